What follows belongs to an exercise in optimizing a design on an open flow for a short achievable clock period and few clock cycles; a production flow would make more cautious choices. Where RTL was checked, it was by simulation tests only, not by an equivalence proof against the original. Runs are listed by start time; runs that overlapped did not see each other's results, and the first one shown may already differ from the original design. Not every run is shown, and edits may drop behaviour that the tests do not exercise. No functional check of the RTL was part of runs 8 and 10.

`flow/config.mk`:
```
export PLATFORM = sky130hd
export DESIGN_NAME = rv_top
export DESIGN_NICKNAME = rv_top
export VERILOG_FILES = /design/flow/design.v
export SDC_FILE = /design/flow/constraint.sdc
export NUM_CORES = 4
export LEC_CHECK = 0
export CAP_MARGIN = 20
export CORE_MARGIN = 2
export CORE_UTILIZATION = 40
export PLACE_DENSITY = 0.6
export SLEW_MARGIN = 20
```
`flow/constraint.sdc`:
```
create_clock -name core_clock -period 11.0 [get_ports {clk}]
set_input_delay 2.2000 -clock core_clock [delete_from_list [all_inputs] [get_ports {clk}]]
set_output_delay 2.2000 -clock core_clock [all_outputs]
set_load 0.01 [all_outputs]
```
`flow/design.v`:
```
 localparam
    LW      = 10'b0000011_010,
    SW      = 10'b0100011_010,
    ALU     = 10'b0110011_xxx,
    BEQ     = 10'b1100011_000,
    JAL     = 10'b1101111_xxx,
    ADDI    = 10'b0010011_000;
 localparam
    PC_ALU = 1'b1,
    PC_INC = 1'b0;
 localparam
    IMM_B   = 2'b00,
    IMM_J   = 2'b01,
    IMM_S   = 2'b10,
    IMM_L   = 2'b11;
 localparam
    ALUA_PCC = 2'b00,
    ALUA_REG = 2'b01,
    ALUA_ALUOUT = 2'b10;
 localparam
    ALUB_IMM = 2'b00,
    ALUB_REG = 2'b01,
    ALUB_ONE = 2'b10;
 localparam
    ALU_ADD = 4'b000_0,
    ALU_SUB = 4'b000_1,
    ALU_SLL = 4'b001_0,
    ALU_SLT = 4'b010_0,
    ALU_SLTU= 4'b011_0,
    ALU_XOR = 4'b100_0,
    ALU_SRL = 4'b101_0,
    ALU_SRA = 4'b101_1,
    ALU_OR  = 4'b110_0,
    ALU_AND = 4'b111_0;
 localparam
    WB_MDR      = 2'b00,
    WB_ALUOUT   = 2'b01,
    WB_PC       = 2'b10;
 module rv_dp
    #(parameter
        DPWIDTH = 32,
        RFSIZE  = 32
    )
 (
     output logic [DPWIDTH-1:0] imem_addr,
     output logic [DPWIDTH-1:0] dmem_addr,
     output logic [DPWIDTH-1:0] dmem_dataout,
     input logic [DPWIDTH-1:0] dmem_datain,
     input logic [DPWIDTH-1:0] imem_datain,
     output logic [DPWIDTH-1:0] instr,
     output logic zero,
     input logic pcsourse,
     input logic pcwrite,
     input logic pccen,
     input logic irwrite,
     input logic [1:0] wbsel,
     input logic regwen,
     input logic [1:0] immsel,
     input logic [1:0] asel,
     input logic [1:0] bsel,
     input logic [3:0] alusel,
     input logic mdrwrite,
     input logic memrw,
     input logic clk,
     input logic rst
 );
 localparam
    LW      = 10'b0000011_010,
    SW      = 10'b0100011_010,
    ALU     = 10'b0110011_xxx,
    BEQ     = 10'b1100011_000,
    JAL     = 10'b1101111_xxx,
    ADDI    = 10'b0010011_000;
 localparam
    PC_ALU = 1'b1,
    PC_INC = 1'b0;
 localparam
    IMM_B   = 2'b00,
    IMM_J   = 2'b01,
    IMM_S   = 2'b10,
    IMM_L   = 2'b11;
 localparam
    ALUA_PCC = 2'b00,
    ALUA_REG = 2'b01,
    ALUA_ALUOUT = 2'b10;
 localparam
    ALUB_IMM = 2'b00,
    ALUB_REG = 2'b01,
    ALUB_ONE = 2'b10;
 localparam
    ALU_ADD = 4'b000_0,
    ALU_SUB = 4'b000_1,
    ALU_SLL = 4'b001_0,
    ALU_SLT = 4'b010_0,
    ALU_SLTU= 4'b011_0,
    ALU_XOR = 4'b100_0,
    ALU_SRL = 4'b101_0,
    ALU_SRA = 4'b101_1,
    ALU_OR  = 4'b110_0,
    ALU_AND = 4'b111_0;
 localparam
    WB_MDR      = 2'b00,
    WB_ALUOUT   = 2'b01,
    WB_PC       = 2'b10;
 logic [DPWIDTH-1:0] pc, pcc, ir, a, b, aluout, mdr;
 logic [DPWIDTH-1:0] pc_next;
 always_comb
     if (rst)
         pc_next = 0;
     else if (pcwrite)
         pc_next = (pcsourse == PC_ALU) ? aluout : pc + 4;
     else
         pc_next = pc;
 always_ff @(posedge clk or posedge rst)
     if (rst)
         pc     <= 0;
     else
         pc     <= pc_next;
 assign imem_addr = pc_next;
 always_ff @(posedge clk or posedge rst)
     if (rst)
         pcc    <= 0;
     else if (pccen)
         pcc    <= pc;
 always_ff @(posedge clk or posedge rst)
     if (rst)
         ir     <= 0;
     else if (irwrite)
         ir     <= imem_datain;
 assign instr = ir;
 logic [DPWIDTH-1:0] datad;
 always_comb
    case (wbsel)
        WB_MDR:     datad = mdr;
        WB_ALUOUT:  datad = aluout;
        WB_PC:      datad = pc;
        default:    datad = pc;
    endcase
 logic [4:0] addra, addrb, addrd;
 assign addra = ir[19:15];
 assign addrb = ir[24:20];
 assign addrd = ir[11:7];
 logic [DPWIDTH-1:0] rf [RFSIZE-1:1];
 always_ff @(posedge clk)
     if (regwen && (addrd != 0))  
         rf[addrd]    <= datad;
 always_ff @(posedge clk or posedge rst)
     if (rst)
     begin
         a      <= 0;
         b      <= 0;
     end
     else
     begin
         a      <= (addra == 0) ? 0 : rf[addra];
         b      <= (addrb == 0) ? 0 : rf[addrb];
     end
 logic [DPWIDTH-1:0] imm;
 always_comb
 begin
     case(immsel)
         IMM_J: imm = {{12{ir[31]}},ir[19:12],ir[20],ir[30:21],1'b0};
         IMM_B: imm = {{20{ir[31]}},ir[7],ir[30:25],ir[11:8],1'b0};
         IMM_S: imm = {{21{ir[31]}},ir[30:25],ir[11:7]};
         IMM_L: imm = {{21{ir[31]}},ir[30:20]};
     endcase
 end
 logic [DPWIDTH-1:0] alu_a;
 always @* begin
 if (asel == ALUA_ALUOUT) 
    alu_a = aluout;
 else 
    alu_a = (asel == ALUA_REG) ? a : pcc;
 end
 logic [DPWIDTH-1:0] alu_b;
 always @* begin
 if (bsel == ALUB_ONE) 
    alu_b = 32'hFFFFFFFF;
 else
    alu_b = (bsel == ALUB_REG) ? b : imm;
 end
 integer alu_as;
 always_comb alu_as = alu_a;
 integer alu_bs;
 always_comb alu_bs = alu_b;
 logic [DPWIDTH-1:0] alu_result;
 always_comb
     case (alusel)
         ALU_ADD: alu_result = alu_a + alu_b;
         ALU_SUB: alu_result = alu_a - alu_b;
         ALU_SLL: alu_result = alu_a << alu_b;
         ALU_SLT: alu_result = (alu_as < alu_bs) ? 1 : 0;
         ALU_SLTU:alu_result = (alu_a < alu_b) ? 1 : 0;
         ALU_XOR: alu_result = alu_a ^ alu_b;
         ALU_SRL: alu_result = alu_a >> alu_b;
         ALU_SRA: alu_result = alu_a >>> alu_b;
         ALU_OR : alu_result = alu_a | alu_b;
         ALU_AND: alu_result = alu_a & alu_b;
         default: alu_result = alu_a + alu_b;
     endcase
 assign zero = (alu_result == 0);
 always_ff @(posedge clk or posedge rst)
     if (rst)
         aluout     <= 0;
     else
         aluout     <= alu_result;
 assign dmem_addr = memrw ? aluout : alu_result;
 assign dmem_dataout = b;
 always_ff @(posedge clk or posedge rst)
     if (rst)
         mdr    <= 0;
     else if (mdrwrite)
         mdr    <= dmem_datain;
endmodule
 module rv_ctl
 (
     output logic memrw,
     input logic [31:0] instr,
     input logic zero,
     output logic pcsourse,
     output logic pcwrite,
     output logic pccen,
     output logic irwrite,
     output logic [1:0] wbsel,
     output logic regwen,
     output logic [1:0] immsel,
     output logic [1:0] asel,
     output logic [1:0] bsel,
     output logic [3:0] alusel,
     output logic mdrwrite,
     input logic clk,
     input logic rst
 );
 localparam
    LW      = 10'b0000011_010,
    SW      = 10'b0100011_010,
    ALU     = 10'b0110011_xxx,
    BEQ     = 10'b1100011_000,
    JAL     = 10'b1101111_xxx,
    ADDI    = 10'b0010011_000;
 localparam
    PC_ALU = 1'b1,
    PC_INC = 1'b0;
 localparam
    IMM_B   = 2'b00,
    IMM_J   = 2'b01,
    IMM_S   = 2'b10,
    IMM_L   = 2'b11;
 localparam
    ALUA_PCC = 2'b00,
    ALUA_REG = 2'b01,
    ALUA_ALUOUT = 2'b10;
 localparam
    ALUB_IMM = 2'b00,
    ALUB_REG = 2'b01,
    ALUB_ONE = 2'b10;
 localparam
    ALU_ADD = 4'b000_0,
    ALU_SUB = 4'b000_1,
    ALU_SLL = 4'b001_0,
    ALU_SLT = 4'b010_0,
    ALU_SLTU= 4'b011_0,
    ALU_XOR = 4'b100_0,
    ALU_SRL = 4'b101_0,
    ALU_SRA = 4'b101_1,
    ALU_OR  = 4'b110_0,
    ALU_AND = 4'b111_0;
 localparam
    WB_MDR      = 2'b00,
    WB_ALUOUT   = 2'b01,
    WB_PC       = 2'b10;
 typedef enum{
    FETCH       = 0,
    DECODE      = 1,
    LSW_ADDR    = 2,
    LW_MEM      = 3,
    LW_WB       = 4,
    SW_MEM      = 5,
    RTYPE_ALU   = 6,
    RTYPE_WB    = 7,
    BEQ_EXEC    = 8,
    JAL_EXEC    = 9,
    ADDI_EXEC   = 10
	} sm_type;
sm_type current,next;
 logic [9:0] opcode_funct3;
 always_ff @(posedge clk or posedge rst)
     if (rst)            current <= FETCH;
     else                current <= next;
 assign opcode_funct3 = {instr[6:0], instr[14:12]};
 always_comb
 begin
    case (current)
        FETCH:
            next = DECODE;
        DECODE: begin
            casex (opcode_funct3)
                LW:     next = LSW_ADDR;
                SW:     next = LSW_ADDR;
                ALU:    next = RTYPE_ALU;
                BEQ:    next = BEQ_EXEC;
                JAL:    next = JAL_EXEC;
                ADDI :  next = LSW_ADDR;
                default:next = FETCH; 
            endcase
        end
        LSW_ADDR: begin
            casex (opcode_funct3)
                LW:     next = LW_MEM;
                SW:     next = SW_MEM;
                ADDI:   next = ADDI_EXEC;
                default:next = SW_MEM;
            endcase
        end
        ADDI_EXEC:
            next = RTYPE_WB;
        LW_MEM:
            next = LW_WB;
        LW_WB:
            next = FETCH;
        SW_MEM:
            next = FETCH;
        RTYPE_ALU:
            next = RTYPE_WB;
        RTYPE_WB:
            next = FETCH;
        BEQ_EXEC:
            next = FETCH;
        JAL_EXEC:
            next = FETCH;
        default:  
            next = FETCH;
    endcase
 end
 always_comb
 begin
    pcsourse = PC_INC;
    pcwrite = 1'b0;
    pccen = 1'b0;
    irwrite = 1'b0;
    wbsel = WB_PC;
    regwen = 1'b0;
    immsel = IMM_B;
    asel = ALUA_REG;
    bsel = ALUB_REG;
    alusel = ALU_ADD;
    mdrwrite = 1'b0;
    memrw = 1'b0;
    case (current)
        FETCH:
        begin
            pccen       = 1'b1;
            pcwrite     = 1'b1;
            irwrite     = 1'b1;
            pcsourse    = PC_INC;
        end
        DECODE: begin
            immsel      = IMM_B;
            asel        = ALUA_PCC;
            bsel        = ALUB_IMM;
            alusel      = ALU_ADD;
        end
        LSW_ADDR: begin
            if (opcode_funct3 == ADDI) begin
                immsel = IMM_L;
            end
            else begin
                immsel      = (opcode_funct3 == LW) ? IMM_L : IMM_S;
            end
            asel        = ALUA_REG;
            bsel        = ALUB_IMM;
            alusel      = ALU_ADD;
        end
        ADDI_EXEC: begin
            asel = ALUA_ALUOUT;
            bsel = ALUB_ONE;
            alusel = ALU_XOR;
        end
        LW_MEM:
            mdrwrite    = 1'b1;
        LW_WB: begin
            wbsel       = WB_MDR;
            regwen      = 1'b1;
        end
        SW_MEM:
            memrw       = 1'b1;
        RTYPE_ALU: begin
            asel        = ALUA_REG;
            bsel        = ALUB_REG;
            alusel      = {instr[14:12],instr[30]};  
        end
        RTYPE_WB: begin
            wbsel       = WB_ALUOUT;
            regwen      = 1'b1;
        end
        BEQ_EXEC: begin
            asel        = ALUA_REG;
            bsel        = ALUB_REG;
            alusel      = ALU_SUB;
            pcsourse    = PC_ALU;
            if (zero)
                pcwrite = 1'b1;
        end
        JAL_EXEC: begin
            asel        = ALUA_PCC;
            bsel        = ALUB_IMM;
            alusel      = ALU_ADD;
            pcsourse    = PC_ALU;
            pcwrite     = 1'b1;
            regwen      = 1'b1;
            wbsel       = WB_PC;
        end
    endcase
 end
endmodule
 module rv_top
    #(parameter
        DPWIDTH = 32,
        RFSIZE  = 32
    )
 (
     output logic [DPWIDTH-1:0] imem_addr,
     output logic [DPWIDTH-1:0] dmem_addr,
     output logic [DPWIDTH-1:0] dmem_dataout,
     output logic memrw,
     input logic [DPWIDTH-1:0] dmem_datain,
     input logic [DPWIDTH-1:0] imem_datain,
     input logic clk,
     input logic rst
 );
 logic [DPWIDTH-1:0] instr;
 logic zero;
 logic pcsourse;
 logic pcwrite;
 logic pccen;
 logic irwrite;
 logic [1:0] wbsel;
 logic regwen;
 logic [1:0] immsel;
 logic [1:0] asel;
 logic [1:0] bsel;
 logic [3:0] alusel;
 logic mdrwrite;
 rv_dp
    #(
        .DPWIDTH(DPWIDTH),
        .RFSIZE(RFSIZE)
    ) dp
 (
     .imem_addr(imem_addr),
     .dmem_addr(dmem_addr),
     .dmem_dataout(dmem_dataout),
     .dmem_datain(dmem_datain),
     .imem_datain(imem_datain),
     .instr(instr),
     .zero(zero),
     .pcsourse(pcsourse),
     .pcwrite(pcwrite),
     .pccen(pccen),
     .irwrite(irwrite),
     .wbsel(wbsel),
     .regwen(regwen),
     .immsel(immsel),
     .asel(asel),
     .bsel(bsel),
     .alusel(alusel),
     .mdrwrite(mdrwrite),
     .memrw(memrw),
     .clk(clk),
     .rst(rst)
 );
 rv_ctl ctl
 (
     .memrw(memrw),
     .instr(instr),
     .zero(zero),
     .pcsourse(pcsourse),
     .pcwrite(pcwrite),
     .pccen(pccen),
     .irwrite(irwrite),
     .wbsel(wbsel),
     .regwen(regwen),
     .immsel(immsel),
     .asel(asel),
     .bsel(bsel),
     .alusel(alusel),
     .mdrwrite(mdrwrite),
     .clk(clk),
     .rst(rst)
 );
 endmodule
```
`flow/run.sh`:
```
#!/bin/bash
# synth_recipe.tcl (not shown) runs the flow's synth.tcl, then flattens the netlist and writes it again
# the make line also repeats each setting of config.mk as NAME=value (left out here)
make -C /OpenROAD-flow-scripts/flow DESIGN_CONFIG=/design/flow/config.mk WORK_HOME=/design/flow/orfs CLKGATE_MAP_FILE= SYNTH_SCRIPT=/design/flow/synth_recipe.tcl finish
```
==> summary.txt, run 1 <==
Maximum fanout along the worst path: 14. The number of hold violations in the final report is 0, and the iteration count of the initial detailed-routing pass is 7. For the synthesized instance count, the log shows 4731.

The first global-routing pass estimated 361 mm of wire. Traced cell by cell, the critical path runs through buf_4, nor2b_1, a2111oi_1, nor2_1, buf_4, ha_1, or2_2, a221oi_1, nor3_1, or3b_2, a211oi_2, buf_4, o21ai_0, xnor2_1, nor2_1, or4_1, nor3_1, nand4_1, nor4_4, buf_4, o21ai_0, mux2i_1, nor2_1, clkdlybuf4s50_1. By instance count, the cell type seen most on the critical path is sky130_fd_sc_hd__buf_4.

The count of buffers added on input and output ports is 162. For the total congestion overflow after global routing, the log shows 0. For the post-placement cell area, the log shows 0.0706 mm2.

The tools report the detailed-placement wirelength estimate as 170 mm. Counting instances in the post-synthesis netlist gives the leading cell types as 992 x sky130_fd_sc_hd__edfxtp_1, 560 x sky130_fd_sc_hd__mux4_2, 446 x sky130_fd_sc_hd__nor2_1. Setup violations remaining at the end of the flow were counted as 0. The flip-flop and latch count after synthesis works out to 1220. Master cell of the clock root buffer: sky130_fd_sc_hd__clkbuf_16. For this run, the slowest stage of the critical path takes 0.89 ns. Pin placement for this block handled 163 I/O pins. The number of fillers in the final layout is 14229, and the minimum clock period is 10.74 ns. For the final database, setup skew stands at 0.0413 ns.

In the synthesized netlist the dominant register cell turns out to be sky130_fd_sc_hd__edfxtp_1. The count of routing violations after the opening detailed-route iteration is 7030, and the initial antenna violation count is 13. The net count of the finished layout is 5043.

Entering global routing, the biggest net connects 164 pins. Together, buffers and inverters on the worst path number 5. The via density per instance was 6.64.

After routing the design area is 0.0756 mm2. CTS buffer count: 136. The logs give 0.509 ns for the final hold slack and 148 for the number of rows in the core area. The starting density of the core is 40.3%. Static timing analysis puts the maximum clock frequency at 93.1 MHz. The flow ran to the end and the layout has no timing, DRC or antenna violations.

The horizontal die dimension is 410 um, and the count of final max-slew check failures is 0. The post-synthesis async set-or-reset flop share came out at 18.7%. The number of DRC violations after detailed routing was 0.

The worst setup path is of the flip-flop to output port kind. The tree built by TritonCTS fans out to 1220 sinks. For the number of nets in the synthesized netlist, the log shows 4896. The maximum number of buffers from clock root to sink was 3. The detailed-route via count was 47595; the fraction of layout cells with a size suffix above 1 was 24.5%. The layout overhead on the synthesized area is 14.9%. The standard cell with the maximum stage delay on the critical path was sky130_fd_sc_hd__a2111oi_1. By area the synthesized netlist is led by sky130_fd_sc_hd__edfxtp_1 45%, sky130_fd_sc_hd__mux4_2 19%, sky130_fd_sc_hd__dfrtp_1 8.7%. The floorplan step defined a die boundary enclosing 0.168 mm2.

The run gives 1.09 as the final RePlAce weighted congestion. After synthesis, the mean cell area works out to 13.9 um2. The mapped netlist covers 0.0658 mm2.

The largest delay contributor family on the critical path is simple AND/OR/NAND/NOR gates. Setup repair after global routing left no endpoint under its margin. In the finished design, the share of the clock period the worst path needs comes to 97.7%. The mean routed wirelength per cell is 36.3 um, and the count of yosys warnings during synthesis is 2.

After clock tree synthesis, the clock-pin slew on the worst setup and hold paths is 0.06 ns. For the number of global-route vias before repair, the log shows 45784. The worst slew slack as a fraction of its limit was 9.75%; the total of max-cap violations was 0. After detailed routing, the total wire length is 260 mm.

Once detail routing completed, the nets flagged for antenna violations numbered 0. The worst hold path belongs to the class flip-flop to flip-flop. Data on the critical path arrives at its endpoint at 8.54 ns. For the worst setup path, the data required time is 8.80 ns.

The cell type with the largest total area after synthesis is sky130_fd_sc_hd__edfxtp_1. Of the synthesized area, sequential elements account for 53.9%. In this run the vertical extent of the chip is 410 um.

Number of flops mapped to enable cells by yosys: 992. H-tree level count: 4. The total global routing track utilization is 30.6%. Clock latency on the worst-skew pair, taken at its later pin, is 0.81 ns. The most instantiated library cell after synthesis is sky130_fd_sc_hd__edfxtp_1.

TritonCTS built the clock tree. For the number of distinct library cell variants in the gate-level netlist after synthesis, the log shows 101. Hold repair after CTS inserted 0 buffers.

At the pin with the least slew margin, the transition time is 1.35 ns. The type of element capturing the critical path is an output port. The total area inside the core boundary comes to 0.163 mm2.

In the final timing run, aggregate negative setup slack is 0 ns. STA classifies the critical path startpoint as a flip-flop. The synthesized design devotes to its leading area cell type 45.3% of total area.
cell usage in the layout, fill, tap and decap left out, types with 28 or more instances in the layout:
cell type	count
sky130_fd_sc_hd__nand3_1	146
sky130_fd_sc_hd__buf_4	192
sky130_fd_sc_hd__mux2i_1	193
sky130_fd_sc_hd__clkbuf_1	28
sky130_fd_sc_hd__a31oi_1	37
sky130_fd_sc_hd__a22oi_1	42
sky130_fd_sc_hd__nor2_1	412
sky130_fd_sc_hd__o21ai_1	48
sky130_fd_sc_hd__ha_1	97
sky130_fd_sc_hd__clkdlybuf4s50_1	159
sky130_fd_sc_hd__o221ai_1	31
sky130_fd_sc_hd__nor2_4	32
sky130_fd_sc_hd__mux4_2	560
sky130_fd_sc_hd__edfxtp_1	992
sky130_fd_sc_hd__mux2_2	100
sky130_fd_sc_hd__o21ai_0	131
sky130_fd_sc_hd__dfrtp_1	216
sky130_fd_sc_hd__o211ai_1	29
sky130_fd_sc_hd__a21oi_1	266
sky130_fd_sc_hd__inv_1	116
sky130_fd_sc_hd__nor3_1	65
sky130_fd_sc_hd__o22ai_1	35
sky130_fd_sc_hd__clkbuf_16	140
sky130_fd_sc_hd__nand2_1	273
sky130_fd_sc_hd__a211oi_1	29
sequential cells by signal, indices dropped and copies added, names as in the netlist:
register	count
dp.rf	992
dp.a	32
dp.aluout	32
dp.b	32
dp.ir	32
dp.mdr	32
dp.pc	32
dp.pcc	32
ctl.current	4
logic make-up (layout without fill, tap and decap cells):
kind of cell	Yosys count	count (layout)	share of synthesized area (%)
AOI/OAI and AO/OA	899	899	8.95
xor gates and xnor gates	24	24	0.319
adders and majority gates	99	99	1.91
buffers and inverters	487	744	3.03
DFF	1220	1220	53.9
muxes	855	855	23.8
other	0	1	0
and+or+nand+nor	1147	1147	8.02
path summary, 6_finish.rpt:
kind | start | to | slack (ns) | depth (start not counted)
worst max register to register | ctl.current[2]$_DFF_PP0_ | dp.pc[13]$_DFF_PP0_ | 3.68 | 23
min in group asynchronous | rst | dp.b[26]$_DFF_PP0_ | 1.71 | 3
max in group asynchronous | rst | dp.ir[18]$_DFFE_PP0P_ | 7.04 | 5
worst max-delay path | ctl.current[2]$_DFF_PP0_ | imem_addr[0] | 0.26 | 24
worst min register to register | dp.pcc[9]$_DFFE_PP0P_ | dp.pcc[9]$_DFFE_PP0P_ | 0.51 | 1
worst min-delay path | dp.pcc[9]$_DFFE_PP0P_ | dp.pcc[9]$_DFFE_PP0P_ | 0.51 | 1
through the flow:
step	utilization, %	worst slack [ns]	instances
after CTS	46.2	0.0449	7147
after detailed placement	43.3	0.843	6899
after floorplan	-	0.518	4731
after global placement	43.3	0.812	6897
after global routing	46.4	0.00964	7163
final	46.4	0.257	7164
layer usage:
metal | part of all wire (%) | GRT usage, %
met2 | 45 | 46.0
met3 | 11 | 7.58
met1 | 39 | 42.3
met4 | 5.0 | 13.1
met5 | 0.013 | 0
timing repair:
| action | in CTS | in global routing |
|---|---|---|
| cloned | 0 | 0 |
| gates resized for setup | 1 | 20 |
| pin swaps | 0 | 2 |
| setup endpoints to repair | 2 | 32 |
| setup buffers | 0 | 8 |
layout make-up:
cell class | count | area (um2) | area share [%]
antenna | 1 | 2.50 | 0.00331
clock buffer | 188 | 3880 | 5.14
clock inverter | 60 | 812 | 1.07
inverter | 121 | 469 | 0.620
multi-input combinational | 3024 | 28800 | 38.1
sequential | 1220 | 35500 | 47.0
tap | 2175 | 2720 | 3.60
timing repair buffer | 375 | 3420 | 4.52
Testbench counts, summed over its fixed seeds: cycles 162,776.
Power of run 1 is not shown: the default activity estimate is doubtful for this run.
==> run 2, diff against run 1 <==
==> flow/design.v (replaced) <==
 module rv_top
    #(parameter
        DPWIDTH = 32,
        RFSIZE  = 32
    )
 (
     output logic [DPWIDTH-1:0] imem_addr,
     output logic [DPWIDTH-1:0] dmem_addr,
     output logic [DPWIDTH-1:0] dmem_dataout,
     output logic memrw,
     input logic [DPWIDTH-1:0] dmem_datain,
     input logic [DPWIDTH-1:0] imem_datain,
     input logic clk,
     input logic rst
 );
 logic [31:0] fa;                  
 logic        f1_v;
 logic [31:0] f1_pc;
 logic        d_v;
 logic [31:0] d_pc, d_tgt, d_imm;
 logic [4:0]  d_rs1, d_rs2, d_rd;
 logic        d_use1, d_use2, d_wr, d_ld, d_st, d_cond, d_jal, d_bimm;
 logic [9:0]  d_op;                
 logic        e_v;
 logic [31:0] e_a, e_b, e_s, e_tgt;
 logic        e_fa_m, e_fa_w, e_fb_m, e_fb_w, e_fs_m, e_fs_w;
 logic [4:0]  e_rd;
 logic        e_wr, e_ld, e_st, e_cond;
 logic [9:0]  e_op;
 logic [31:0] m_res, m_sd;
 logic [4:0]  m_rd;
 logic        m_wr, m_ld, m_st;
 logic [31:0] w_res;
 logic [4:0]  w_rd;
 logic        w_wr, w_ld;
 localparam OP_ADD = 0, OP_SUB = 1, OP_SLL = 2, OP_SLT = 3, OP_SLTU = 4,
            OP_XOR = 5, OP_SRL = 6, OP_OR = 7, OP_AND = 8, OP_INV = 9;
 logic        red_e, red_d, take_f;
 logic [31:0] tgt_f;
 logic [31:0] fi;
 assign fi = imem_datain;
 logic f_jal, f_beq, f_same, f_r, f_addi, f_lw, f_sw;
 assign f_jal  = (fi[6:0] == 7'b1101111);
 assign f_beq  = (fi[6:0] == 7'b1100011) && (fi[14:12] == 3'b000);
 assign f_r    = (fi[6:0] == 7'b0110011);
 assign f_addi = (fi[6:0] == 7'b0010011) && (fi[14:12] == 3'b000);
 assign f_lw   = (fi[6:0] == 7'b0000011) && (fi[14:12] == 3'b010);
 assign f_sw   = (fi[6:0] == 7'b0100011) && (fi[14:12] == 3'b010);
 assign f_same = (fi[19:15] == fi[24:20]);
 logic [31:0] immb;
 assign immb = {{20{fi[31]}}, fi[7], fi[30:25], fi[11:8], 1'b0};
 logic [13:0] tlo;
 logic [18:0] phi, phi_p1, phi_m1;
 assign tlo    = {1'b0, f1_pc[12:0]} + {1'b0, immb[12:0]};
 assign phi    = f1_pc[31:13];
 assign phi_p1 = phi + 19'd1;
 assign phi_m1 = phi - 19'd1;
 always_comb begin
     tgt_f[12:0] = tlo[12:0];
     case ({fi[31], tlo[13]})
         2'b00: tgt_f[31:13] = phi;
         2'b01: tgt_f[31:13] = phi_p1;
         2'b10: tgt_f[31:13] = phi_m1;
         2'b11: tgt_f[31:13] = phi;
     endcase
 end
 assign take_f = f1_v && (f_jal || (f_beq && f_same));
 logic [9:0] f_op;
 always_comb begin
     f_op = '0;
     if (f_r) begin
         case ({fi[14:12], fi[30]})
             4'b0001: f_op[OP_SUB]  = 1'b1;
             4'b0010: f_op[OP_SLL]  = 1'b1;
             4'b0100: f_op[OP_SLT]  = 1'b1;
             4'b0110: f_op[OP_SLTU] = 1'b1;
             4'b1000: f_op[OP_XOR]  = 1'b1;
             4'b1010: f_op[OP_SRL]  = 1'b1;
             4'b1011: f_op[OP_SRL]  = 1'b1;
             4'b1100: f_op[OP_OR]   = 1'b1;
             4'b1110: f_op[OP_AND]  = 1'b1;
             default: f_op[OP_ADD]  = 1'b1;
         endcase
     end
     else if (f_addi)
         f_op[OP_INV] = 1'b1;
     else
         f_op[OP_ADD] = 1'b1;
 end
 logic [31:0] f_imm;
 always_comb
     if (f_jal)      f_imm = 32'd4;
     else if (f_sw)  f_imm = {{21{fi[31]}}, fi[30:25], fi[11:7]};
     else            f_imm = {{21{fi[31]}}, fi[30:20]};
 always_ff @(posedge clk or posedge rst)
     if (rst) begin
         fa   <= 0;
         f1_v <= 1'b0;
     end
     else begin
         if (red_e)       fa <= e_tgt;
         else if (red_d)  fa <= d_pc;
         else if (take_f) fa <= tgt_f;
         else             fa <= fa + 32'd4;
         f1_v <= !(red_e || red_d || take_f);
     end
 always_ff @(posedge clk)
     f1_pc <= fa;
 assign imem_addr = fa;
 always_ff @(posedge clk or posedge rst)
     if (rst) d_v <= 1'b0;
     else     d_v <= f1_v && !red_e && !red_d;
 always_ff @(posedge clk) begin
     d_pc   <= f1_pc;
     d_tgt  <= tgt_f;
     d_imm  <= f_imm;
     d_rs1  <= fi[19:15];
     d_rs2  <= fi[24:20];
     d_rd   <= fi[11:7];
     d_use1 <= (f_r || f_addi || f_lw || f_sw || f_beq) && (fi[19:15] != 5'd0);
     d_use2 <= (f_r || f_sw || f_beq) && (fi[24:20] != 5'd0);
     d_wr   <= (f_r || f_addi || f_lw || f_jal) && (fi[11:7] != 5'd0);
     d_ld   <= f_lw;
     d_st   <= f_sw;
     d_cond <= f_beq && !f_same;
     d_jal  <= f_jal;
     d_bimm <= !(f_r || f_beq);
     d_op   <= f_op;
 end
 logic [31:0] rf [1:31];
 logic [31:0] wd;
 assign wd = w_ld ? dmem_datain : w_res;
 always_ff @(posedge clk)
     if (w_wr)
         rf[w_rd] <= wd;
 logic [31:0] r1, r2;
 always_comb begin
     if (d_rs1 == 5'd0)                 r1 = 32'd0;
     else if (w_wr && w_rd == d_rs1)    r1 = wd;
     else                               r1 = rf[d_rs1];
     if (d_rs2 == 5'd0)                 r2 = 32'd0;
     else if (w_wr && w_rd == d_rs2)    r2 = wd;
     else                               r2 = rf[d_rs2];
 end
 logic m1e, m2e, m1m, m2m;
 assign m1e = d_use1 && e_v && e_wr && (e_rd == d_rs1);
 assign m2e = d_use2 && e_v && e_wr && (e_rd == d_rs2);
 assign m1m = d_use1 && m_wr && (m_rd == d_rs1);
 assign m2m = d_use2 && m_wr && (m_rd == d_rs2);
 assign red_d = d_v && ((m1e && e_ld) || (m2e && e_ld) || (m1m && m_ld) || (m2m && m_ld));
 always_ff @(posedge clk or posedge rst)
     if (rst) e_v <= 1'b0;
     else     e_v <= d_v && !red_e && !red_d;
 always_ff @(posedge clk) begin
     e_a    <= d_jal ? d_pc : r1;
     e_b    <= d_bimm ? d_imm : r2;
     e_s    <= r2;
     e_tgt  <= d_tgt;
     e_fa_m <= m1e;
     e_fa_w <= m1m && !m1e;
     e_fb_m <= m2e && !d_bimm;
     e_fb_w <= m2m && !m2e && !d_bimm;
     e_fs_m <= m2e;
     e_fs_w <= m2m && !m2e;
     e_rd   <= d_rd;
     e_wr   <= d_wr;
     e_ld   <= d_ld;
     e_st   <= d_st;
     e_cond <= d_cond;
     e_op   <= d_op;
 end
 logic [31:0] a, b, s;
 always_comb begin
     a = e_fa_m ? m_res : e_fa_w ? w_res : e_a;
     b = e_fb_m ? m_res : e_fb_w ? w_res : e_b;
     s = e_fs_m ? m_res : e_fs_w ? w_res : e_s;
 end
 logic [31:0] sum, dif, shl, shr, res;
 logic        lts, ltu, big;
 assign sum = a + b;
 assign dif = a - b;
 logic        lt31;
 assign lt31 = a[30:0] < b[30:0];
 assign lts = (a[31] ^ b[31]) ? a[31] : lt31;
 assign ltu = (a[31] ^ b[31]) ? b[31] : lt31;
 assign big = |b[31:5];
 assign shl = big ? 32'd0 : (a << b[4:0]);
 assign shr = big ? 32'd0 : (a >> b[4:0]);
 always_comb
     res = ({32{e_op[OP_ADD]}}  & sum)
         | ({32{e_op[OP_INV]}}  & ~sum)
         | ({32{e_op[OP_SUB]}}  & dif)
         | ({32{e_op[OP_SLL]}}  & shl)
         | ({32{e_op[OP_SRL]}}  & shr)
         | ({32{e_op[OP_SLT]}}  & {31'd0, lts})
         | ({32{e_op[OP_SLTU]}} & {31'd0, ltu})
         | ({32{e_op[OP_XOR]}}  & (a ^ b))
         | ({32{e_op[OP_OR]}}   & (a | b))
         | ({32{e_op[OP_AND]}}  & (a & b));
 assign red_e = e_v && e_cond && (a == s);
 always_ff @(posedge clk or posedge rst)
     if (rst) begin
         m_wr <= 1'b0;
         m_st <= 1'b0;
         m_ld <= 1'b0;
     end
     else begin
         m_wr <= e_v && e_wr;
         m_st <= e_v && e_st;
         m_ld <= e_v && e_ld;
     end
 always_ff @(posedge clk) begin
     m_res <= res;
     m_sd  <= s;
     m_rd  <= e_rd;
 end
 assign dmem_addr    = m_res;
 assign dmem_dataout = m_sd;
 assign memrw        = m_st;
 always_ff @(posedge clk or posedge rst)
     if (rst) begin
         w_wr <= 1'b0;
         w_ld <= 1'b0;
     end
     else begin
         w_wr <= m_wr;
         w_ld <= m_ld;
     end
 always_ff @(posedge clk) begin
     w_res <= m_res;
     w_rd  <= m_rd;
 end
 endmodule
==> summary.txt, run 2 <==
The class of the worst hold path is flip-flop to flip-flop. Pre-CTS setup slack: 2.37 ns (+1.53 ns). The number of distinct library cell variants in the gate-level netlist after synthesis was 88 (-13%); the clock slew at the register clock pins of the worst setup and hold paths was 0.06 ns (about the same). Setup repair after global routing left no endpoint under its margin. The detailed-route wire length was 253 mm (-2.7%).

In the post-synthesis netlist, the cell with the most instances is sky130_fd_sc_hd__edfxtp_1. The logs give 8.67 ns (+0.13 ns) for the worst endpoint data arrival time and 126 MHz (+35%) for the maximum frequency from static timing analysis. The logs give 40.2% (-0.15 points) for the starting density of the core and 3.07 ns (+2.81 ns) for the worst setup margin. The setup path with the least slack is of type primary input to flip-flop. The area share of the largest cell type after synthesis was 41.6% (-3.6 points); the number of failing setup endpoints in the final timing report was 0 (unchanged).

The maximum fanout along the worst path is 38 (+24), and the number of DRC violations after detailed routing is 0 (unchanged). The detailed-placement wirelength estimate is 164 mm (-3.8%). The initial antenna violation count came out at 7 (-6). The first-pass GRT wire length was 356 mm (-1.4%). The number of buffer and inverter stages on the critical path was 2 (-3); the number of gates given a new drive strength after cts was 0 (-1). For the largest net degree at the start of global routing, the log shows 99 (-40%). The xor and xnor area share after synthesis is 1.92% (+1.6 points). The total global routing track utilization is 27.2% (-3.4 points), and the final standard cell utilization of the core is 45.3% (-1.1 points). For the synthesized instance count, the log shows 5372 (+14%). Cell type with the largest total area after synthesis: sky130_fd_sc_hd__edfxtp_1. The run gives 0 (unchanged) as the total congestion overflow after global routing.

The flip-flop and latch count after synthesis was 1431 (+17%); the count of yosys warnings during synthesis was 1 (-1). Mean routed wirelength per cell: 32.1 um (-12%). The tools report the number of global-route vias before repair as 48248 (+5.4%).

The combinational family with the most area after synthesis is multiplexers. Final RePlAce weighted congestion: 0.970 (-11%). The worst setup path is captured at a flip-flop. The total of max-cap violations is 0 (unchanged).

The flow ran to the end and the layout has no timing, DRC or antenna violations. Clock tree synthesis selected as its root buffer the cell sky130_fd_sc_hd__clkbuf_16. The tools report the number of nets in the synthesized netlist as 5558 (+14%).

The fraction of layout cells with a size suffix above 1 is 18.8% (-5.7 points), and the post-detailed-route count of antenna-violating nets is 0 (unchanged). The net count of the finished layout came out at 5586 (+11%). The required time of the worst setup path was 11.74 ns (+2.94 ns); the horizontal die dimension was 427 um (+4.2%). Standard cell with the maximum stage delay on the critical path: sky130_fd_sc_hd__a2111oi_0.

The logs give 155 (+4.7%) for the number of rows in the core area and 163 (unchanged) for the number of top-level design ports. The transition at the pin with the smallest max-transition slack was 1.22 ns (-0.128 ns). Walking the worst path, the cells encountered are clkdlybuf4s50_1, ha_1, fa_1, a21o_1, a21oi_1, o21bai_1, a2111oi_0, o31ai_1, a21oi_1, o21bai_1, a21oi_1, ha_1, buf_4, xor2_1, ha_1, and3b_1, o21ai_0, a21oi_1, o21ai_0, mux2i_1, nor2_1, or3_1, a21oi_1, o22a_1. The count of routing violations after the opening detailed-route iteration is 5833 (-17%), and the simple-gate area share of the yosys netlist is 6.29% (-1.7 points). The minimum clock period works out to 7.93 ns (-2.81 ns). For the summed negative setup slack over all endpoints, the log shows 0 ns (unchanged). The area of the mapped netlist came out at 0.0715 mm2 (+8.7%). Most frequent standard cell in the layout excluding fill and tap cells: sky130_fd_sc_hd__edfxtp_1. The commonest cells after synthesis are 992 x sky130_fd_sc_hd__edfxtp_1, 434 x sky130_fd_sc_hd__mux2i_1, 426 x sky130_fd_sc_hd__mux4_2. The fraction of the mapped netlist area in adder cells is 2.15% (+0.25 points). The tools report the number of setup buffers added after CTS as 0 (unchanged). The run gives 0.178 mm2 (+9.1%) as the area of the core. Compared with the post-synthesis result, the final layout area differs by 12.7%. The die extent in y is 427 um (+4.2%).

The worst setup path is launched from a primary input. Via density per instance: 6.31 (-5.0%). The number of hold violations in the final report is 0 (unchanged). The TritonCTS sink count is 1431 (+17%), and the maximum number of buffers from clock root to sink is 3 (unchanged). The tools report the detailed-route via count as 49744 (+4.5%). The post-synthesis async set-or-reset flop share works out to 2.80% (-16 points). For the count of final max-slew check failures, the log shows 0 (unchanged). TritonCTS built the clock tree. The multiplexer share of the synthesized area was 22.4% (-1.4 points); the final hold slack was 0.317 ns (-0.192 ns).

More flip-flops sit in one register than any other, and that register is rf. Clock latency at the later pin of the worst-skew pair: 0.81 ns (about the same). Number of fillers in the final layout: 15837 (+11%). The library cells used most frequently in the layout, excluding fill and tap cells, are 992 x sky130_fd_sc_hd__edfxtp_1, 434 x sky130_fd_sc_hd__mux2i_1, 426 x sky130_fd_sc_hd__mux4_2, 382 x sky130_fd_sc_hd__dfxtp_1, 357 x sky130_fd_sc_hd__a21oi_1. The number of flops mapped to enable cells by yosys was 992 (unchanged). The mean area per synthesized cell works out to 13.3 um2 (-4.3%). Yosys attributes the largest share of cell area to sky130_fd_sc_hd__edfxtp_1 42%, sky130_fd_sc_hd__mux4_2 13%, sky130_fd_sc_hd__dfxtp_1 11%. The worst slew slack as a fraction of its limit is 18.2% (+8.4 points), and the fraction of the mapped netlist area in compound gates is 9.87% (+0.92 points). For the cts-stage hold buffer count, the log shows 0 (unchanged).

The number of buffer cells added on primary ports is 162 (unchanged), and the flip-flop count of the largest register after layout is 992 (unchanged). Worst clock skew: 0.0319 ns (-0.00936 ns). The run gives 4 (unchanged) as the H-tree level count.

Area of the die: 0.182 mm2 (+8.6%). On the critical path the largest part of the delay comes from compound AO/OA/AOI/OAI gates. The tools report the iteration count of the initial detailed-routing pass as 8 (+1).

Among all flip-flop cells after synthesis, the most frequent one is sky130_fd_sc_hd__edfxtp_1. The share of the cycle needed by the critical path after routing was 72.1% (-26 points). The tools report the CTS buffer count as 152 (+12%). The delay of the slowest cell on the worst path came out at 0.61 ns (-0.28 ns). Among the stages of the critical path, the cell type that occurs most often is sky130_fd_sc_hd__a21oi_1. The sequential fraction of the synthesis area is 54.2% (+0.27 points).
-- run 2: layout make-up --
class	instances	area [um2]	share of cell area, %
repair buffers	285	2610	3.23
diodes	4	10.0	0.0124
clock inverters	81	769	0.955
multi-input cells	3403	30800	38.2
inverters	127	477	0.591
flip-flops and latches	1431	38800	48.2
clock buffers	196	4170	5.17
well taps	2355	2950	3.66
-- run 2: worst paths after layout --
| kind | from | end | slack [ns] | cells after the start |
|---|---|---|---|---|
| hold / removal | d_op[9]$_SDFF_PP0_ | e_op[9]$_DFF_P_ | 0.32 | 0 |
| setup / recovery | imem_datain[8] | fa[31]$_DFF_PP0_ | 3.07 | 24 |
| min in group asynchronous | rst | m_st$_DFF_PP0_ | 1.90 | 3 |
| setup reg to reg | e_fb_w$_DFF_P_ | m_res[31]$_DFF_P_ | 4.35 | 19 |
| hold reg to reg | d_op[9]$_SDFF_PP0_ | e_op[9]$_DFF_P_ | 0.32 | 0 |
| max in group asynchronous | rst | w_ld$_DFF_PP0_ | 8.54 | 3 |
-- run 2: metal layers --
| metal | GRT usage, % | vias up | wire length (um) |
|---|---|---|---|
| met5 | 0.238 | - | 10 |
| met4 | 12.3 | 2 | 12300 |
| met3 | 5.00 | 494 | 23200 |
| met2 | 42.0 | 2731 | 116000 |
| met1 | 37.4 | 25528 | 102000 |
| li1 | - | 20989 | - |
-- run 2: per-stage QoR --
stage          instances  cell area [um2]
2_1_floorplan       5372            71500
3_3_place_gp        7601            75700
3_5_place_dp        7601            75700
4_1_cts             7878            80600
5_1_grt             7880            80600
6_report            7882            80600
-- run 2: cell families (layout without fill, tap and decap cells) --
logic type                 Yosys count  in the layout
DFF                               1431           1431
AOI/OAI and AO/OA                 1103           1103
muxes                             1035           1035
and+or+nand+nor                    988            988
buffers and inverters              538            689
xor gates and xnor gates           157            157
adders and majority gates          120            120
other                                0              4
Testbench counts for the RTL of run 2, summed over its fixed seeds: cycles 47,231.
Power of run 2 is not shown: the default activity estimate is doubtful for this run.
==> run 3, diff against run 2 <==
--- a/flow/config.mk
+++ b/flow/config.mk
@@ -5,8 +5,10 @@
 export SDC_FILE = /design/flow/constraint.sdc
 export NUM_CORES = 4
 export LEC_CHECK = 0
+export ABC_CLOCK_PERIOD_IN_PS = 3000
 export CAP_MARGIN = 20
 export CORE_MARGIN = 2
 export CORE_UTILIZATION = 40
 export PLACE_DENSITY = 0.6
+export SETUP_SLACK_MARGIN = 5
 export SLEW_MARGIN = 20
==> summary.txt, run 3 <==
The mean area per synthesized cell is 13.3 um2 (unchanged), and the logic depth of the worst register-to-register path is 17 (-2). met2 is the most crowded layer. TritonCTS built the clock tree. The most used flip-flop cell after synthesis is sky130_fd_sc_hd__edfxtp_1. The required time of the worst setup path was 11.72 ns (-0.02 ns); the initial antenna violation count was 13 (+6). The cell type with the largest total area after synthesis is sky130_fd_sc_hd__edfxtp_1. The transition at the pin with the smallest max-transition slack works out to 1.23 ns (+0.0168 ns). Mean routed wirelength per cell: 31.8 um (-0.90%).

After synthesis, the most frequently instantiated cells are 992 x sky130_fd_sc_hd__edfxtp_1, 434 x sky130_fd_sc_hd__mux2i_1, 426 x sky130_fd_sc_hd__mux4_2. The area of the mapped netlist is 0.0715 mm2 (unchanged). The final RePlAce weighted congestion is 0.951 (-1.9%). The flip-flop and latch count after synthesis works out to 1431 (unchanged). The critical path starts at imem_datain[8]. The share of the cycle needed by the critical path after routing was 53.9% (-18 points); the number of fillers in the final layout was 15802 (-0.22%).

Largest net degree at the start of global routing: 99 (unchanged). Setup repair after global routing could not meet its margin everywhere. The CTS buffer count is 156 (+2.6%). Post-synthesis async set-or-reset flop share: 2.80% (unchanged). The area of the die was 0.182 mm2 (unchanged); the detailed-route wire length was 252 mm (-0.65%).

Compared with the post-synthesis result, the final layout area differs by 13.4%. The tools report the total global routing track utilization as 27.3% (+0.031 points). The critical path is of the primary input to flip-flop type. The tools report the beginning of the worst hold path as d_st$_DFF_P_. Startpoint type of the worst setup path: a primary input. The maximum number of buffers from clock root to sink was 3 (unchanged); the sequential fraction of the synthesis area was 54.2% (unchanged). Total of max-cap violations: 0 (unchanged). The cell family contributing the most delay on the critical path is compound AO/OA/AOI/OAI gates.

The global-route met3 utilization is 5.04% (+0.036 points), and the cell depth of the worst min-delay path is 0 (unchanged). Worst endpoint data arrival time: 6.65 ns (-2.02 ns). Delay of the slowest cell on the worst path: 0.37 ns (-0.24 ns).

Class of the worst hold path: flip-flop to flip-flop. The number of nets in the synthesized netlist was 5558 (unchanged). The count of final max-slew check failures was 0 (unchanged). The clock latency at the later pin of the worst-skew pair came out at 0.82 ns (about the same). The most instantiated library cell after synthesis is sky130_fd_sc_hd__edfxtp_1. The tools report the TritonCTS sink count as 1431 (unchanged). The logs give 5610 (+0.43%) for the net count of the finished layout and 155 (unchanged) for the number of rows in the core area. The maximum frequency from static timing analysis came out at 169 MHz (+34%). The largest register by flop count was rf. The count of yosys warnings during synthesis is 1 (unchanged), and the first-pass GRT wire length is 358 mm (+0.74%). The number of flops mapped to enable cells by yosys works out to 992 (unchanged). The synthesized instance count was 5372 (unchanged). The horizontal die dimension came out at 427 um (unchanged). For the number of distinct library cell variants in the gate-level netlist after synthesis, the log shows 88 (unchanged).

Number of DRC violations after detailed routing: 0 (unchanged). The tools report the detailed-route via count as 49603 (-0.28%). The maximum fanout along the worst path was 5 (-87%); the worst slew slack as a fraction of its limit was 16.8% (-1.4 points). The detailed-placement wirelength estimate is 164 mm (+0.23%), and the number of buffer and inverter stages on the critical path is 2 (unchanged).

By area the synthesized netlist is led by sky130_fd_sc_hd__edfxtp_1 42%, sky130_fd_sc_hd__mux4_2 13%, sky130_fd_sc_hd__dfxtp_1 11%. The run gives 0 (unchanged) as the total congestion overflow after global routing. The post-detailed-route count of antenna-violating nets is 0 (unchanged).

The fraction of layout cells with a size suffix above 1 was 19.5% (+0.72 points). Standard cell with the maximum stage delay on the critical path: sky130_fd_sc_hd__a2111oi_2. The flow ran to the end and the layout has no timing, DRC or antenna violations. For the final standard cell utilization of the core, the log shows 45.6% (+0.27 points).

The minimum clock period was 5.93 ns (-2.01 ns); the H-tree level count was 4 (unchanged). Leaving out fill and tap cells, the most frequent cells in the layout are 992 x sky130_fd_sc_hd__edfxtp_1, 432 x sky130_fd_sc_hd__mux2i_1, 426 x sky130_fd_sc_hd__mux4_2, 382 x sky130_fd_sc_hd__dfxtp_1, 350 x sky130_fd_sc_hd__a21oi_1. The number of hold violations in the final report came out at 0 (unchanged). The run gives 0 ns (unchanged) as the summed negative setup slack over all endpoints.

The global routing met2 resource utilization came out at 42.5% (+0.47 points). The path with the worst hold slack has its endpoint at e_st$_DFF_P_. Starting density of the core: 40.2% (unchanged). Count of routing violations after the opening detailed-route iteration: 6418 (+10%). The worst clock skew is 0.0360 ns (+0.00408 ns), and the area share of the largest cell type after synthesis is 41.6% (unchanged). The reg-to-reg setup timing slack came out at 5.20 ns (+0.85 ns). The iteration count of the initial detailed-routing pass was 8 (unchanged).

In this run the clock root is driven by a sky130_fd_sc_hd__clkbuf_16. Clock slew at the register clock pins of the worst setup and hold paths: 0.06 ns (about the same). Number of global-route vias before repair: 49014 (+1.6%). The run gives 36.6% (-0.83 points) as the met1 routing resource usage after global routing.

The flip-flop count of the largest register after layout works out to 992 (unchanged). The via density per instance was 6.28 (-0.54%); the area of the core was 0.178 mm2 (unchanged). The type of element capturing the critical path is a flip-flop. Leaving out fill and tap cells, the most frequent cell in the layout is sky130_fd_sc_hd__edfxtp_1.

For the number of failing setup endpoints in the final timing report, the log shows 0 (unchanged). The critical path goes through buf_8, ha_4, fa_2, a21o_1, a21oi_2, o21bai_1, a2111oi_2, o31ai_1, a21oi_1, o21bai_1, a21oi_2, ha_4, buf_6, xor2_1, ha_2, and3b_1, o21ai_2, a21oi_4, or3_1, a31oi_2, xor2_1, nor2_1, a211o_1, o211ai_2. The number of top-level design ports came out at 163 (unchanged).

The number of buffer cells added on primary ports came out at 162 (unchanged). The startpoint identified for the worst register-to-register timing path is e_fb_m$_DFF_P_. The worst register-to-register path ends at m_res[31]$_DFF_P_. The die extent in y was 427 um (unchanged).
run 3: how the worst max path moves through the flow:
stage,cells after the start,end,slack [ns]
2_1_floorplan,26,fa[23]$_DFF_PP0_,4.35
6_report,24,fa[23]$_DFF_PP0_,5.07
5_1_grt,25,fa[27]$_DFF_PP0_,4.81
3_5_place_dp,21,fa[28]$_DFF_PP0_,2.77
3_3_place_gp,21,fa[28]$_DFF_PP0_,2.83
4_1_cts,18,m_res[31]$_DFF_P_,5.01
run 3: cell families after synthesis:
family          synth area share [%]
flops                           54.2
compound gates                  9.87
mux                             22.4
simple gates                    6.29
buf+inv                         3.15
xor+xnor                        1.92
fa+ha+maj                       2.15
run 3: routing by layer:
metal / vias to the layer above / part of all wire (%)
met5: - / 0.034
met4: 12 / 5.5
met3: 523 / 8.5
met2: 2573 / 46
met1: 25469 / 40
li1: 21026 / -
run 3: stage by stage:
stage	area [um2]	hold WS [ns]	std cells	setup WS, ns
global placement	75700	0.310	7594	2.83
global route	81100	0.329	7901	4.81
detailed placement	75700	0.312	7596	2.77
CTS	80900	0.323	7893	5.01
finish	81100	0.325	7902	5.07
floorplan	71600	0.310	5372	4.35
run 3: cell type report:
type | count | area (um2) | share of cell area [%]
antenna | 2 | 5.00 | 0.00617
clock buffer | 203 | 4210 | 5.19
clock inverter | 76 | 728 | 0.898
inverter | 127 | 480 | 0.592
multi-input combinational | 3403 | 31000 | 38.3
sequential | 1431 | 38800 | 47.9
tap | 2355 | 2950 | 3.63
timing repair buffer | 304 | 2860 | 3.53
timing repair inverter | 1 | 5.00 | 0.00617
run 3: timing repair:
item | CTS | global route
setup endpoints to repair | 35 | 23
hold buffers | 0 | 0
pin swaps | 24 | 21
gates resized for setup | 26 | 23
buffers inserted | 17 | 6
gates cloned | 1 | 0
run 3: worst register-to-register path: cells and delay by family, from the launching register on:
kind	cells	cell delay (ns)
flops	1	0.31
compound gates	12	3.40
simple gates	1	0.09
fa+ha+maj	2	0.86
buf+inv	2	0.98
Power of run 3 is not shown: the default activity estimate is doubtful for this run.
==> run 4, diff against run 3 <==
--- a/flow/config.mk
+++ b/flow/config.mk
@@ -5,7 +5,7 @@
 export SDC_FILE = /design/flow/constraint.sdc
 export NUM_CORES = 4
 export LEC_CHECK = 0
-export ABC_CLOCK_PERIOD_IN_PS = 3000
+export ABC_CLOCK_PERIOD_IN_PS = 1000
 export CAP_MARGIN = 20
 export CORE_MARGIN = 2
 export CORE_UTILIZATION = 40
==> summary.txt, run 4 <==
The count of final max-slew check failures came out at 0 (unchanged). In the layout the commonest cells are 992 x sky130_fd_sc_hd__edfxtp_1, 432 x sky130_fd_sc_hd__mux2i_1, 426 x sky130_fd_sc_hd__mux4_2, 382 x sky130_fd_sc_hd__dfxtp_1, 350 x sky130_fd_sc_hd__a21oi_1. sky130_fd_sc_hd__edfxtp_1 takes more of the synthesized area than any other cell. The number of global-route vias before repair was 49014 (unchanged); the largest net degree at the start of global routing was 99 (unchanged). The fraction of layout cells with a size suffix above 1 was 19.5% (unchanged); the detailed-route wire length was 252 mm (unchanged). In this run the most critical hold path is launched from d_st$_DFF_P_. The tools report the starting density of the core as 40.2% (unchanged). The horizontal die dimension is 427 um (unchanged), and the share of the cycle needed by the critical path after routing is 53.9% (unchanged). The tools report the worst setup margin as 5.07 ns (unchanged).

The maximum fanout along the worst path was 5 (unchanged). The run gives 0.0715 mm2 (unchanged) as the area of the mapped netlist. The run gives 1431 (unchanged) as the TritonCTS sink count. Master cell of the clock root buffer: sky130_fd_sc_hd__clkbuf_16. The area of the die is 0.182 mm2 (unchanged), and the net count of the finished layout is 5610 (unchanged). The run gives 0 ns (unchanged) as the summed negative setup slack over all endpoints. The maximum number of buffers from clock root to sink is 3 (unchanged).

TritonCTS built the clock tree. For the worst endpoint data arrival time, the log shows 6.65 ns (about the same). The flip-flop and latch count after synthesis is 1431 (unchanged). The largest register by flop count was rf. The library cell used most frequently in the layout, excluding fill and tap cells, is sky130_fd_sc_hd__edfxtp_1. The clock slew at the register clock pins of the worst setup and hold paths is 0.06 ns (about the same).

Count of routing violations after the opening detailed-route iteration: 6418 (unchanged). The iteration count of the initial detailed-routing pass came out at 8 (unchanged). The post-synthesis async set-or-reset flop share is 2.80% (unchanged). In this run the critical register-to-register path is launched from e_fb_m$_DFF_P_. The logs give 155 (unchanged) for the number of rows in the core area and 54.2% (unchanged) for the sequential fraction of the synthesis area. The tools report the number of failing setup endpoints in the final timing report as 0 (unchanged). The most instantiated library cell after synthesis was sky130_fd_sc_hd__edfxtp_1.

Worst setup path startpoint: imem_datain[8]. The area share of the largest cell type after synthesis is 41.6% (unchanged), and the final standard cell utilization of the core is 45.6% (unchanged). The number of flops mapped to enable cells by yosys is 992 (unchanged). Prevailing post-synth register cell: sky130_fd_sc_hd__edfxtp_1. The run gives 164 mm (unchanged) as the detailed-placement wirelength estimate.

The logs give 16.8% (unchanged) for the worst slew slack as a fraction of its limit and 1 (unchanged) for the count of yosys warnings during synthesis. The run gives 0.178 mm2 (unchanged) as the area of the core. The mean routed wirelength per cell came out at 31.8 um (unchanged). The via density per instance is 6.28 (unchanged), and the first-pass GRT wire length is 358 mm (unchanged). By area the synthesized netlist is led by sky130_fd_sc_hd__edfxtp_1 42%, sky130_fd_sc_hd__mux4_2 13%, sky130_fd_sc_hd__dfxtp_1 11%. The minimum clock period was 5.93 ns (unchanged); the H-tree level count was 4 (unchanged).

Setup repair after global routing could not meet its margin everywhere. The run gives 0.82 ns (about the same) as the clock latency at the later pin of the worst-skew pair. The mean area per synthesized cell was 13.3 um2 (unchanged); the layout overhead on the synthesized area was 13.4% (unchanged). Total of max-cap violations: 0 (unchanged).

The maximum frequency from static timing analysis is 169 MHz (unchanged), and the number of DRC violations after detailed routing is 0 (unchanged). The worst setup path is of the primary input to flip-flop kind. The tools report the number of top-level design ports as 163 (unchanged). For the number of nets in the synthesized netlist, the log shows 5558 (unchanged).

The class of the worst hold path was flip-flop to flip-flop. The required time of the worst setup path is 11.72 ns (about the same). The cts-stage hold buffer count was 0 (unchanged). Number of distinct library cell variants in the gate-level netlist after synthesis: 88 (unchanged).

The number of buffer cells added on primary ports was 162 (unchanged). The worst clock skew is 0.0360 ns (unchanged). The flow ran to the end and the layout has no timing, DRC or antenna violations. The post-detailed-route count of antenna-violating nets is 0 (unchanged).

The transition at the pin with the smallest max-transition slack came out at 1.23 ns (unchanged). The total congestion overflow after global routing is 0 (unchanged). The filler-free cell count of the finished design was 7902 (unchanged).

The pre-CTS setup slack is 2.77 ns (unchanged), and the CTS buffer count is 156 (unchanged). The cell total after placement is 7596 (unchanged). Sorting the synthesized cells by how often they occur yields 992 x sky130_fd_sc_hd__edfxtp_1, 434 x sky130_fd_sc_hd__mux2i_1, 426 x sky130_fd_sc_hd__mux4_2. For the number of hold violations in the final report, the log shows 0 (unchanged). For the total global routing track utilization, the log shows 27.3% (unchanged).

Flip-flop count of the largest register after layout: 992 (unchanged). The initial antenna violation count is 13 (unchanged). Startpoint type of the worst setup path: a primary input. The detailed-route via count was 49603 (unchanged); the final RePlAce weighted congestion was 0.951 (unchanged). The synthesized instance count is 5372 (unchanged). STA classifies the critical path endpoint as a flip-flop. Die extent in y: 427 um (unchanged).
-- run 4: cell counts in the layout (fill, tap and decap cells not counted) --
No cell type changed its count.
-- run 4: worst max-delay path, cell delays in order --
cell,delay (ns)
sky130_fd_sc_hd__buf_8,0.10
sky130_fd_sc_hd__ha_4,0.15
sky130_fd_sc_hd__fa_2,0.34
sky130_fd_sc_hd__a21o_1,0.18
sky130_fd_sc_hd__a21oi_2,0.16
sky130_fd_sc_hd__o21bai_1,0.12
sky130_fd_sc_hd__a2111oi_2,0.37
sky130_fd_sc_hd__o31ai_1,0.15
sky130_fd_sc_hd__a21oi_1,0.19
sky130_fd_sc_hd__o21bai_1,0.13
sky130_fd_sc_hd__a21oi_2,0.27
sky130_fd_sc_hd__ha_4,0.23
sky130_fd_sc_hd__buf_6,0.12
sky130_fd_sc_hd__xor2_1,0.06
sky130_fd_sc_hd__ha_2,0.21
sky130_fd_sc_hd__and3b_1,0.19
sky130_fd_sc_hd__o21ai_2,0.21
sky130_fd_sc_hd__a21oi_4,0.12
sky130_fd_sc_hd__or3_1,0.33
sky130_fd_sc_hd__a31oi_2,0.21
sky130_fd_sc_hd__xor2_1,0.21
sky130_fd_sc_hd__nor2_1,0.07
sky130_fd_sc_hd__a211o_1,0.26
sky130_fd_sc_hd__o211ai_2,0.06
-- run 4: worst paths after layout --
check | to | slack [ns] | cells after the start
max | fa[23]$_DFF_PP0_ | 5.07 | 24
min | e_st$_DFF_P_ | 0.32 | 0
max reg2reg | m_res[31]$_DFF_P_ | 5.20 | 17
min reg2reg | e_st$_DFF_P_ | 0.32 | 0
max in group asynchronous | w_ld$_DFF_PP0_ | 8.60 | 3
min in group asynchronous | m_st$_DFF_PP0_ | 1.87 | 3
-- run 4: cell type report --
| type | instances | area, um2 |
|---|---|---|
| clock buffers | 203 | 4210 |
| flip-flops and latches | 1431 | 38800 |
| diodes | 2 | 5.00 |
| well taps | 2355 | 2950 |
| repair inverters | 1 | 5.00 |
| multi-input cells | 3403 | 31000 |
| fillers | 15802 | 96900 |
| repair buffers | 304 | 2860 |
| clock inverters | 76 | 728 |
| inverters | 127 | 480 |
-- run 4: logic make-up after synthesis --
group / after synthesis / share of synthesized area (%)
flip-flops: 1431 / 54.2
AO/OA/AOI/OAI: 1103 / 9.87
multiplexers: 1035 / 22.4
AND/OR/NAND/NOR: 988 / 6.29
buffers and inverters: 538 / 3.15
XOR/XNOR: 157 / 1.92
adder cells (fa/ha/maj): 120 / 2.15
-- run 4: layer usage --
| layer | wire, um | global-route usage (%) |
|---|---|---|
| met1 | 100000 | 36.6 |
| met2 | 116000 | 42.5 |
| met3 | 21400 | 5.04 |
| met4 | 13900 | 13.6 |
| met5 | 85 | 0 |
-- run 4: per-stage QoR --
stage / hold slack [ns] / instance area (um2)
floorplan: 0.310 / 71600
global placement: 0.310 / 75700
detailed placement: 0.312 / 75700
CTS: 0.323 / 80900
global route: 0.329 / 81100
finish: 0.325 / 81100
-- run 4: what timing repair did --
item	4_1_cts	5_1_grt
cloned	1	0
pin swaps	24	21
setup endpoints to repair	35	23
endpoints found under the hold margin	0	0
buffers inserted	17	6
gates resized for setup	26	23
Power of run 4 is not shown: the default activity estimate is doubtful for this run.
==> run 5, diff against run 4 <==
--- a/flow/config.mk
+++ b/flow/config.mk
@@ -5,7 +5,7 @@
 export SDC_FILE = /design/flow/constraint.sdc
 export NUM_CORES = 4
 export LEC_CHECK = 0
-export ABC_CLOCK_PERIOD_IN_PS = 1000
+export ABC_CLOCK_PERIOD_IN_PS = 10
 export CAP_MARGIN = 20
 export CORE_MARGIN = 2
 export CORE_UTILIZATION = 40
==> summary.txt, run 5 <==
Layout overhead on the synthesized area: 13.4% (unchanged). The total of max-cap violations was 0 (unchanged). The CTS buffer count was 156 (unchanged); the post-detailed-route count of antenna-violating nets was 0 (unchanged). The area share of the largest cell type after synthesis is 41.6% (unchanged). TritonCTS built the clock tree. The post-placement cell area was 0.0757 mm2 (unchanged); the via density per instance was 6.28 (unchanged). The minimum clock period was 5.93 ns (unchanged); the final standard cell utilization of the core was 45.6% (unchanged).

The number of nets in the synthesized netlist came out at 5558 (unchanged). The logs give 6418 (unchanged) for the count of routing violations after the opening detailed-route iteration and 358 mm (unchanged) for the first-pass GRT wire length. The number of fillers in the final layout was 15802 (unchanged).

The worst clock skew came out at 0.0360 ns (unchanged). The run gives 0 ns (unchanged) as the summed negative setup slack over all endpoints. The worst setup path is of the primary input to flip-flop kind.

The tools report the detailed-placement wirelength estimate as 164 mm (unchanged). The area of the die came out at 0.182 mm2 (unchanged). The logs give 0 (unchanged) for the number of failing setup endpoints in the final timing report and 1 (unchanged) for the count of yosys warnings during synthesis.

STA classifies the critical path startpoint as a primary input. The number of buffer cells added on primary ports is 162 (unchanged), and the worst slew slack as a fraction of its limit is 16.8% (unchanged). The transition at the pin with the smallest max-transition slack is 1.23 ns (unchanged).

The library cells used most frequently in the layout, excluding fill and tap cells, are 992 x sky130_fd_sc_hd__edfxtp_1, 432 x sky130_fd_sc_hd__mux2i_1, 426 x sky130_fd_sc_hd__mux4_2, 382 x sky130_fd_sc_hd__dfxtp_1, 350 x sky130_fd_sc_hd__a21oi_1. The required time of the worst setup path was 11.72 ns (about the same); the maximum fanout along the worst path was 5 (unchanged). The detailed-route via count is 49603 (unchanged), and the flip-flop and latch count after synthesis is 1431 (unchanged).

The sequential fraction of the synthesis area is 54.2% (unchanged), and the horizontal die dimension is 427 um (unchanged). The clock slew at the register clock pins of the worst setup and hold paths came out at 0.06 ns (about the same). The share of the cycle needed by the critical path after routing works out to 53.9% (unchanged). The number of DRC violations after detailed routing is 0 (unchanged). The total congestion overflow after global routing is 0 (unchanged), and the mean routed wirelength per cell is 31.8 um (unchanged). The mean area per synthesized cell is 13.3 um2 (unchanged), and the maximum frequency from static timing analysis is 169 MHz (unchanged). The most frequent standard cell in the layout excluding fill and tap cells was sky130_fd_sc_hd__edfxtp_1.

The die extent in y works out to 427 um (unchanged). The run gives 155 (unchanged) as the number of rows in the core area. The maximum number of buffers from clock root to sink came out at 3 (unchanged).

Starting density of the core: 40.2% (unchanged). Flip-flop count of the largest register after layout: 992 (unchanged). The H-tree level count came out at 4 (unchanged). The fraction of layout cells with a size suffix above 1 was 19.5% (unchanged); the reg-to-reg setup timing slack was 5.20 ns (about the same). The number of top-level design ports was 163 (unchanged). The largest net degree at the start of global routing was 99 (unchanged). The tools report the multi-input gate area in the final layout as 0.0310 mm2 (unchanged).

Post-synthesis async set-or-reset flop share: 2.80% (unchanged). For the sequential cell area, the log shows 0.0388 mm2 (unchanged). The run gives 13 (unchanged) as the initial antenna violation count.

The count of final max-slew check failures is 0 (unchanged), and the TritonCTS sink count is 1431 (unchanged). The logs give 27.3% (unchanged) for the total global routing track utilization and 0.0811 mm2 (unchanged) for the final instance area. The run finished with no timing, DRC or antenna violations.

The number of distinct library cell variants in the gate-level netlist after synthesis came out at 88 (unchanged). The cell type with the largest total area after synthesis is sky130_fd_sc_hd__edfxtp_1. Setup repair after global routing could not meet its margin everywhere. The tree is rooted in a sky130_fd_sc_hd__clkbuf_16. The synthesized instance count was 5372 (unchanged). STA classifies the critical path endpoint as a flip-flop.

Net count of the finished layout: 5610 (unchanged). The tools report the detailed-route wire length as 252 mm (unchanged). For the number of hold violations in the final report, the log shows 0 (unchanged).

The number of flops mapped to enable cells by yosys was 992 (unchanged); the worst endpoint data arrival time was 6.65 ns (about the same). The largest register by flop count was rf. For the iteration count of the initial detailed-routing pass, the log shows 8 (unchanged). The min-delay analysis places its worst path in the category flip-flop to flip-flop.

Yosys instantiated no cell more often than sky130_fd_sc_hd__edfxtp_1. The clock latency at the later pin of the worst-skew pair was 0.82 ns (about the same). Prevailing post-synth register cell: sky130_fd_sc_hd__edfxtp_1. Counting instances in the post-synthesis netlist gives the leading cell types as 992 x sky130_fd_sc_hd__edfxtp_1, 434 x sky130_fd_sc_hd__mux2i_1, 426 x sky130_fd_sc_hd__mux4_2. The area of the mapped netlist came out at 0.0715 mm2 (unchanged). The final RePlAce weighted congestion was 0.951 (unchanged). Area of the core: 0.178 mm2 (unchanged). Number of global-route vias before repair: 49014 (unchanged). In the post-synthesis netlist, the biggest area contributors are sky130_fd_sc_hd__edfxtp_1 42%, sky130_fd_sc_hd__mux4_2 13%, sky130_fd_sc_hd__dfxtp_1 11%.
run 5: cell counts after synthesis:
Identical to the previous run, type by type.
run 5: cell families (layout without fill, tap and decap cells):
family | Yosys count | in the layout | share of synthesized area (%)
flops | 1431 | 1431 | 54.2
compound gates | 1103 | 1103 | 9.87
mux | 1035 | 1035 | 22.4
simple gates | 988 | 988 | 6.29
buf+inv | 538 | 711 | 3.15
xor+xnor | 157 | 157 | 1.92
fa+ha+maj | 120 | 120 | 2.15
other cells | 0 | 2 | 0
run 5: per-layer routing:
layer | global-route usage [%] | vias up | share of wire, %
met5 | 0 | - | 0.034
met3 | 5.04 | 523 | 8.5
met2 | 42.5 | 2573 | 46
met1 | 36.6 | 25469 | 40
li1 | - | 21026 | -
met4 | 13.6 | 12 | 5.5
run 5: what timing repair did:
item / 4_1_cts / 5_1_grt
gates cloned: 1 / 0
hold buffers: 0 / 0
pin swaps: 24 / 21
gates resized for setup: 26 / 23
setup buffers: 17 / 6
endpoints found under the setup margin: 35 / 23
run 5: layout make-up:
| type | instances | share of cell area (%) |
|---|---|---|
| Multi-Input combinational cell | 3403 | 38.3 |
| Sequential cell | 1431 | 47.9 |
| Clock inverter | 76 | 0.898 |
| Clock buffer | 203 | 5.19 |
| Timing Repair Buffer | 304 | 3.53 |
| Tap cell | 2355 | 3.63 |
| Antenna cell | 2 | 0.00617 |
| Timing Repair inverter | 1 | 0.00617 |
| Inverter | 127 | 0.592 |
run 5: worst max-delay path, cell delays in order:
cell	delay, ns
sky130_fd_sc_hd__buf_8	0.10
sky130_fd_sc_hd__ha_4	0.15
sky130_fd_sc_hd__fa_2	0.34
sky130_fd_sc_hd__a21o_1	0.18
sky130_fd_sc_hd__a21oi_2	0.16
sky130_fd_sc_hd__o21bai_1	0.12
sky130_fd_sc_hd__a2111oi_2	0.37
sky130_fd_sc_hd__o31ai_1	0.15
sky130_fd_sc_hd__a21oi_1	0.19
sky130_fd_sc_hd__o21bai_1	0.13
sky130_fd_sc_hd__a21oi_2	0.27
sky130_fd_sc_hd__ha_4	0.23
sky130_fd_sc_hd__buf_6	0.12
sky130_fd_sc_hd__xor2_1	0.06
sky130_fd_sc_hd__ha_2	0.21
sky130_fd_sc_hd__and3b_1	0.19
sky130_fd_sc_hd__o21ai_2	0.21
sky130_fd_sc_hd__a21oi_4	0.12
sky130_fd_sc_hd__or3_1	0.33
sky130_fd_sc_hd__a31oi_2	0.21
sky130_fd_sc_hd__xor2_1	0.21
sky130_fd_sc_hd__nor2_1	0.07
sky130_fd_sc_hd__a211o_1	0.26
sky130_fd_sc_hd__o211ai_2	0.06
run 5: per-stage QoR:
step                cells  worst slack (ns)  hold slack, ns
finish               7902              5.07           0.325
CTS                  7893              5.01           0.323
global route         7901              4.81           0.329
global placement     7594              2.83           0.310
floorplan            5372              4.35           0.310
detailed placement   7596              2.77           0.312
run 5: path summary, 6_finish.rpt:
| check | start | to | cells past startpoint |
|---|---|---|---|
| min in group asynchronous | rst | m_st$_DFF_PP0_ | 3 |
| worst min register to register | d_st$_DFF_P_ | e_st$_DFF_P_ | 0 |
| worst max-delay path | imem_datain[8] | fa[23]$_DFF_PP0_ | 24 |
| worst min-delay path | d_st$_DFF_P_ | e_st$_DFF_P_ | 0 |
| max in group asynchronous | rst | w_ld$_DFF_PP0_ | 3 |
| worst max register to register | e_fb_m$_DFF_P_ | m_res[31]$_DFF_P_ | 17 |
Power of run 5 is not shown: the default activity estimate is doubtful for this run.
==> run 6, diff against run 5 <==
--- a/flow/design.v
+++ b/flow/design.v
@@ -23,7 +23,7 @@
  logic [9:0]  d_op;                
  logic        e_v;
  logic [31:0] e_a, e_b, e_s, e_tgt;
- logic        e_fa_m, e_fa_w, e_fb_m, e_fb_w, e_fs_m, e_fs_w;
+ logic        e_su, e_sum;
  logic [4:0]  e_rd;
  logic        e_wr, e_ld, e_st, e_cond;
  logic [9:0]  e_op;
@@ -49,19 +49,16 @@
  assign f_same = (fi[19:15] == fi[24:20]);
  logic [31:0] immb;
  assign immb = {{20{fi[31]}}, fi[7], fi[30:25], fi[11:8], 1'b0};
- logic [13:0] tlo;
- logic [18:0] phi, phi_p1, phi_m1;
- assign tlo    = {1'b0, f1_pc[12:0]} + {1'b0, immb[12:0]};
- assign phi    = f1_pc[31:13];
- assign phi_p1 = phi + 19'd1;
- assign phi_m1 = phi - 19'd1;
- always_comb begin
-     tgt_f[12:0] = tlo[12:0];
-     case ({fi[31], tlo[13]})
-         2'b00: tgt_f[31:13] = phi;
-         2'b01: tgt_f[31:13] = phi_p1;
-         2'b10: tgt_f[31:13] = phi_m1;
-         2'b11: tgt_f[31:13] = phi;
+ logic [12:0] tlo;
+ logic [19:0] f1_hip, f1_him;
+ assign tlo = {1'b0, f1_pc[11:0]} + {1'b0, immb[11:0]};
+ always_comb begin
+     tgt_f[11:0] = tlo[11:0];
+     case ({fi[31], tlo[12]})
+         2'b00: tgt_f[31:12] = f1_pc[31:12];
+         2'b01: tgt_f[31:12] = f1_hip;
+         2'b10: tgt_f[31:12] = f1_him;
+         2'b11: tgt_f[31:12] = f1_pc[31:12];
      endcase
  end
  assign take_f = f1_v && (f_jal || (f_beq && f_same));
@@ -104,8 +101,11 @@
          else             fa <= fa + 32'd4;
          f1_v <= !(red_e || red_d || take_f);
      end
- always_ff @(posedge clk)
-     f1_pc <= fa;
+ always_ff @(posedge clk) begin
+     f1_pc  <= fa;
+     f1_hip <= fa[31:12] + 20'd1;
+     f1_him <= fa[31:12] - 20'd1;
+ end
  assign imem_addr = fa;
  always_ff @(posedge clk or posedge rst)
      if (rst) d_v <= 1'b0;
@@ -148,48 +148,45 @@
  assign m1m = d_use1 && m_wr && (m_rd == d_rs1);
  assign m2m = d_use2 && m_wr && (m_rd == d_rs2);
  assign red_d = d_v && ((m1e && e_ld) || (m2e && e_ld) || (m1m && m_ld) || (m2m && m_ld));
+ logic [31:0] res;
+ logic [31:0] oa_early, ob_early, os_early;
+ always_comb begin
+     oa_early = d_jal ? d_pc : (m1m ? m_res : r1);
+     os_early = m2m ? m_res : r2;
+     ob_early = d_bimm ? d_imm : os_early;
+ end
  always_ff @(posedge clk or posedge rst)
      if (rst) e_v <= 1'b0;
      else     e_v <= d_v && !red_e && !red_d;
  always_ff @(posedge clk) begin
-     e_a    <= d_jal ? d_pc : r1;
-     e_b    <= d_bimm ? d_imm : r2;
-     e_s    <= r2;
+     e_a    <= m1e ? res : oa_early;
+     e_b    <= (m2e && !d_bimm) ? res : ob_early;
+     e_s    <= m2e ? res : os_early;
      e_tgt  <= d_tgt;
-     e_fa_m <= m1e;
-     e_fa_w <= m1m && !m1e;
-     e_fb_m <= m2e && !d_bimm;
-     e_fb_w <= m2m && !m2e && !d_bimm;
-     e_fs_m <= m2e;
-     e_fs_w <= m2m && !m2e;
      e_rd   <= d_rd;
      e_wr   <= d_wr;
      e_ld   <= d_ld;
      e_st   <= d_st;
      e_cond <= d_cond;
      e_op   <= d_op;
+     e_su   <= d_op[OP_SUB] || d_op[OP_SLT] || d_op[OP_SLTU];
+     e_sum  <= d_op[OP_ADD] || d_op[OP_SUB];
  end
  logic [31:0] a, b, s;
- always_comb begin
-     a = e_fa_m ? m_res : e_fa_w ? w_res : e_a;
-     b = e_fb_m ? m_res : e_fb_w ? w_res : e_b;
-     s = e_fs_m ? m_res : e_fs_w ? w_res : e_s;
- end
- logic [31:0] sum, dif, shl, shr, res;
- logic        lts, ltu, big;
- assign sum = a + b;
- assign dif = a - b;
- logic        lt31;
- assign lt31 = a[30:0] < b[30:0];
- assign lts = (a[31] ^ b[31]) ? a[31] : lt31;
- assign ltu = (a[31] ^ b[31]) ? b[31] : lt31;
+ assign a = e_a;
+ assign b = e_b;
+ assign s = e_s;
+ logic [31:0] sum, shl, shr;
+ logic        cout, lts, ltu, big;
+ ks_add32 adder (.a(a), .b(b ^ {32{e_su}}), .cin(e_su), .s(sum), .cout(cout));
+ assign ltu = !cout;
+ assign lts = (a[31] ^ b[31]) ? a[31] : sum[31];
  assign big = |b[31:5];
  assign shl = big ? 32'd0 : (a << b[4:0]);
  assign shr = big ? 32'd0 : (a >> b[4:0]);
  always_comb
-     res = ({32{e_op[OP_ADD]}}  & sum)
+     res = ({32{e_sum}}         & sum)
          | ({32{e_op[OP_INV]}}  & ~sum)
-         | ({32{e_op[OP_SUB]}}  & dif)
          | ({32{e_op[OP_SLL]}}  & shl)
          | ({32{e_op[OP_SRL]}}  & shr)
          | ({32{e_op[OP_SLT]}}  & {31'd0, lts})
@@ -231,3 +228,45 @@
      w_rd  <= m_rd;
  end
  endmodule
+ module ks_add32
+ (
+     input  logic [31:0] a,
+     input  logic [31:0] b,
+     input  logic        cin,
+     output logic [31:0] s,
+     output logic        cout
+ );
+ logic [32:0] g0, p0, g1, p1, g2, p2, g3, p3, g4, p4, g5;
+ assign g0 = {a & b, cin};
+ assign p0 = {a ^ b, 1'b0};
+ always_comb begin
+     for (int i = 0; i < 33; i++) begin
+         g1[i] = (i >= 1)  ? (g0[i] | (p0[i] & g0[i-1]))  : g0[i];
+         p1[i] = (i >= 1)  ? (p0[i] & p0[i-1])            : p0[i];
+     end
+ end
+ always_comb begin
+     for (int i = 0; i < 33; i++) begin
+         g2[i] = (i >= 2)  ? (g1[i] | (p1[i] & g1[i-2]))  : g1[i];
+         p2[i] = (i >= 2)  ? (p1[i] & p1[i-2])            : p1[i];
+     end
+ end
+ always_comb begin
+     for (int i = 0; i < 33; i++) begin
+         g3[i] = (i >= 4)  ? (g2[i] | (p2[i] & g2[i-4]))  : g2[i];
+         p3[i] = (i >= 4)  ? (p2[i] & p2[i-4])            : p2[i];
+     end
+ end
+ always_comb begin
+     for (int i = 0; i < 33; i++) begin
+         g4[i] = (i >= 8)  ? (g3[i] | (p3[i] & g3[i-8]))  : g3[i];
+         p4[i] = (i >= 8)  ? (p3[i] & p3[i-8])            : p3[i];
+     end
+ end
+ always_comb begin
+     for (int i = 0; i < 33; i++)
+         g5[i] = (i >= 16) ? (g4[i] | (p4[i] & g4[i-16])) : g4[i];
+ end
+ assign s    = p0[32:1] ^ g5[31:0];
+ assign cout = g5[32] | (p4[32] & p4[16] & g0[0]);
+ endmodule
--- a/flow/config.mk
+++ b/flow/config.mk
@@ -5,7 +5,6 @@
 export SDC_FILE = /design/flow/constraint.sdc
 export NUM_CORES = 4
 export LEC_CHECK = 0
-export ABC_CLOCK_PERIOD_IN_PS = 10
 export CAP_MARGIN = 20
 export CORE_MARGIN = 2
 export CORE_UTILIZATION = 40
==> summary.txt, run 6 <==
The number of flops mapped to enable cells by yosys came out at 992 (unchanged). The fraction of layout cells with a size suffix above 1 is 22.4% (+3.0 points), and the number of gates given a new drive strength after cts is 0 (-100%). The logs give 0 (-17) for the number of setup buffers added after CTS and 0 (unchanged) for the total of max-cap violations. The tools report the area of the die as 0.180 mm2 (-1.2%). By area, the combinational part of the netlist is dominated by multiplexers.

The flow ran to the end and the layout has no timing, DRC or antenna violations. Among all cell types in the netlist, the one instantiated most often is sky130_fd_sc_hd__edfxtp_1. The number of distinct library cell variants in the gate-level netlist after synthesis came out at 91 (+3.4%). The library cell used most frequently in the layout, excluding fill and tap cells, is sky130_fd_sc_hd__edfxtp_1.

The summed negative setup slack over all endpoints is 0 ns (unchanged), and the number of top-level design ports is 163 (unchanged). Horizontal die dimension: 424 um (-0.61%). Number of rows in the core area: 154 (-0.65%). The number of failing setup endpoints in the final timing report was 0 (unchanged); the transition at the pin with the smallest max-transition slack was 1.31 ns (+0.0729 ns). The number of hold violations in the final report was 0 (unchanged). The fraction of the mapped netlist area in adder cells is 2.14% (-0.016 points), and the worst endpoint data arrival time is 6.32 ns (-0.33 ns). The prevailing post-synth register cell is sky130_fd_sc_hd__edfxtp_1. The number of DRC violations after detailed routing was 0 (unchanged); the logic depth of the worst register-to-register path was 8 (-9). The via density per instance is 6.24 (-0.65%), and the area of the core is 0.176 mm2 (-1.2%). The critical path is of the primary input to flip-flop type. The flip-flop count of the largest register after layout works out to 992 (unchanged).

The share of the cycle needed by the critical path after routing is 50.8% (-3.1 points), and the detailed-route via count is 46032 (-7.2%). Detailed-route wire length: 241 mm (-4.2%). Worst clock skew: 0.0432 ns (+0.00718 ns). The number of nets in the synthesized netlist is 5047 (-9.2%).

The synthesized instance count is 4861 (-9.5%), and the xor and xnor area share after synthesis is 2.29% (+0.37 points). STA classifies the critical path endpoint as a flip-flop. Setup repair after global routing left no endpoint under its margin. The worst slew slack as a fraction of its limit was 11.9% (-4.9 points); the post-synthesis async set-or-reset flop share was 2.73% (-0.063 points). The maximum frequency from static timing analysis was 179 MHz (+6.1%); the required time of the worst setup path was 11.73 ns (about the same).

The layout overhead on the synthesized area works out to 13.3% (about the same). The area of the mapped netlist was 0.0707 mm2 (-1.2%). The number of fillers in the final layout was 15244 (-3.5%).

TritonCTS built the clock tree. The final hold slack is 0.320 ns (-0.00525 ns). The master cell of the clock root buffer was sky130_fd_sc_hd__clkbuf_16. For the total global routing track utilization, the log shows 26.4% (-0.83 points).

The initial antenna violation count came out at 10 (-3). Net count of the finished layout: 5096 (-9.2%). The iteration count of the initial detailed-routing pass came out at 6 (-2). Starting density of the core: 40.2% (about the same).

The simple-gate area share of the yosys netlist works out to 5.57% (-0.72 points). The detailed-placement wirelength estimate is 157 mm (-4.2%), and the sequential fraction of the synthesis area is 55.8% (+1.6 points). The die extent in y works out to 424 um (-0.61%).

Sorting the synthesized cells by how often they occur yields 992 x sky130_fd_sc_hd__edfxtp_1, 586 x sky130_fd_sc_hd__mux4_2, 432 x sky130_fd_sc_hd__dfxtp_1. Minimum clock period: 5.59 ns (-0.339 ns). The number of global-route vias before repair was 45237 (-7.7%); the maximum fanout along the worst path was 20 (+15). Final RePlAce weighted congestion: 0.983 (+3.4%). The maximum number of buffers from clock root to sink is 3 (unchanged), and the flip-flop and latch count after synthesis is 1464 (+2.3%). The TritonCTS sink count was 1464 (+2.3%); the clock latency at the later pin of the worst-skew pair was 0.82 ns (about the same).

The run gives 0 (unchanged) as the total congestion overflow after global routing. STA classifies the critical path startpoint as a primary input. The tools report the cts-stage hold buffer count as 0 (unchanged). The area share of the largest cell type after synthesis came out at 42.2% (+0.52 points).

The mean routed wirelength per cell was 32.7 um (+2.5%). For the CTS buffer count, the log shows 151 (-3.2%). The top cell types in the final layout, fill and taps aside, are 992 x sky130_fd_sc_hd__edfxtp_1, 586 x sky130_fd_sc_hd__mux4_2, 414 x sky130_fd_sc_hd__dfxtp_1, 285 x sky130_fd_sc_hd__nand2_1, 243 x sky130_fd_sc_hd__o21ai_0.

The logs give 2 (+1) for the count of yosys warnings during synthesis and 4 (unchanged) for the H-tree level count. The largest register by flop count was rf. The post-detailed-route count of antenna-violating nets was 0 (unchanged). Yosys attributes the largest share of cell area to sky130_fd_sc_hd__edfxtp_1 42%, sky130_fd_sc_hd__mux4_2 19%, sky130_fd_sc_hd__dfxtp_1 12%. The largest net degree at the start of global routing is 92 (-7.1%), and the first-pass GRT wire length is 340 mm (-5.2%). The multiplexer share of the synthesized area works out to 23.0% (+0.59 points). The mean area per synthesized cell was 14.5 um2 (+9.1%). Cell type with the largest total area after synthesis: sky130_fd_sc_hd__edfxtp_1. The fraction of the mapped netlist area in compound gates was 8.20% (-1.7 points). For the count of routing violations after the opening detailed-route iteration, the log shows 5844 (-8.9%).

Cell depth of the worst min-delay path: 0 (unchanged). The number of buffer cells added on primary ports is 162 (unchanged). The count of final max-slew check failures was 0 (unchanged); the clock slew at the register clock pins of the worst setup and hold paths was 0.06 ns (about the same). The tightest min-delay check is of the flip-flop to flip-flop type.
run 6: cell types whose count changed after synthesis, sizes merged, moves of 27 or more:
| cell | previous run | this run |
|---|---|---|
| xor2 | 67 | 112 |
| dfxtp | 399 | 432 |
| nor3 | 119 | 63 |
| nor2 | 289 | 223 |
| mux2 | 165 | 110 |
| a22oi | 10 | 43 |
| a21oi | 358 | 183 |
| a211oi | 27 | 59 |
| clkbuf | 254 | 221 |
| nand2 | 312 | 285 |
| mux2i | 444 | 181 |
| o221ai | 54 | 13 |
| mux4 | 426 | 586 |
| o31ai | 47 | 16 |
run 6: worst max-delay path: stages:
cell and delay (ns):
sky130_fd_sc_hd__clkdlybuf4s50_1 0.46, sky130_fd_sc_hd__ha_1 0.33, sky130_fd_sc_hd__a21o_1 0.20, sky130_fd_sc_hd__a211oi_1 0.31
sky130_fd_sc_hd__o21ai_0 0.17, sky130_fd_sc_hd__a31o_2 0.27, sky130_fd_sc_hd__a21oi_1 0.23, sky130_fd_sc_hd__o21bai_1 0.09
sky130_fd_sc_hd__a21o_1 0.20, sky130_fd_sc_hd__ha_1 0.84, sky130_fd_sc_hd__a22oi_1 0.20, sky130_fd_sc_hd__o21ai_0 0.25
sky130_fd_sc_hd__nor2_1 0.06, sky130_fd_sc_hd__a211oi_1 0.27, sky130_fd_sc_hd__a211oi_1 0.08, sky130_fd_sc_hd__a21oi_1 0.14
run 6: through the flow:
step	util [%]	cell area, um2	setup WS (ns)	cells
6_report	45.5	80000	5.41	7381
5_1_grt	45.5	80000	5.15	7379
4_1_cts	45.5	80000	5.46	7377
3_5_place_dp	42.5	74800	4.66	7096
3_3_place_gp	42.5	74800	4.66	7095
2_1_floorplan	-	70700	5.90	4861
run 6: final timing paths:
kind,from,end,slack (ns)
max,imem_datain[9],fa[13]$_DFF_PP0_,5.41
min,d_tgt[28]$_DFF_P_,e_tgt[28]$_DFF_P_,0.32
max reg2reg,d_rs1[0]$_DFF_P_,e_a[27]$_DFF_P_,6.25
min reg2reg,d_tgt[28]$_DFF_P_,e_tgt[28]$_DFF_P_,0.32
max in group asynchronous,rst,w_ld$_DFF_PP0_,8.60
min in group asynchronous,rst,fa[23]$_DFF_PP0_,1.88
run 6: kinds of logic after synthesis:
| kind of cell | after synthesis |
|---|---|
| compound gates | 873 |
| fa+ha+maj | 120 |
| mux | 877 |
| buf+inv | 501 |
| simple gates | 841 |
| xor+xnor | 185 |
| flops | 1464 |
run 6: cell type report:
class                      count  area, um2  area share, %
tap                         2340       2930           3.66
clock buffer                 192       4100           5.12
multi-input combinational   2896      29400           36.8
inverter                     129        484          0.605
antenna                        3       7.51        0.00938
sequential                  1464      39500           49.3
clock inverter                89       1120           1.40
timing repair buffer         268       2460           3.08
run 6: routing by layer:
metal | GRT usage, % | share of wire, % | vias up
met5 | 0 | 0 | -
met1 | 34.2 | 38 | 23913
met2 | 42.7 | 48 | 2314
met3 | 4.28 | 7.7 | 473
li1 | - | - | 19332
met4 | 14.4 | 6.1 | 0
Testbench counts for the RTL of run 6, summed over its fixed seeds: cycles 47,231.
Power of run 6 is not shown: the default activity estimate is doubtful for this run.
==> run 7, diff against run 6 <==
==> flow/flow/run.sh (new file) <==
#!/bin/bash
export SETUP_SLACK_MARGIN=${MY_SETUP_MARGIN:-7.5}
bash standard.sh > standard.log 2>&1
==> flow/standard.sh (new file) <==
#!/bin/bash
# synth_recipe.tcl (not shown) runs the flow's synth.tcl, then flattens the netlist and writes it again
# the make line also repeats each setting of config.mk as NAME=value (left out here)
make -C /OpenROAD-flow-scripts/flow DESIGN_CONFIG=/design/flow/config.mk WORK_HOME=/design/flow/orfs CLKGATE_MAP_FILE= SYNTH_SCRIPT=/design/flow/synth_recipe.tcl "${@:-finish}"
--- a/flow/config.mk
+++ b/flow/config.mk
@@ -9,5 +9,4 @@
 export CORE_MARGIN = 2
 export CORE_UTILIZATION = 40
 export PLACE_DENSITY = 0.6
-export SETUP_SLACK_MARGIN = 5
 export SLEW_MARGIN = 20
removed: flow/run.sh
==> summary.txt, run 7 <==
The worst endpoint data arrival time is 4.88 ns (-1.44 ns), and the area share of the largest cell type after synthesis is 42.2% (unchanged). The tools report the starting density of the core as 40.2% (unchanged). Detailed-placement wirelength estimate: 152 mm (-3.2%). The signal on the critical path passes through buf_8, ha_4, a21o_1, a211oi_4, o21ai_2, a31o_2, a21oi_2, o21bai_1, a21o_1, ha_4, bufbuf_16, a22oi_2, o21ai_1, nor2b_1, o21ai_1, nand3_1. The share of the cycle needed by the critical path after routing is 38.1% (-13 points). The run gives 0 ns (unchanged) as the summed negative setup slack over all endpoints. The multi-input gate area in the final layout is 0.0308 mm2 (+4.5%), and the detailed-route via count is 47853 (+4.0%).

The die extent in y was 424 um (unchanged). The fraction of the mapped netlist area in adder cells was 2.14% (unchanged). Setup repair after global routing could not meet its margin everywhere.

TritonCTS built the clock tree. The library cells used most frequently in the layout, excluding fill and tap cells, are 992 x sky130_fd_sc_hd__edfxtp_1, 586 x sky130_fd_sc_hd__mux4_2, 351 x sky130_fd_sc_hd__dfxtp_1, 281 x sky130_fd_sc_hd__nand2_1, 193 x sky130_fd_sc_hd__buf_4. The startpoint type of the worst setup path was a primary input. The flip-flop and latch count after synthesis is 1464 (unchanged), and the clock slew at the register clock pins of the worst setup and hold paths is 0.06 ns (about the same). The required time of the worst setup path came out at 11.68 ns (-0.05 ns). The run finished with no timing, DRC or antenna violations. The transition at the pin with the smallest max-transition slack came out at 1.28 ns (-0.0240 ns). The number of buffer and inverter stages on the critical path works out to 2 (+1).

The count of yosys warnings during synthesis is 2 (unchanged), and the number of DRC violations after detailed routing is 0 (unchanged). The net count of the finished layout was 5270 (+3.4%); the delay of the slowest cell on the worst path was 0.32 ns (-0.52 ns). The tools report the largest net degree at the start of global routing as 121 (+32%). By count the netlist is led by 992 x sky130_fd_sc_hd__edfxtp_1, 586 x sky130_fd_sc_hd__mux4_2, 432 x sky130_fd_sc_hd__dfxtp_1.

For the H-tree level count, the log shows 4 (unchanged). Master cell of the clock root buffer: sky130_fd_sc_hd__clkbuf_16. The minimum clock period is 4.20 ns (-1.39 ns), and the xor and xnor area share after synthesis is 2.29% (unchanged).

After synthesis, the largest family of logic cells by area is multiplexers. The most instantiated library cell after synthesis was sky130_fd_sc_hd__edfxtp_1. Layout overhead on the synthesized area: 18.4%. Broken down by cell family, the worst path's largest delay share belongs to compound AO/OA/AOI/OAI gates. The worst hold path belongs to the class flip-flop to flip-flop.

The sequential cell area came out at 0.0397 mm2 (+0.56%). The tools report the total of max-cap violations as 0 (unchanged). The largest register by flop count is rf. The critical path is of the primary input to flip-flop type. The post-synthesis async set-or-reset flop share came out at 2.73% (unchanged).

The maximum number of buffers from clock root to sink came out at 3 (unchanged). The run gives 8 (-2) as the initial antenna violation count. The slowest stage of the critical path is the sky130_fd_sc_hd__ha_4 cell. Sorting the synthesized cells by area gives the leading types as sky130_fd_sc_hd__edfxtp_1 42%, sky130_fd_sc_hd__mux4_2 19%, sky130_fd_sc_hd__dfxtp_1 12%. The simple-gate area share of the yosys netlist is 5.57% (unchanged).

TritonCTS sink count: 1464 (unchanged). Worst setup path startpoint: imem_datain[9]. The prevailing post-synth register cell was sky130_fd_sc_hd__edfxtp_1. The flip-flop count of the largest register after layout came out at 992 (unchanged).

The run gives 27.6% (+1.1 points) as the total global routing track utilization. The number of failing setup endpoints in the final timing report is 0 (unchanged), and the iteration count of the initial detailed-routing pass is 6 (unchanged). The run gives 255 mm (+5.7%) as the detailed-route wire length. The tools report the area of the die as 0.180 mm2 (unchanged). The via density per instance works out to 6.33 (+1.6%).

Number of rows in the core area: 154 (unchanged). The fraction of the mapped netlist area in compound gates was 8.20% (unchanged); the worst slew slack as a fraction of its limit was 13.5% (+1.6 points). For the post-detailed-route count of antenna-violating nets, the log shows 0 (unchanged).

The worst setup path is captured at a flip-flop. The number of buffer cells added on primary ports came out at 162 (unchanged). The number of global-route vias before repair is 46956 (+3.8%).

Multiplexer share of the synthesized area: 23.0% (unchanged). The synthesized instance count is 4861 (unchanged), and the sequential fraction of the synthesis area is 55.8% (unchanged). The fraction of layout cells with a size suffix above 1 was 32.1% (+9.7 points); the number of distinct library cell variants in the gate-level netlist after synthesis was 91 (unchanged). The number of flops mapped to enable cells by yosys works out to 992 (unchanged).

Count of routing violations after the opening detailed-route iteration: 6124 (+4.8%). The final RePlAce weighted congestion came out at 0.998 (+1.6%). In this run the critical register-to-register path is launched from e_su$_DFF_P_. The most frequent standard cell in the layout excluding fill and tap cells was sky130_fd_sc_hd__edfxtp_1.

The tools report the beginning of the worst hold path as d_tgt[26]$_DFF_P_. Cell type with the largest total area after synthesis: sky130_fd_sc_hd__edfxtp_1. The first-pass GRT wire length came out at 352 mm (+3.5%). The total congestion overflow after global routing was 0 (unchanged). The mean routed wirelength per cell was 33.7 um (+3.3%); the area of the mapped netlist was 0.0707 mm2 (unchanged). The tools report the area of the core as 0.176 mm2 (unchanged). The logs give 0 (unchanged) for the number of hold violations in the final report and 5047 (unchanged) for the number of nets in the synthesized netlist. The number of fillers in the final layout came out at 15029 (-1.4%). The cts-stage hold buffer count is 0 (unchanged), and the horizontal die dimension is 424 um (unchanged). The CTS buffer count was 153 (+1.3%); the mean area per synthesized cell was 14.5 um2 (unchanged). The run gives 238 MHz (+33%) as the maximum frequency from static timing analysis. The number of top-level design ports came out at 163 (unchanged).

The maximum fanout along the worst path works out to 6 (-70%). Worst clock skew: 0.0291 ns (-0.0141 ns). Clock latency at the later pin of the worst-skew pair: 0.80 ns (-0.02 ns).

The count of final max-slew check failures is 0 (unchanged).
[run 7: cell count changes in the layout (fill, tap and decap cells not counted), sizes merged, moves of 3 or more]
cell	before	now
bufinv	17	14
bufbuf	0	7
clkinvlp	6	12
buf	106	354
dlygate4sd2	0	6
dlymetal6s2s	0	14
clkbuf	192	214
inv	138	132
clkdlybuf4s50	162	37
[run 7: metrics by stage]
step / setup WS [ns] / instances / utilization, % / cell area (um2) / hold WS (ns)
6_report: 6.80 / 7554 / 47.6 / 83700 / 0.322
5_1_grt: 6.71 / 7549 / 47.5 / 83700 / 0.327
4_1_cts: 6.73 / 7492 / 46.8 / 82400 / 0.323
3_5_place_dp: 4.93 / 7103 / 42.6 / 75000 / 0.312
3_3_place_gp: 4.96 / 7103 / 42.6 / 75000 / 0.310
2_1_floorplan: 6.32 / 4861 / - / 70900 / 0.310
[run 7: what timing repair did]
action | in CTS | in global routing
endpoints found under the setup margin | 282 | 232
pin swaps | 43 | 50
cloned | 16 | 10
buffers inserted | 93 | 47
resized for setup | 813 | 194
[run 7: final cells by class]
type | count | area share (%)
Multi-Input combinational cell | 2898 | 36.8
Clock buffer | 199 | 4.99
Tap cell | 2340 | 3.50
Clock inverter | 81 | 1.07
Timing Repair Buffer | 434 | 5.56
Antenna cell | 5 | 0.0150
Inverter | 129 | 0.603
Sequential cell | 1464 | 47.5
Timing Repair inverter | 4 | 0.0269
[run 7: cells by family after synthesis]
logic type / Yosys count
and+or+nand+nor: 841
DFF: 1464
xor gates and xnor gates: 185
muxes: 877
buffers and inverters: 501
AOI/OAI and AO/OA: 873
adders and majority gates: 120
[run 7: final timing paths]
path                                      to  slack [ns]  cells after the start
setup / recovery            fa[31]$_DFF_PP0_        6.80                     16
hold / removal             e_tgt[26]$_DFF_P_        0.32                      0
setup reg to reg             e_b[24]$_DFF_P_        7.44                     12
hold reg to reg            e_tgt[26]$_DFF_P_        0.32                      0
max in group asynchronous     w_ld$_DFF_PP0_        8.61                      3
min in group asynchronous   fa[17]$_DFF_PP0_        1.89                      3
[run 7: worst reg2reg max path: stages, from the launching register on]
cell and delay (ns):
sky130_fd_sc_hd__dfxtp_4 0.42, sky130_fd_sc_hd__buf_4 0.18, sky130_fd_sc_hd__buf_16 0.16, sky130_fd_sc_hd__xor2_1 0.18
sky130_fd_sc_hd__ha_2 0.38, sky130_fd_sc_hd__and3_1 0.24, sky130_fd_sc_hd__and2_0 0.25, sky130_fd_sc_hd__a2111oi_0 0.50
sky130_fd_sc_hd__a211oi_1 0.12, sky130_fd_sc_hd__o311ai_2 0.10, sky130_fd_sc_hd__mux2i_1 0.38, sky130_fd_sc_hd__and3_4 0.30
sky130_fd_sc_hd__o221ai_1 0.17
[run 7: metal layers]
layer,global-route usage [%],vias up,routed length [um]
li1,-,19735,-
met3,5.30,658,22400
met4,16.8,6,18400
met5,0,-,41
met1,34.6,24761,93300
met2,44.3,2693,121000
Power of run 7 is not shown: the default activity estimate is doubtful for this run.
==> run 8, diff against run 7 <==
--- a/flow/design.v
+++ b/flow/design.v
@@ -14,12 +14,16 @@
      input logic rst
  );
  logic [31:0] fa;                  
- logic        f1_v;
- logic [31:0] f1_pc;
+ logic        f1_v, f1_pred;
+ logic [31:0] f1_pc, f1_ptgt;
  logic        d_v;
  logic [31:0] d_pc, d_tgt, d_imm;
- logic [4:0]  d_rs1, d_rs2, d_rd;
+ logic [4:0]  d_rd;
+ logic [31:1] d_oh1, d_oh2;        
+ logic        d_m1e, d_m2e, d_m1m, d_m2m, d_byp1, d_byp2, d_haz;
  logic        d_use1, d_use2, d_wr, d_ld, d_st, d_cond, d_jal, d_bimm;
+ logic        d_pred, d_jump;
+ logic [31:0] d_ptgt, d_pc4;
  logic [9:0]  d_op;                
  logic        e_v;
  logic [31:0] e_a, e_b, e_s, e_tgt;
@@ -35,7 +39,8 @@
  logic        w_wr, w_ld;
  localparam OP_ADD = 0, OP_SUB = 1, OP_SLL = 2, OP_SLT = 3, OP_SLTU = 4,
             OP_XOR = 5, OP_SRL = 6, OP_OR = 7, OP_AND = 8, OP_INV = 9;
- logic        red_e, red_d, take_f;
+ logic        red_e, red_d, take_f, haz_d, bfix_d;
+ logic [31:0] red_d_tgt;
  logic [31:0] tgt_f;
  logic [31:0] fi;
  assign fi = imem_datain;
@@ -51,7 +56,7 @@
  assign immb = {{20{fi[31]}}, fi[7], fi[30:25], fi[11:8], 1'b0};
  logic [12:0] tlo;
  logic [19:0] f1_hip, f1_him;
- assign tlo = {1'b0, f1_pc[11:0]} + {1'b0, immb[11:0]};
+ ks_add #(.W(12)) tadder (.a(f1_pc[11:0]), .b(immb[11:0]), .cin(1'b0), .s(tlo[11:0]), .cout(tlo[12]));
  always_comb begin
      tgt_f[11:0] = tlo[11:0];
      case ({fi[31], tlo[12]})
@@ -61,7 +66,18 @@
          2'b11: tgt_f[31:12] = f1_pc[31:12];
      endcase
  end
- assign take_f = f1_v && (f_jal || (f_beq && f_same));
+ logic f_use1, f_use2;
+ logic [31:1] f_oh1, f_oh2;
+ assign f_use1 = (f_r || f_addi || f_lw || f_sw || f_beq) && (fi[19:15] != 5'd0);
+ assign f_use2 = (f_r || f_sw || f_beq) && (fi[24:20] != 5'd0);
+ always_comb
+     for (int i = 1; i < 32; i++) begin
+         f_oh1[i] = f_use1 && (fi[19:15] == i[4:0]);
+         f_oh2[i] = f_use2 && (fi[24:20] == i[4:0]);
+     end
+ logic f_jump;
+ assign f_jump = f_jal || (f_beq && f_same);
+ assign take_f = f1_v && !f1_pred && f_jump;
  logic [9:0] f_op;
  always_comb begin
      f_op = '0;
@@ -89,36 +105,84 @@
      if (f_jal)      f_imm = 32'd4;
      else if (f_sw)  f_imm = {{21{fi[31]}}, fi[30:25], fi[11:7]};
      else            f_imm = {{21{fi[31]}}, fi[30:20]};
+ localparam BTB_IW = 5;
+ localparam BTB_N  = 1 << BTB_IW;
+ localparam BTB_TW = 7;
+ logic [BTB_N-1:0]  btb_v;
+ logic [BTB_TW-1:0] btb_tag [0:BTB_N-1];
+ logic [31:0]       btb_tgt [0:BTB_N-1];
+ logic [BTB_IW-1:0] fidx, widx, iidx;
+ logic              btb_hit;
+ logic [31:0]       btb_out;
+ assign fidx    = fa[BTB_IW+1:2];
+ assign btb_hit = btb_v[fidx] && (btb_tag[fidx] == fa[BTB_IW+BTB_TW+1:BTB_IW+2]);
+ assign btb_out = btb_tgt[fidx];
+ assign widx    = f1_pc[BTB_IW+1:2];
+ assign iidx    = d_pc[BTB_IW+1:2];
+ always_ff @(posedge clk or posedge rst)
+     if (rst)
+         btb_v <= '0;
+     else if (take_f)
+         btb_v[widx] <= 1'b1;
+     else if (bfix_d)
+         btb_v[iidx] <= 1'b0;
+ always_ff @(posedge clk)
+     if (take_f) begin
+         btb_tag[widx] <= f1_pc[BTB_IW+BTB_TW+1:BTB_IW+2];
+         btb_tgt[widx] <= tgt_f;
+     end
+ logic [31:0] fa_next, fa_o;
+ always_comb
+     if (red_e)         fa_next = e_tgt;
+     else if (red_d)    fa_next = red_d_tgt;
+     else if (take_f)   fa_next = tgt_f;
+     else if (btb_hit)  fa_next = btb_out;
+     else               fa_next = fa + 32'd4;
  always_ff @(posedge clk or posedge rst)
      if (rst) begin
          fa   <= 0;
          f1_v <= 1'b0;
      end
      else begin
-         if (red_e)       fa <= e_tgt;
-         else if (red_d)  fa <= d_pc;
-         else if (take_f) fa <= tgt_f;
-         else             fa <= fa + 32'd4;
+         fa   <= fa_next;
          f1_v <= !(red_e || red_d || take_f);
      end
+ always_ff @(posedge clk)
+     fa_o <= rst ? 32'd0 : fa_next;
  always_ff @(posedge clk) begin
      f1_pc  <= fa;
+     f1_pred <= btb_hit;
+     f1_ptgt <= btb_out;
      f1_hip <= fa[31:12] + 20'd1;
      f1_him <= fa[31:12] - 20'd1;
  end
- assign imem_addr = fa;
+ assign imem_addr = fa_o;
  always_ff @(posedge clk or posedge rst)
      if (rst) d_v <= 1'b0;
      else     d_v <= f1_v && !red_e && !red_d;
  always_ff @(posedge clk) begin
      d_pc   <= f1_pc;
+     d_pc4  <= f1_pc + 32'd4;
+     d_pred <= f1_pred;
+     d_ptgt <= f1_ptgt;
+     d_jump <= f_jump;
      d_tgt  <= tgt_f;
      d_imm  <= f_imm;
-     d_rs1  <= fi[19:15];
-     d_rs2  <= fi[24:20];
      d_rd   <= fi[11:7];
-     d_use1 <= (f_r || f_addi || f_lw || f_sw || f_beq) && (fi[19:15] != 5'd0);
-     d_use2 <= (f_r || f_sw || f_beq) && (fi[24:20] != 5'd0);
+     d_use1 <= f_use1;
+     d_use2 <= f_use2;
+     d_oh1  <= f_oh1;
+     d_oh2  <= f_oh2;
+     d_m1e  <= f_use1 && d_v && d_wr && (d_rd == fi[19:15]);
+     d_m2e  <= f_use2 && d_v && d_wr && (d_rd == fi[24:20]);
+     d_m1m  <= f_use1 && e_v && e_wr && (e_rd == fi[19:15]);
+     d_m2m  <= f_use2 && e_v && e_wr && (e_rd == fi[24:20]);
+     d_byp1 <= f_use1 && m_wr && (m_rd == fi[19:15]);
+     d_byp2 <= f_use2 && m_wr && (m_rd == fi[24:20]);
+     d_haz  <= (f_use1 && ((d_v && d_wr && d_ld && (d_rd == fi[19:15])) ||
+                           (e_v && e_wr && e_ld && (e_rd == fi[19:15])))) ||
+               (f_use2 && ((d_v && d_wr && d_ld && (d_rd == fi[24:20])) ||
+                           (e_v && e_wr && e_ld && (e_rd == fi[24:20]))));
      d_wr   <= (f_r || f_addi || f_lw || f_jal) && (fi[11:7] != 5'd0);
      d_ld   <= f_lw;
      d_st   <= f_sw;
@@ -133,21 +197,26 @@
  always_ff @(posedge clk)
      if (w_wr)
          rf[w_rd] <= wd;
- logic [31:0] r1, r2;
+ logic [31:0] rf1, rf2, r1, r2;
  always_comb begin
-     if (d_rs1 == 5'd0)                 r1 = 32'd0;
-     else if (w_wr && w_rd == d_rs1)    r1 = wd;
-     else                               r1 = rf[d_rs1];
-     if (d_rs2 == 5'd0)                 r2 = 32'd0;
-     else if (w_wr && w_rd == d_rs2)    r2 = wd;
-     else                               r2 = rf[d_rs2];
+     rf1 = 32'd0;
+     rf2 = 32'd0;
+     for (int i = 1; i < 32; i++) begin
+         rf1 = rf1 | ({32{d_oh1[i]}} & rf[i]);
+         rf2 = rf2 | ({32{d_oh2[i]}} & rf[i]);
+     end
+     r1 = d_byp1 ? wd : rf1;
+     r2 = d_byp2 ? wd : rf2;
  end
  logic m1e, m2e, m1m, m2m;
- assign m1e = d_use1 && e_v && e_wr && (e_rd == d_rs1);
- assign m2e = d_use2 && e_v && e_wr && (e_rd == d_rs2);
- assign m1m = d_use1 && m_wr && (m_rd == d_rs1);
- assign m2m = d_use2 && m_wr && (m_rd == d_rs2);
- assign red_d = d_v && ((m1e && e_ld) || (m2e && e_ld) || (m1m && m_ld) || (m2m && m_ld));
+ assign m1e = d_m1e;
+ assign m2e = d_m2e;
+ assign m1m = d_m1m;
+ assign m2m = d_m2m;
+ assign haz_d = d_v && d_haz;
+ assign bfix_d = d_v && d_pred && (!d_jump || (d_ptgt != d_tgt));
+ assign red_d  = haz_d || bfix_d;
+ assign red_d_tgt = haz_d ? d_pc : d_jump ? d_tgt : d_pc4;
  logic [31:0] res;
  logic [31:0] oa_early, ob_early, os_early;
  always_comb begin
@@ -157,7 +226,7 @@
  end
  always_ff @(posedge clk or posedge rst)
      if (rst) e_v <= 1'b0;
-     else     e_v <= d_v && !red_e && !red_d;
+     else     e_v <= d_v && !red_e && !haz_d;
  always_ff @(posedge clk) begin
      e_a    <= m1e ? res : oa_early;
      e_b    <= (m2e && !d_bimm) ? res : ob_early;
@@ -178,7 +247,7 @@
  assign s = e_s;
  logic [31:0] sum, shl, shr;
  logic        cout, lts, ltu, big;
- ks_add32 adder (.a(a), .b(b ^ {32{e_su}}), .cin(e_su), .s(sum), .cout(cout));
+ ks_add #(.W(32)) adder (.a(a), .b(b ^ {32{e_su}}), .cin(e_su), .s(sum), .cout(cout));
  assign ltu = !cout;
  assign lts = (a[31] ^ b[31]) ? a[31] : sum[31];
  assign big = |b[31:5];
@@ -206,12 +275,16 @@
          m_st <= e_v && e_st;
          m_ld <= e_v && e_ld;
      end
+ logic [31:0] m_addr;
+ always_ff @(posedge clk)
+     if (e_v && (e_ld || e_st))
+         m_addr <= res;
  always_ff @(posedge clk) begin
      m_res <= res;
      m_sd  <= s;
      m_rd  <= e_rd;
  end
- assign dmem_addr    = m_res;
+ assign dmem_addr    = m_addr;
  assign dmem_dataout = m_sd;
  assign memrw        = m_st;
  always_ff @(posedge clk or posedge rst)
@@ -228,45 +301,46 @@
      w_rd  <= m_rd;
  end
  endmodule
- module ks_add32
+ module ks_add
+    #(parameter W = 32)
  (
-     input  logic [31:0] a,
-     input  logic [31:0] b,
-     input  logic        cin,
-     output logic [31:0] s,
-     output logic        cout
+     input  logic [W-1:0] a,
+     input  logic [W-1:0] b,
+     input  logic         cin,
+     output logic [W-1:0] s,
+     output logic         cout
  );
- logic [32:0] g0, p0, g1, p1, g2, p2, g3, p3, g4, p4, g5;
+ logic [W:0] g0, p0, g1, p1, g2, p2, g3, p3, g4, p4, g5, p5, g6;
  assign g0 = {a & b, cin};
  assign p0 = {a ^ b, 1'b0};
- always_comb begin
-     for (int i = 0; i < 33; i++) begin
+ always_comb
+     for (int i = 0; i <= W; i++) begin
          g1[i] = (i >= 1)  ? (g0[i] | (p0[i] & g0[i-1]))  : g0[i];
          p1[i] = (i >= 1)  ? (p0[i] & p0[i-1])            : p0[i];
      end
- end
- always_comb begin
-     for (int i = 0; i < 33; i++) begin
+ always_comb
+     for (int i = 0; i <= W; i++) begin
          g2[i] = (i >= 2)  ? (g1[i] | (p1[i] & g1[i-2]))  : g1[i];
          p2[i] = (i >= 2)  ? (p1[i] & p1[i-2])            : p1[i];
      end
- end
- always_comb begin
-     for (int i = 0; i < 33; i++) begin
+ always_comb
+     for (int i = 0; i <= W; i++) begin
          g3[i] = (i >= 4)  ? (g2[i] | (p2[i] & g2[i-4]))  : g2[i];
          p3[i] = (i >= 4)  ? (p2[i] & p2[i-4])            : p2[i];
      end
- end
- always_comb begin
-     for (int i = 0; i < 33; i++) begin
+ always_comb
+     for (int i = 0; i <= W; i++) begin
          g4[i] = (i >= 8)  ? (g3[i] | (p3[i] & g3[i-8]))  : g3[i];
          p4[i] = (i >= 8)  ? (p3[i] & p3[i-8])            : p3[i];
      end
- end
- always_comb begin
-     for (int i = 0; i < 33; i++)
+ always_comb
+     for (int i = 0; i <= W; i++) begin
          g5[i] = (i >= 16) ? (g4[i] | (p4[i] & g4[i-16])) : g4[i];
- end
- assign s    = p0[32:1] ^ g5[31:0];
- assign cout = g5[32] | (p4[32] & p4[16] & g0[0]);
+         p5[i] = (i >= 16) ? (p4[i] & p4[i-16])           : p4[i];
+     end
+ always_comb
+     for (int i = 0; i <= W; i++)
+         g6[i] = (i >= 32) ? (g5[i] | (p5[i] & g5[i-32])) : g5[i];
+ assign s    = p0[W:1] ^ g6[W-1:0];
+ assign cout = g6[W];
  endmodule
==> summary.txt, run 8 <==
The clock slew at the register clock pins of the worst setup and hold paths works out to 0.06 ns (about the same). Minimum clock period: 4.55 ns (+0.356 ns). The tools report the maximum number of buffers from clock root to sink as 4 (+1). Clock tree synthesis selected as its root buffer the cell sky130_fd_sc_hd__clkbuf_16.

For the area of the core, the log shows 0.301 mm2 (+71%). The tools report the maximum frequency from static timing analysis as 220 MHz (-7.8%). The run finished with no timing, DRC or antenna violations. The transition at the pin with the smallest max-transition slack is 1.34 ns (+0.0616 ns). The logs give 3 (+1) for the count of yosys warnings during synthesis and 11803 (+66%) for the cell total after placement. The critical path is of the primary input to flip-flop type. The flip-flop count of the largest register after layout is 1024 (+3.2%). For the detailed-route via count, the log shows 93349 (+95%). Number of distinct library cell variants in the gate-level netlist after synthesis: 78 (-14%). In this run the worst hold path is classified as flip-flop to flip-flop. The run gives 0 (unchanged) as the post-detailed-route count of antenna-violating nets. The most frequent standard cell in the layout excluding fill and tap cells was sky130_fd_sc_hd__edfxtp_1.

Synthesized instance count: 7985 (+64%). The first-pass GRT wire length was 756 mm (+110%); the post-synthesis async set-or-reset flop share was 2.43% (-0.30 points). In the layout the commonest cells are 2272 x sky130_fd_sc_hd__edfxtp_1, 644 x sky130_fd_sc_hd__a22oi_1, 471 x sky130_fd_sc_hd__dfxtp_1, 422 x sky130_fd_sc_hd__mux4_2, 354 x sky130_fd_sc_hd__clkbuf_16.

The logs give 9199 (+75%) for the net count of the finished layout and 0 (unchanged) for the number of DRC violations after detailed routing. The mean area per synthesized cell works out to 15.2 um2 (+4.3%). The tools report the TritonCTS sink count as 2962 (+100%).

The mean routed wirelength per cell came out at 44.5 um (+32%). The detailed-route wire length is 589 mm (+130%). The prevailing post-synth register cell is sky130_fd_sc_hd__edfxtp_1.

The number of global-route vias before repair is 87388 (+86%). In the post-synthesis netlist, the cell with the most instances is sky130_fd_sc_hd__edfxtp_1. The worst clock skew is 0.0969 ns (+0.0677 ns), and the number of hold violations in the final report is 0 (unchanged). The horizontal die dimension works out to 554 um (+31%). The flip-flop and latch count after synthesis was 2962 (+100%). Number of failing setup endpoints in the final timing report: 0 (unchanged). The final RePlAce weighted congestion is 0.960 (-3.9%), and the required time of the worst setup path is 11.84 ns (+0.16 ns). The largest net degree at the start of global routing is 82 (-32%). The worst setup path is captured at a flip-flop. The maximum fanout along the worst path is 6 (unchanged), and the filler-free cell count of the finished design is 13247 (+75%).

The H-tree level count was 5 (+1). The largest registers in the layout are btb_tgt: 1024 flops, rf: 992 flops, btb_tag: 224 flops. Sorting the synthesized cells by how often they occur yields 2272 x sky130_fd_sc_hd__edfxtp_1, 664 x sky130_fd_sc_hd__a22oi_1, 618 x sky130_fd_sc_hd__dfxtp_1.

The area share of the largest cell type after synthesis is 56.4% (+14 points), and the number of nets in the synthesized netlist is 8176 (+62%). The via density per instance was 7.05 (+11%); the CTS buffer count was 315 (+110%). Largest register by flop count: btb_tgt. The total congestion overflow after global routing was 0 (unchanged). TritonCTS built the clock tree. The worst endpoint data arrival time came out at 5.39 ns (+0.51 ns). The clock latency at the later pin of the worst-skew pair was 0.98 ns (+0.18 ns); the iteration count of the initial detailed-routing pass was 10 (+4).

The share of the cycle needed by the critical path after routing works out to 41.4% (+3.2 points). The area of the mapped netlist came out at 0.121 mm2 (+71%). Worst slew slack as a fraction of its limit: 9.52% (-4.0 points). From synthesis to final layout, the design area changed by 30.1%.

In the post-synthesis netlist, the biggest area contributors are sky130_fd_sc_hd__edfxtp_1 56%, sky130_fd_sc_hd__dfxtp_1 10%, sky130_fd_sc_hd__mux4_2 7.9%. The fraction of layout cells with a size suffix above 1 was 30.1% (-2.0 points). The logs give 41 (+33) for the initial antenna violation count and 35.8% (+8.3 points) for the total global routing track utilization. The startpoint type of the worst setup path is a primary input. Number of rows in the core area: 201 (+31%).

The die extent in y was 554 um (+31%). The number of buffer cells added on primary ports was 162 (unchanged). Total of max-cap violations: 0 (unchanged). The tools report the count of routing violations after the opening detailed-route iteration as 19934 (+230%). The logs give 163 (unchanged) for the number of top-level design ports and 68.1% (+12 points) for the sequential fraction of the synthesis area.

The summed negative setup slack over all endpoints was 0 ns (unchanged); the detailed-placement wirelength estimate was 284 mm (+87%). The area of the die came out at 0.307 mm2 (+71%). The synthesized design spends more area on one cell type than any other, namely sky130_fd_sc_hd__edfxtp_1. Setup repair after global routing could not meet its margin everywhere. For the starting density of the core, the log shows 40.3% (+0.12 points). Count of final max-slew check failures: 0 (unchanged). Number of flops mapped to enable cells by yosys: 2272 (+130%).
-- run 8: cell types whose count changed after synthesis, moves of 133 or more --
cell	previous run	this run
sky130_fd_sc_hd__edfxtp_1	992	2272
sky130_fd_sc_hd__a22oi_1	43	664
sky130_fd_sc_hd__dfxtp_1	432	618
sky130_fd_sc_hd__a22o_1	3	178
sky130_fd_sc_hd__mux4_2	586	422
sky130_fd_sc_hd__clkbuf_1	221	366
sky130_fd_sc_hd__nand3_1	55	198
sky130_fd_sc_hd__a21oi_1	182	321
sky130_fd_sc_hd__nand4_1	19	155
sky130_fd_sc_hd__nor2_1	222	355
-- run 8: path summary, 6_finish.rpt --
path	start	to	slack [ns]	cells after the start
setup / recovery	imem_datain[9]	fa_o[13]$_SDFF_PP0_	6.45	21
hold / removal	f1_ptgt[16]$_DFF_P_	d_ptgt[16]$_DFF_P_	0.32	0
setup reg to reg	fa[6]$_DFF_PP0_	fa[30]$_DFF_PP0_	6.69	10
hold reg to reg	f1_ptgt[16]$_DFF_P_	d_ptgt[16]$_DFF_P_	0.32	0
max in group asynchronous	rst	w_ld$_DFF_PP0_	7.77	4
min in group asynchronous	rst	fa[14]$_DFF_PP0_	1.88	3
-- run 8: through the flow --
step	utilization (%)	setup WS (ns)	cell area (um2)	hold slack, ns
3_5_place_dp	42.8	4.27	129000	0.312
4_1_cts	51.0	6.65	153000	0.310
3_3_place_gp	42.8	4.26	129000	0.310
2_1_floorplan	-	5.91	122000	0.310
5_1_grt	52.4	6.38	157000	0.324
6_report	52.4	6.45	157000	0.325
-- run 8: per-layer routing --
metal  share of wire, %  GRT usage, %  routed length, um  up-vias
met5              0.085             0                501        -
met4                 10          26.3              58800       26
met1                 32          44.3             191000    46307
met2                 41          51.3             243000    10109
li1                   -             -                  -    34141
met3                 16          13.4              95900     2766
-- run 8: critical path, stage by stage --
cell	delay, ns
sky130_fd_sc_hd__buf_8	0.10
sky130_fd_sc_hd__ha_4	0.20
sky130_fd_sc_hd__a21o_1	0.20
sky130_fd_sc_hd__a21oi_4	0.14
sky130_fd_sc_hd__o21ai_2	0.10
sky130_fd_sc_hd__a21oi_4	0.17
sky130_fd_sc_hd__o21ai_2	0.08
sky130_fd_sc_hd__a31o_2	0.26
sky130_fd_sc_hd__a21o_1	0.17
sky130_fd_sc_hd__nand2_2	0.07
sky130_fd_sc_hd__nand2b_4	0.09
sky130_fd_sc_hd__ha_4	0.30
sky130_fd_sc_hd__buf_6	0.13
sky130_fd_sc_hd__buf_6	0.11
sky130_fd_sc_hd__a22oi_2	0.20
sky130_fd_sc_hd__buf_4	0.17
sky130_fd_sc_hd__o21ai_4	0.07
sky130_fd_sc_hd__a21oi_2	0.22
sky130_fd_sc_hd__o2bb2ai_2	0.17
sky130_fd_sc_hd__a21oi_4	0.06
sky130_fd_sc_hd__and2_4	0.17
-- run 8: final cells by class --
class,count,area (um2)
Clock inverter,191,2320
Sequential cell,2962,82800
Timing Repair Buffer,1177,18200
Antenna cell,22,55.1
Fill cell,23311,143000
Multi-Input combinational cell,4367,40000
Timing Repair inverter,3,47.5
Inverter,182,711
Clock buffer,385,8420
Tap cell,3958,4950
-- run 8: repair_timing --
item	4_1_cts	5_1_grt
buffers inserted	456	136
gates resized for setup	1551	414
pin swaps	217	186
gates cloned	217	37
hold buffers	0	0
endpoints found under the setup margin	2672	2348
-- run 8: cell families (layout without fill, tap and decap cells) --
group	after synthesis	in the layout	share of synthesized area (%)
flip-flops	2962	2962	68.1
buffers and inverters	691	1938	2.25
multiplexers	648	648	9.76
other	0	22	0
adder cells (fa/ha/maj)	125	125	1.30
AO/OA/AOI/OAI	1878	1897	11.1
AND/OR/NAND/NOR	1413	1427	5.63
XOR/XNOR	268	270	1.94
Power of run 8 is not shown: the default activity estimate is doubtful for this run.
==> run 9, diff against run 8 <==
--- a/flow/design.v
+++ b/flow/design.v
@@ -17,16 +17,18 @@
  logic        f1_v, f1_pred;
  logic [31:0] f1_pc, f1_ptgt;
  logic        d_v;
- logic [31:0] d_pc, d_tgt, d_imm;
+ logic [31:0] d_pc, d_imm;
  logic [4:0]  d_rd;
  logic [31:1] d_oh1, d_oh2;        
  logic        d_m1e, d_m2e, d_m1m, d_m2m, d_byp1, d_byp2, d_haz;
  logic        d_use1, d_use2, d_wr, d_ld, d_st, d_cond, d_jal, d_bimm;
  logic        d_pred, d_jump;
+ logic [31:0] d_immb;
  logic [31:0] d_ptgt, d_pc4;
  logic [9:0]  d_op;                
  logic        e_v;
- logic [31:0] e_a, e_b, e_s, e_tgt;
+ logic [31:0] e_a, e_b, e_s, e_tgt, e_pc, e_ptgt;
+ logic        e_pjmp;
  logic        e_su, e_sum;
  logic [4:0]  e_rd;
  logic        e_wr, e_ld, e_st, e_cond;
@@ -39,9 +41,9 @@
  logic        w_wr, w_ld;
  localparam OP_ADD = 0, OP_SUB = 1, OP_SLL = 2, OP_SLT = 3, OP_SLTU = 4,
             OP_XOR = 5, OP_SRL = 6, OP_OR = 7, OP_AND = 8, OP_INV = 9;
- logic        red_e, red_d, take_f, haz_d, bfix_d;
+ logic        red_e, red_d, take_d, haz_d, bfix_d, bfix_e, brm_e;
  logic [31:0] red_d_tgt;
- logic [31:0] tgt_f;
+ logic [31:0] tgt_d;
  logic [31:0] fi;
  assign fi = imem_datain;
  logic f_jal, f_beq, f_same, f_r, f_addi, f_lw, f_sw;
@@ -54,22 +56,10 @@
  assign f_same = (fi[19:15] == fi[24:20]);
  logic [31:0] immb;
  assign immb = {{20{fi[31]}}, fi[7], fi[30:25], fi[11:8], 1'b0};
- logic [12:0] tlo;
- logic [19:0] f1_hip, f1_him;
- ks_add #(.W(12)) tadder (.a(f1_pc[11:0]), .b(immb[11:0]), .cin(1'b0), .s(tlo[11:0]), .cout(tlo[12]));
- always_comb begin
-     tgt_f[11:0] = tlo[11:0];
-     case ({fi[31], tlo[12]})
-         2'b00: tgt_f[31:12] = f1_pc[31:12];
-         2'b01: tgt_f[31:12] = f1_hip;
-         2'b10: tgt_f[31:12] = f1_him;
-         2'b11: tgt_f[31:12] = f1_pc[31:12];
-     endcase
- end
  logic f_use1, f_use2;
  logic [31:1] f_oh1, f_oh2;
- assign f_use1 = (f_r || f_addi || f_lw || f_sw || f_beq) && (fi[19:15] != 5'd0);
- assign f_use2 = (f_r || f_sw || f_beq) && (fi[24:20] != 5'd0);
+ assign f_use1 = (f_r || f_addi || f_lw || f_sw || (f_beq && !f_same)) && (fi[19:15] != 5'd0);
+ assign f_use2 = (f_r || f_sw || (f_beq && !f_same)) && (fi[24:20] != 5'd0);
  always_comb
      for (int i = 1; i < 32; i++) begin
          f_oh1[i] = f_use1 && (fi[19:15] == i[4:0]);
@@ -77,7 +67,6 @@
      end
  logic f_jump;
  assign f_jump = f_jal || (f_beq && f_same);
- assign take_f = f1_v && !f1_pred && f_jump;
  logic [9:0] f_op;
  always_comb begin
      f_op = '0;
@@ -107,35 +96,38 @@
      else            f_imm = {{21{fi[31]}}, fi[30:20]};
  localparam BTB_IW = 5;
  localparam BTB_N  = 1 << BTB_IW;
- localparam BTB_TW = 7;
+ localparam BTB_TW = 10 - BTB_IW;
  logic [BTB_N-1:0]  btb_v;
  logic [BTB_TW-1:0] btb_tag [0:BTB_N-1];
- logic [31:0]       btb_tgt [0:BTB_N-1];
- logic [BTB_IW-1:0] fidx, widx, iidx;
+ logic [11:1]       btb_tgt [0:BTB_N-1];
+ logic [BTB_IW-1:0] fidx, widx, eidx;
  logic              btb_hit;
  logic [31:0]       btb_out;
  assign fidx    = fa[BTB_IW+1:2];
  assign btb_hit = btb_v[fidx] && (btb_tag[fidx] == fa[BTB_IW+BTB_TW+1:BTB_IW+2]);
- assign btb_out = btb_tgt[fidx];
- assign widx    = f1_pc[BTB_IW+1:2];
- assign iidx    = d_pc[BTB_IW+1:2];
+ assign btb_out = {fa[31:12], btb_tgt[fidx], 1'b0};
+ assign widx    = d_pc[BTB_IW+1:2];
+ assign eidx    = e_pc[BTB_IW+1:2];
  always_ff @(posedge clk or posedge rst)
      if (rst)
          btb_v <= '0;
-     else if (take_f)
-         btb_v[widx] <= 1'b1;
-     else if (bfix_d)
-         btb_v[iidx] <= 1'b0;
+     else begin
+         if (take_d)
+             btb_v[widx] <= 1'b1;
+         else if (bfix_d)
+             btb_v[widx] <= 1'b0;
+         if (bfix_e)
+             btb_v[eidx] <= 1'b0;
+     end
  always_ff @(posedge clk)
-     if (take_f) begin
-         btb_tag[widx] <= f1_pc[BTB_IW+BTB_TW+1:BTB_IW+2];
-         btb_tgt[widx] <= tgt_f;
+     if (take_d) begin
+         btb_tag[widx] <= d_pc[BTB_IW+BTB_TW+1:BTB_IW+2];
+         btb_tgt[widx] <= tgt_d[11:1];
      end
  logic [31:0] fa_next, fa_o;
  always_comb
-     if (red_e)         fa_next = e_tgt;
+     if (brm_e)         fa_next = e_tgt;
      else if (red_d)    fa_next = red_d_tgt;
-     else if (take_f)   fa_next = tgt_f;
      else if (btb_hit)  fa_next = btb_out;
      else               fa_next = fa + 32'd4;
  always_ff @(posedge clk or posedge rst)
@@ -145,7 +137,7 @@
      end
      else begin
          fa   <= fa_next;
-         f1_v <= !(red_e || red_d || take_f);
+         f1_v <= !(brm_e || red_d);
      end
  always_ff @(posedge clk)
      fa_o <= rst ? 32'd0 : fa_next;
@@ -153,20 +145,18 @@
      f1_pc  <= fa;
      f1_pred <= btb_hit;
      f1_ptgt <= btb_out;
-     f1_hip <= fa[31:12] + 20'd1;
-     f1_him <= fa[31:12] - 20'd1;
  end
  assign imem_addr = fa_o;
  always_ff @(posedge clk or posedge rst)
      if (rst) d_v <= 1'b0;
-     else     d_v <= f1_v && !red_e && !red_d;
+     else     d_v <= f1_v && !brm_e && !red_d;
  always_ff @(posedge clk) begin
      d_pc   <= f1_pc;
      d_pc4  <= f1_pc + 32'd4;
      d_pred <= f1_pred;
      d_ptgt <= f1_ptgt;
      d_jump <= f_jump;
-     d_tgt  <= tgt_f;
+     d_immb <= immb;
      d_imm  <= f_imm;
      d_rd   <= fi[11:7];
      d_use1 <= f_use1;
@@ -214,9 +204,11 @@
  assign m1m = d_m1m;
  assign m2m = d_m2m;
  assign haz_d = d_v && d_haz;
- assign bfix_d = d_v && d_pred && (!d_jump || (d_ptgt != d_tgt));
- assign red_d  = haz_d || bfix_d;
- assign red_d_tgt = haz_d ? d_pc : d_jump ? d_tgt : d_pc4;
+ assign tgt_d = d_pc + d_immb;
+ assign take_d = d_v && d_jump && !d_pred;
+ assign bfix_d = d_v && d_pred && !d_jump;
+ assign red_d  = haz_d || take_d || bfix_d;
+ assign red_d_tgt = haz_d ? d_pc : take_d ? tgt_d : d_pc4;
  logic [31:0] res;
  logic [31:0] oa_early, ob_early, os_early;
  always_comb begin
@@ -226,12 +218,15 @@
  end
  always_ff @(posedge clk or posedge rst)
      if (rst) e_v <= 1'b0;
-     else     e_v <= d_v && !red_e && !haz_d;
+     else     e_v <= d_v && !brm_e && !haz_d;
  always_ff @(posedge clk) begin
      e_a    <= m1e ? res : oa_early;
      e_b    <= (m2e && !d_bimm) ? res : ob_early;
      e_s    <= m2e ? res : os_early;
-     e_tgt  <= d_tgt;
+     e_tgt  <= tgt_d;
+     e_pc   <= d_pc;
+     e_pjmp <= d_pred && d_jump;
+     e_ptgt <= d_ptgt;
      e_rd   <= d_rd;
      e_wr   <= d_wr;
      e_ld   <= d_ld;
@@ -264,6 +259,8 @@
          | ({32{e_op[OP_OR]}}   & (a | b))
          | ({32{e_op[OP_AND]}}  & (a & b));
  assign red_e = e_v && e_cond && (a == s);
+ assign bfix_e = e_v && e_pjmp && (e_ptgt != e_tgt);
+ assign brm_e = red_e || bfix_e;
  always_ff @(posedge clk or posedge rst)
      if (rst) begin
          m_wr <= 1'b0;
==> summary.txt, run 9 <==
The post-synthesis async set-or-reset flop share is 3.34% (+0.91 points), and the via density per instance is 6.95 (-1.4%). The cell type with the largest total area after synthesis was sky130_fd_sc_hd__edfxtp_1. The number of buffer cells added on primary ports is 162 (unchanged). The tools report the count of yosys warnings during synthesis as 2 (-1). Setup repair after global routing could not meet its margin everywhere. Yosys attributes the largest share of cell area to sky130_fd_sc_hd__edfxtp_1 50%, sky130_fd_sc_hd__dfxtp_1 12%, sky130_fd_sc_hd__a22oi_1 5.4%. The final instance area came out at 0.108 mm2 (-31%).

Reg-to-reg setup timing slack: 7.26 ns (+0.57 ns). The run gives 0.957 (-0.33%) as the final RePlAce weighted congestion. Grouping stages by cell kind, the critical path spends the most delay in flip-flops. The fraction of layout cells with a size suffix above 1 was 20.5% (-9.6 points).

The logic depth of the worst register-to-register path is 13 (+3), and the count of routing violations after the opening detailed-route iteration is 14412 (-28%). The library cell used most frequently in the layout, excluding fill and tap cells, is sky130_fd_sc_hd__edfxtp_1. The first-pass GRT wire length was 537 mm (-29%). The tools report the type of element capturing the critical path as an output port. The number of rows in the core area was 176 (-12%); the number of nets in the synthesized netlist was 6986 (-15%).

The run gives 33 (-20%) as the initial antenna violation count. The share of the cycle needed by the critical path after routing is 34.8% (-6.6 points). The setup path with the least slack is of type flip-flop to output port. The count of final max-slew check failures was 0 (unchanged).

For the number of distinct library cell variants in the gate-level netlist after synthesis, the log shows 90 (+15%). The run gives 398 mm (-32%) as the detailed-route wire length. Sorting the synthesized cells by how often they occur yields 1536 x sky130_fd_sc_hd__edfxtp_1, 667 x sky130_fd_sc_hd__a22oi_1, 550 x sky130_fd_sc_hd__dfxtp_1.

The logs give 0 (unchanged) for the number of failing setup endpoints in the final timing report and 0 (unchanged) for the cts-stage hold buffer count. The run gives 10 (unchanged) as the iteration count of the initial detailed-routing pass. The TritonCTS sink count was 2158 (-27%); the mean routed wirelength per cell was 38.7 um (-13%). The tools report the number of DRC violations after detailed routing as 0 (unchanged).

The tools report the master cell of the clock root buffer as sky130_fd_sc_hd__clkbuf_16. Maximum number of buffers from clock root to sink: 3 (-1). The flow ran to the end and the layout has no timing, DRC or antenna violations. The path with the worst hold slack has its endpoint at d_ptgt[1]$_DFF_P_.

The summed negative setup slack over all endpoints is 0 ns (unchanged), and the minimum clock period is 3.83 ns (-0.726 ns). The library cells used most frequently in the layout, excluding fill and tap cells, are 1536 x sky130_fd_sc_hd__edfxtp_1, 663 x sky130_fd_sc_hd__a22oi_1, 398 x sky130_fd_sc_hd__dfxtp_1, 280 x sky130_fd_sc_hd__a21oi_1, 272 x sky130_fd_sc_hd__nor2_1. The number of buffer and inverter stages on the critical path is 1 (-3). The tools report the number of global-route vias before repair as 66892 (-23%).

The number of flops mapped to enable cells by yosys was 1536 (-32%); the final hold slack was 0.305 ns (-0.0202 ns). In the synthesized netlist the dominant register cell turns out to be sky130_fd_sc_hd__edfxtp_1. For the total congestion overflow after global routing, the log shows 0 (unchanged).

In this run the critical register-to-register path is launched from fa[2]$_DFF_PP0_. The area of the mapped netlist was 0.0921 mm2 (-24%). In the final layout, the registers with the most flip-flops are rf: 992 flops, btb_tgt: 352 flops, btb_tag: 160 flops. The cell total after placement came out at 9709 (-18%). Walking the worst path, the cells encountered are buf_2.

The area of the die is 0.234 mm2 (-24%). The worst clock skew is 0.0572 ns (-0.0397 ns), and the starting density of the core is 40.1% (-0.15 points). The die extent in y works out to 484 um (-13%).

The filler-free cell count of the finished design is 10275 (-22%), and the H-tree level count is 4 (-1). Number of top-level design ports: 163 (unchanged). The horizontal die dimension is 484 um (-13%).

The number of hold violations in the final report was 0 (unchanged). The startpoint identified for the worst hold timing path is f1_ptgt[1]$_DFF_P_. The clock slew at the register clock pins of the worst setup and hold paths was 0.07 ns (about the same); the flip-flop count of the largest register after layout was 992 (-3.1%). Cell depth of the worst min-delay path: 0 (unchanged). The maximum frequency from static timing analysis is 261 MHz (+19%), and the required time of the worst setup path is 8.80 ns (-3.04 ns). The total global routing track utilization was 32.6% (-3.2 points); the detailed-placement wirelength estimate was 224 mm (-21%). The worst endpoint data arrival time came out at 1.63 ns (-3.76 ns). The run gives 6779 (-15%) as the synthesized instance count. More flip-flops sit in one register than any other, and that register is rf. The CTS buffer count is 212 (-33%), and the clock latency at the later pin of the worst-skew pair is 0.90 ns (-0.08 ns). The detailed-route via count is 71398 (-24%), and the post-detailed-route count of antenna-violating nets is 0 (unchanged). The transition at the pin with the smallest max-transition slack was 1.29 ns (-0.0561 ns); the worst slew slack as a fraction of its limit was 13.3% (+3.8 points). The sequential fraction of the synthesis area is 64.0% (-4.1 points). The delay of the slowest cell on the worst path is 0.56 ns (+0.26 ns), and the area of the core is 0.229 mm2 (-24%). The area share of the largest cell type after synthesis came out at 50.1% (-6.3 points). The worst setup path is launched from a flip-flop. The tools report the total of max-cap violations as 0 (unchanged). The flip-flop and latch count after synthesis came out at 2158 (-27%). TritonCTS built the clock tree. By instance count, the leading cell after synthesis is sky130_fd_sc_hd__edfxtp_1. The net count of the finished layout was 7253 (-21%); the largest net degree at the start of global routing was 73 (-11%). The min-delay analysis places its worst path in the category flip-flop to flip-flop. The post-placement cell area was 0.0978 mm2 (-24%); the maximum fanout along the worst path was 1 (-5).

The mean area per synthesized cell came out at 13.6 um2 (-10%). The slowest stage of the critical path is the sky130_fd_sc_hd__edfxtp_1 cell. From synthesis to final layout, the design area changed by 17.4%.

The capture instance of the worst register-to-register path is fa_o[3]$_SDFF_PP0_.
run 9: kinds of logic after synthesis:
kind of cell | Yosys count | share of synthesized area, %
xor gates and xnor gates | 238 | 2.26
DFF | 2158 | 64.0
and+or+nand+nor | 1343 | 7.24
AOI/OAI and AO/OA | 1882 | 14.8
buffers and inverters | 608 | 2.64
muxes | 409 | 7.13
adders and majority gates | 141 | 1.92
run 9: worst max path at each step:
| stage | startpoint | to | slack [ns] | cells past startpoint |
|---|---|---|---|---|
| 3_5_place_dp | fa[2]$_DFF_PP0_ | fa_o[3]$_SDFF_PP0_ | 5.91 | 11 |
| 4_1_cts | m_addr[14]$_DFFE_PP_ | dmem_addr[14] | 7.16 | 1 |
| 5_1_grt | m_addr[14]$_DFFE_PP_ | dmem_addr[14] | 7.13 | 1 |
| 6_report | m_addr[14]$_DFFE_PP_ | dmem_addr[14] | 7.17 | 1 |
| 2_1_floorplan | imem_datain[24] | d_haz$_DFF_P_ | 7.14 | 11 |
| 3_3_place_gp | fa[2]$_DFF_PP0_ | fa_o[3]$_SDFF_PP0_ | 5.91 | 11 |
run 9: what timing repair did:
| action | CTS | global route |
|---|---|---|
| buffers inserted | 84 | 50 |
| cloned | 12 | 3 |
| pin swaps | 64 | 88 |
| hold endpoints to repair | 0 | 0 |
| endpoints found under the setup margin | 541 | 357 |
| resized for setup | 764 | 225 |
run 9: cell type report:
class,count,area (um2)
diodes,25,62.6
clock buffers,286,6050
clock inverters,106,1080
fillers,19896,121000
inverters,171,664
multi-input cells,4015,32500
flip-flops and latches,2158,59300
well taps,3026,3790
repair buffers,486,4690
repair inverters,2,12.5
run 9: through the flow:
stage	setup WS, ns	util (%)
6_report	7.17	47.1
4_1_cts	7.16	46.5
5_1_grt	7.13	47.1
3_3_place_gp	5.91	42.6
2_1_floorplan	7.14	-
3_5_place_dp	5.91	42.6
run 9: per-layer routing:
| metal | wire (um) | GRT usage, % | up-vias |
|---|---|---|---|
| li1 | - | - | 27497 |
| met3 | 57600 | 11.3 | 1663 |
| met1 | 140000 | 41.3 | 35455 |
| met5 | 123 | 0 | - |
| met4 | 30100 | 19.4 | 12 |
| met2 | 170000 | 48.2 | 6771 |
run 9: worst register-to-register path, stage by stage (launching register included):
cell and delay [ns]:
sky130_fd_sc_hd__dfrtp_4 0.54, sky130_fd_sc_hd__buf_16 0.18, sky130_fd_sc_hd__buf_12 0.14, sky130_fd_sc_hd__mux4_2 0.42, sky130_fd_sc_hd__mux2i_2 0.21, sky130_fd_sc_hd__o22a_1 0.21, sky130_fd_sc_hd__nand3_2 0.10, sky130_fd_sc_hd__xor2_2 0.17
sky130_fd_sc_hd__nor4_4 0.46, sky130_fd_sc_hd__buf_4 0.21, sky130_fd_sc_hd__and2_4 0.21, sky130_fd_sc_hd__mux2_4 0.32, sky130_fd_sc_hd__a221o_1 0.32, sky130_fd_sc_hd__and2_1 0.16
Testbench counts for the RTL of run 9, summed over its fixed seeds: cycles 45,532.
Power of run 9 is not shown: the default activity estimate is doubtful for this run.
==> run 10, diff against run 9 <==
--- a/flow/design.v
+++ b/flow/design.v
@@ -17,13 +17,14 @@
  logic        f1_v, f1_pred;
  logic [31:0] f1_pc, f1_ptgt;
  logic        d_v;
- logic [31:0] d_pc, d_imm;
+ logic [31:0] d_pc, d_ir, d_imm;
  logic [4:0]  d_rd;
  logic [31:1] d_oh1, d_oh2;        
  logic        d_m1e, d_m2e, d_m1m, d_m2m, d_byp1, d_byp2, d_haz;
+ logic        d_ldb1, d_ldb2, d_resb2;    
  logic        d_use1, d_use2, d_wr, d_ld, d_st, d_cond, d_jal, d_bimm;
  logic        d_pred, d_jump;
- logic [31:0] d_immb;
+ logic [31:0] d_immb;    
  logic [31:0] d_ptgt, d_pc4;
  logic [9:0]  d_op;                
  logic        e_v;
@@ -54,8 +55,6 @@
  assign f_lw   = (fi[6:0] == 7'b0000011) && (fi[14:12] == 3'b010);
  assign f_sw   = (fi[6:0] == 7'b0100011) && (fi[14:12] == 3'b010);
  assign f_same = (fi[19:15] == fi[24:20]);
- logic [31:0] immb;
- assign immb = {{20{fi[31]}}, fi[7], fi[30:25], fi[11:8], 1'b0};
  logic f_use1, f_use2;
  logic [31:1] f_oh1, f_oh2;
  assign f_use1 = (f_r || f_addi || f_lw || f_sw || (f_beq && !f_same)) && (fi[19:15] != 5'd0);
@@ -89,11 +88,6 @@
      else
          f_op[OP_ADD] = 1'b1;
  end
- logic [31:0] f_imm;
- always_comb
-     if (f_jal)      f_imm = 32'd4;
-     else if (f_sw)  f_imm = {{21{fi[31]}}, fi[30:25], fi[11:7]};
-     else            f_imm = {{21{fi[31]}}, fi[30:20]};
  localparam BTB_IW = 5;
  localparam BTB_N  = 1 << BTB_IW;
  localparam BTB_TW = 10 - BTB_IW;
@@ -156,8 +150,7 @@
      d_pred <= f1_pred;
      d_ptgt <= f1_ptgt;
      d_jump <= f_jump;
-     d_immb <= immb;
-     d_imm  <= f_imm;
+     d_ir   <= fi;
      d_rd   <= fi[11:7];
      d_use1 <= f_use1;
      d_use2 <= f_use2;
@@ -167,8 +160,13 @@
      d_m2e  <= f_use2 && d_v && d_wr && (d_rd == fi[24:20]);
      d_m1m  <= f_use1 && e_v && e_wr && (e_rd == fi[19:15]);
      d_m2m  <= f_use2 && e_v && e_wr && (e_rd == fi[24:20]);
-     d_byp1 <= f_use1 && m_wr && (m_rd == fi[19:15]);
-     d_byp2 <= f_use2 && m_wr && (m_rd == fi[24:20]);
+     d_byp1 <= f_use1 && m_wr && !m_ld && (m_rd == fi[19:15]);
+     d_byp2 <= f_use2 && m_wr && !m_ld && (m_rd == fi[24:20]);
+     d_ldb1 <= f_use1 && m_wr && m_ld && (m_rd == fi[19:15]) &&
+               !(d_v && d_wr && (d_rd == fi[19:15])) && !(e_v && e_wr && (e_rd == fi[19:15]));
+     d_ldb2 <= f_use2 && m_wr && m_ld && (m_rd == fi[24:20]) &&
+               !(d_v && d_wr && (d_rd == fi[24:20])) && !(e_v && e_wr && (e_rd == fi[24:20]));
+     d_resb2 <= f_use2 && d_v && d_wr && (d_rd == fi[24:20]) && !(f_addi || f_lw || f_sw);
      d_haz  <= (f_use1 && ((d_v && d_wr && d_ld && (d_rd == fi[19:15])) ||
                            (e_v && e_wr && e_ld && (e_rd == fi[19:15])))) ||
                (f_use2 && ((d_v && d_wr && d_ld && (d_rd == fi[24:20])) ||
@@ -187,7 +185,7 @@
  always_ff @(posedge clk)
      if (w_wr)
          rf[w_rd] <= wd;
- logic [31:0] rf1, rf2, r1, r2;
+ logic [31:0] rf1, rf2, r1, r2;   
  always_comb begin
      rf1 = 32'd0;
      rf2 = 32'd0;
@@ -195,8 +193,8 @@
          rf1 = rf1 | ({32{d_oh1[i]}} & rf[i]);
          rf2 = rf2 | ({32{d_oh2[i]}} & rf[i]);
      end
-     r1 = d_byp1 ? wd : rf1;
-     r2 = d_byp2 ? wd : rf2;
+     r1 = d_byp1 ? w_res : rf1;
+     r2 = d_byp2 ? w_res : rf2;
  end
  logic m1e, m2e, m1m, m2m;
  assign m1e = d_m1e;
@@ -204,6 +202,11 @@
  assign m1m = d_m1m;
  assign m2m = d_m2m;
  assign haz_d = d_v && d_haz;
+ always_comb
+     if (d_jal)      d_imm = 32'd4;
+     else if (d_st)  d_imm = {{21{d_ir[31]}}, d_ir[30:25], d_ir[11:7]};
+     else            d_imm = {{21{d_ir[31]}}, d_ir[30:20]};
+ assign d_immb = {{20{d_ir[31]}}, d_ir[7], d_ir[30:25], d_ir[11:8], 1'b0};
  assign tgt_d = d_pc + d_immb;
  assign take_d = d_v && d_jump && !d_pred;
  assign bfix_d = d_v && d_pred && !d_jump;
@@ -211,6 +214,9 @@
  assign red_d_tgt = haz_d ? d_pc : take_d ? tgt_d : d_pc4;
  logic [31:0] res;
  logic [31:0] oa_early, ob_early, os_early;
+ logic        d_su, d_inv;
+ assign d_su  = d_op[OP_SUB] || d_op[OP_SLT] || d_op[OP_SLTU] || d_op[OP_INV];
+ assign d_inv = d_op[OP_INV];
  always_comb begin
      oa_early = d_jal ? d_pc : (m1m ? m_res : r1);
      os_early = m2m ? m_res : r2;
@@ -220,9 +226,10 @@
      if (rst) e_v <= 1'b0;
      else     e_v <= d_v && !brm_e && !haz_d;
  always_ff @(posedge clk) begin
-     e_a    <= m1e ? res : oa_early;
-     e_b    <= (m2e && !d_bimm) ? res : ob_early;
-     e_s    <= m2e ? res : os_early;
+     e_a    <= m1e ? (d_inv ? ~res : res) : (d_ldb1 ? dmem_datain : oa_early) ^ {32{d_inv}};
+     e_b    <= d_resb2 ? (d_su ? ~res : res) :
+               ((d_ldb2 && !d_bimm) ? dmem_datain : ob_early) ^ {32{d_su}};
+     e_s    <= m2e ? res : d_ldb2 ? dmem_datain : os_early;
      e_tgt  <= tgt_d;
      e_pc   <= d_pc;
      e_pjmp <= d_pred && d_jump;
@@ -233,8 +240,8 @@
      e_st   <= d_st;
      e_cond <= d_cond;
      e_op   <= d_op;
-     e_su   <= d_op[OP_SUB] || d_op[OP_SLT] || d_op[OP_SLTU];
-     e_sum  <= d_op[OP_ADD] || d_op[OP_SUB];
+     e_su   <= d_su;
+     e_sum  <= d_op[OP_ADD] || d_op[OP_SUB] || d_op[OP_INV];
  end
  logic [31:0] a, b, s;
  assign a = e_a;
@@ -242,15 +249,14 @@
  assign s = e_s;
  logic [31:0] sum, shl, shr;
  logic        cout, lts, ltu, big;
- ks_add #(.W(32)) adder (.a(a), .b(b ^ {32{e_su}}), .cin(e_su), .s(sum), .cout(cout));
+ ks_add #(.W(32)) adder (.a(a), .b(b), .cin(e_su), .s(sum), .cout(cout));
  assign ltu = !cout;
- assign lts = (a[31] ^ b[31]) ? a[31] : sum[31];
+ assign lts = (a[31] ^ !b[31]) ? a[31] : sum[31];
  assign big = |b[31:5];
  assign shl = big ? 32'd0 : (a << b[4:0]);
  assign shr = big ? 32'd0 : (a >> b[4:0]);
  always_comb
      res = ({32{e_sum}}         & sum)
-         | ({32{e_op[OP_INV]}}  & ~sum)
          | ({32{e_op[OP_SLL]}}  & shl)
          | ({32{e_op[OP_SRL]}}  & shr)
          | ({32{e_op[OP_SLT]}}  & {31'd0, lts})
@@ -274,10 +280,11 @@
      end
  logic [31:0] m_addr;
  always_ff @(posedge clk)
-     if (e_v && (e_ld || e_st))
-         m_addr <= res;
+     m_addr <= res;
+ always_ff @(posedge clk)
+     if (e_v && e_wr)
+         m_res <= res;
  always_ff @(posedge clk) begin
-     m_res <= res;
      m_sd  <= s;
      m_rd  <= e_rd;
  end
==> summary.txt, run 10 <==
The fraction of the mapped netlist area in adder cells is 1.52% (-0.40 points), and the final standard cell utilization of the core is 47.6% (+0.43 points). The number of DRC violations after detailed routing came out at 0 (unchanged). The starting density of the core came out at 40.3% (+0.14 points).

The tools report the final RePlAce weighted congestion as 0.971 (+1.5%). By count the netlist is led by 1536 x sky130_fd_sc_hd__edfxtp_1, 545 x sky130_fd_sc_hd__dfxtp_1, 415 x sky130_fd_sc_hd__nand2_1. For the worst endpoint data arrival time, the log shows 4.54 ns (+2.91 ns). Count of routing violations after the opening detailed-route iteration: 14767 (+2.5%). Mean routed wirelength per cell: 40.0 um (+3.4%). The post-detailed-route count of antenna-violating nets came out at 0 (unchanged).

The tools report the number of hold violations in the final report as 0 (unchanged). The via density per instance came out at 7.04 (+1.4%). The tools report the type of element capturing the critical path as a flip-flop.

Summed over all instances, the cell type with the most area after synthesis is sky130_fd_sc_hd__edfxtp_1. The tools report the beginning of the worst hold path as f1_ptgt[10]$_DFF_P_. Setup repair after global routing could not meet its margin everywhere.

The final instance area was 0.110 mm2 (+1.3%); the maximum frequency from static timing analysis was 263 MHz (+0.47%). Ranked by total cell area, the synthesized netlist is headed by sky130_fd_sc_hd__edfxtp_1 50%, sky130_fd_sc_hd__dfxtp_1 12%, sky130_fd_sc_hd__mux4_2 5.0%. The worst setup path category is flip-flop to flip-flop. The flip-flop count of the largest register after layout came out at 992 (unchanged). The tools report the summed negative setup slack over all endpoints as 0 ns (unchanged). The first-pass GRT wire length was 559 mm (+4.1%); the required time of the worst setup path was 11.73 ns (+2.93 ns). For the total global routing track utilization, the log shows 34.0% (+1.4 points).

The largest register by flop count is rf. The area of the core came out at 0.230 mm2 (+0.38%). The xor and xnor area share after synthesis came out at 2.27% (+0.0026 points). The number of top-level design ports is 163 (unchanged).

The share of the cycle needed by the critical path after routing works out to 34.6% (-0.16 points). For the clock latency at the later pin of the worst-skew pair, the log shows 0.94 ns (+0.04 ns). The run gives 63.4% (-0.57 points) as the sequential fraction of the synthesis area. The tools report the master cell of the clock root buffer as sky130_fd_sc_hd__clkbuf_16.

The logs give 7.19 ns (+0.0177 ns) for the worst setup margin and 7039 (+0.76%) for the number of nets in the synthesized netlist. The top cell types in the final layout, fill and taps aside, are 1536 x sky130_fd_sc_hd__edfxtp_1, 407 x sky130_fd_sc_hd__nand2_1, 343 x sky130_fd_sc_hd__a22oi_1, 334 x sky130_fd_sc_hd__dfxtp_1. The flip-flop and latch count after synthesis was 2153 (-0.23%). The fraction of the mapped netlist area in compound gates came out at 16.2% (+1.4 points). The standard cell with the maximum stage delay on the critical path was sky130_fd_sc_hd__o211ai_1.

For the detailed-route via count, the log shows 73004 (+2.2%). The flow ran to the end and the layout has no timing, DRC or antenna violations. Total congestion overflow after global routing: 0 (unchanged). In the synthesized netlist the dominant register cell turns out to be sky130_fd_sc_hd__edfxtp_1. The pre-CTS setup slack was 5.79 ns (-0.123 ns); the detailed-route wire length was 415 mm (+4.2%). The run gives 40 (+21%) as the initial antenna violation count. The TritonCTS sink count was 2153 (-0.23%); the die extent in y was 486 um (+0.36%).

The minimum clock period was 3.81 ns (-0.0177 ns). For the synthesized instance count, the log shows 6862 (+1.2%). The number of buffer cells added on primary ports was 162 (unchanged); the detailed-placement wirelength estimate was 242 mm (+8.0%). The simple-gate area share of the yosys netlist was 6.97% (-0.27 points); the number of rows in the core area was 176 (unchanged). The worst setup path startpoint was d_byp2$_DFF_P_. The fraction of layout cells with a size suffix above 1 works out to 21.4% (+0.85 points).

The number of failing setup endpoints in the final timing report was 0 (unchanged); the maximum fanout along the worst path was 21 (+20). The area of the mapped netlist was 0.0927 mm2 (+0.73%); the number of fillers in the final layout was 19975 (+0.40%). The count of final max-slew check failures is 0 (unchanged). The most frequent standard cell in the layout excluding fill and tap cells was sky130_fd_sc_hd__edfxtp_1. Delay of the slowest cell on the worst path: 0.68 ns (+0.12 ns). The area share of the largest cell type after synthesis is 49.7% (-0.36 points), and the post-placement cell area is 0.0986 mm2 (+0.80%). Cell seen most often among critical-path stages: sky130_fd_sc_hd__buf_4. The post-synthesis async set-or-reset flop share is 3.34% (+0.0077 points). The horizontal die dimension came out at 486 um (+0.36%). Traced cell by cell, the critical path runs through buf_4, buf_4, inv_4, buf_8, o32ai_1, o211ai_1, o21ai_0, a211oi_1, a21oi_1, xnor2_1. For the worst slew slack as a fraction of its limit, the log shows 7.91% (-5.4 points). The net count of the finished layout is 7283 (+0.41%), and the cts-stage hold buffer count is 0 (unchanged). Largest net degree at the start of global routing: 81 (+11%). The number of flops mapped to enable cells by yosys was 1536 (unchanged).

For the maximum number of buffers from clock root to sink, the log shows 3 (unchanged). The class of the worst hold path is flip-flop to flip-flop. In this run the critical register-to-register path is launched from d_byp2$_DFF_P_. The transition at the pin with the smallest max-transition slack is 1.38 ns (+0.0883 ns), and the layout overhead on the synthesized area is 18.1%.

Mean area per synthesized cell: 13.5 um2 (-0.49%). The largest registers in the layout are rf: 992 flops, btb_tgt: 352 flops, btb_tag: 160 flops. TritonCTS built the clock tree. Startpoint type of the worst setup path: a flip-flop. The count of yosys warnings during synthesis is 2 (unchanged), and the number of global-route vias before repair is 68229 (+2.0%). The combinational family with the most area after synthesis was compound AO/OA/AOI/OAI gates. For the area of the die, the log shows 0.236 mm2 (+0.72%).

The H-tree level count is 4 (unchanged), and the total of max-cap violations is 0 (unchanged). The iteration count of the initial detailed-routing pass was 15 (+5). By instance count, the leading cell after synthesis is sky130_fd_sc_hd__edfxtp_1. The number of distinct library cell variants in the gate-level netlist after synthesis was 99 (+10%); the clock slew at the register clock pins of the worst setup and hold paths was 0.06 ns (about the same). The logs give 217 (+2.4%) for the CTS buffer count and 0.105 ns (+0.0481 ns) for the worst clock skew. The multiplexer share of the synthesized area is 6.90% (-0.23 points).
==> run 10: cells by family (layout without fill, tap and decap cells) <==
logic type,Yosys count,after routing
AOI/OAI and AO/OA,2020,2020
adders and majority gates,111,111
xor gates and xnor gates,240,240
buffers and inverters,627,1063
and+or+nand+nor,1335,1337
DFF,2153,2153
other,0,37
muxes,376,376
==> run 10: worst paths after layout <==
check	endpoint	slack, ns	cells past startpoint
max in group asynchronous	btb_v[15]$_DFF_PP0_	8.54	3
min in group asynchronous	fa[6]$_DFF_PP0_	1.92	3
worst min register to register	d_ptgt[10]$_DFF_P_	0.31	0
worst max-delay path	e_b[17]$_DFF_P_	7.19	10
worst min-delay path	d_ptgt[10]$_DFF_P_	0.31	0
worst max register to register	e_b[17]$_DFF_P_	7.19	10
==> run 10: stage by stage <==
| step | hold slack (ns) | std cells |
|---|---|---|
| 6_report | 0.312 | 10363 |
| 5_1_grt | 0.322 | 10335 |
| 4_1_cts | 0.301 | 10277 |
| 3_5_place_dp | 0.312 | 9775 |
| 3_3_place_gp | 0.310 | 9774 |
| 2_1_floorplan | 0.310 | 6862 |
==> run 10: area by class of cell <==
class | count | area [um2] | area share (%)
antenna | 37 | 92.6 | 0.0845
clock inverter | 122 | 1510 | 1.38
timing repair buffer | 507 | 5100 | 4.65
clock buffer | 291 | 5970 | 5.45
sequential | 2153 | 59400 | 54.2
tap | 3026 | 3790 | 3.46
inverter | 141 | 604 | 0.552
multi-input combinational | 4084 | 33100 | 30.2
timing repair inverter | 2 | 32.5 | 0.0297
==> run 10: layer usage <==
layer | share of wire [%] | wire, um | vias to the layer above | global-route usage, %
li1 | - | - | 28043 | -
met1 | 35 | 146000 | 36185 | 43.4
met2 | 41 | 172000 | 6927 | 48.0
met3 | 15 | 60500 | 1819 | 12.4
met4 | 8.7 | 36100 | 30 | 23.3
met5 | 0.054 | 223 | - | 0.184
==> run 10: critical path, delay by kind of cell (launching register included) <==
family                    cells  cell delay (ns)
xor gates and xnor gates      1             0.16
DFF                           1             0.31
AOI/OAI and AO/OA             5             1.69
buffers and inverters         4             1.43
==> run 10: what timing repair did <==
action / 4_1_cts / 5_1_grt
buffers inserted: 73 / 40
gates cloned: 16 / 5
gates resized for setup: 804 / 210
endpoints found under the setup margin: 907 / 274
pin swaps: 36 / 73
Power of run 10 is not shown: the default activity estimate is doubtful for this run.
==> run 11, diff against run 10 <==
--- a/flow/design.v
+++ b/flow/design.v
@@ -30,7 +30,7 @@
  logic        e_v;
  logic [31:0] e_a, e_b, e_s, e_tgt, e_pc, e_ptgt;
  logic        e_pjmp;
- logic        e_su, e_sum;
+ logic        e_su, e_inv, e_sum;
  logic [4:0]  e_rd;
  logic        e_wr, e_ld, e_st, e_cond;
  logic [9:0]  e_op;
@@ -214,9 +214,6 @@
  assign red_d_tgt = haz_d ? d_pc : take_d ? tgt_d : d_pc4;
  logic [31:0] res;
  logic [31:0] oa_early, ob_early, os_early;
- logic        d_su, d_inv;
- assign d_su  = d_op[OP_SUB] || d_op[OP_SLT] || d_op[OP_SLTU] || d_op[OP_INV];
- assign d_inv = d_op[OP_INV];
  always_comb begin
      oa_early = d_jal ? d_pc : (m1m ? m_res : r1);
      os_early = m2m ? m_res : r2;
@@ -226,9 +223,8 @@
      if (rst) e_v <= 1'b0;
      else     e_v <= d_v && !brm_e && !haz_d;
  always_ff @(posedge clk) begin
-     e_a    <= m1e ? (d_inv ? ~res : res) : (d_ldb1 ? dmem_datain : oa_early) ^ {32{d_inv}};
-     e_b    <= d_resb2 ? (d_su ? ~res : res) :
-               ((d_ldb2 && !d_bimm) ? dmem_datain : ob_early) ^ {32{d_su}};
+     e_a    <= m1e ? res : d_ldb1 ? dmem_datain : oa_early;
+     e_b    <= d_resb2 ? res : (d_ldb2 && !d_bimm) ? dmem_datain : ob_early;
      e_s    <= m2e ? res : d_ldb2 ? dmem_datain : os_early;
      e_tgt  <= tgt_d;
      e_pc   <= d_pc;
@@ -240,7 +236,8 @@
      e_st   <= d_st;
      e_cond <= d_cond;
      e_op   <= d_op;
-     e_su   <= d_su;
+     e_su   <= d_op[OP_SUB] || d_op[OP_SLT] || d_op[OP_SLTU] || d_op[OP_INV];
+     e_inv  <= d_op[OP_INV];
      e_sum  <= d_op[OP_ADD] || d_op[OP_SUB] || d_op[OP_INV];
  end
  logic [31:0] a, b, s;
@@ -249,9 +246,9 @@
  assign s = e_s;
  logic [31:0] sum, shl, shr;
  logic        cout, lts, ltu, big;
- ks_add #(.W(32)) adder (.a(a), .b(b), .cin(e_su), .s(sum), .cout(cout));
+ ks_add #(.W(32)) adder (.a(a ^ {32{e_inv}}), .b(b ^ {32{e_su}}), .cin(e_su), .s(sum), .cout(cout));
  assign ltu = !cout;
- assign lts = (a[31] ^ !b[31]) ? a[31] : sum[31];
+ assign lts = (a[31] ^ b[31]) ? a[31] : sum[31];
  assign big = |b[31:5];
  assign shl = big ? 32'd0 : (a << b[4:0]);
  assign shr = big ? 32'd0 : (a >> b[4:0]);
==> summary.txt, run 11 <==
Via density per instance: 6.99 (-0.75%). The post-synthesis async set-or-reset flop share is 3.34% (about the same). Most frequent standard cell in the layout excluding fill and tap cells: sky130_fd_sc_hd__edfxtp_1. The global routing met2 resource utilization was 49.7% (+1.7 points). The H-tree level count came out at 4 (unchanged).

The number of rows in the core area is 176 (unchanged). The number of buffer cells added on primary ports came out at 162 (unchanged). The detailed-route wire length is 419 mm (+0.95%).

The fraction of layout cells with a size suffix above 1 was 21.9% (+0.50 points). The run gives 0 (unchanged) as the total congestion overflow after global routing. The mean area per synthesized cell came out at 13.5 um2 (+0.11%). The commonest cells after synthesis are 1536 x sky130_fd_sc_hd__edfxtp_1, 546 x sky130_fd_sc_hd__dfxtp_1, 439 x sky130_fd_sc_hd__nor2_1. Yosys attributes the largest share of cell area to sky130_fd_sc_hd__edfxtp_1 50%, sky130_fd_sc_hd__dfxtp_1 12%, sky130_fd_sc_hd__mux4_2 4.6%. The flip-flop count of the largest register after layout is 992 (unchanged), and the reg-to-reg setup timing slack is 7.35 ns (+0.15 ns).

The cts-stage hold buffer count was 0 (unchanged); the mean routed wirelength per cell was 40.3 um (+0.77%). The synthesized design spends more area on one cell type than any other, namely sky130_fd_sc_hd__edfxtp_1. The synthesized instance count is 6835 (-0.39%), and the sequential fraction of the synthesis area is 63.6% (+0.20 points). Minimum clock period: 3.65 ns (-0.154 ns). The logs give 0 (unchanged) for the post-detailed-route count of antenna-violating nets and 2 (unchanged) for the count of yosys warnings during synthesis. The logs give 16.0% (+8.0 points) for the worst slew slack as a fraction of its limit and 30 (-25%) for the initial antenna violation count.

The horizontal die dimension is 485 um (-0.14%). Global-route met3 utilization: 11.9% (-0.50 points). The maximum fanout along the worst path came out at 5 (-76%).

The number of distinct library cell variants in the gate-level netlist after synthesis is 94 (-5.1%), and the final hold slack is 0.326 ns (+0.0134 ns). The tools report the number of global-route vias before repair as 68839 (+0.89%). The tightest min-delay check is of the flip-flop to flip-flop type.

The largest net degree at the start of global routing was 65 (-20%); the starting density of the core was 40.2% (about the same). For the number of nets in the synthesized netlist, the log shows 7042 (+0.043%). For the summed negative setup slack over all endpoints, the log shows 0 ns (unchanged).

The final RePlAce weighted congestion came out at 0.965 (-0.67%). Iteration count of the initial detailed-routing pass: 13 (-2). The number of flops mapped to enable cells by yosys was 1536 (unchanged). The count of final max-slew check failures is 0 (unchanged).

First-pass GRT wire length: 566 mm (+1.2%). The flip-flop and latch count after synthesis was 2154 (+0.046%). Setup repair after global routing could not meet its margin everywhere.

Net count of the finished layout: 7340 (+0.78%). The worst clock skew came out at 0.0950 ns (-0.0102 ns). The top cell types in the final layout, fill and taps aside, are 1536 x sky130_fd_sc_hd__edfxtp_1, 367 x sky130_fd_sc_hd__nor2_1, 364 x sky130_fd_sc_hd__dfxtp_1, 344 x sky130_fd_sc_hd__a22oi_1, 327 x sky130_fd_sc_hd__a221oi_1. The largest registers in the layout are rf: 992 flops, btb_tgt: 352 flops, btb_tag: 160 flops.

The largest register by flop count was rf. The tools report the number of DRC violations after detailed routing as 0 (unchanged). The met1 routing resource usage after global routing was 43.5% (+0.18 points); the detailed-route via count was 72582 (-0.58%).

The logs give 4.40 ns (-0.14 ns) for the worst endpoint data arrival time and 5.69 ns (-0.0959 ns) for the pre-CTS setup slack. The worst setup margin was 7.35 ns (+0.154 ns). The required time of the worst setup path was 11.75 ns (+0.02 ns). The total of max-cap violations was 0 (unchanged); the maximum frequency from static timing analysis was 274 MHz (+4.2%). The count of routing violations after the opening detailed-route iteration is 15230 (+3.1%). The most instantiated library cell after synthesis was sky130_fd_sc_hd__edfxtp_1. TritonCTS built the clock tree. The clock slew at the register clock pins of the worst setup and hold paths came out at 0.06 ns (about the same).

The area share of the largest cell type after synthesis is 49.9% (+0.14 points). Clock latency at the later pin of the worst-skew pair: 0.92 ns (-0.02 ns). The master cell of the clock root buffer is sky130_fd_sc_hd__clkbuf_16.

The maximum number of buffers from clock root to sink is 3 (unchanged), and the area of the mapped netlist is 0.0925 mm2 (-0.28%). The run finished with no timing, DRC or antenna violations. For the number of hold violations in the final report, the log shows 0 (unchanged).

The tools report the number of failing setup endpoints in the final timing report as 0 (unchanged). The detailed-placement wirelength estimate is 242 mm (about the same), and the layout overhead on the synthesized area is 18.5%. The total global routing track utilization came out at 34.5% (+0.56 points). met2 is the most crowded layer. The share of the cycle needed by the critical path after routing is 33.2% (-1.4 points), and the die extent in y is 485 um (-0.14%). The run gives 219 (+0.92%) as the CTS buffer count.

The worst setup path is captured at a flip-flop. The worst setup path is of the flip-flop to flip-flop kind. Startpoint type of the worst setup path: a flip-flop. The logs give 0.230 mm2 (-0.19%) for the area of the core and 2154 (+0.046%) for the TritonCTS sink count. The number of top-level design ports is 163 (unchanged), and the transition at the pin with the smallest max-transition slack is 1.26 ns (-0.119 ns). The area of the die is 0.235 mm2 (-0.28%). The prevailing post-synth register cell is sky130_fd_sc_hd__edfxtp_1.
-- run 11: cell count changes in the layout (fill, tap and decap cells not counted), sizes merged, moves of 32 or more --
cell | before | now
a21oi | 216 | 313
buf | 423 | 468
ha | 108 | 140
mux2 | 52 | 85
nand2 | 415 | 309
nor2 | 313 | 439
o211ai | 97 | 19
o21ai | 290 | 255
xnor2 | 132 | 83
xor2 | 108 | 190
-- run 11: path summary, 6_finish.rpt --
path / endpoint / cells after the start / start
max in group asynchronous: fa[3]$_DFF_PP0_ / 3 / rst
worst max-delay path: e_a[29]$_DFF_P_ / 13 / e_b[1]$_DFF_P_
worst min-delay path: d_pc4[0]$_DFF_P_ / 0 / f1_pc[0]$_DFF_P_
min in group asynchronous: fa[18]$_DFF_PP0_ / 2 / rst
worst min register to register: d_pc4[0]$_DFF_P_ / 0 / f1_pc[0]$_DFF_P_
worst max register to register: e_a[29]$_DFF_P_ / 13 / e_b[1]$_DFF_P_
-- run 11: timing repair --
item                                    in CTS  in global routing
gates cloned                                19                  0
pin swaps                                   48                 87
setup buffers                               87                 46
endpoints found under the setup margin     454                344
resized for setup                          762                220
-- run 11: layout make-up --
cell class | instances | area [um2]
Tap cell | 3026 | 3790
Inverter | 127 | 497
Clock buffer | 295 | 6070
Sequential cell | 2154 | 59200
Antenna cell | 24 | 60.1
Clock inverter | 124 | 1530
Multi-Input combinational cell | 4087 | 33000
Timing Repair Buffer | 543 | 5400
Timing Repair inverter | 1 | 7.51
Fill cell | 19966 | 120000
-- run 11: metrics by stage --
step	utilization [%]	cell area [um2]	instances
6_report	47.7	110000	10381
5_1_grt	47.6	110000	10364
4_1_cts	47.0	108000	10311
3_5_place_dp	42.8	98400	9786
3_3_place_gp	42.8	98400	9785
2_1_floorplan	-	92700	6835
-- run 11: critical path: stages, from the launching register on --
cell                       delay (ns)
sky130_fd_sc_hd__dfxtp_4         0.37
sky130_fd_sc_hd__buf_12          0.14
sky130_fd_sc_hd__xor2_1          0.15
sky130_fd_sc_hd__ha_1            0.32
sky130_fd_sc_hd__and3b_1         0.19
sky130_fd_sc_hd__o21ai_2         0.13
sky130_fd_sc_hd__or4b_4          0.49
sky130_fd_sc_hd__nand4_1         0.15
sky130_fd_sc_hd__nand3_2         0.12
sky130_fd_sc_hd__a31o_4          0.27
sky130_fd_sc_hd__a221o_1         0.36
sky130_fd_sc_hd__mux2i_2         0.29
sky130_fd_sc_hd__o221ai_4        0.21
sky130_fd_sc_hd__mux2_4          0.32
-- run 11: logic make-up (layout without fill, tap and decap cells) --
| family | after synthesis | after routing | share of synthesized area, % |
|---|---|---|---|
| other cells | 0 | 24 | 0 |
| compound gates | 1957 | 1957 | 15.5 |
| xor+xnor | 273 | 273 | 2.59 |
| simple gates | 1319 | 1319 | 6.76 |
| flops | 2154 | 2154 | 63.6 |
| mux | 397 | 397 | 7.07 |
| buf+inv | 594 | 1090 | 2.55 |
| fa+ha+maj | 141 | 141 | 1.92 |
-- run 11: layer usage --
metal / vias up / part of all wire [%]
met4: 24 / 8.9
met3: 1821 / 14
li1: 27823 / -
met5: - / 0.075
met1: 35972 / 35
met2: 6942 / 42
Testbench counts for the RTL of run 11, summed over its fixed seeds: cycles 45,532.
Power of run 11 is not shown: the default activity estimate is doubtful for this run.
==> run 12, diff against run 11 <==
==> flow/flow/run.sh (replaced) <==
#!/bin/bash
export SETUP_SLACK_MARGIN=${MY_SETUP_MARGIN:-8.0}
bash standard.sh > standard.log 2>&1
==> summary.txt, run 12 <==
Prevailing post-synth register cell: sky130_fd_sc_hd__edfxtp_1. The area of the mapped netlist is 0.0925 mm2 (unchanged). The cell depth of the worst min-delay path works out to 0 (unchanged). For the maximum number of buffers from clock root to sink, the log shows 3 (unchanged). The tools report the iteration count of the initial detailed-routing pass as 9 (-4). The area share of the largest cell type after synthesis was 49.9% (unchanged). Leaving out fill and tap cells, the most frequent cells in the layout are 1536 x sky130_fd_sc_hd__edfxtp_1, 353 x sky130_fd_sc_hd__nor2_1, 347 x sky130_fd_sc_hd__dfxtp_1, 345 x sky130_fd_sc_hd__a22oi_1, 326 x sky130_fd_sc_hd__a221oi_1.

The met1 wire length was 143 mm (-2.4%). For the total congestion overflow after global routing, the log shows 0 (unchanged). The post-detailed-route count of antenna-violating nets was 0 (unchanged); the synthesized instance count was 6835 (unchanged).

The mean routed wirelength per cell was 39.9 um (-1.2%). The number of hold violations in the final report was 0 (unchanged); the initial antenna violation count was 45 (+50%). The number of flops mapped to enable cells by yosys was 1536 (unchanged). In this run the critical register-to-register path is captured at e_a[29]$_DFF_P_.

The logs give 68940 (+0.15%) for the number of global-route vias before repair and 176 (unchanged) for the number of rows in the core area. The logs give 0 (unchanged) for the number of failing setup endpoints in the final timing report and 0.976 (+1.2%) for the final RePlAce weighted congestion. The most instantiated library cell after synthesis was sky130_fd_sc_hd__edfxtp_1. For the required time of the worst setup path, the log shows 11.74 ns (about the same). The largest individual stage delay along the critical path comes from the cell sky130_fd_sc_hd__or4b_4. The TritonCTS sink count was 2154 (unchanged); the reg-to-reg setup timing slack was 7.26 ns (-0.09 ns).

The flip-flop count of the largest register after layout was 992 (unchanged); the net count of the finished layout was 7379 (+0.53%). The CTS buffer count was 215 (-1.8%); the horizontal die dimension was 485 um (unchanged). The number of nets in the synthesized netlist came out at 7042 (unchanged).

In this run the most critical hold path is launched from d_ptgt[5]$_DFF_P_. The count of routing violations after the opening detailed-route iteration was 13848 (-9.1%); the clock slew at the register clock pins of the worst setup and hold paths was 0.07 ns (about the same). The detailed-route via count was 72621 (+0.054%). The tools report the startpoint type of the worst setup path as a flip-flop. The topmost layer with routed signal wires was met5.

More flip-flops sit in one register than any other, and that register is rf. The count of final max-slew check failures was 0 (unchanged); the clock latency at the later pin of the worst-skew pair was 0.93 ns (about the same). Maximum frequency from static timing analysis: 267 MHz (-2.4%). The tools report the destination of the worst hold path as e_ptgt[5]$_DFF_P_. The flow ran to the end and the layout has no timing, DRC or antenna violations.

Leaving out fill and tap cells, the most frequent cell in the layout is sky130_fd_sc_hd__edfxtp_1. The logs give 0.230 mm2 (unchanged) for the area of the core and 73 (+12%) for the largest net degree at the start of global routing. Compared with the post-synthesis result, the final layout area differs by 20.4%.

The logic depth of the worst register-to-register path works out to 13 (unchanged). The worst clock skew was 0.0965 ns (+0.00150 ns); the mean area per synthesized cell was 13.5 um2 (unchanged). Flip-flop and latch count after synthesis: 2154 (unchanged). H-tree level count: 4 (unchanged).

The maximum fanout along the worst path is 8 (+3), and the worst endpoint data arrival time is 4.49 ns (+0.09 ns). The run gives 170 mm (-2.4%) as the met2 layer wire length in the routed design. The largest registers in the layout are rf: 992 flops, btb_tgt: 352 flops, btb_tag: 160 flops. Setup repair after global routing could not meet its margin everywhere. The sequential fraction of the synthesis area was 63.6% (unchanged).

The tree is rooted in a sky130_fd_sc_hd__clkbuf_16. The tools report the number of fillers in the final layout as 19789 (-0.89%). Summed over all instances, the cell type with the most area after synthesis is sky130_fd_sc_hd__edfxtp_1.

The critical path goes through buf_12, xor2_1, ha_1, and3b_1, o21ai_1, or4b_4, nand4_1, nand3_4, a31o_4, a221o_1, mux2i_1, o221ai_2, mux2_4. The share of the cycle needed by the critical path after routing was 34.0% (+0.82 points); the area of the die was 0.235 mm2 (unchanged). The total global routing track utilization was 34.1% (-0.45 points); the first-pass GRT wire length was 560 mm (-1.0%). Count of yosys warnings during synthesis: 2 (unchanged).

TritonCTS built the clock tree. The tools report the starting density of the core as 40.2% (unchanged). Yosys attributes the largest share of cell area to sky130_fd_sc_hd__edfxtp_1 50%, sky130_fd_sc_hd__dfxtp_1 12%, sky130_fd_sc_hd__mux4_2 4.6%. Beginning of the worst register-to-register path: e_su$_DFF_P_.

For the detailed-placement wirelength estimate, the log shows 235 mm (-2.8%). The summed negative setup slack over all endpoints came out at 0 ns (unchanged). The worst slew slack as a fraction of its limit was 14.7% (-1.3 points); the fraction of layout cells with a size suffix above 1 was 24.3% (+2.4 points).

For the number of distinct library cell variants in the gate-level netlist after synthesis, the log shows 94 (unchanged). The worst hold path belongs to the class flip-flop to flip-flop. The minimum clock period is 3.74 ns (+0.0899 ns).

The delay of the slowest cell on the worst path works out to 0.48 ns (about the same). Counting instances in the post-synthesis netlist gives the leading cell types as 1536 x sky130_fd_sc_hd__edfxtp_1, 546 x sky130_fd_sc_hd__dfxtp_1, 439 x sky130_fd_sc_hd__nor2_1. The post-synthesis async set-or-reset flop share was 3.34% (unchanged); the routed wire length on met3 was 63.4 mm (+5.9%).

The detailed-route wire length came out at 415 mm (-0.94%). The transition at the pin with the smallest max-transition slack was 1.28 ns (+0.0182 ns). By startpoint and endpoint, the worst setup path is classified as flip-flop to flip-flop. The via density per instance was 6.98 (-0.19%); the number of top-level design ports was 163 (unchanged). The type of element capturing the critical path is a flip-flop. The die extent in y was 485 um (unchanged).

The run gives 0 (unchanged) as the total of max-cap violations. The run gives 0 (unchanged) as the number of DRC violations after detailed routing. The number of buffer cells added on primary ports was 162 (unchanged); the cts-stage hold buffer count was 0 (unchanged).
## run 12: cell types whose count changed in the layout (fill, tap and decap cells not counted), sizes merged, moves of 6 or more
cell | before | now
buf | 468 | 526
bufinv | 22 | 10
clkbuf | 299 | 322
clkdlybuf4s50 | 51 | 39
clkinv | 85 | 76
diode | 24 | 15
dlygate4sd2 | 7 | 0
inv | 131 | 125
## run 12: what timing repair did
| item | 4_1_cts | 5_1_grt |
|---|---|---|
| buffers inserted | 143 | 49 |
| gates resized for setup | 1133 | 271 |
| pin swaps | 140 | 121 |
| endpoints found under the setup margin | 954 | 647 |
| gates cloned | 17 | 3 |
## run 12: cell type report
cell class                 count  area [um2]  share of cell area [%]
timing repair buffer         586        6270                    5.63
clock inverter                93        1020                   0.920
inverter                     127         508                   0.456
multi-input combinational   4087       34100                    30.6
timing repair inverter         1        7.51                 0.00674
sequential                  2154       59300                    53.2
clock buffer                 317        6380                    5.73
tap                         3026        3790                    3.40
antenna                       15        37.5                  0.0337
## run 12: metrics by stage
stage	cell area, um2	hold slack [ns]	util (%)	worst slack [ns]	instances
finish	111000	0.323	48.4	7.26	10406
global route	111000	0.327	48.4	7.19	10394
CTS	110000	0.324	47.7	7.25	10339
detailed placement	98500	0.312	42.8	5.64	9769
global placement	98500	0.310	42.8	5.72	9769
floorplan	93100	0.310	-	7.28	6835
## run 12: cell families (layout without fill, tap and decap cells)
group	count (synthesis)	in the layout	synth area share, %
and+or+nand+nor	1319	1319	6.76
other	0	15	0
AOI/OAI and AO/OA	1957	1957	15.5
muxes	397	397	7.07
xor gates and xnor gates	273	273	2.59
DFF	2154	2154	63.6
buffers and inverters	594	1124	2.55
adders and majority gates	141	141	1.92
## run 12: worst max-delay path: cells and delay by family, from the launching register on
kind / cells / cell delay (ns)
adder cells (fa/ha/maj): 1 / 0.31
XOR/XNOR: 1 / 0.14
AND/OR/NAND/NOR: 4 / 0.98
multiplexers: 2 / 0.56
AO/OA/AOI/OAI: 4 / 1.05
buffers and inverters: 1 / 0.15
flip-flops: 1 / 0.37
## run 12: worst max path at each step
stage                               start             endpoint  cells after the start
after CTS                    e_su$_DFF_P_       e_b[0]$_DFF_P_                     13
after global placement    fa[2]$_DFF_PP0_  fa_o[30]$_SDFF_PP0_                     12
final                        e_su$_DFF_P_      e_a[29]$_DFF_P_                     13
after detailed placement  fa[2]$_DFF_PP0_  fa_o[22]$_SDFF_PP0_                     12
after floorplan           imem_datain[19]        d_haz$_DFF_P_                     10
after global routing        e_inv$_DFF_P_      e_a[29]$_DFF_P_                     13
## run 12: routing by layer
layer	up-vias	global-route usage, %
met5	-	1.10
met4	42	23.8
met3	1900	13.2
met2	7074	48.3
met1	35725	42.5
li1	27880	-
Power of run 12 is not shown: the default activity estimate is doubtful for this run.

==> port drivers added, routing unchanged <==
Ports are ideal in the flow. The routed layouts listed here were re-timed in OpenROAD. Step 1 assumes that a clkbuf_16 drives the clock port and a buf_2 every other input. Step 2 times the ports against the registers' clock, not the clock port: input delays grow and output delays shrink by t, the midpoint of the rising clock arrivals with the driver on. Three values: ideal, step 1, step 2; two values: the first two.
run | shift t [ns] | setup slack, ns | worst setup path after step 2 | slew at the worst register clock pin (ns)
run 1 | 0.877 | 0.257 / 0.166 / 1.044 | register to output | 0.07 / 0.07
run 2 | 0.878 | 3.069 / 3.133 / 2.255 | input to register | 0.07 / 0.07
run 3 | 0.887 | 5.074 / 5.120 / 4.233 | input to register | 0.08 / 0.08
run 4 | 0.887 | 5.074 / 5.120 / 4.233 | input to register | 0.08 / 0.08
run 5 | 0.887 | 5.074 / 5.120 / 4.233 | input to register | 0.08 / 0.08
run 6 | 0.881 | 5.413 / 5.468 / 4.588 | input to register | 0.07 / 0.07
run 7 | 0.881 | 6.804 / 6.843 / 5.962 | input to register | 0.07 / 0.07
run 8 | 1.040 | 6.447 / 6.505 / 5.464 | input to register | 0.08 / 0.08
run 9 | 0.955 | 7.174 / 7.085 / 6.439 | input to register | 0.08 / 0.08
run 10 | 0.980 | 7.191 / 7.191 / 6.446 | input to register | 0.07 / 0.07
run 11 | 0.981 | 7.345 / 7.254 / 6.570 | input to register | 0.07 / 0.07
run 12 | 0.970 | 7.255 / 7.255 / 6.804 | input to register | 0.07 / 0.07
After both steps every run listed still meets setup and hold. For run 8, which loses most, drivers alone change the setup slack by +0.058 ns; drivers and shift together by -0.983 ns.
